This design comes from an exercise in tuning for small area, a short achievable clock period and few clock cycles on the open sky130 flow, not from production work.
Only simulation tests tie the RTL to the original design; equivalence was not proved.
Runs are listed by start time; runs that overlapped did not see each other's results, and the first one shown may already differ from the original design.
Not every run is shown, and edits may drop behaviour that the tests do not exercise.
Power figures rest on the tool's default switching activity, not on a simulated workload.

==> design.v <==
module EPU(
  input clk,rst,
  input EPU_start,
  output logic im0_CEB,
  output logic im0_WEB,
  output logic [13:0]im0_A,
  output logic [7:0]im0_D,
  input [7:0]im0_Q,
  output logic im1_CEB,
  output logic im1_WEB,
  output logic [13:0]im1_A,
  output logic [7:0]im1_D,
  input [7:0]im1_Q,
  output logic w_CEB,
  output logic [13:0]w_A,
  input [7:0]w_Q,
  output logic EPU_done
);
  logic layer1_done;
  logic layer2_done;
  logic layer3_done;
  logic layer4_done;
  logic layer5_done;
  logic layer6_done;
  logic control_o_read_done;
  logic image_ctlr_o_gap_saved;
  logic image_ctlr_o_fc_saved;
  logic image_buf_shift;
  logic [13:0]Image_SRAM_A;
  logic Image_SRAM_CEB,Image_SRAM_WEB;
  logic [31:0]Image_SRAM_DI;
  logic     control_o_read_25_image;
  logic     control_o_read_16_image;
  logic     control_o_read_8_image;
  logic     control_o_read_5_image;
  logic     control_o_read_weight;
  logic     control_o_load;
  logic   control_o_cal_done;
  logic   control_o_image_new;
  logic [4:0] control_o_conv1_ifchannel;
  logic [4:0] control_o_conv1_ofchannel;
  logic     control_o_cal_start;
  logic     control_o_row_start;
  logic [2:0] control_o_layer;
  logic 	control_o_gap_cal;
  logic [23:0] PE_result;
  logic     psum_buffer_output_valid;
  logic [7:0] psum_buffer_data_out;
  logic       gap_unit_output_valid;
  logic [7:0] gap_unit_data_out;
  logic       image_ctlr_o_read_25_done;
  logic       image_ctlr_o_read_5_done;
  logic       image_ctlr_o_read_16_done;
  logic       image_ctlr_o_read_8_done;
  logic       image_ctlr_o_conv_2row_done;
  logic       image_ctlr_o_gap_done;
  logic       image_ctlr_o_image_new_25;
  logic       image_ctlr_o_image_new_5;
  logic       image_ctlr_o_image_new_16;
  logic       image_ctlr_o_image_new_8;
  logic [7:0] image_ctlr_o_image;
  logic [7:0] image_RC[0:24];
  logic       weight_ctlr_o_weight_new;
  logic       weight_ctlr_o_weight_new_16;
  logic       weight_ctlr_o_weight_new_8;
  logic [7:0] weight_ctlr_o_weight;
  logic       weight_ctlr_o_bias_new;
  logic [7:0] weight_ctlr_o_bias;
  logic [7:0] weight_RC[0:24];
  logic [7:0] weight_buf_bias;
EPU_Control epu_control(
  .clk                (clk                        ),
  .rst                (rst                        ),
  .i_EPU_start        (EPU_start                  ),
  .i_read_5_done      (image_ctlr_o_read_5_done   ),
  .i_read_8_done	  (image_ctlr_o_read_8_done	  ),
  .i_read_16_done     (image_ctlr_o_read_16_done  ),
  .i_read_25_done     (image_ctlr_o_read_25_done  ),
  .i_weight_done      (control_o_read_done        ),
  .i_2_row_done       (image_ctlr_o_conv_2row_done),
  .i_gap_saved        (image_ctlr_o_gap_saved     ),
  .i_fc_saved         (image_ctlr_o_fc_saved      ),
  .o_cal_start        (control_o_cal_start        ),
  .o_load             (control_o_load             ),
  .o_read_5_image     (control_o_read_5_image     ),
  .o_read_8_image     (control_o_read_8_image     ),
  .o_read_16_image    (control_o_read_16_image    ),
  .o_read_25_image    (control_o_read_25_image    ),
  .o_read_weight      (control_o_read_weight      ),
  .o_image_new        (control_o_image_new        ),
  .o_conv1_ifchannel  (control_o_conv1_ifchannel  ),
  .o_conv1_ofchannel  (control_o_conv1_ofchannel  ),
  .o_cal_done         (control_o_cal_done         ),
  .o_row_start        (control_o_row_start        ),
  .o_gap_cal		  (control_o_gap_cal		  ),
  .o_layer            (control_o_layer            ),
  .o_layer1_done      (layer1_done                ),
  .o_layer2_done      (layer2_done                ),
  .o_layer3_done      (layer3_done                ),
  .o_layer4_done      (layer4_done                ),
  .o_layer5_done      (layer5_done                ),
  .o_layer6_done      (layer6_done                ),
  .o_EPU_done         (EPU_done                   )
);
Image_SRAM_ctlr image_SRAM_ctlr(
  .clk                (clk                        ),
  .rst                (rst                        ),
  .i_read_25          (control_o_read_25_image    ),
  .i_read_5           (control_o_read_5_image     ),
  .i_read_16          (control_o_read_16_image    ),
  .i_read_8           (control_o_read_8_image     ),
  .i_image_new        (control_o_image_new        ),
  .i_layer            (control_o_layer            ),
  .i_if_channel       (control_o_conv1_ifchannel  ),
  .i_layer1_done      (layer1_done                ),
  .i_layer2_done      (layer2_done                ),
  .i_layer3_done      (layer3_done                ),
  .i_layer4_done      (layer4_done                ),
  .i_layer5_done      (layer5_done                ),
  .i_layer6_done      (layer6_done                ),
  .i_psum_new         (psum_buffer_output_valid   ),
  .i_psum             (psum_buffer_data_out       ),
  .i_gap_new          (gap_unit_output_valid      ),
  .i_gap              (gap_unit_data_out          ),
  .o_read_25_done     (image_ctlr_o_read_25_done  ),
  .o_read_5_done      (image_ctlr_o_read_5_done   ),
  .o_read_16_done     (image_ctlr_o_read_16_done  ),
  .o_read_8_done      (image_ctlr_o_read_8_done   ),
  .o_conv_2row_done   (image_ctlr_o_conv_2row_done),
  .o_gap_saved        (image_ctlr_o_gap_saved     ),
  .o_fc_saved         (image_ctlr_o_fc_saved      ),
  .o_image_new_25     (image_ctlr_o_image_new_25  ),
  .o_image_new_5      (image_ctlr_o_image_new_5   ),
  .o_image_new_16     (image_ctlr_o_image_new_16  ),
  .o_image_new_8      (image_ctlr_o_image_new_8   ),
  .o_image            (image_ctlr_o_image         ),
  .o_im0_CEB          (im0_CEB                    ),
  .o_im0_WEB          (im0_WEB                    ),
  .o_im0_A            (im0_A                      ),
  .o_im0_D            (im0_D                      ),
  .i_im0_Q            (im0_Q                      ),
  .o_im1_CEB          (im1_CEB                    ),
  .o_im1_WEB          (im1_WEB                    ),
  .o_im1_A            (im1_A                      ),
  .o_im1_D            (im1_D                      ),
  .i_im1_Q            (im1_Q                      )
);
Weight_SRAM_ctlr weight_SRAM_ctlr(
  .clk                (clk                        ),
  .rst                (rst                        ),
  .i_read             (control_o_read_weight      ),
  .i_layer            (control_o_layer            ),
  .i_if_channel       (control_o_conv1_ifchannel  ),
  .i_of_channel       (control_o_conv1_ofchannel  ),
  .o_read_done        (control_o_read_done        ),
  .o_weight_new       (weight_ctlr_o_weight_new   ),
  .o_weight_new_16    (weight_ctlr_o_weight_new_16),
  .o_weight_new_8     (weight_ctlr_o_weight_new_8 ),
  .o_weight           (weight_ctlr_o_weight       ),
  .o_bias_new         (weight_ctlr_o_bias_new     ),
  .o_bias             (weight_ctlr_o_bias         ),
  .o_w_CEB            (w_CEB                      ),
  .o_w_A              (w_A                        ),
  .i_w_Q              (w_Q                        )
);
assign image_buf_shift = control_o_cal_done && (control_o_layer < 3'd4);
Image_buf image_buf(
  .clk                (clk                        ),
  .rst                (rst                        ),
  .i_image_new_25     (image_ctlr_o_image_new_25  ),
  .i_image_new_5      (image_ctlr_o_image_new_5   ),
  .i_image_new_16     (image_ctlr_o_image_new_16  ),
  .i_image_new_8      (image_ctlr_o_image_new_8   ),
  .i_conv_done        (image_buf_shift            ),
  .i_image            (image_ctlr_o_image         ),
  .o_RC00             (image_RC[0]                ), 
  .o_RC01             (image_RC[1]                ), 
  .o_RC02             (image_RC[2]                ), 
  .o_RC03             (image_RC[3]                ), 
  .o_RC04             (image_RC[4]                ),
  .o_RC10             (image_RC[5]                ), 
  .o_RC11             (image_RC[6]                ), 
  .o_RC12             (image_RC[7]                ), 
  .o_RC13             (image_RC[8]                ), 
  .o_RC14             (image_RC[9]                ),
  .o_RC20             (image_RC[10]               ), 
  .o_RC21             (image_RC[11]               ), 
  .o_RC22             (image_RC[12]               ), 
  .o_RC23             (image_RC[13]               ), 
  .o_RC24             (image_RC[14]               ),
  .o_RC30             (image_RC[15]               ), 
  .o_RC31             (image_RC[16]               ), 
  .o_RC32             (image_RC[17]               ), 
  .o_RC33             (image_RC[18]               ), 
  .o_RC34             (image_RC[19]               ),
  .o_RC40             (image_RC[20]               ), 
  .o_RC41             (image_RC[21]               ),
  .o_RC42             (image_RC[22]               ), 
  .o_RC43             (image_RC[23]               ), 
  .o_RC44             (image_RC[24]               )
);
Weight_buf weight_buf(
  .clk                (clk                        ),
  .rst                (rst                        ),
  .i_weight_new       (weight_ctlr_o_weight_new   ),
  .i_weight_new_16    (weight_ctlr_o_weight_new_16),
  .i_weight_new_8     (weight_ctlr_o_weight_new_8 ),
  .i_weight           (weight_ctlr_o_weight       ),
  .i_bias_new         (weight_ctlr_o_bias_new     ),
  .i_bias             (weight_ctlr_o_bias         ),
  .o_RC00             (weight_RC[0]               ), 
  .o_RC01             (weight_RC[1]               ), 
  .o_RC02             (weight_RC[2]               ), 
  .o_RC03             (weight_RC[3]               ), 
  .o_RC04             (weight_RC[4]               ),
  .o_RC10             (weight_RC[5]               ), 
  .o_RC11             (weight_RC[6]               ), 
  .o_RC12             (weight_RC[7]               ), 
  .o_RC13             (weight_RC[8]               ), 
  .o_RC14             (weight_RC[9]               ),
  .o_RC20             (weight_RC[10]              ), 
  .o_RC21             (weight_RC[11]              ), 
  .o_RC22             (weight_RC[12]              ), 
  .o_RC23             (weight_RC[13]              ), 
  .o_RC24             (weight_RC[14]              ),
  .o_RC30             (weight_RC[15]              ), 
  .o_RC31             (weight_RC[16]              ), 
  .o_RC32             (weight_RC[17]              ), 
  .o_RC33             (weight_RC[18]              ), 
  .o_RC34             (weight_RC[19]              ),
  .o_RC40             (weight_RC[20]              ), 
  .o_RC41             (weight_RC[21]              ), 
  .o_RC42             (weight_RC[22]              ), 
  .o_RC43             (weight_RC[23]              ), 
  .o_RC44             (weight_RC[24]              ),
  .o_BIAS             (weight_buf_bias            )
);
PE_unit pe_unit(
  .clk                (clk                        ),
  .rst                (rst                        ),
  .Conv_en            (control_o_cal_start        ),
  .image1             (image_RC[0]                ),
  .image2             (image_RC[1]                ),
  .image3             (image_RC[2]                ),
  .image4             (image_RC[3]                ),
  .image5             (image_RC[4]                ),
  .image6             (image_RC[5]                ),
  .image7             (image_RC[6]                ),
  .image8             (image_RC[7]                ),
  .image9             (image_RC[8]                ),
  .image10            (image_RC[9]                ),
  .image11            (image_RC[10]               ),
  .image12            (image_RC[11]               ),
  .image13            (image_RC[12]               ),
  .image14            (image_RC[13]               ),
  .image15            (image_RC[14]               ),
  .image16            (image_RC[15]               ),
  .image17            (image_RC[16]               ),
  .image18            (image_RC[17]               ),
  .image19            (image_RC[18]               ),
  .image20            (image_RC[19]               ),
  .image21            (image_RC[20]               ),
  .image22            (image_RC[21]               ),
  .image23            (image_RC[22]               ),
  .image24            (image_RC[23]               ),
  .image25            (image_RC[24]               ),
  .weight1            (weight_RC[0]               ),
  .weight2            (weight_RC[1]               ),
  .weight3            (weight_RC[2]               ),
  .weight4            (weight_RC[3]               ),
  .weight5            (weight_RC[4]               ),
  .weight6            (weight_RC[5]               ),
  .weight7            (weight_RC[6]               ),
  .weight8            (weight_RC[7]               ),
  .weight9            (weight_RC[8]               ),
  .weight10           (weight_RC[9]               ),
  .weight11           (weight_RC[10]         	    ),
  .weight12           (weight_RC[11]         	    ),
  .weight13           (weight_RC[12]         	    ),
  .weight14           (weight_RC[13]         	    ),
  .weight15           (weight_RC[14]         	    ),
  .weight16           (weight_RC[15]         	    ),
  .weight17           (weight_RC[16]         	    ),
  .weight18           (weight_RC[17]         	    ),
  .weight19           (weight_RC[18]         	    ),
  .weight20           (weight_RC[19]         	    ),
  .weight21           (weight_RC[20]         	    ),
  .weight22           (weight_RC[21]         	    ),
  .weight23           (weight_RC[22]         	    ),
  .weight24           (weight_RC[23]         	    ),
  .weight25           (weight_RC[24]         	    ),
  .bias               (weight_buf_bias       	    ),
  .result             (PE_result             	    )
);
psum_buffer psum_buf(
  .clk              (clk                        ),
  .rst              (rst                        ),      
  .start            (control_o_row_start        ),
  .layer            (control_o_layer            ),
  .data_valid       (control_o_cal_done         ),
  .data_in          (PE_result                  ),
  .output_valid     (psum_buffer_output_valid   ),
  .data_out         (psum_buffer_data_out       )
);
GAP_unit gap_unit(
    .clk            (clk                        ),
    .rst            (rst                        ),
    .start          (control_o_read_16_image   	),
    .data_valid     (control_o_gap_cal	        ),
    .data_in_00     (image_RC[ 0]               ),
    .data_in_10     (image_RC[ 5]               ),
    .data_in_20     (image_RC[10]               ),
    .data_in_30     (image_RC[15]               ),
    .data_in_01     (image_RC[ 1]               ),
    .data_in_11     (image_RC[ 6]               ),
    .data_in_21     (image_RC[11]               ),
    .data_in_31     (image_RC[16]               ),
    .data_in_02     (image_RC[ 2]               ),
    .data_in_12     (image_RC[ 7]               ),
    .data_in_22     (image_RC[12]               ),
    .data_in_32     (image_RC[17]               ),
    .data_in_03     (image_RC[ 3]               ),
    .data_in_13     (image_RC[ 8]               ),
    .data_in_23     (image_RC[13]               ),
    .data_in_33     (image_RC[18]               ),
    .output_valid   (gap_unit_output_valid      ),
    .data_out       (gap_unit_data_out          )
);
endmodule
module EPU_Control(
	input clk,rst,
	input i_EPU_start,
	input i_read_5_done,
	input i_read_8_done,
	input i_read_25_done,
	input i_read_16_done,
	input i_weight_done,
	input i_2_row_done,
	input i_gap_saved,
	input i_fc_saved,		 
	output logic o_cal_start,
	output logic o_load,
	output logic o_read_5_image,
	output logic o_read_8_image,
	output logic o_read_16_image,
	output logic o_read_25_image,
	output logic o_read_weight,
	output logic o_image_new,
	output logic [4:0]o_conv1_ifchannel,
	output logic [4:0]o_conv1_ofchannel,
	output logic o_cal_done, 
	output logic o_row_start,
	output logic o_gap_cal,
	output logic [2:0]o_layer,
	output logic o_layer1_done,
	output logic o_layer2_done,
	output logic o_layer3_done,
	output logic o_layer4_done,
	output logic o_layer5_done,
	output logic o_layer6_done,
	output logic o_EPU_done
);
localparam IDLE 							= 6'd0;
localparam conv1_read_input_25 				= 6'd1;
localparam conv1_read_input_5 				= 6'd2;
localparam conv1_read_weight				= 6'd3;
localparam conv1_calculate					= 6'd4;
localparam conv1_1_row_done					= 6'd5;
localparam conv_2_row_done					= 6'd6;
localparam conv1_image_done					= 6'd7;
localparam conv1_save_layer					= 6'd8;
localparam conv1_save_2_row					= 6'd9;
localparam conv1_save_image					= 6'd10;
localparam layer1_done						= 6'd11;
localparam conv2_read_input_25				= 6'd12;
localparam conv2_read_input_5 				= 6'd13;
localparam conv2_read_weight				= 6'd14;
localparam conv2_calculate					= 6'd15;
localparam conv2_1_row_done					= 6'd16;
localparam conv2_2_row_done					= 6'd17;
localparam conv2_all_ifchannel_2_row_done	= 6'd18;
localparam conv2_save_data			   		= 6'd19;
localparam conv2_1_ofchannel_2_row_done		= 6'd20;
localparam conv2_all_ofchannel_2_row_done	= 6'd21;
localparam conv2_save_layer			   		= 6'd22;
localparam conv2_choose						= 6'd23;
localparam layer2_done						= 6'd24;
localparam conv3_read_input_25				= 6'd25;
localparam conv3_read_input_5 				= 6'd26;
localparam conv3_read_weight				= 6'd27;
localparam conv3_calculate					= 6'd28;
localparam conv3_1_row_done					= 6'd29;
localparam conv3_2_row_done					= 6'd30;
localparam conv3_all_ifchannel_2_row_done	= 6'd31;
localparam conv3_save_data			   		= 6'd32;
localparam conv3_1_ofchannel_2_row_done		= 6'd33;
localparam conv3_all_ofchannel_2_row_done	= 6'd34;
localparam conv3_save_layer			   		= 6'd35;
localparam conv3_choose						= 6'd36;
localparam layer3_done						= 6'd37;
localparam conv4_read_input_25				= 6'd38;
localparam conv4_read_input_5 				= 6'd39;
localparam conv4_read_weight				= 6'd40;
localparam conv4_calculate					= 6'd41;
localparam conv4_1_row_done					= 6'd42;
localparam conv4_2_row_done					= 6'd43;
localparam conv4_all_ifchannel_2_row_done	= 6'd44;
localparam conv4_save_data			   		= 6'd45;
localparam conv4_1_ofchannel_2_row_done		= 6'd46;
localparam conv4_all_ofchannel_2_row_done	= 6'd47;
localparam conv4_save_layer			   		= 6'd48;
localparam conv4_choose						= 6'd49;
localparam layer4_done						= 6'd50;
localparam gap1_read_input_16				= 6'd51;
localparam gap1_cal							= 6'd52;
localparam gap2_read_input_16				= 6'd53;
localparam gap2_cal							= 6'd54;
localparam layer5_done						= 6'd55;
localparam fc1_read_input_8					= 6'd56;
localparam fc1_read_weight					= 6'd57;
localparam fc1_calculate					= 6'd58;
localparam layer6_done						= 6'd59;
localparam fc2_read_input_16				= 6'd60;
localparam fc2_read_weight					= 6'd61;
localparam fc2_calculate					= 6'd62;
localparam EPU_done							= 6'd63;
	logic [5:0]state,next_state;
	logic Conv_1_pixel_done;
	logic Conv1_1_row_done;
	logic Conv1_1_image_done;
	logic Conv_2_row_done;
	logic Conv2_1_image_done;
	logic Conv1_all_ofchannel_done;
	logic Conv2_1_row_done;
	logic Conv2_ifchannel_done;
	logic Conv2_all_ofchannel_done;
	logic Conv2_1_ofchannel_done;
	logic Conv3_1_row_done;
	logic Conv3_ifchannel_done;
	logic Conv3_all_ofchannel_done;
	logic Conv3_1_ofchannel_done;
	logic Conv4_1_row_done;
	logic Conv4_ifchannel_done;
	logic Conv4_all_ofchannel_done;
	logic Conv4_1_ofchannel_done;
	logic fc1_all_ofchannel_done;
	logic fc2_all_ofchannel_done;
	logic [1:0]Conv_pixel_counter;
	logic [6:0]Conv_row_counter; 
	logic Conv_2_row_counter;
	logic [6:0]Conv_column_counter; 
	logic [4:0]Conv_ifchannel_counter; 
	logic [4:0]Conv_ofchannel_counter; 
	always_ff @(posedge clk or posedge rst)begin
		if (rst)
			Conv_pixel_counter <= 2'd0;
		else begin
			case(state)
				conv1_calculate:	Conv_pixel_counter <= Conv_pixel_counter + 2'd1;
				conv2_calculate:	Conv_pixel_counter <= Conv_pixel_counter + 2'd1;
				conv3_calculate:	Conv_pixel_counter <= Conv_pixel_counter + 2'd1;
				conv4_calculate:	Conv_pixel_counter <= Conv_pixel_counter + 2'd1;
				fc1_calculate:		Conv_pixel_counter <= Conv_pixel_counter + 2'd1;
				fc2_calculate:		Conv_pixel_counter <= Conv_pixel_counter + 2'd1;
				default:			Conv_pixel_counter <= 2'd0;
			endcase
		end
	end
	always_ff @(posedge clk or posedge rst)begin
		if (rst)
			Conv_row_counter <= 7'd0;
		else if(Conv_1_pixel_done && (Conv1_1_row_done || Conv2_1_row_done || Conv3_1_row_done || Conv4_1_row_done))
			Conv_row_counter <= 7'd0;
		else if(Conv_1_pixel_done) 
			Conv_row_counter <= Conv_row_counter + 7'd1;
		else
			Conv_row_counter <= Conv_row_counter;
	end
	always_ff @(posedge clk or posedge rst)begin
		if (rst)
			Conv_2_row_counter <= 1'd0;
		else if(state == conv1_save_2_row || state == conv2_2_row_done || state == conv3_2_row_done || state == conv4_2_row_done)
			Conv_2_row_counter <= 1'd0;
		else if(Conv_1_pixel_done && (Conv1_1_row_done || Conv2_1_row_done || Conv3_1_row_done || Conv4_1_row_done)) 
			Conv_2_row_counter <= Conv_2_row_counter + 1'd1;
		else
			Conv_2_row_counter <= Conv_2_row_counter;
	end
	always_ff @(posedge clk or posedge rst)begin
		if (rst)
			Conv_column_counter <= 7'd0;
		else if(state == layer1_done || state == layer2_done || state == layer3_done || state == layer4_done)
			Conv_column_counter <= 7'd0;
		else if(Conv_1_pixel_done && Conv1_1_image_done) 
			Conv_column_counter <= 7'd0;
		else if(state == conv2_1_ofchannel_2_row_done) 
			Conv_column_counter <= 7'd0;
		else if(state == conv3_1_ofchannel_2_row_done) 
			Conv_column_counter <= 7'd0;
		else if(state == conv4_1_ofchannel_2_row_done) 
			Conv_column_counter <= 7'd0;
		else if(next_state == conv4_all_ifchannel_2_row_done && state != conv4_all_ifchannel_2_row_done)
			Conv_column_counter <= Conv_column_counter + 7'd1;
		else if(next_state == conv3_all_ifchannel_2_row_done && state != conv3_all_ifchannel_2_row_done)
			Conv_column_counter <= Conv_column_counter + 7'd1;
		else if(next_state == conv2_all_ifchannel_2_row_done && state != conv2_all_ifchannel_2_row_done)
			Conv_column_counter <= Conv_column_counter + 7'd1;
		else if(Conv_1_pixel_done && Conv1_1_row_done)
			Conv_column_counter <= Conv_column_counter + 7'd1;
		else
			Conv_column_counter <= Conv_column_counter;
	end
	always_ff @(posedge clk or posedge rst)begin
		if (rst)
			Conv_ifchannel_counter <= 5'd0;
		else begin
			case(state)
				conv2_1_ofchannel_2_row_done:			Conv_ifchannel_counter <= 5'd0;
				conv2_all_ifchannel_2_row_done:			Conv_ifchannel_counter <= 5'd0;
				conv2_all_ofchannel_2_row_done:			Conv_ifchannel_counter <= 5'd0;
				conv3_1_ofchannel_2_row_done:			Conv_ifchannel_counter <= 5'd0;
				conv3_all_ifchannel_2_row_done:			Conv_ifchannel_counter <= 5'd0;
				conv3_all_ofchannel_2_row_done:			Conv_ifchannel_counter <= 5'd0;
				conv4_all_ifchannel_2_row_done:			Conv_ifchannel_counter <= 5'd0;
				conv4_1_ofchannel_2_row_done:			Conv_ifchannel_counter <= 5'd0;
				conv4_all_ofchannel_2_row_done:			Conv_ifchannel_counter <= 5'd0;
				conv2_choose:begin
					case(next_state)
						conv2_2_row_done:				Conv_ifchannel_counter <= Conv_ifchannel_counter + 5'd1;
						default:						Conv_ifchannel_counter <= Conv_ifchannel_counter;
					endcase
				end
				conv2_save_data:begin
					case(next_state)
						conv2_all_ifchannel_2_row_done:	Conv_ifchannel_counter <= 5'd0;
						conv2_1_ofchannel_2_row_done:	Conv_ifchannel_counter <= 5'd0;
						default:						Conv_ifchannel_counter <= Conv_ifchannel_counter;
					endcase
				end
				conv3_choose:begin
					case(next_state)
						conv3_2_row_done:				Conv_ifchannel_counter <= Conv_ifchannel_counter + 5'd1;
						default:						Conv_ifchannel_counter <= Conv_ifchannel_counter;
					endcase
				end
				conv3_save_data:begin
					case(next_state)
						conv3_all_ifchannel_2_row_done:	Conv_ifchannel_counter <= 5'd0;
						conv3_1_ofchannel_2_row_done:	Conv_ifchannel_counter <= 5'd0;
						default:						Conv_ifchannel_counter <= Conv_ifchannel_counter;
					endcase
				end
				conv4_choose:begin
					case(next_state)
						conv4_2_row_done:				Conv_ifchannel_counter <= Conv_ifchannel_counter + 5'd1;
						default:						Conv_ifchannel_counter <= Conv_ifchannel_counter;
					endcase
				end
				conv4_save_data:begin
					case(next_state)
						conv4_all_ifchannel_2_row_done:	Conv_ifchannel_counter <= 5'd0;
						conv4_1_ofchannel_2_row_done:	Conv_ifchannel_counter <= 5'd0;
						default:						Conv_ifchannel_counter <= Conv_ifchannel_counter;
					endcase
				end
				default:Conv_ifchannel_counter <= Conv_ifchannel_counter;
			endcase
		end
	end
	always_ff @(posedge clk or posedge rst)begin
		if (rst)
			Conv_ofchannel_counter <= 5'd0;
		else if(Conv_1_pixel_done && Conv1_1_image_done && o_layer == 3'd0) 
			Conv_ofchannel_counter <= Conv_ofchannel_counter + 5'd1;
		else begin
			case(state)
				layer1_done:							Conv_ofchannel_counter <= 5'd0;
				layer2_done:							Conv_ofchannel_counter <= 5'd0;
				layer3_done:							Conv_ofchannel_counter <= 5'd0;
				layer4_done:							Conv_ofchannel_counter <= 5'd0;
				layer5_done:							Conv_ofchannel_counter <= 5'd0;
				layer6_done:							Conv_ofchannel_counter <= 5'd0;
				conv2_save_data:begin
					case(next_state)
						conv2_1_ofchannel_2_row_done:	Conv_ofchannel_counter <= Conv_ofchannel_counter + 5'd1;
						default:						Conv_ofchannel_counter <= Conv_ofchannel_counter;
					endcase
				end
				conv3_save_data:begin
					case(next_state)
						conv3_1_ofchannel_2_row_done:	Conv_ofchannel_counter <= Conv_ofchannel_counter + 5'd1;
						default:						Conv_ofchannel_counter <= Conv_ofchannel_counter;
					endcase
				end
				conv4_save_data:begin
					case(next_state)
						conv4_1_ofchannel_2_row_done:	Conv_ofchannel_counter <= Conv_ofchannel_counter + 5'd1;
						default:						Conv_ofchannel_counter <= Conv_ofchannel_counter;
					endcase
				end
				fc1_read_weight:begin
					case(next_state)
						fc1_calculate:					Conv_ofchannel_counter <= Conv_ofchannel_counter + 5'd1;
						default:						Conv_ofchannel_counter <= Conv_ofchannel_counter;
					endcase
				end
				fc2_read_weight:begin
					case(next_state)
						fc2_calculate:					Conv_ofchannel_counter <= Conv_ofchannel_counter + 5'd1;
						default:						Conv_ofchannel_counter <= Conv_ofchannel_counter;
					endcase
				end
				default:Conv_ofchannel_counter <= Conv_ofchannel_counter;
			endcase
		end
	end
	assign Conv_1_pixel_done = (Conv_pixel_counter == 2'd2)? 1'b1: 1'b0;
	assign Conv1_1_row_done = (o_layer == 3'd0 && Conv_row_counter == 7'd95)? 1'b1: 1'b0;
	assign Conv2_1_row_done = (o_layer == 3'd1 && Conv_row_counter == 7'd43)? 1'b1: 1'b0;
	assign Conv3_1_row_done = (o_layer == 3'd2 && Conv_row_counter == 7'd17)? 1'b1: 1'b0;
	assign Conv4_1_row_done = (o_layer == 3'd3 && Conv_row_counter == 7'd3 )? 1'b1: 1'b0;
	assign Conv_2_row_done = (Conv_2_row_counter == 1'd1)? 1'b1: 1'b0;
	assign Conv1_1_image_done = (Conv_row_counter == 7'd95 && Conv_column_counter == 7'd95)? 1'b1: 1'b0;
	assign Conv2_ifchannel_done = (o_layer == 3'd1 && Conv_ifchannel_counter == 5'd3 )? 1'b1: 1'b0;
	assign Conv3_ifchannel_done = (o_layer == 3'd2 && Conv_ifchannel_counter == 5'd7 )? 1'b1: 1'b0;
	assign Conv4_ifchannel_done = (o_layer == 3'd3 && Conv_ifchannel_counter == 5'd7 )? 1'b1: 1'b0;
	assign Conv1_all_ofchannel_done = (o_layer == 3'd0 && Conv_ofchannel_counter == 5'd3)? 1'b1: 1'b0;
	assign Conv2_1_ofchannel_done 	= (o_layer == 3'd1 && Conv2_ifchannel_done && Conv_column_counter == 7'd21)? 1'b1: 1'b0;
	assign Conv2_all_ofchannel_done = (o_layer == 3'd1 && Conv_ofchannel_counter == 5'd7 && Conv2_1_ofchannel_done && Conv2_ifchannel_done)? 1'b1: 1'b0;
	assign Conv3_1_ofchannel_done	= (o_layer == 3'd2 && Conv3_ifchannel_done && Conv_column_counter == 7'd8)? 1'b1: 1'b0;
	assign Conv3_all_ofchannel_done = (o_layer == 3'd2 && Conv_ofchannel_counter == 5'd7 && Conv3_1_ofchannel_done && Conv3_ifchannel_done)? 1'b1: 1'b0;
	assign Conv4_1_ofchannel_done	= (o_layer == 3'd3 && Conv4_ifchannel_done && Conv_column_counter == 7'd1 )? 1'b1: 1'b0;
	assign Conv4_all_ofchannel_done = (o_layer == 3'd3 && Conv_ofchannel_counter == 5'd7 && Conv4_1_ofchannel_done && Conv4_ifchannel_done)? 1'b1: 1'b0;
	assign fc1_all_ofchannel_done   = (o_layer == 3'd5 && Conv_ofchannel_counter == 5'd16)? 1'b1: 1'b0;
	assign fc2_all_ofchannel_done   = (o_layer == 3'd6 && Conv_ofchannel_counter == 5'd5)? 1'b1: 1'b0;
	always_ff @(posedge clk or posedge rst)begin
        if (rst)
            state <= IDLE;	
        else
            state <= next_state;
    end
	always_comb begin
		case(state)
			IDLE:begin
				if(i_EPU_start)
					next_state = conv1_read_input_25;
				else
					next_state = IDLE;			
			end
			conv1_read_input_25:begin
				if(i_read_25_done)
					next_state = conv1_read_weight;
				else
					next_state = conv1_read_input_25;
			end
			conv1_read_input_5:begin
				if(i_read_5_done)
					next_state = conv1_calculate;
				else
					next_state = conv1_read_input_5;
			end
			conv1_read_weight:begin
				if(i_weight_done)
					next_state = conv1_calculate;
				else
					next_state = conv1_read_weight;
			end
			conv1_calculate:begin
				if(Conv_1_pixel_done)
					if(Conv1_all_ofchannel_done && Conv1_1_image_done)
						next_state = conv1_save_layer;
					else if(Conv1_1_image_done)
						next_state = conv1_save_image;
					else if(Conv_2_row_done && Conv1_1_row_done)
						next_state = conv1_save_2_row;
					else if(Conv1_1_row_done)
						next_state = conv1_1_row_done;
					else
						next_state = conv1_read_input_5;
				else
					next_state = conv1_calculate;
			end
			conv1_1_row_done:begin
				if(i_read_25_done)
					next_state = conv1_calculate;
				else
					next_state = conv1_1_row_done;
			end
			conv_2_row_done:begin
				if(i_read_25_done)
					next_state = conv1_calculate;
				else
					next_state = conv_2_row_done;
			end
			conv1_image_done:begin
				if(i_read_25_done)
					next_state = conv1_read_weight;
				else
					next_state = conv1_image_done;
			end
			conv1_save_image:begin
				if(i_2_row_done)
					next_state = conv1_image_done;
				else
					next_state = conv1_save_image;
			end
			conv1_save_2_row:begin
				if(i_2_row_done)
					next_state = conv_2_row_done;
				else
					next_state = conv1_save_2_row;
			end
			conv1_save_layer:begin
				if(i_2_row_done)
					next_state = layer1_done;
				else
					next_state = conv1_save_layer;
			end
			layer1_done:begin
				next_state = conv2_read_input_25;
			end
			conv2_read_input_25:begin
				if(i_read_25_done)
					next_state = conv2_read_weight;
				else
					next_state = conv2_read_input_25;
			end
			conv2_read_input_5:begin
				if(i_read_5_done)
					next_state = conv2_calculate;
				else
					next_state = conv2_read_input_5;
			end
			conv2_read_weight:begin
				if(i_weight_done)
					next_state = conv2_calculate;
				else
					next_state = conv2_read_weight;
			end
			conv2_calculate:begin
				if(Conv_1_pixel_done)
					if(Conv_2_row_done && Conv2_1_row_done)
						next_state = conv2_choose;
					else if(Conv2_1_row_done)
						next_state = conv2_1_row_done;
					else
						next_state = conv2_read_input_5;
				else
					next_state = conv2_calculate;
			end
			conv2_choose:begin
				if(Conv2_all_ofchannel_done)
					next_state = conv2_all_ofchannel_2_row_done;
				else if(Conv2_1_ofchannel_done || Conv2_ifchannel_done)
					next_state = conv2_save_data;
				else
					next_state = conv2_2_row_done;
			end
			conv2_1_row_done:begin
				if(i_read_25_done)
					next_state = conv2_calculate;
				else
					next_state = conv2_1_row_done;
			end
			conv2_2_row_done:begin
				if(i_read_25_done)
					next_state = conv2_read_weight;
				else 
					next_state = conv2_2_row_done;
			end
			conv2_all_ifchannel_2_row_done:begin
				if(i_read_25_done)
					next_state = conv2_read_weight;
				else
					next_state = conv2_all_ifchannel_2_row_done;
			end
			conv2_1_ofchannel_2_row_done:begin
				if(i_read_25_done)
					next_state = conv2_read_weight;
				else
					next_state = conv2_1_ofchannel_2_row_done;
			end
			conv2_all_ofchannel_2_row_done:begin
				next_state = conv2_save_layer;
			end
			conv2_save_data:begin
				if(i_2_row_done)begin
					if(Conv2_1_ofchannel_done && Conv2_ifchannel_done)
						next_state = conv2_1_ofchannel_2_row_done;
					else
						next_state = conv2_all_ifchannel_2_row_done;
				end
				else
					next_state = conv2_save_data;
			end
			conv2_save_layer:begin
				if(i_2_row_done)
					next_state = layer2_done;
				else
					next_state = conv2_save_layer;
			end
			layer2_done:begin
				next_state = conv3_read_input_25;
			end
			conv3_read_input_25:begin
				if(i_read_25_done)
					next_state = conv3_read_weight;
				else
					next_state = conv3_read_input_25;
			end
			conv3_read_input_5:begin
				if(i_read_5_done)
					next_state = conv3_calculate;
				else
					next_state = conv3_read_input_5;
			end
			conv3_read_weight:begin
				if(i_weight_done)
					next_state = conv3_calculate;
				else
					next_state = conv3_read_weight;
			end
			conv3_calculate:begin
				if(Conv_1_pixel_done)
					if(Conv_2_row_done && Conv3_1_row_done)
						next_state = conv3_choose;
					else if(Conv3_1_row_done)
						next_state = conv3_1_row_done;
					else
						next_state = conv3_read_input_5;
				else
					next_state = conv3_calculate;
			end
			conv3_choose:begin
				if(Conv3_all_ofchannel_done)
					next_state = conv3_all_ofchannel_2_row_done;
				else if(Conv3_1_ofchannel_done || Conv3_ifchannel_done)
					next_state = conv3_save_data;
				else
					next_state = conv3_2_row_done;
			end
			conv3_1_row_done:begin
				if(i_read_25_done)
					next_state = conv3_calculate;
				else
					next_state = conv3_1_row_done;
			end
			conv3_2_row_done:begin
				if(i_read_25_done)
					next_state = conv3_read_weight;
				else 
					next_state = conv3_2_row_done;
			end
			conv3_all_ifchannel_2_row_done:begin
				if(i_read_25_done)
					next_state = conv3_read_weight;
				else
					next_state = conv3_all_ifchannel_2_row_done;
			end
			conv3_1_ofchannel_2_row_done:begin
				if(i_read_25_done)
					next_state = conv3_read_weight;
				else
					next_state = conv3_1_ofchannel_2_row_done;
			end
			conv3_all_ofchannel_2_row_done:begin
				next_state = conv3_save_layer;
			end
			conv3_save_data:begin
				if(i_2_row_done)begin
					if(Conv3_1_ofchannel_done && Conv3_ifchannel_done)
						next_state = conv3_1_ofchannel_2_row_done;
					else
						next_state = conv3_all_ifchannel_2_row_done;
				end
				else
					next_state = conv3_save_data;
			end
			conv3_save_layer:begin
				if(i_2_row_done)
					next_state = layer3_done;
				else
					next_state = conv3_save_layer;
			end
			layer3_done:begin
				next_state = conv4_read_input_25;
			end
			conv4_read_input_25:begin
				if(i_read_25_done)
					next_state = conv4_read_weight;
				else
					next_state = conv4_read_input_25;
			end
			conv4_read_input_5:begin
				if(i_read_5_done)
					next_state = conv4_calculate;
				else
					next_state = conv4_read_input_5;
			end
			conv4_read_weight:begin
				if(i_weight_done)
					next_state = conv4_calculate;
				else
					next_state = conv4_read_weight;
			end
			conv4_calculate:begin
				if(Conv_1_pixel_done)
					if(Conv_2_row_done && Conv4_1_row_done)
						next_state = conv4_choose;
					else if(Conv4_1_row_done)
						next_state = conv4_1_row_done;
					else
						next_state = conv4_read_input_5;
				else
					next_state = conv4_calculate;
			end
			conv4_choose:begin
				if(Conv4_all_ofchannel_done)
					next_state = conv4_all_ofchannel_2_row_done;
				else if(Conv4_1_ofchannel_done || Conv4_ifchannel_done)
					next_state = conv4_save_data;
				else
					next_state = conv4_2_row_done;
			end
			conv4_1_row_done:begin
				if(i_read_25_done)
					next_state = conv4_calculate;
				else
					next_state = conv4_1_row_done;
			end
			conv4_2_row_done:begin
				if(i_read_25_done)
					next_state = conv4_read_weight;
				else 
					next_state = conv4_2_row_done;
			end
			conv4_all_ifchannel_2_row_done:begin
				if(i_read_25_done)
					next_state = conv4_read_weight;
				else
					next_state = conv4_all_ifchannel_2_row_done;
			end
			conv4_1_ofchannel_2_row_done:begin
				if(i_read_25_done)
					next_state = conv4_read_weight;
				else
					next_state = conv4_1_ofchannel_2_row_done;
			end
			conv4_all_ofchannel_2_row_done:begin
				next_state = conv4_save_layer;
			end
			conv4_save_data:begin
				if(i_2_row_done)begin
					if(Conv4_1_ofchannel_done && Conv4_ifchannel_done)
						next_state = conv4_1_ofchannel_2_row_done;
					else
						next_state = conv4_all_ifchannel_2_row_done;
				end
				else
					next_state = conv4_save_data;
			end
			conv4_save_layer:begin
				if(i_2_row_done)
					next_state = layer4_done;
				else
					next_state = conv4_save_layer;
			end
			layer4_done:begin
				next_state = gap1_read_input_16;
			end
			gap1_read_input_16:begin
				if(i_read_16_done)
					next_state = gap1_cal;
				else
					next_state = gap1_read_input_16;
			end
			gap1_cal:begin
				if(i_gap_saved)
					next_state = gap2_read_input_16;
				else
					next_state = gap1_cal;
			end
			gap2_read_input_16:begin
				if(i_read_16_done)
					next_state = gap2_cal;
				else
					next_state = gap2_read_input_16;
			end
			gap2_cal:begin
				if(i_gap_saved)
					next_state = layer5_done;
				else
					next_state = gap2_cal;
			end
			layer5_done:begin
				next_state = fc1_read_input_8;
			end
			fc1_read_input_8:begin
				if(i_read_8_done)
					next_state = fc1_read_weight;
				else
					next_state = fc1_read_input_8;
			end
			fc1_read_weight:begin
				if(i_weight_done)
					next_state = fc1_calculate;
				else
					next_state = fc1_read_weight;
			end
			fc1_calculate:begin
				if(Conv_1_pixel_done)begin
					if(fc1_all_ofchannel_done)
						next_state = layer6_done;
					else
						next_state = fc1_read_weight;
				end
				else
					next_state = fc1_calculate;
			end
			layer6_done:begin
				if(i_fc_saved)
					next_state = fc2_read_input_16;
				else
					next_state = layer6_done;
			end
			fc2_read_input_16:begin
				if(i_read_16_done)
					next_state = fc2_read_weight;
				else
					next_state = fc2_read_input_16;
			end
			fc2_read_weight:begin
				if(i_weight_done)
					next_state = fc2_calculate;
				else
					next_state = fc2_read_weight;
			end
			fc2_calculate:begin
				if(Conv_1_pixel_done)begin
					if(fc2_all_ofchannel_done)
						next_state = EPU_done;
					else
						next_state = fc2_read_weight;
				end
				else
					next_state = fc2_calculate;
			end
			EPU_done:begin
				if(i_fc_saved)
					next_state = IDLE;
				else
					next_state = EPU_done;
			end
		endcase
	end
	assign o_layer = ((6'd0  < state) && (state < 6'd11))? 3'd0 : 
					 ((6'd11 < state) && (state < 6'd25))? 3'd1 :
					 ((6'd24 < state) && (state < 6'd38))? 3'd2 :
					 ((6'd37 < state) && (state < 6'd51))? 3'd3 :
					 ((6'd50 < state) && (state < 6'd56))? 3'd4 :
					 ((6'd55 < state) && (state < 6'd60))? 3'd5 :
					 (6'd59 < state)					 ? 3'd6 : 3'd0;
	assign o_layer1_done = (state == layer1_done)? 1'b1 : 1'b0;
	assign o_layer2_done = (state == layer2_done)? 1'b1 : 1'b0;
	assign o_layer3_done = (state == layer3_done)? 1'b1 : 1'b0;
	assign o_layer4_done = (state == layer4_done)? 1'b1 : 1'b0;
	assign o_layer5_done = (state == layer5_done)? 1'b1 : 1'b0;
	assign o_layer6_done = (state == layer6_done)? 1'b1 : 1'b0;
	assign o_EPU_done	 = (state == EPU_done && i_fc_saved)? 1'b1 : 1'b0;	 
	logic [4:0]image_new_counter;
	always_ff @(posedge clk or posedge rst)begin
		if (rst)
			image_new_counter <= 5'd0;
		else begin
			case(state)
				conv1_image_done:				image_new_counter <= image_new_counter + 5'd1;
				conv2_2_row_done:				image_new_counter <= image_new_counter + 5'd1;
				conv3_2_row_done:				image_new_counter <= image_new_counter + 5'd1;
				conv4_2_row_done:				image_new_counter <= image_new_counter + 5'd1;
				conv2_1_ofchannel_2_row_done:	image_new_counter <= image_new_counter + 5'd1;
				conv3_1_ofchannel_2_row_done:	image_new_counter <= image_new_counter + 5'd1;
				conv4_1_ofchannel_2_row_done:	image_new_counter <= image_new_counter + 5'd1;
				default:						image_new_counter <= 5'd0;
			endcase
		end
	end
	always_comb begin
		o_conv1_ifchannel = Conv_ifchannel_counter;
		o_conv1_ofchannel = Conv_ofchannel_counter;
		o_load = !i_EPU_start;
		case(next_state)
			conv1_read_weight:begin
				case(state)
					conv1_read_weight:	o_read_weight = 1'b0;
					default:			o_read_weight = 1'b1;
				endcase
			end
			conv2_read_weight:begin
				case(state)
					conv2_read_weight:	o_read_weight = 1'b0;
					default:			o_read_weight = 1'b1;
				endcase
			end
			conv3_read_weight:begin
				case(state)
					conv3_read_weight:	o_read_weight = 1'b0;
					default:			o_read_weight = 1'b1;
				endcase
			end
			conv4_read_weight:begin
				case(state)
					conv4_read_weight:	o_read_weight = 1'b0;
					default:			o_read_weight = 1'b1;
				endcase
			end
			fc1_read_weight:begin
				case(state)
					fc1_read_weight:	o_read_weight = 1'b0;
					default:			o_read_weight = 1'b1;
				endcase
			end
			fc2_read_weight:begin
				case(state)
					fc2_read_weight:	o_read_weight = 1'b0;
					default:			o_read_weight = 1'b1;
				endcase
			end
			default:					o_read_weight = 1'b0;
		endcase
		case(state)
			conv1_read_input_25:			o_read_25_image = 1'b1;
			conv1_1_row_done:				o_read_25_image = 1'b1;
			conv_2_row_done:				o_read_25_image = 1'b1;
			conv1_image_done:				o_read_25_image = 1'b1;
			conv2_read_input_25:			o_read_25_image = 1'b1;
			conv2_1_row_done:				o_read_25_image = 1'b1;
			conv2_2_row_done:				o_read_25_image = 1'b1;
			conv2_all_ifchannel_2_row_done:	o_read_25_image = 1'b1;
			conv2_1_ofchannel_2_row_done:	o_read_25_image = 1'b1;
			conv3_read_input_25:			o_read_25_image = 1'b1;
			conv3_1_row_done:				o_read_25_image = 1'b1;
			conv3_2_row_done:				o_read_25_image = 1'b1;
			conv3_all_ifchannel_2_row_done:	o_read_25_image = 1'b1;
			conv3_1_ofchannel_2_row_done:	o_read_25_image = 1'b1;
			conv4_read_input_25:			o_read_25_image = 1'b1;
			conv4_1_row_done:				o_read_25_image = 1'b1;
			conv4_2_row_done:				o_read_25_image = 1'b1;
			conv4_all_ifchannel_2_row_done:	o_read_25_image = 1'b1;
			conv4_1_ofchannel_2_row_done:	o_read_25_image = 1'b1;
			default:						o_read_25_image = 1'b0;
		endcase
		case(state)
			conv1_read_input_5:				o_read_5_image = 1'b1;
			conv2_read_input_5:				o_read_5_image = 1'b1;
			conv3_read_input_5:				o_read_5_image = 1'b1;
			conv4_read_input_5:				o_read_5_image = 1'b1;
			default:						o_read_5_image = 1'b0;
		endcase
		case(state)
			gap1_read_input_16:				o_read_16_image = 1'b1;
			gap2_read_input_16:				o_read_16_image = 1'b1;
			fc2_read_input_16:				o_read_16_image = 1'b1;
			default:						o_read_16_image = 1'b0;
		endcase
		case(state)
			fc1_read_input_8:				o_read_8_image = 1'b1;
			default:						o_read_8_image = 1'b0;
		endcase
		case(state)
			conv1_image_done:begin
				case(image_new_counter)
					5'd0:					o_image_new = 1'b1;
					default:				o_image_new = 1'b0;
				endcase
			end
			conv2_2_row_done:begin
				case(image_new_counter)
					5'd0:begin
						case(Conv_column_counter)
							7'd0:			o_image_new = 1'b1;
							default:		o_image_new = 1'b0;
						endcase
					end
					default:				o_image_new = 1'b0;
				endcase
			end
			conv2_1_ofchannel_2_row_done:begin
				case(image_new_counter)
					5'd0:					o_image_new = 1'b1;
					default:				o_image_new = 1'b0;
				endcase
			end
			conv3_2_row_done:begin
				case(image_new_counter)
					5'd0:begin
						case(Conv_column_counter)
							7'd0:			o_image_new = 1'b1;
							default:		o_image_new = 1'b0;
						endcase
					end
					default:				o_image_new = 1'b0;
				endcase
			end
			conv3_1_ofchannel_2_row_done:begin
				case(image_new_counter)
					5'd0:					o_image_new = 1'b1;
					default:				o_image_new = 1'b0;
				endcase
			end
			conv4_2_row_done:begin
				case(image_new_counter)
					5'd0:begin
						case(Conv_column_counter)
							7'd0:			o_image_new = 1'b1;
							default:		o_image_new = 1'b0;
						endcase
					end
					default:				o_image_new = 1'b0;
				endcase
			end
			conv4_1_ofchannel_2_row_done:begin
				case(image_new_counter)
					5'd0:					o_image_new = 1'b1;
					default:				o_image_new = 1'b0;
				endcase
			end
			default:						o_image_new = 1'b0;
		endcase
	end
	always_comb begin
		case(state)
			gap1_cal:						o_gap_cal = 1'b1;
			gap2_cal:						o_gap_cal = 1'b1;
			default:						o_gap_cal = 1'b0;
		endcase
		case(Conv_pixel_counter)
			2'd3:							o_cal_done = 1'b1;
			default:						o_cal_done = 1'b0;
		endcase
		case(state)
			conv1_read_input_25:			o_row_start = 1'b1;
			conv_2_row_done:				o_row_start = 1'b1;
			conv1_image_done:				o_row_start = 1'b1;
			conv2_read_input_25:			o_row_start = 1'b1;
			conv2_all_ifchannel_2_row_done:	o_row_start = 1'b1;
			conv2_1_ofchannel_2_row_done:	o_row_start = 1'b1;
			conv3_read_input_25:			o_row_start = 1'b1;
			conv3_all_ifchannel_2_row_done:	o_row_start = 1'b1;
			conv3_1_ofchannel_2_row_done:	o_row_start = 1'b1;
			conv4_read_input_25:			o_row_start = 1'b1;
			conv4_all_ifchannel_2_row_done:	o_row_start = 1'b1;
			conv4_1_ofchannel_2_row_done:	o_row_start = 1'b1;
			fc1_read_weight:				o_row_start = 1'b1;
			fc2_read_weight:				o_row_start = 1'b1;
			default:						o_row_start = 1'b0;
		endcase
	end
	always_comb	begin
		case(state)
			conv1_calculate:				o_cal_start = 1'b1;
			conv2_calculate:				o_cal_start = 1'b1;
			conv3_calculate:				o_cal_start = 1'b1;
			conv4_calculate:				o_cal_start = 1'b1;
			fc1_calculate:					o_cal_start = 1'b1;
			fc2_calculate:					o_cal_start = 1'b1;
			default:						o_cal_start = 1'b0;
		endcase
	end
endmodule
module Image_SRAM_ctlr (
input                 clk,
input                 rst,
input                 i_read_25,         
input                 i_read_5,          
input                 i_read_16,         
input                 i_read_8,          
input                 i_image_new,
input         [2:0]   i_layer,           
input         [4:0]   i_if_channel,      
input                 i_layer1_done,
input                 i_layer2_done,
input                 i_layer3_done,
input                 i_layer4_done,
input                 i_layer5_done,
input                 i_layer6_done,
input                 i_psum_new,
input         [7:0]   i_psum,
input                 i_gap_new,
input         [7:0]   i_gap,
output  logic         o_read_25_done,
output  logic         o_read_5_done,
output  logic         o_read_16_done,
output  logic         o_read_8_done,
output  logic         o_conv_2row_done,     
output  logic         o_gap_saved,
output  logic         o_fc_saved,
output  logic         o_image_new_25,
output  logic         o_image_new_5,
output  logic         o_image_new_16,
output  logic         o_image_new_8,
output  logic [7:0]   o_image,
output  logic         o_im0_CEB,
output  logic         o_im0_WEB,
output  logic [13:0]  o_im0_A,
output  logic [7:0]   o_im0_D,
input         [7:0]   i_im0_Q,
output  logic         o_im1_CEB,
output  logic         o_im1_WEB,
output  logic [13:0]  o_im1_A,
output  logic [7:0]   o_im1_D,
input         [7:0]   i_im1_Q
);
logic [2:0]   layer_d;
logic [4:0]   if_channel_d;
logic         read_25_d;
logic         image_new_d;
logic         read_5_d;
logic [7:0]   psum_d;
logic         psum_new_d;
logic [7:0]   gap_d;
logic         gap_new_d;
logic         layer_done;
logic         rd_sel1;
logic [4:0]   rd_state;
logic [4:0]   rd_next_state;
logic [3:0]   wr_state;
logic [3:0]   wr_next_state;
logic [6:0]   col_cnt;
logic         row_last_col;
logic [13:0]  tla_inc;
logic         conv1_row_empty;
logic         conv2_row_empty;
logic         conv3_row_empty;
logic         conv4_row_empty;
logic [13:0]  C0_TLA, C1_TLA, C2_TLA, C3_TLA, C4_TLA, C5_TLA, C6_TLA, C7_TLA;
logic [13:0]  PSUM_A;
logic [6:0]   conv_PSUM_saved;
logic [4:0]   cnt_16;
logic [13:0]  rd16_addr;
logic [13:0]  GAP_A;
logic [3:0]   GAP_saved;
logic [4:0]   cnt_8;
logic [13:0]  rd8_addr;
logic         tobuf_state_25;
logic         tobuf_state_5;
logic [13:0]  image_SRAM_A_conv;
logic         addr_state_25;
logic         addr_state_5;
logic         image_SRAM0_CEB;
logic         image_SRAM0_WEB;
logic [13:0]  image_SRAM0_A;
logic [31:0]  image_SRAM0_DI;
logic [31:0]  image_SRAM0_DO;
logic         image_SRAM1_CEB;
logic         image_SRAM1_WEB;
logic [13:0]  image_SRAM1_A;
logic [31:0]  image_SRAM1_DI;
logic [31:0]  image_SRAM1_DO;
localparam  rdst_IDLE             = 5'd0;
localparam  rdst_RD25             = 5'd1;
localparam  rdst_RD25_RC00        = 5'd2;
localparam  rdst_RD25_RC10        = 5'd3;
localparam  rdst_RD25_RC20        = 5'd4;
localparam  rdst_RD25_RC30        = 5'd5;
localparam  rdst_RD25_RC40        = 5'd6;
localparam  rdst_RD25_TOBUF       = 5'd7;
localparam  rdst_RD5              = 5'd8;
localparam  rdst_RD5_RC00         = 5'd9;
localparam  rdst_RD5_RC10         = 5'd10;
localparam  rdst_RD5_RC20         = 5'd11;
localparam  rdst_RD5_RC30         = 5'd12;
localparam  rdst_RD5_RC40         = 5'd13;
localparam  rdst_RD5_TOBUF        = 5'd14;
localparam  rdst_RD16             = 5'd15;
localparam  rdst_RD16_ADDR        = 5'd16;
localparam  rdst_RD16_ADDR_TOBUF  = 5'd17;
localparam  rdst_RD16_TOBUF       = 5'd18;
localparam  rdst_RD8              = 5'd19;
localparam  rdst_RD8_ADDR         = 5'd20;
localparam  rdst_RD8_ADDR_TOBUF   = 5'd21;
localparam  rdst_RD8_TOBUF        = 5'd22;
localparam  wrst_IDLE       = 4'd0;
localparam  wrst_L1_WRPSUM  = 4'd1;
localparam  wrst_L2_WRPSUM  = 4'd2;
localparam  wrst_L3_WRPSUM  = 4'd3;
localparam  wrst_L4_WRPSUM  = 4'd4;
localparam  wrst_WRGAP      = 4'd5;
localparam  wrst_WRFC1      = 4'd6;
localparam  wrst_WRFC2      = 4'd7;
always_ff @(posedge clk or posedge rst) begin
  if (rst) begin
    layer_d       <= 3'd0;
    if_channel_d  <= 5'd0;
    image_new_d   <= 1'b0;
  end
  else if (i_read_25 || i_read_16 || i_read_8) begin
    layer_d       <= i_layer;
    if_channel_d  <= i_if_channel;
    image_new_d   <= i_image_new;
  end
end
always_ff @(posedge clk or posedge rst) begin
  if (rst)  read_25_d <= 1'b0;
  else      read_25_d <= i_read_25;
end
always_ff @(posedge clk or posedge rst) begin
  if (rst)  read_5_d  <= 1'b0;
  else      read_5_d  <= i_read_5;
end
always_ff @(posedge clk or posedge rst) begin
  if (rst) begin
    psum_d      <= 8'd0;
  end
  else if (i_psum_new) begin
    psum_d      <= i_psum;
  end
end
always_ff @(posedge clk or posedge rst) begin
  if (rst)  psum_new_d  <= 1'b0;
  else      psum_new_d  <= i_psum_new;
end
always_ff @(posedge clk or posedge rst) begin
  if (rst)  gap_d       <= 8'd0;
  else      gap_d       <= i_gap;
end
always_ff @(posedge clk or posedge rst) begin
  if (rst)  gap_new_d   <= 1'b0;
  else      gap_new_d   <= i_gap_new;
end
assign  layer_done  = i_layer1_done || i_layer2_done || i_layer3_done || i_layer4_done || i_layer5_done || i_layer6_done;
always_ff @(posedge clk or posedge rst) begin
  if (rst)  rd_state <= rdst_IDLE;
  else      rd_state <= rd_next_state;
end
always_comb begin
  case (rd_state)
    rdst_IDLE:            rd_next_state = i_read_25 ? rdst_RD25 :
                                          i_read_5  ? rdst_RD5  :
                                          i_read_16 ? rdst_RD16 :
                                          i_read_8  ? rdst_RD8  : rdst_IDLE;
    rdst_RD25:            rd_next_state = rdst_RD25_RC00;
    rdst_RD25_RC00:       rd_next_state = rdst_RD25_RC10;
    rdst_RD25_RC10:       rd_next_state = rdst_RD25_RC20;
    rdst_RD25_RC20:       rd_next_state = rdst_RD25_RC30;
    rdst_RD25_RC30:       rd_next_state = rdst_RD25_RC40;
    rdst_RD25_RC40:       rd_next_state = rdst_RD25_TOBUF;
    rdst_RD25_TOBUF:      rd_next_state = (col_cnt < 3'd5)  ? rdst_RD25_RC00 : rdst_IDLE;
    rdst_RD5:             rd_next_state = rdst_RD5_RC00;
    rdst_RD5_RC00:        rd_next_state = rdst_RD5_RC10;
    rdst_RD5_RC10:        rd_next_state = rdst_RD5_RC20;
    rdst_RD5_RC20:        rd_next_state = rdst_RD5_RC30;
    rdst_RD5_RC30:        rd_next_state = rdst_RD5_RC40;
    rdst_RD5_RC40:        rd_next_state = rdst_RD5_TOBUF;
    rdst_RD5_TOBUF:       rd_next_state = rdst_IDLE;
    rdst_RD16:            rd_next_state = rdst_RD16_ADDR;
    rdst_RD16_ADDR:       rd_next_state = rdst_RD16_ADDR_TOBUF;
    rdst_RD16_ADDR_TOBUF: rd_next_state = (cnt_16 == 5'd14) ? rdst_RD16_TOBUF : rdst_RD16_ADDR_TOBUF;
    rdst_RD16_TOBUF:      rd_next_state = rdst_IDLE;
    rdst_RD8:             rd_next_state = rdst_RD8_ADDR;
    rdst_RD8_ADDR:        rd_next_state = rdst_RD8_ADDR_TOBUF;
    rdst_RD8_ADDR_TOBUF:  rd_next_state = (cnt_8 == 5'd6)   ? rdst_RD8_TOBUF  : rdst_RD8_ADDR_TOBUF;
    rdst_RD8_TOBUF:       rd_next_state = rdst_IDLE;
    default:              rd_next_state = rdst_IDLE;
  endcase
end
always_ff @(posedge clk or posedge rst) begin
  if (rst)  wr_state  <= wrst_IDLE;
  else      wr_state  <= wr_next_state;
end
always_comb begin
  case (wr_state)
    wrst_IDLE:        wr_next_state = (i_psum_new && (layer_d == 3'd0)) ? wrst_L1_WRPSUM  :
                                      (i_psum_new && (layer_d == 3'd1)) ? wrst_L2_WRPSUM  :
                                      (i_psum_new && (layer_d == 3'd2)) ? wrst_L3_WRPSUM  :
                                      (i_psum_new && (layer_d == 3'd3)) ? wrst_L4_WRPSUM  :
                                      i_gap_new                         ? wrst_WRGAP      : 
                                      (i_psum_new && (layer_d == 3'd5)) ? wrst_WRFC1      :
                                      (i_psum_new && (layer_d == 3'd6)) ? wrst_WRFC2      : rdst_IDLE;
    wrst_L1_WRPSUM:   wr_next_state = wrst_IDLE;
    wrst_L2_WRPSUM:   wr_next_state = wrst_IDLE;
    wrst_L3_WRPSUM:   wr_next_state = wrst_IDLE;
    wrst_L4_WRPSUM:   wr_next_state = wrst_IDLE;
    wrst_WRGAP:       wr_next_state = (GAP_saved == 4'd4) ? wrst_IDLE : wrst_WRGAP;
    wrst_WRFC1:       wr_next_state = wrst_IDLE;
    wrst_WRFC2:       wr_next_state = wrst_IDLE;
    default:          wr_next_state = wrst_IDLE;
  endcase
end
always_ff @(posedge clk or posedge rst) begin
  if      (rst) col_cnt <= 7'd0;
  else if (row_last_col && (rd_state == rdst_RD5_RC40))  col_cnt <= 7'd0;
  else if ((rd_state == rdst_RD25_RC40) || (rd_state == rdst_RD5_RC40)) col_cnt <= col_cnt + 7'd1;
end
assign  row_last_col  = ((layer_d == 3'd0) && (col_cnt == 7'd99)) ||
                        ((layer_d == 3'd1) && (col_cnt == 7'd47)) ||
                        ((layer_d == 3'd2) && (col_cnt == 7'd21)) ||
                        ((layer_d == 3'd3) && (col_cnt == 7'd7));
assign  tla_inc       = ((layer_d == 3'd3) && (col_cnt == 7'd7)) ? 14'd2 : 14'd1;
always_ff @(posedge clk or posedge rst) begin
  if      (rst) conv1_row_empty <= 1'b0;
  else if ((layer_d == 3'd0) && (col_cnt == 7'd96)) conv1_row_empty <= 1'b1;
  else if (read_25_d) conv1_row_empty <= 1'b0;
end
always_ff @(posedge clk or posedge rst) begin
  if      (rst) conv2_row_empty <= 1'b0;
  else if ((layer_d == 3'd1) && (col_cnt == 7'd44)) conv2_row_empty <= 1'b1;
  else if (read_25_d) conv2_row_empty <= 1'b0;
end
always_ff @(posedge clk or posedge rst) begin
  if      (rst) conv3_row_empty <= 1'b0;
  else if ((layer_d == 3'd2) && (col_cnt == 7'd18)) conv3_row_empty <= 1'b1;
  else if (read_25_d) conv3_row_empty <= 1'b0;
end
always_ff @(posedge clk or posedge rst) begin
  if      (rst) conv4_row_empty <= 1'b0;
  else if ((layer_d == 3'd3) && (col_cnt == 7'd5)) conv4_row_empty <= 1'b1;
  else if (read_25_d) conv4_row_empty <= 1'b0;
end
always_ff @(posedge clk or posedge rst) begin
  if      (rst)                                                                                     C0_TLA  <= 14'd0;
  else if ((read_25_d && image_new_d && (layer_d == 3'd0) && (if_channel_d == 5'd0)) || layer_done) C0_TLA  <= 14'd0;      
  else if ((read_25_d && image_new_d && (layer_d == 3'd1) && (if_channel_d == 5'd0)) || layer_done) C0_TLA  <= 14'd0;      
  else if ((read_25_d && image_new_d && (layer_d == 3'd2) && (if_channel_d == 5'd0)) || layer_done) C0_TLA  <= 14'd0;      
  else if ((read_25_d && image_new_d && (layer_d == 3'd3) && (if_channel_d == 5'd0)) || layer_done) C0_TLA  <= 14'd0;      
  else if ((if_channel_d == 5'd0) && ((rd_state == rdst_RD25_RC40) || (rd_state == rdst_RD5_RC40))) C0_TLA  <= C0_TLA + tla_inc;
end
always_ff @(posedge clk or posedge rst) begin
  if      (rst)                                                                                     C1_TLA  <= 14'd0;
  else if (read_25_d && image_new_d && (layer_d == 3'd1) && (if_channel_d == 5'd1))                 C1_TLA  <= 14'd2304;   
  else if (read_25_d && image_new_d && (layer_d == 3'd2) && (if_channel_d == 5'd1))                 C1_TLA  <= 14'd484;    
  else if (read_25_d && image_new_d && (layer_d == 3'd3) && (if_channel_d == 5'd1))                 C1_TLA  <= 14'd81;     
  else if ((if_channel_d == 5'd1) && ((rd_state == rdst_RD25_RC40) || (rd_state == rdst_RD5_RC40))) C1_TLA  <= C1_TLA + tla_inc;
end
always_ff @(posedge clk or posedge rst) begin
  if      (rst)                                                                                     C2_TLA  <= 14'd0;
  else if (read_25_d && image_new_d && (layer_d == 3'd1) && (if_channel_d == 5'd2))                 C2_TLA  <= 14'd4608;   
  else if (read_25_d && image_new_d && (layer_d == 3'd2) && (if_channel_d == 5'd2))                 C2_TLA  <= 14'd968;    
  else if (read_25_d && image_new_d && (layer_d == 3'd3) && (if_channel_d == 5'd2))                 C2_TLA  <= 14'd162;    
  else if ((if_channel_d == 5'd2) && ((rd_state == rdst_RD25_RC40) || (rd_state == rdst_RD5_RC40))) C2_TLA  <= C2_TLA + tla_inc;
end
always_ff @(posedge clk or posedge rst) begin
  if      (rst)                                                                                     C3_TLA  <= 14'd0;
  else if (read_25_d && image_new_d && (layer_d == 3'd1) && (if_channel_d == 5'd3))                 C3_TLA  <= 14'd6912;   
  else if (read_25_d && image_new_d && (layer_d == 3'd2) && (if_channel_d == 5'd3))                 C3_TLA  <= 14'd1452;   
  else if (read_25_d && image_new_d && (layer_d == 3'd3) && (if_channel_d == 5'd3))                 C3_TLA  <= 14'd243;    
  else if ((if_channel_d == 5'd3) && ((rd_state == rdst_RD25_RC40) || (rd_state == rdst_RD5_RC40))) C3_TLA  <= C3_TLA + tla_inc;
end
always_ff @(posedge clk or posedge rst) begin
  if      (rst)                                                                                     C4_TLA  <= 14'd0;
  else if (read_25_d && image_new_d && (layer_d == 3'd2) && (if_channel_d == 5'd4))                 C4_TLA  <= 14'd1936;   
  else if (read_25_d && image_new_d && (layer_d == 3'd3) && (if_channel_d == 5'd4))                 C4_TLA  <= 14'd324;    
  else if ((if_channel_d == 5'd4) && ((rd_state == rdst_RD25_RC40) || (rd_state == rdst_RD5_RC40))) C4_TLA  <= C4_TLA + tla_inc;
end
always_ff @(posedge clk or posedge rst) begin
  if      (rst)                                                                                     C5_TLA  <= 14'd0;
  else if (read_25_d && image_new_d && (layer_d == 3'd2) && (if_channel_d == 5'd5))                 C5_TLA  <= 14'd2420;   
  else if (read_25_d && image_new_d && (layer_d == 3'd3) && (if_channel_d == 5'd5))                 C5_TLA  <= 14'd405;    
  else if ((if_channel_d == 5'd5) && ((rd_state == rdst_RD25_RC40) || (rd_state == rdst_RD5_RC40))) C5_TLA  <= C5_TLA + tla_inc;
end
always_ff @(posedge clk or posedge rst) begin
  if      (rst)                                                                                     C6_TLA  <= 14'd0;
  else if (read_25_d && image_new_d && (layer_d == 3'd2) && (if_channel_d == 5'd6))                 C6_TLA  <= 14'd2904;   
  else if (read_25_d && image_new_d && (layer_d == 3'd3) && (if_channel_d == 5'd6))                 C6_TLA  <= 14'd486;    
  else if ((if_channel_d == 5'd6) && ((rd_state == rdst_RD25_RC40) || (rd_state == rdst_RD5_RC40))) C6_TLA  <= C6_TLA + tla_inc;
end
always_ff @(posedge clk or posedge rst) begin
  if      (rst)                                                                                     C7_TLA  <= 14'd0;
  else if (read_25_d && image_new_d && (layer_d == 3'd2) && (if_channel_d == 5'd7))                 C7_TLA  <= 14'd3388;   
  else if (read_25_d && image_new_d && (layer_d == 3'd3) && (if_channel_d == 5'd7))                 C7_TLA  <= 14'd567;    
  else if ((if_channel_d == 5'd7) && ((rd_state == rdst_RD25_RC40) || (rd_state == rdst_RD5_RC40))) C7_TLA  <= C7_TLA + tla_inc;
end
always_ff @(posedge clk or posedge rst) begin
  if      (rst)           PSUM_A <= 14'd0;
  else if (layer_d != i_layer)   PSUM_A <= 14'd0;
  else if (psum_new_d)    PSUM_A <= PSUM_A + 14'd1;
end
assign  wrpsum_state  = (wr_state == wrst_L1_WRPSUM) || (wr_state == wrst_L2_WRPSUM) || (wr_state == wrst_L3_WRPSUM) || (wr_state == wrst_L4_WRPSUM);
always_ff @(posedge clk or posedge rst) begin
  if      (rst)                                               conv_PSUM_saved <= 7'd0;
  else if ((conv_PSUM_saved == 7'd48)  && (layer_d == 3'd0))  conv_PSUM_saved <= 7'd0;
  else if ((conv_PSUM_saved == 7'd22)  && (layer_d == 3'd1))  conv_PSUM_saved <= 7'd0;
  else if ((conv_PSUM_saved == 7'd9)   && (layer_d == 3'd2))  conv_PSUM_saved <= 7'd0;
  else if ((conv_PSUM_saved == 7'd2)   && (layer_d == 3'd3))  conv_PSUM_saved <= 7'd0;
  else if (wrpsum_state)                                      conv_PSUM_saved <= conv_PSUM_saved + 7'd1;
end
always_ff @(posedge clk or posedge rst) begin
  if      (rst)                               cnt_16  <= 5'd0;
  else if (rd_state == rdst_RD16_TOBUF)       cnt_16  <= 5'd0;
  else if (rd_state == rdst_RD16_ADDR_TOBUF)  cnt_16  <= cnt_16 + 5'd1;
end
always_ff @(posedge clk or posedge rst) begin
  if      (rst)                                                                 rd16_addr <= 14'd0;
  else if ((rd_state == rdst_RD16_ADDR) || (rd_state == rdst_RD16_ADDR_TOBUF))  rd16_addr <= rd16_addr + 14'd1;
end
always_ff @(posedge clk or posedge rst) begin
  if      (rst)       GAP_A <= 14'd0;
  else if (gap_new_d) GAP_A <= GAP_A + 14'd1;
end
always_ff @(posedge clk or posedge rst) begin
  if      (rst)                     GAP_saved <= 4'd0;
  else if (GAP_saved == 4'd4)       GAP_saved <= 4'd0;
  else if (wr_state == wrst_WRGAP)  GAP_saved <= GAP_saved + 4'd1;
end
always_ff @(posedge clk or posedge rst) begin
  if      (rst)                             cnt_8 <= 5'd0;
  else if (rd_state == rdst_RD8_TOBUF)      cnt_8 <= 5'd0;
  else if (rd_state == rdst_RD8_ADDR_TOBUF) cnt_8 <= cnt_8 + 5'd1;
end
always_ff @(posedge clk or posedge rst) begin
  if      (rst)                                                               rd8_addr  <= 14'd0;
  else if ((rd_state == rdst_RD8_ADDR) || (rd_state == rdst_RD8_ADDR_TOBUF))  rd8_addr  <= rd8_addr + 14'd1;
end
assign  tobuf_state_25    = (rd_state == rdst_RD25_RC10) || (rd_state == rdst_RD25_RC20) || (rd_state == rdst_RD25_RC30) || (rd_state == rdst_RD25_RC40) || (rd_state == rdst_RD25_TOBUF);
assign  tobuf_state_5     = (rd_state == rdst_RD5_RC10)  || (rd_state == rdst_RD5_RC20)  || (rd_state == rdst_RD5_RC30)  || (rd_state == rdst_RD5_RC40)  || (rd_state == rdst_RD5_TOBUF);
assign  tobuf_state_16    = (rd_state == rdst_RD16_ADDR_TOBUF)  || (rd_state == rdst_RD16_TOBUF);
assign  tobuf_state_8     = (rd_state == rdst_RD8_ADDR_TOBUF)   || (rd_state == rdst_RD8_TOBUF);
always_ff @(posedge clk or posedge rst) begin
  if      (rst)                                   rd_sel1 <= 1'b0;
  else if (!image_SRAM1_CEB && image_SRAM1_WEB)   rd_sel1 <= 1'b1;
  else if (!image_SRAM0_CEB && image_SRAM0_WEB)   rd_sel1 <= 1'b0;
end
assign  o_image           = (tobuf_state_25 || tobuf_state_5 || tobuf_state_16 || tobuf_state_8) ? (rd_sel1 ? image_SRAM1_DO[7:0] : image_SRAM0_DO[7:0]) : 8'd0;
assign  o_image_new_25    = tobuf_state_25;
assign  o_image_new_5     = tobuf_state_5;
assign  o_image_new_16    = tobuf_state_16;
assign  o_image_new_8     = tobuf_state_8;
assign  o_read_25_done    = (rd_state == rdst_RD25_TOBUF) && (rd_next_state == rdst_IDLE);
assign  o_read_5_done     = (rd_state == rdst_RD5_TOBUF)  && (rd_next_state == rdst_IDLE);
assign  o_read_16_done    = (rd_state == rdst_RD16_TOBUF) && (rd_next_state == rdst_IDLE);
assign  o_read_8_done     = (rd_state == rdst_RD8_TOBUF)  && (rd_next_state == rdst_IDLE);
assign  o_conv_2row_done  = (layer_d == 3'd0) ? (conv_PSUM_saved == 7'd48)  :
                            (layer_d == 3'd1) ? (conv_PSUM_saved == 7'd22)  :
                            (layer_d == 3'd2) ? (conv_PSUM_saved == 7'd9)   :
                            (layer_d == 3'd3) ? (conv_PSUM_saved == 7'd2)   : 1'b0;
assign  o_gap_saved       = (GAP_saved == 4'd4);
assign  o_fc_saved        = (wr_state == wrst_WRFC1) || (wr_state == wrst_WRFC2);
assign  RC00  = (rd_state == rdst_RD25_RC00) || (rd_state == rdst_RD5_RC00);
assign  RC10  = (rd_state == rdst_RD25_RC10) || (rd_state == rdst_RD5_RC10);
assign  RC20  = (rd_state == rdst_RD25_RC20) || (rd_state == rdst_RD5_RC20);
assign  RC30  = (rd_state == rdst_RD25_RC30) || (rd_state == rdst_RD5_RC30);
assign  RC40  = (rd_state == rdst_RD25_RC40) || (rd_state == rdst_RD5_RC40);
always_comb begin
  case ({RC40, RC30, RC20, RC10, RC00, layer_d, if_channel_d})
    {5'b00001, 3'd0, 5'd0}: image_SRAM_A_conv = C0_TLA;
    {5'b00010, 3'd0, 5'd0}: image_SRAM_A_conv = C0_TLA + 14'd100;
    {5'b00100, 3'd0, 5'd0}: image_SRAM_A_conv = C0_TLA + 14'd200;
    {5'b01000, 3'd0, 5'd0}: image_SRAM_A_conv = C0_TLA + 14'd300;
    {5'b10000, 3'd0, 5'd0}: image_SRAM_A_conv = C0_TLA + 14'd400;
    {5'b00001, 3'd1, 5'd0}: image_SRAM_A_conv = C0_TLA;
    {5'b00010, 3'd1, 5'd0}: image_SRAM_A_conv = C0_TLA + 14'd48;
    {5'b00100, 3'd1, 5'd0}: image_SRAM_A_conv = C0_TLA + 14'd96;
    {5'b01000, 3'd1, 5'd0}: image_SRAM_A_conv = C0_TLA + 14'd144;
    {5'b10000, 3'd1, 5'd0}: image_SRAM_A_conv = C0_TLA + 14'd192;
    {5'b00001, 3'd1, 5'd1}: image_SRAM_A_conv = C1_TLA;
    {5'b00010, 3'd1, 5'd1}: image_SRAM_A_conv = C1_TLA + 14'd48;
    {5'b00100, 3'd1, 5'd1}: image_SRAM_A_conv = C1_TLA + 14'd96;
    {5'b01000, 3'd1, 5'd1}: image_SRAM_A_conv = C1_TLA + 14'd144;
    {5'b10000, 3'd1, 5'd1}: image_SRAM_A_conv = C1_TLA + 14'd192;
    {5'b00001, 3'd1, 5'd2}: image_SRAM_A_conv = C2_TLA;
    {5'b00010, 3'd1, 5'd2}: image_SRAM_A_conv = C2_TLA + 14'd48;
    {5'b00100, 3'd1, 5'd2}: image_SRAM_A_conv = C2_TLA + 14'd96;
    {5'b01000, 3'd1, 5'd2}: image_SRAM_A_conv = C2_TLA + 14'd144;
    {5'b10000, 3'd1, 5'd2}: image_SRAM_A_conv = C2_TLA + 14'd192;
    {5'b00001, 3'd1, 5'd3}: image_SRAM_A_conv = C3_TLA;
    {5'b00010, 3'd1, 5'd3}: image_SRAM_A_conv = C3_TLA + 14'd48;
    {5'b00100, 3'd1, 5'd3}: image_SRAM_A_conv = C3_TLA + 14'd96;
    {5'b01000, 3'd1, 5'd3}: image_SRAM_A_conv = C3_TLA + 14'd144;
    {5'b10000, 3'd1, 5'd3}: image_SRAM_A_conv = C3_TLA + 14'd192;
    {5'b00001, 3'd2, 5'd0}: image_SRAM_A_conv = C0_TLA;
    {5'b00010, 3'd2, 5'd0}: image_SRAM_A_conv = C0_TLA + 14'd22;
    {5'b00100, 3'd2, 5'd0}: image_SRAM_A_conv = C0_TLA + 14'd44;
    {5'b01000, 3'd2, 5'd0}: image_SRAM_A_conv = C0_TLA + 14'd66;
    {5'b10000, 3'd2, 5'd0}: image_SRAM_A_conv = C0_TLA + 14'd88;
    {5'b00001, 3'd2, 5'd1}: image_SRAM_A_conv = C1_TLA;
    {5'b00010, 3'd2, 5'd1}: image_SRAM_A_conv = C1_TLA + 14'd22;
    {5'b00100, 3'd2, 5'd1}: image_SRAM_A_conv = C1_TLA + 14'd44;
    {5'b01000, 3'd2, 5'd1}: image_SRAM_A_conv = C1_TLA + 14'd66;
    {5'b10000, 3'd2, 5'd1}: image_SRAM_A_conv = C1_TLA + 14'd88;
    {5'b00001, 3'd2, 5'd2}: image_SRAM_A_conv = C2_TLA;
    {5'b00010, 3'd2, 5'd2}: image_SRAM_A_conv = C2_TLA + 14'd22;
    {5'b00100, 3'd2, 5'd2}: image_SRAM_A_conv = C2_TLA + 14'd44;
    {5'b01000, 3'd2, 5'd2}: image_SRAM_A_conv = C2_TLA + 14'd66;
    {5'b10000, 3'd2, 5'd2}: image_SRAM_A_conv = C2_TLA + 14'd88;
    {5'b00001, 3'd2, 5'd3}: image_SRAM_A_conv = C3_TLA;
    {5'b00010, 3'd2, 5'd3}: image_SRAM_A_conv = C3_TLA + 14'd22;
    {5'b00100, 3'd2, 5'd3}: image_SRAM_A_conv = C3_TLA + 14'd44;
    {5'b01000, 3'd2, 5'd3}: image_SRAM_A_conv = C3_TLA + 14'd66;
    {5'b10000, 3'd2, 5'd3}: image_SRAM_A_conv = C3_TLA + 14'd88;
    {5'b00001, 3'd2, 5'd4}: image_SRAM_A_conv = C4_TLA;
    {5'b00010, 3'd2, 5'd4}: image_SRAM_A_conv = C4_TLA + 14'd22;
    {5'b00100, 3'd2, 5'd4}: image_SRAM_A_conv = C4_TLA + 14'd44;
    {5'b01000, 3'd2, 5'd4}: image_SRAM_A_conv = C4_TLA + 14'd66;
    {5'b10000, 3'd2, 5'd4}: image_SRAM_A_conv = C4_TLA + 14'd88;
    {5'b00001, 3'd2, 5'd5}: image_SRAM_A_conv = C5_TLA;
    {5'b00010, 3'd2, 5'd5}: image_SRAM_A_conv = C5_TLA + 14'd22;
    {5'b00100, 3'd2, 5'd5}: image_SRAM_A_conv = C5_TLA + 14'd44;
    {5'b01000, 3'd2, 5'd5}: image_SRAM_A_conv = C5_TLA + 14'd66;
    {5'b10000, 3'd2, 5'd5}: image_SRAM_A_conv = C5_TLA + 14'd88;
    {5'b00001, 3'd2, 5'd6}: image_SRAM_A_conv = C6_TLA;
    {5'b00010, 3'd2, 5'd6}: image_SRAM_A_conv = C6_TLA + 14'd22;
    {5'b00100, 3'd2, 5'd6}: image_SRAM_A_conv = C6_TLA + 14'd44;
    {5'b01000, 3'd2, 5'd6}: image_SRAM_A_conv = C6_TLA + 14'd66;
    {5'b10000, 3'd2, 5'd6}: image_SRAM_A_conv = C6_TLA + 14'd88;
    {5'b00001, 3'd2, 5'd7}: image_SRAM_A_conv = C7_TLA;
    {5'b00010, 3'd2, 5'd7}: image_SRAM_A_conv = C7_TLA + 14'd22;
    {5'b00100, 3'd2, 5'd7}: image_SRAM_A_conv = C7_TLA + 14'd44;
    {5'b01000, 3'd2, 5'd7}: image_SRAM_A_conv = C7_TLA + 14'd66;
    {5'b10000, 3'd2, 5'd7}: image_SRAM_A_conv = C7_TLA + 14'd88;
    {5'b00001, 3'd3, 5'd0}: image_SRAM_A_conv = C0_TLA;
    {5'b00010, 3'd3, 5'd0}: image_SRAM_A_conv = C0_TLA + 14'd9;
    {5'b00100, 3'd3, 5'd0}: image_SRAM_A_conv = C0_TLA + 14'd18;
    {5'b01000, 3'd3, 5'd0}: image_SRAM_A_conv = C0_TLA + 14'd27;
    {5'b10000, 3'd3, 5'd0}: image_SRAM_A_conv = C0_TLA + 14'd36;
    {5'b00001, 3'd3, 5'd1}: image_SRAM_A_conv = C1_TLA;
    {5'b00010, 3'd3, 5'd1}: image_SRAM_A_conv = C1_TLA + 14'd9;
    {5'b00100, 3'd3, 5'd1}: image_SRAM_A_conv = C1_TLA + 14'd18;
    {5'b01000, 3'd3, 5'd1}: image_SRAM_A_conv = C1_TLA + 14'd27;
    {5'b10000, 3'd3, 5'd1}: image_SRAM_A_conv = C1_TLA + 14'd36;
    {5'b00001, 3'd3, 5'd2}: image_SRAM_A_conv = C2_TLA;
    {5'b00010, 3'd3, 5'd2}: image_SRAM_A_conv = C2_TLA + 14'd9;
    {5'b00100, 3'd3, 5'd2}: image_SRAM_A_conv = C2_TLA + 14'd18;
    {5'b01000, 3'd3, 5'd2}: image_SRAM_A_conv = C2_TLA + 14'd27;
    {5'b10000, 3'd3, 5'd2}: image_SRAM_A_conv = C2_TLA + 14'd36;
    {5'b00001, 3'd3, 5'd3}: image_SRAM_A_conv = C3_TLA;
    {5'b00010, 3'd3, 5'd3}: image_SRAM_A_conv = C3_TLA + 14'd9;
    {5'b00100, 3'd3, 5'd3}: image_SRAM_A_conv = C3_TLA + 14'd18;
    {5'b01000, 3'd3, 5'd3}: image_SRAM_A_conv = C3_TLA + 14'd27;
    {5'b10000, 3'd3, 5'd3}: image_SRAM_A_conv = C3_TLA + 14'd36;
    {5'b00001, 3'd3, 5'd4}: image_SRAM_A_conv = C4_TLA;
    {5'b00010, 3'd3, 5'd4}: image_SRAM_A_conv = C4_TLA + 14'd9;
    {5'b00100, 3'd3, 5'd4}: image_SRAM_A_conv = C4_TLA + 14'd18;
    {5'b01000, 3'd3, 5'd4}: image_SRAM_A_conv = C4_TLA + 14'd27;
    {5'b10000, 3'd3, 5'd4}: image_SRAM_A_conv = C4_TLA + 14'd36;
    {5'b00001, 3'd3, 5'd5}: image_SRAM_A_conv = C5_TLA;
    {5'b00010, 3'd3, 5'd5}: image_SRAM_A_conv = C5_TLA + 14'd9;
    {5'b00100, 3'd3, 5'd5}: image_SRAM_A_conv = C5_TLA + 14'd18;
    {5'b01000, 3'd3, 5'd5}: image_SRAM_A_conv = C5_TLA + 14'd27;
    {5'b10000, 3'd3, 5'd5}: image_SRAM_A_conv = C5_TLA + 14'd36;
    {5'b00001, 3'd3, 5'd6}: image_SRAM_A_conv = C6_TLA;
    {5'b00010, 3'd3, 5'd6}: image_SRAM_A_conv = C6_TLA + 14'd9;
    {5'b00100, 3'd3, 5'd6}: image_SRAM_A_conv = C6_TLA + 14'd18;
    {5'b01000, 3'd3, 5'd6}: image_SRAM_A_conv = C6_TLA + 14'd27;
    {5'b10000, 3'd3, 5'd6}: image_SRAM_A_conv = C6_TLA + 14'd36;
    {5'b00001, 3'd3, 5'd7}: image_SRAM_A_conv = C7_TLA;
    {5'b00010, 3'd3, 5'd7}: image_SRAM_A_conv = C7_TLA + 14'd9;
    {5'b00100, 3'd3, 5'd7}: image_SRAM_A_conv = C7_TLA + 14'd18;
    {5'b01000, 3'd3, 5'd7}: image_SRAM_A_conv = C7_TLA + 14'd27;
    {5'b10000, 3'd3, 5'd7}: image_SRAM_A_conv = C7_TLA + 14'd36;
    default:                image_SRAM_A_conv = 14'd0;
  endcase
end
assign  addr_state_25   = (rd_state == rdst_RD25_RC00) || (rd_state == rdst_RD25_RC10) || (rd_state == rdst_RD25_RC20) || (rd_state == rdst_RD25_RC30) || (rd_state == rdst_RD25_RC40);
assign  addr_state_5    = (rd_state == rdst_RD5_RC00)  || (rd_state == rdst_RD5_RC10)  || (rd_state == rdst_RD5_RC20)  || (rd_state == rdst_RD5_RC30)  || (rd_state == rdst_RD5_RC40);
assign  addr_state_16   = (rd_state == rdst_RD16_ADDR) || (rd_state == rdst_RD16_ADDR_TOBUF);
assign  addr_state_8    = (rd_state == rdst_RD8_ADDR)  || (rd_state == rdst_RD8_ADDR_TOBUF);
assign  image_SRAM0_CEB = ((addr_state_25 || addr_state_5) && (layer_d == 3'd0))  ? 1'b0              :
                          (wr_state == wrst_L2_WRPSUM)                            ? 1'b0              :
                          ((addr_state_25 || addr_state_5) && (layer_d == 3'd2))  ? 1'b0              :
                          (wr_state == wrst_L4_WRPSUM)                            ? 1'b0              :
                          addr_state_16                                           ? 1'b0              :
                          (wr_state == wrst_WRFC1)                                ? 1'b0              : 1'b1;
assign  image_SRAM0_WEB = (wr_state == wrst_L2_WRPSUM)                            ? 1'b0              :
                          (wr_state == wrst_L4_WRPSUM)                            ? 1'b0              :
                          (wr_state == wrst_WRFC1)                                ? 1'b0              : 1'b1;
assign  image_SRAM0_A   = ((addr_state_25 || addr_state_5) && (layer_d == 3'd0))  ? image_SRAM_A_conv :
                          (wr_state == wrst_L2_WRPSUM)                            ? PSUM_A            :
                          ((addr_state_25 || addr_state_5) && (layer_d == 3'd2))  ? image_SRAM_A_conv :
                          (wr_state == wrst_L4_WRPSUM)                            ? PSUM_A            :
                          addr_state_16                                           ? rd16_addr         :      
                          (wr_state == wrst_WRFC1)                                ? PSUM_A + 14'd32   : 14'd0;
assign  image_SRAM0_DI  = (wr_state == wrst_L2_WRPSUM)                            ? {24'd0, psum_d}   : 
                          (wr_state == wrst_L4_WRPSUM)                            ? {24'd0, psum_d}   :
                          (wr_state == wrst_WRFC1)                                ? {24'd0, psum_d}   : 32'd0;
assign  image_SRAM1_CEB = (wr_state == wrst_L1_WRPSUM)                            ? 1'b0              :
                          ((addr_state_25 || addr_state_5) && (layer_d == 3'd1))  ? 1'b0              :
                          (wr_state == wrst_L3_WRPSUM)                            ? 1'b0              :
                          ((addr_state_25 || addr_state_5) && (layer_d == 3'd3))  ? 1'b0              :
                          gap_new_d                                               ? 1'b0              :
                          addr_state_8                                            ? 1'b0              :      
                          (wr_state == wrst_WRFC2)                                ? 1'b0              : 1'b1;
assign  image_SRAM1_WEB = (wr_state == wrst_L1_WRPSUM)                            ? 1'b0              :
                          (wr_state == wrst_L3_WRPSUM)                            ? 1'b0              :
                          gap_new_d                                               ? 1'b0              :
                          (wr_state == wrst_WRFC2)                                ? 1'b0              : 1'b1;
assign  image_SRAM1_A   = (wr_state == wrst_L1_WRPSUM)                            ? PSUM_A            :
                          ((addr_state_25 || addr_state_5) && (layer_d == 3'd1))  ? image_SRAM_A_conv :
                          (wr_state == wrst_L3_WRPSUM)                            ? PSUM_A            :
                          ((addr_state_25 || addr_state_5) && (layer_d == 3'd3))  ? image_SRAM_A_conv :
                          gap_new_d                                               ? GAP_A             :
                          addr_state_8                                            ? rd8_addr          :      
                          (wr_state == wrst_WRFC2)                                ? PSUM_A            : 14'd0;
assign  image_SRAM1_DI  = (wr_state == wrst_L1_WRPSUM)                            ? {24'd0, psum_d}   :
                          (wr_state == wrst_L3_WRPSUM)                            ? {24'd0, psum_d}   :
                          gap_new_d                                               ? {24'd0, i_gap}    :
                          (wr_state == wrst_WRFC2)                                ? {24'd0, psum_d}   : 32'd0;
assign  o_im0_CEB       = image_SRAM0_CEB;
assign  o_im0_WEB       = image_SRAM0_WEB;
assign  o_im0_A         = image_SRAM0_A;
assign  o_im0_D         = image_SRAM0_DI[7:0];
assign  image_SRAM0_DO  = {24'd0, i_im0_Q};
assign  o_im1_CEB       = image_SRAM1_CEB;
assign  o_im1_WEB       = image_SRAM1_WEB;
assign  o_im1_A         = image_SRAM1_A;
assign  o_im1_D         = image_SRAM1_DI[7:0];
assign  image_SRAM1_DO  = {24'd0, i_im1_Q};
endmodule
module Weight_SRAM_ctlr (
input                 clk,
input                 rst,
input                 i_read,
input         [2:0]   i_layer,
input         [4:0]   i_if_channel,
input         [4:0]   i_of_channel,
output  logic         o_read_done,
output  logic         o_weight_new,
output  logic         o_weight_new_16,
output  logic         o_weight_new_8,
output  logic [7:0]   o_weight,
output  logic         o_bias_new,
output  logic [7:0]   o_bias,
output  logic         o_w_CEB,
output  logic [13:0]  o_w_A,
input         [7:0]   i_w_Q
);
logic         read_d;
logic [2:0]   layer_d;
logic [4:0]   if_channel_d;
logic [4:0]   of_channel_d;
logic [4:0]   of_channel_1t;
logic [2:0]   state;
logic [2:0]   next_state;
logic [4:0]   w_cnt;
logic [13:0]  w_addr;
logic [13:0]  b_addr;
logic         wtobuf_state;
logic         btobuf_state;
logic         waddr_state;
logic         baddr_state;
logic         weight_SRAM_CEB;
logic         weight_SRAM_WEB;
logic [13:0]  weight_SRAM_A;
logic [31:0]  weight_SRAM_DI;
logic [31:0]  weight_SRAM_DO;
localparam  st_IDLE         = 3'd0;
localparam  st_WADDR        = 3'd1;
localparam  st_WADDR_WTOBUF = 3'd2;
localparam  st_BADDR_WTOBUF = 3'd3;
localparam  st_WTOBUF       = 3'd4;
localparam  st_BTOBUF       = 3'd5;
always_ff @(posedge clk or posedge rst) begin
  if (rst) begin
    layer_d       <= 3'd0;
    if_channel_d  <= 5'd0;
    of_channel_d  <= 5'd0;
  end
  else if (i_read) begin
    layer_d       <= i_layer;
    if_channel_d  <= i_if_channel;
    of_channel_d  <= i_of_channel;
  end
end
always_ff @(posedge clk or posedge rst) begin
  if (rst)  read_d  <= 1'b0;
  else      read_d  <= i_read;
end
always_ff @(posedge clk or posedge rst) begin
  if (rst)  of_channel_1t <= 5'd0;
  else      of_channel_1t <= i_of_channel;
end
always_ff @(posedge clk or posedge rst) begin
  if (rst)  state <= st_IDLE;
  else      state <= next_state;
end
always_comb begin
  case (state)
    st_IDLE:          next_state  = read_d  ? st_WADDR : st_IDLE;
    st_WADDR:         next_state  = st_WADDR_WTOBUF;
    st_WADDR_WTOBUF:  next_state  = ((layer_d < 5'd4)  && (w_cnt == 5'd23)) ? st_BADDR_WTOBUF :
                                    ((layer_d == 5'd4) && (w_cnt == 5'd15)) ? st_WTOBUF      :
                                    ((layer_d == 5'd5) && (w_cnt == 5'd6))  ? st_BADDR_WTOBUF :
                                    ((layer_d == 5'd6) && (w_cnt == 5'd14)) ? st_BADDR_WTOBUF : st_WADDR_WTOBUF;
    st_BADDR_WTOBUF:  next_state  = st_BTOBUF;
    st_BTOBUF:        next_state  = st_IDLE;
    st_WTOBUF:        next_state  = st_IDLE;
    default:          next_state  = st_IDLE;
  endcase
end
always_ff @(posedge clk or posedge rst) begin
  if      (rst)                       w_cnt <= 5'd0;
  else if (state == st_BADDR_WTOBUF)  w_cnt <= 5'd0;
  else if (state == st_WTOBUF)        w_cnt <= 5'd0;
  else if (state == st_WADDR_WTOBUF)  w_cnt <= w_cnt + 5'd1;
end
always_ff @(posedge clk or posedge rst) begin
  if      (rst)                                                                             w_addr  <= 14'd0;
  else if (read_d && (layer_d == 3'd0) && (if_channel_d == 5'd0) && (of_channel_d == 5'd0)) w_addr  <= 14'd0;
  else if (read_d && (layer_d == 3'd1) && (if_channel_d == 5'd0) && (of_channel_d == 5'd0)) w_addr  <= 14'd100;
  else if (read_d && (layer_d == 3'd1) && (if_channel_d == 5'd0) && (of_channel_d == 5'd1)) w_addr  <= 14'd200;
  else if (read_d && (layer_d == 3'd1) && (if_channel_d == 5'd0) && (of_channel_d == 5'd2)) w_addr  <= 14'd300;
  else if (read_d && (layer_d == 3'd1) && (if_channel_d == 5'd0) && (of_channel_d == 5'd3)) w_addr  <= 14'd400;
  else if (read_d && (layer_d == 3'd1) && (if_channel_d == 5'd0) && (of_channel_d == 5'd4)) w_addr  <= 14'd500;
  else if (read_d && (layer_d == 3'd1) && (if_channel_d == 5'd0) && (of_channel_d == 5'd5)) w_addr  <= 14'd600;
  else if (read_d && (layer_d == 3'd1) && (if_channel_d == 5'd0) && (of_channel_d == 5'd6)) w_addr  <= 14'd700;
  else if (read_d && (layer_d == 3'd1) && (if_channel_d == 5'd0) && (of_channel_d == 5'd7)) w_addr  <= 14'd800;
  else if (read_d && (layer_d == 3'd2) && (if_channel_d == 5'd0) && (of_channel_d == 5'd0)) w_addr  <= 14'd900;
  else if (read_d && (layer_d == 3'd2) && (if_channel_d == 5'd0) && (of_channel_d == 5'd1)) w_addr  <= 14'd1100;
  else if (read_d && (layer_d == 3'd2) && (if_channel_d == 5'd0) && (of_channel_d == 5'd2)) w_addr  <= 14'd1300;
  else if (read_d && (layer_d == 3'd2) && (if_channel_d == 5'd0) && (of_channel_d == 5'd3)) w_addr  <= 14'd1500;
  else if (read_d && (layer_d == 3'd2) && (if_channel_d == 5'd0) && (of_channel_d == 5'd4)) w_addr  <= 14'd1700;
  else if (read_d && (layer_d == 3'd2) && (if_channel_d == 5'd0) && (of_channel_d == 5'd5)) w_addr  <= 14'd1900;
  else if (read_d && (layer_d == 3'd2) && (if_channel_d == 5'd0) && (of_channel_d == 5'd6)) w_addr  <= 14'd2100;
  else if (read_d && (layer_d == 3'd2) && (if_channel_d == 5'd0) && (of_channel_d == 5'd7)) w_addr  <= 14'd2300;
  else if (read_d && (layer_d == 3'd3) && (if_channel_d == 5'd0) && (of_channel_d == 5'd0)) w_addr  <= 14'd2500;
  else if (read_d && (layer_d == 3'd3) && (if_channel_d == 5'd0) && (of_channel_d == 5'd1)) w_addr  <= 14'd2700;
  else if (read_d && (layer_d == 3'd3) && (if_channel_d == 5'd0) && (of_channel_d == 5'd2)) w_addr  <= 14'd2900;
  else if (read_d && (layer_d == 3'd3) && (if_channel_d == 5'd0) && (of_channel_d == 5'd3)) w_addr  <= 14'd3100;
  else if (read_d && (layer_d == 3'd3) && (if_channel_d == 5'd0) && (of_channel_d == 5'd4)) w_addr  <= 14'd3300;
  else if (read_d && (layer_d == 3'd3) && (if_channel_d == 5'd0) && (of_channel_d == 5'd5)) w_addr  <= 14'd3500;
  else if (read_d && (layer_d == 3'd3) && (if_channel_d == 5'd0) && (of_channel_d == 5'd6)) w_addr  <= 14'd3700;
  else if (read_d && (layer_d == 3'd3) && (if_channel_d == 5'd0) && (of_channel_d == 5'd7)) w_addr  <= 14'd3900;
  else if (read_d && (layer_d == 3'd5) && (if_channel_d == 5'd0) && (of_channel_d == 5'd0)) w_addr  <= 14'd4100;
  else if (read_d && (layer_d == 3'd6) && (if_channel_d == 5'd0) && (of_channel_d == 5'd0)) w_addr  <= 14'd4228;
  else if ((state == st_WADDR) || (state == st_WADDR_WTOBUF))                               w_addr  <= w_addr + 14'd1;
end
always_ff @(posedge clk or posedge rst) begin
  if (rst)  b_addr  <= 13'd0;
  else if (read_d && (layer_d == 3'd0) && (of_channel_d == 3'd0)) b_addr  <= 14'd5120;     
  else if (read_d && (layer_d == 3'd1) && (if_channel_d == 3'd0) && (of_channel_d == 3'd0)) b_addr  <= 14'd5124;
  else if (read_d && (layer_d == 3'd2) && (if_channel_d == 3'd0) && (of_channel_d == 3'd0)) b_addr  <= 14'd5132;
  else if (read_d && (layer_d == 3'd3) && (if_channel_d == 3'd0) && (of_channel_d == 3'd0)) b_addr  <= 14'd5140;
  else if (read_d && (layer_d == 3'd5) && (if_channel_d == 3'd0) && (of_channel_d == 3'd0)) b_addr  <= 14'd5148;
  else if (read_d && (layer_d == 3'd6) && (if_channel_d == 3'd0) && (of_channel_d == 3'd0)) b_addr  <= 14'd5164;
  else if (of_channel_1t != i_of_channel)                                                   b_addr  <= b_addr + 14'd1;
end
assign  wtobuf_state    = (state == st_WADDR_WTOBUF) || (state == st_BADDR_WTOBUF) || (state == st_WTOBUF);
assign  btobuf_state    = (state == st_BTOBUF);
assign  o_weight        = wtobuf_state ? weight_SRAM_DO[7:0]  : 8'd0;
assign  o_weight_new    = wtobuf_state && (layer_d < 3'd4);    
assign  o_weight_new_16 = wtobuf_state && (layer_d == 3'd5);   
assign  o_weight_new_8  = wtobuf_state && (layer_d == 3'd6);   
assign  o_bias          = (btobuf_state && (if_channel_d == 5'd0)) ? weight_SRAM_DO[7:0] : 8'd0;  
assign  o_bias_new      = btobuf_state;
assign  o_read_done     = (state == st_BTOBUF) && (next_state == st_IDLE);
assign  waddr_state     = (state == st_WADDR) || (state == st_WADDR_WTOBUF);
assign  baddr_state     = (state == st_BADDR_WTOBUF);
assign  weight_SRAM_CEB = waddr_state   ? 1'b0          :
                          baddr_state   ? 1'b0          : 1'b1;
assign  weight_SRAM_WEB = 1'b1;
assign  weight_SRAM_A   = waddr_state   ? w_addr        :
                          baddr_state   ? b_addr        : 14'd0;
assign  weight_SRAM_DI  = 32'd0;
assign  o_w_CEB         = weight_SRAM_CEB;
assign  o_w_A           = weight_SRAM_A;
assign  weight_SRAM_DO  = {24'd0, i_w_Q};
endmodule
module Image_buf (
input               clk,
input               rst,
input               i_image_new_25,
input               i_image_new_5,
input               i_image_new_16,
input               i_image_new_8,
input               i_conv_done,
input         [7:0] i_image,
output  logic [7:0] o_RC00, o_RC01, o_RC02, o_RC03, o_RC04,
output  logic [7:0] o_RC10, o_RC11, o_RC12, o_RC13, o_RC14,
output  logic [7:0] o_RC20, o_RC21, o_RC22, o_RC23, o_RC24,
output  logic [7:0] o_RC30, o_RC31, o_RC32, o_RC33, o_RC34,
output  logic [7:0] o_RC40, o_RC41, o_RC42, o_RC43, o_RC44
);
logic [7:0] buf0    [4:0];
logic [7:0] buf1    [4:0];
logic [7:0] buf2    [4:0];
logic [7:0] buf3    [4:0];
logic [7:0] buf4    [4:0];
logic [3:0] row_cnt;
logic [3:0] col_cnt;
always_ff @(posedge clk or posedge rst) begin
  if (rst) begin
    for (int i = 0; i < 5; i++) buf0[i] <= 8'd0;
    for (int i = 0; i < 5; i++) buf1[i] <= 8'd0;
    for (int i = 0; i < 5; i++) buf2[i] <= 8'd0;
    for (int i = 0; i < 5; i++) buf3[i] <= 8'd0;
    for (int i = 0; i < 5; i++) buf4[i] <= 8'd0;
  end
  else begin
    if (i_image_new_25) begin
      case (row_cnt)
        3'd0: buf0[col_cnt] <= i_image;
        3'd1: buf1[col_cnt] <= i_image;
        3'd2: buf2[col_cnt] <= i_image;
        3'd3: buf3[col_cnt] <= i_image;
        3'd4: buf4[col_cnt] <= i_image;
        default:  begin
          buf0[col_cnt] <= 8'd0;
          buf1[col_cnt] <= 8'd0;
          buf2[col_cnt] <= 8'd0;
          buf3[col_cnt] <= 8'd0;
          buf4[col_cnt] <= 8'd0;
        end
      endcase
    end
    else if (i_image_new_5) begin
      case (row_cnt)
        3'd0: buf0[4] <= i_image;
        3'd1: buf1[4] <= i_image;
        3'd2: buf2[4] <= i_image;
        3'd3: buf3[4] <= i_image;
        3'd4: buf4[4] <= i_image;
        default:  begin
          buf0[4] <= 8'd0;
          buf1[4] <= 8'd0;
          buf2[4] <= 8'd0;
          buf3[4] <= 8'd0;
          buf4[4] <= 8'd0;
        end
      endcase
    end
    else if (i_image_new_16 || i_image_new_8) begin
      case (row_cnt)
        3'd0: buf0[col_cnt] <= i_image;
        3'd1: buf1[col_cnt] <= i_image;
        3'd2: buf2[col_cnt] <= i_image;
        3'd3: buf3[col_cnt] <= i_image;
        3'd4: buf4[col_cnt] <= 8'd0;
        default: begin
          buf0[4] <= 8'd0;
          buf1[4] <= 8'd0;
          buf2[4] <= 8'd0;
          buf3[4] <= 8'd0;
          buf4[4] <= 8'd0;
        end
      endcase
    end
    else if (i_conv_done) begin    
      buf0[0] <= buf0[1];
      buf0[1] <= buf0[2];
      buf0[2] <= buf0[3];
      buf0[3] <= buf0[4];
      buf1[0] <= buf1[1];
      buf1[1] <= buf1[2];
      buf1[2] <= buf1[3];
      buf1[3] <= buf1[4];
      buf2[0] <= buf2[1];
      buf2[1] <= buf2[2];
      buf2[2] <= buf2[3];
      buf2[3] <= buf2[4];
      buf3[0] <= buf3[1];
      buf3[1] <= buf3[2];
      buf3[2] <= buf3[3];
      buf3[3] <= buf3[4];
      buf4[0] <= buf4[1];
      buf4[1] <= buf4[2];
      buf4[2] <= buf4[3];
      buf4[3] <= buf4[4];
    end
  end
end
always_ff @(posedge clk or posedge rst) begin
  if      (rst) row_cnt <= 3'd0;
  else if ((i_image_new_5 || i_image_new_25) && (row_cnt == 3'd4))  row_cnt <= 3'd0;
  else if ((i_image_new_16 || i_image_new_8) && (row_cnt == 3'd3))  row_cnt <= 3'd0;
  else if (i_image_new_5 || i_image_new_25 || i_image_new_16 || i_image_new_8)  row_cnt <= row_cnt + 3'd1;
end
always_ff @(posedge clk or posedge rst) begin
  if      (rst) col_cnt <= 3'd0;
  else if (i_image_new_25 && (col_cnt == 3'd4) && (row_cnt == 3'd4))  col_cnt <= 3'd0;
  else if ((i_image_new_16 || i_image_new_8) && (col_cnt == 3'd3) && (row_cnt == 3'd3)) col_cnt <= 3'd0;
  else if (i_image_new_8 && (col_cnt == 3'd1) && (row_cnt == 3'd3)) col_cnt <= 3'd0;    
  else if (i_image_new_25 && (row_cnt == 3'd4)) col_cnt <= col_cnt + 3'd1;
  else if ((i_image_new_16 || i_image_new_8) && (row_cnt == 3'd3))  col_cnt <= col_cnt + 3'd1;
end
assign  o_RC00  = buf0[0];
assign  o_RC01  = buf0[1];
assign  o_RC02  = buf0[2];
assign  o_RC03  = buf0[3];
assign  o_RC04  = buf0[4];
assign  o_RC10  = buf1[0];
assign  o_RC11  = buf1[1];
assign  o_RC12  = buf1[2];
assign  o_RC13  = buf1[3];
assign  o_RC14  = buf1[4];
assign  o_RC20  = buf2[0];
assign  o_RC21  = buf2[1];
assign  o_RC22  = buf2[2];
assign  o_RC23  = buf2[3];
assign  o_RC24  = buf2[4];
assign  o_RC30  = buf3[0];
assign  o_RC31  = buf3[1];
assign  o_RC32  = buf3[2];
assign  o_RC33  = buf3[3];
assign  o_RC34  = buf3[4];
assign  o_RC40  = buf4[0];
assign  o_RC41  = buf4[1];
assign  o_RC42  = buf4[2];
assign  o_RC43  = buf4[3];
assign  o_RC44  = buf4[4];
endmodule
module Weight_buf (
input               clk,
input               rst,
input               i_weight_new,
input               i_weight_new_16,
input               i_weight_new_8,
input         [7:0] i_weight,
input               i_bias_new,
input         [7:0] i_bias,
output  logic [7:0] o_RC00, o_RC01, o_RC02, o_RC03, o_RC04,
output  logic [7:0] o_RC10, o_RC11, o_RC12, o_RC13, o_RC14,
output  logic [7:0] o_RC20, o_RC21, o_RC22, o_RC23, o_RC24,
output  logic [7:0] o_RC30, o_RC31, o_RC32, o_RC33, o_RC34,
output  logic [7:0] o_RC40, o_RC41, o_RC42, o_RC43, o_RC44,
output  logic [7:0] o_BIAS
);
logic   [7:0] buf0 [4:0];
logic   [7:0] buf1 [4:0];
logic   [7:0] buf2 [4:0];
logic   [7:0] buf3 [4:0];
logic   [7:0] buf4 [4:0];
logic   [7:0] bias_buf;
logic   [2:0] row_cnt;
logic   [2:0] col_cnt;
logic   [4:0] fc_cnt;
always_ff @(posedge clk or posedge rst) begin
  if (rst) begin
    for (int i = 0; i < 5; i++) buf0[i] <= 8'd0;
    for (int i = 0; i < 5; i++) buf1[i] <= 8'd0;
    for (int i = 0; i < 5; i++) buf2[i] <= 8'd0;
    for (int i = 0; i < 5; i++) buf3[i] <= 8'd0;
    for (int i = 0; i < 5; i++) buf4[i] <= 8'd0;
  end
  else begin
    if (i_weight_new) begin
      case (row_cnt)
        3'd0: buf0[col_cnt] <= i_weight;
        3'd1: buf1[col_cnt] <= i_weight;
        3'd2: buf2[col_cnt] <= i_weight;
        3'd3: buf3[col_cnt] <= i_weight;
        3'd4: buf4[col_cnt] <= i_weight;
        default:  begin
          buf0[col_cnt] <= 8'd0;
          buf1[col_cnt] <= 8'd0;
          buf2[col_cnt] <= 8'd0;
          buf3[col_cnt] <= 8'd0;
          buf4[col_cnt] <= 8'd0;
        end
      endcase
    end
    else if (i_weight_new_16 || i_weight_new_8) begin
      if (fc_cnt == 5'd0) begin
        for (int i = 0; i < 5; i++) buf0[i] <= 8'd0;
        for (int i = 0; i < 5; i++) buf1[i] <= 8'd0;
        for (int i = 0; i < 5; i++) buf2[i] <= 8'd0;
        for (int i = 0; i < 5; i++) buf3[i] <= 8'd0;
        for (int i = 0; i < 5; i++) buf4[i] <= 8'd0;
      end
      case (fc_cnt[3:2])
        2'd0: buf0[fc_cnt[1:0]] <= i_weight;
        2'd1: buf1[fc_cnt[1:0]] <= i_weight;
        2'd2: buf2[fc_cnt[1:0]] <= i_weight;
        2'd3: buf3[fc_cnt[1:0]] <= i_weight;
      endcase
    end
  end
end
always_ff @(posedge clk or posedge rst) begin
  if      (rst)                                 fc_cnt  <= 5'd0;
  else if (i_bias_new)                          fc_cnt  <= 5'd0;
  else if (i_weight_new_16 || i_weight_new_8)   fc_cnt  <= fc_cnt + 5'd1;
end
always_ff @(posedge clk or posedge rst) begin
  if      (rst) bias_buf  <= 8'd0;
  else if (i_bias_new)  bias_buf  <= i_bias;
end
always_ff @(posedge clk or posedge rst) begin
  if      (rst) row_cnt <= 3'd0;
  else if (i_weight_new && (row_cnt == 3'd4)) row_cnt <= 3'd0;
  else if (i_weight_new_16 && (row_cnt == 3'd3))  row_cnt <= 3'd0;
  else if (i_weight_new_8  && (row_cnt == 3'd3))  row_cnt <= 3'd0;
  else if (i_weight_new || i_weight_new_16 || i_weight_new_8) row_cnt <= row_cnt + 3'd1;
end
always_ff @(posedge clk or posedge rst) begin
  if      (rst) col_cnt <= 3'd0;
  else if (i_weight_new && (col_cnt == 3'd4) && (row_cnt == 3'd4))  col_cnt <= 3'd0;
  else if (i_weight_new_16 && (col_cnt == 3'd3) && (row_cnt == 3'd3)) col_cnt <= 3'd0;
  else if (i_weight_new_8  && (col_cnt == 3'd1) && (row_cnt == 3'd3)) col_cnt <= 3'd0;
  else if (i_weight_new && (row_cnt == 3'd4)) col_cnt <= col_cnt + 3'd1;
  else if (i_weight_new_16 && (row_cnt == 3'd3))  col_cnt <= col_cnt + 3'd1;
  else if (i_weight_new_8  && (row_cnt == 3'd3))  col_cnt <= col_cnt + 3'd1;
end
assign  o_RC00  = buf0[0];
assign  o_RC01  = buf1[0];
assign  o_RC02  = buf2[0];
assign  o_RC03  = buf3[0];
assign  o_RC04  = buf4[0];
assign  o_RC10  = buf0[1];
assign  o_RC11  = buf1[1];
assign  o_RC12  = buf2[1];
assign  o_RC13  = buf3[1];
assign  o_RC14  = buf4[1];
assign  o_RC20  = buf0[2];
assign  o_RC21  = buf1[2];
assign  o_RC22  = buf2[2];
assign  o_RC23  = buf3[2];
assign  o_RC24  = buf4[2];
assign  o_RC30  = buf0[3];
assign  o_RC31  = buf1[3];
assign  o_RC32  = buf2[3];
assign  o_RC33  = buf3[3];
assign  o_RC34  = buf4[3];
assign  o_RC40  = buf0[4];
assign  o_RC41  = buf1[4];
assign  o_RC42  = buf2[4];
assign  o_RC43  = buf3[4];
assign  o_RC44  = buf4[4];
assign  o_BIAS  = bias_buf;
endmodule
module PE_unit(
	input clk,rst,
	input Conv_en,
	input [7:0]image1,
	input [7:0]image2,
	input [7:0]image3,
	input [7:0]image4,
	input [7:0]image5,
	input [7:0]image6,
	input [7:0]image7,
	input [7:0]image8,
	input [7:0]image9,
	input [7:0]image10,
	input [7:0]image11,
	input [7:0]image12,
	input [7:0]image13,
	input [7:0]image14,
	input [7:0]image15,
	input [7:0]image16,
	input [7:0]image17,
	input [7:0]image18,
	input [7:0]image19,
	input [7:0]image20,
	input [7:0]image21,
	input [7:0]image22,
	input [7:0]image23,
	input [7:0]image24,
	input [7:0]image25,
	input [7:0]weight1,
	input [7:0]weight2,
	input [7:0]weight3,
	input [7:0]weight4,
	input [7:0]weight5,
	input [7:0]weight6,
	input [7:0]weight7,
	input [7:0]weight8,
	input [7:0]weight9,
	input [7:0]weight10,
	input [7:0]weight11,
	input [7:0]weight12,
	input [7:0]weight13,
	input [7:0]weight14,
	input [7:0]weight15,
	input [7:0]weight16,
	input [7:0]weight17,
	input [7:0]weight18,
	input [7:0]weight19,
	input [7:0]weight20,
	input [7:0]weight21,
	input [7:0]weight22,
	input [7:0]weight23,
	input [7:0]weight24,
	input [7:0]weight25,
	input [7:0]bias,
	output logic [23:0]result
);
	logic [23:0]conv[0:24];
	logic [23:0]sum1,sum2,sum3,sum4,sum5;
	logic [23:0]sum11,sum12,sum13;
	logic [23:0]sum;
	logic [23:0]bias_extend;
	assign bias_extend = {{16{bias[7]}},bias};
	always_ff @(posedge clk or posedge rst) begin
		if(rst)begin
			for(int i=0;i<25;i++)begin
				conv[i] <= 24'd0;
			end
		end
		else if(Conv_en)begin
			conv[0]  <= $signed(image1)  * $signed(weight1);
			conv[1]  <= $signed(image2)  * $signed(weight2);
			conv[2]  <= $signed(image3)  * $signed(weight3);
			conv[3]  <= $signed(image4)  * $signed(weight4);
			conv[4]  <= $signed(image5)  * $signed(weight5);
			conv[5]  <= $signed(image6)  * $signed(weight6);
			conv[6]  <= $signed(image7)  * $signed(weight7);
			conv[7]  <= $signed(image8)  * $signed(weight8);
			conv[8]  <= $signed(image9)  * $signed(weight9);
			conv[9]  <= $signed(image10) * $signed(weight10);
			conv[10] <= $signed(image11) * $signed(weight11);
			conv[11] <= $signed(image12) * $signed(weight12);
			conv[12] <= $signed(image13) * $signed(weight13);
			conv[13] <= $signed(image14) * $signed(weight14);
			conv[14] <= $signed(image15) * $signed(weight15);
			conv[15] <= $signed(image16) * $signed(weight16);
			conv[16] <= $signed(image17) * $signed(weight17);
			conv[17] <= $signed(image18) * $signed(weight18);
			conv[18] <= $signed(image19) * $signed(weight19);
			conv[19] <= $signed(image20) * $signed(weight20);
			conv[20] <= $signed(image21) * $signed(weight21);
			conv[21] <= $signed(image22) * $signed(weight22);
			conv[22] <= $signed(image23) * $signed(weight23);
			conv[23] <= $signed(image24) * $signed(weight24);
			conv[24] <= $signed(image25) * $signed(weight25);
		end
		else begin
			for(int i=0;i<25;i++)begin
				conv[i] <= 24'd0;
			end
		end
	end
	always_ff @(posedge clk or posedge rst) begin
		if(rst)begin
			sum1 <= 24'd0;
			sum2 <= 24'd0;
			sum3 <= 24'd0;
			sum4 <= 24'd0;
			sum5 <= 24'd0;
		end
		else if(Conv_en) begin
			sum1 <= conv[0]  + conv[1]  + conv[2]  + conv[3]  + conv[4];
			sum2 <=	conv[5]  + conv[6]  + conv[7]  + conv[8]  + conv[9];
			sum3 <= conv[10] + conv[11] + conv[12] + conv[13] + conv[14];	
			sum4 <= conv[15] + conv[16] + conv[17] + conv[18] + conv[19];
			sum5 <= conv[20] + conv[21] + conv[22] + conv[23] + conv[24];
		end
		else begin
			sum1 <= 24'd0;
			sum2 <= 24'd0;
			sum3 <= 24'd0;
			sum4 <= 24'd0;
			sum5 <= 24'd0;
		end
	end
	always_ff @(posedge clk or posedge rst) begin
		if(rst)
			sum <= 24'd0;
		else if(Conv_en)
			sum <= sum1 + sum2 + sum3 + sum4 + sum5 + bias_extend;
		else
			sum <= 24'd0;
	end
	always_comb begin
		result = sum;
	end
endmodule
module psum_buffer(
input                   clk,
input                   rst,
input                   start,
input           [ 2:0]  layer,
input                   data_valid,
input           [23:0]  data_in,
output logic            output_valid,
output logic    [ 7:0]  data_out
);
localparam IDLE           = 3'd0;
localparam FIRST          = 3'd1;
localparam SECOND         = 3'd2;
localparam MAX_POOL       = 3'd3;
localparam FC             = 3'd4;
localparam RE_QUAN        = 3'd5;
localparam POP            = 3'd6;
localparam INPUT_SIZE_0   = 7'd95;   
localparam INPUT_SIZE_1   = 7'd43;   
localparam INPUT_SIZE_2   = 7'd17;   
localparam INPUT_SIZE_3   = 7'd3;    
localparam OUTPUT_SIZE_0  = 7'd47;   
localparam OUTPUT_SIZE_1  = 7'd21;   
localparam OUTPUT_SIZE_2  = 7'd8;    
localparam OUTPUT_SIZE_3  = 7'd1;    
localparam CHANNEL_SIZE_1 = 4'd0;    
localparam CHANNEL_SIZE_4 = 4'd3;    
localparam CHANNEL_SIZE_8 = 4'd7;    
logic [ 2:0] cur_state;
logic [ 2:0] next_state;
logic [ 2:0] layer_latch;    
logic [ 6:0] input_size;             
logic [ 6:0] output_size;            
logic [ 3:0] channel_size;           
logic [ 3:0] count_c;                
logic [ 6:0] count_1;                
logic [ 6:0] count_2;                
logic [ 6:0] count_mp;               
logic [ 6:0] count_mp1;              
logic [ 6:0] count_o;                
logic [23:0] psum_1[0:95];           
logic [23:0] psum_2[0:95];           
logic [23:0] psum_fc;                
logic [23:0] psum_mp;                
logic [23:0] psum_relu;              
logic        round_0;
logic        round_1;
logic        round_2;
logic        round_3;
logic        round_5;
logic        round_6;
assign count_mp1    = count_mp + 7'd1;
assign output_valid = (cur_state == POP)       ? 1'b1   : 1'b0;
assign round_0      = (layer_latch == 3'd0) && ((psum_relu[9:0] > 10'b10_0000_0000) || (psum_relu[9:0] == 10'b10_0000_0000 && psum_relu[10]));
assign round_1      = (layer_latch == 3'd1) && ((psum_relu[8:0] >   9'b1_0000_0000) || (psum_relu[8:0] ==   9'b1_0000_0000 && psum_relu[9]));
assign round_2      = (layer_latch == 3'd2) && ((psum_relu[8:0] >   9'b1_0000_0000) || (psum_relu[8:0] ==   9'b1_0000_0000 && psum_relu[9]));
assign round_3      = (layer_latch == 3'd3) && ((psum_relu[8:0] >   9'b1_0000_0000) || (psum_relu[8:0] ==   9'b1_0000_0000 && psum_relu[9]));
assign round_5      = (layer_latch == 3'd5) && ((psum_relu[6:0] >      7'b100_0000) || (psum_relu[6:0] ==      7'b100_0000 && psum_relu[7]));
assign round_6      = (layer_latch == 3'd6) && ((psum_relu[6:0] >      7'b100_0000) || (psum_relu[6:0] ==      7'b100_0000 && psum_relu[7]));
assign psum_relu    = ((layer_latch == 3'd0 || layer_latch == 3'd1 || layer_latch == 3'd2 || layer_latch == 3'd3) && (~psum_mp[23])) ? psum_mp : 
                      ((layer_latch == 3'd5 || layer_latch == 3'd6) && (~psum_fc[23]))                                               ? psum_fc : 24'd0;
always_ff@(posedge clk or posedge rst)begin
    if(rst) cur_state <= IDLE;
    else    cur_state <= next_state;
end
always_comb 
begin
    case(cur_state)
    IDLE:       next_state = (start) ? (layer == 3'd5 || layer == 3'd6) ? FC : FIRST : IDLE;
    FIRST:      next_state = (data_valid && count_1 == input_size) ? SECOND : FIRST;
    SECOND:     next_state = (data_valid && count_2 == input_size) ? ((count_c == channel_size) ? MAX_POOL : FIRST) : SECOND;
    MAX_POOL:   next_state = RE_QUAN;
    FC:         next_state = (data_valid) ? RE_QUAN : FC;
    RE_QUAN:    next_state = POP;
    POP:        next_state = (count_o == output_size) ? IDLE : MAX_POOL;
    default:    next_state = IDLE;
    endcase
end
always_ff@(posedge clk or posedge rst)begin
    if(rst)
        layer_latch <= 3'd0;
    else if(start)
        layer_latch <= layer;
    else
        layer_latch <= layer_latch;
end
assign input_size   =   (layer_latch == 3'd0) ? INPUT_SIZE_0    :
                        (layer_latch == 3'd1) ? INPUT_SIZE_1    :
                        (layer_latch == 3'd2) ? INPUT_SIZE_2    :
                        (layer_latch == 3'd3) ? INPUT_SIZE_3    : 7'd0;
assign output_size  =   (layer_latch == 3'd0) ? OUTPUT_SIZE_0   :
                        (layer_latch == 3'd1) ? OUTPUT_SIZE_1   :
                        (layer_latch == 3'd2) ? OUTPUT_SIZE_2   :
                        (layer_latch == 3'd3) ? OUTPUT_SIZE_3   : 7'd0;
assign channel_size =   (layer_latch == 3'd0) ? CHANNEL_SIZE_1  :
                        (layer_latch == 3'd1) ? CHANNEL_SIZE_4  :
                        (layer_latch == 3'd2) ? CHANNEL_SIZE_8  :
                        (layer_latch == 3'd3) ? CHANNEL_SIZE_8  : 4'd0;
always_ff@(posedge clk or posedge rst)begin
    if(rst)
        count_1 <= 7'd0;
    else if(cur_state == SECOND)
        count_1 <= 7'd0;
    else if(cur_state == FIRST && data_valid)
        count_1 <= count_1 + 7'd1;
    else
        count_1 <= count_1;
end
always_ff@(posedge clk or posedge rst)begin
    if(rst)begin
        for(integer i=0; i<96; i=i+1)
            psum_1[i] <= 24'd0;
    end
    else if(cur_state == IDLE)begin
        for(integer j=0; j<96; j=j+1)
            psum_1[j] <= 24'd0;
    end
    else if(cur_state == FIRST && data_valid)begin
        for(integer j=0; j<95; j=j+1)
            psum_1[j] <= psum_1[j+1];
        case(layer_latch)
        3'd0:    psum_1[95] <= psum_1[0] + data_in;
        3'd1:    psum_1[43] <= psum_1[0] + data_in;
        3'd2:    psum_1[17] <= psum_1[0] + data_in;
        3'd3:    psum_1[3]  <= psum_1[0] + data_in;
        default: psum_1[0]  <= psum_1[0] + data_in;
        endcase
    end
    else if(cur_state == MAX_POOL)begin
        for(integer j=0; j<94; j=j+1)
            psum_1[j] <= psum_1[j+2];
    end
end
always_ff@(posedge clk or posedge rst)begin
    if(rst)
        count_2 <= 7'd0;
    else if(cur_state == FIRST)
        count_2 <= 7'd0;
    else if(cur_state == SECOND && data_valid)
        count_2 <= count_2 + 7'd1;
    else
        count_2 <= count_2;
end
always_ff@(posedge clk or posedge rst)begin
    if(rst)begin
        for(integer i=0; i<96; i=i+1)
            psum_2[i] <= 24'd0;
    end
    else if(cur_state == IDLE)begin
        for(integer j=0; j<96; j=j+1)
            psum_2[j] <= 24'd0;
    end
    else if(cur_state == SECOND && data_valid)begin
        for(integer j=0; j<95; j=j+1)
            psum_2[j] <= psum_2[j+1];
        case(layer_latch)
        3'd0:    psum_2[95] <= psum_2[0] + data_in;
        3'd1:    psum_2[43] <= psum_2[0] + data_in;
        3'd2:    psum_2[17] <= psum_2[0] + data_in;
        3'd3:    psum_2[3]  <= psum_2[0] + data_in;
        default: psum_2[0]  <= psum_2[0] + data_in;
        endcase
    end
    else if(cur_state == MAX_POOL)begin
        for(integer j=0; j<94; j=j+1)
            psum_2[j] <= psum_2[j+2];
    end
end
always_ff@(posedge clk or posedge rst)begin
    if(rst)
        count_c <= 4'd0;
    else if(cur_state == IDLE)
        count_c <= 4'd0;
    else if(data_valid && count_2 == input_size)
        count_c <= count_c + 4'd1;
    else
        count_c <= count_c;
end
always_ff@(posedge clk or posedge rst)begin
    if(rst)
        count_mp <= 7'd0;
    else if(cur_state == IDLE)
        count_mp <= 7'd0;
    else if(cur_state == MAX_POOL)
        count_mp <= count_mp + 7'd2;
    else
        count_mp <= count_mp;
end
always_ff@(posedge clk or posedge rst)begin
    if(rst)
        psum_mp <= 24'd0;
    else if(cur_state == MAX_POOL)begin
        if(($signed(psum_1[0])>=$signed(psum_1[1])) && ($signed(psum_1[0])>=$signed(psum_2[0])) && ($signed(psum_1[0])>=$signed(psum_2[1])))
            psum_mp <= psum_1[0];
        else if(($signed(psum_1[1])>=$signed(psum_1[0])) && ($signed(psum_1[1])>=$signed(psum_2[0])) && ($signed(psum_1[1])>=$signed(psum_2[1])))
            psum_mp <= psum_1[1];
        else if(($signed(psum_2[0])>=$signed(psum_1[0])) && ($signed(psum_2[0])>=$signed(psum_1[1])) && ($signed(psum_2[0])>=$signed(psum_2[1])))
            psum_mp <= psum_2[0];
        else
            psum_mp <= psum_2[1];
    end
end
always_ff@(posedge clk or posedge rst)begin
    if(rst)
        psum_fc <= 24'd0;
    else if(cur_state == IDLE)
        psum_fc <= 24'd0;
    else if(cur_state == FC && data_valid)
        psum_fc <= data_in;
    else 
        psum_fc <= psum_fc;
end
always_ff@(posedge clk or posedge rst)begin
    if(rst)
        data_out <= 8'd0;
    else if(cur_state == RE_QUAN)begin
        case(layer_latch)
        3'd0:    data_out <= (round_0) ? psum_relu[17:10] + 8'd1 : psum_relu[17:10];
        3'd1:    data_out <= (round_1) ? psum_relu[16:9]  + 8'd1 : psum_relu[16:9];
        3'd2:    data_out <= (round_2) ? psum_relu[16:9]  + 8'd1 : psum_relu[16:9];
        3'd3:    data_out <= (round_3) ? psum_relu[16:9]  + 8'd1 : psum_relu[16:9];
        3'd5:    data_out <= (round_5) ? psum_relu[14:7]  + 8'd1 : psum_relu[14:7];
        3'd6:    data_out <= (round_6) ? psum_relu[14:7]  + 8'd1 : psum_relu[14:7];
        default: data_out <= 8'd0;
        endcase
    end
end
always_ff@(posedge clk or posedge rst)begin
    if(rst)
        count_o <= 7'd0;
    else if(cur_state == IDLE)
        count_o <= 7'd0;
    else if(cur_state == POP)
        count_o <= count_o + 7'd1;
    else
        count_o <= count_o;
end
endmodule
module GAP_unit(
    input                   clk,
    input                   rst,
    input                   start,
    input                   data_valid,
    input           [7:0]   data_in_00,
    input           [7:0]   data_in_10,
    input           [7:0]   data_in_20,
    input           [7:0]   data_in_30,
    input           [7:0]   data_in_01,
    input           [7:0]   data_in_11,
    input           [7:0]   data_in_21,
    input           [7:0]   data_in_31,
    input           [7:0]   data_in_02,
    input           [7:0]   data_in_12,
    input           [7:0]   data_in_22,
    input           [7:0]   data_in_32,
    input           [7:0]   data_in_03,
    input           [7:0]   data_in_13,
    input           [7:0]   data_in_23,
    input           [7:0]   data_in_33,
    output logic            output_valid,
    output logic    [7:0]   data_out
);
localparam IDLE = 2'd0;
localparam SUM  = 2'd1;
localparam POP  = 2'd2;
logic [1:0] cur_state;
logic [1:0] next_state;
logic [1:0] count_o;
logic [9:0] sum_0;
logic [9:0] sum_1;
logic [9:0] sum_2;
logic [9:0] sum_3;
logic [7:0] data_out_0;
logic [7:0] data_out_1;
logic [7:0] data_out_2;
logic [7:0] data_out_3;
assign output_valid = (cur_state == POP) ? 1'b1 : 1'b0;
assign data_out_0 = ((sum_0[1] && sum_0[0]) || (sum_0[2] && sum_0[1] && ~sum_0[0]))? sum_0[9:2] + 8'd1 : sum_0[9:2];
assign data_out_1 = ((sum_1[1] && sum_1[0]) || (sum_1[2] && sum_1[1] && ~sum_1[0]))? sum_1[9:2] + 8'd1 : sum_1[9:2];
assign data_out_2 = ((sum_2[1] && sum_2[0]) || (sum_2[2] && sum_2[1] && ~sum_2[0]))? sum_2[9:2] + 8'd1 : sum_2[9:2];
assign data_out_3 = ((sum_3[1] && sum_3[0]) || (sum_3[2] && sum_3[1] && ~sum_3[0]))? sum_3[9:2] + 8'd1 : sum_3[9:2];
always_ff@(posedge clk or posedge rst)begin
    if(rst) cur_state <= IDLE;
    else    cur_state <= next_state;
end
always_comb
begin
    case(cur_state)
    IDLE: next_state = (start)           ? SUM  : IDLE;
    SUM:  next_state = (data_valid)      ? POP  : SUM;
    POP:  next_state = (count_o == 2'd3) ? IDLE : POP;
    default: next_state = IDLE;
    endcase
end
always_ff@(posedge clk or posedge rst)begin
    if(rst)begin
        sum_0 <= 10'd0;
        sum_1 <= 10'd0;
        sum_2 <= 10'd0;
        sum_3 <= 10'd0;
    end
    else if(data_valid)begin
        sum_0 <= data_in_00 + data_in_10 + data_in_20 + data_in_30; 
        sum_1 <= data_in_01 + data_in_11 + data_in_21 + data_in_31; 
        sum_2 <= data_in_02 + data_in_12 + data_in_22 + data_in_32; 
        sum_3 <= data_in_03 + data_in_13 + data_in_23 + data_in_33;
    end 
end
always_ff@(posedge clk or posedge rst)begin
    if(rst)
        count_o <= 2'd0;
    else if(cur_state == IDLE)
        count_o <= 2'd0;
    else if(cur_state == POP)
        count_o <= count_o + 2'd1;
    else
        count_o <= count_o;
end
always_ff@(posedge clk or posedge rst)begin
    if(rst)
        data_out <= 8'd0;
    else if(cur_state == POP)begin
        case(count_o)
        2'd0: data_out <= data_out_0;
        2'd1: data_out <= data_out_1;
        2'd2: data_out <= data_out_2;
        2'd3: data_out <= data_out_3;
        endcase
    end
end
endmodule
==> run.sh <==
#!/bin/bash
# synth_recipe.tcl (not shown) runs the flow's synth.tcl, then flattens the netlist and writes it again
# the make line also repeats each setting of config.mk as NAME=value (left out here)
make -C /OpenROAD-flow-scripts/flow DESIGN_CONFIG=/design/flow/config.mk WORK_HOME=/design/flow/orfs CLKGATE_MAP_FILE= SYNTH_SCRIPT=/design/flow/synth_recipe.tcl finish
==> config.mk <==
export PLATFORM = sky130hd
export DESIGN_NAME = EPU
export DESIGN_NICKNAME = EPU
export VERILOG_FILES = /design/flow/design.v
export SDC_FILE = /design/flow/constraint.sdc
export NUM_CORES = 8
export LEC_CHECK = 0
export CAP_MARGIN = 20
export CORE_MARGIN = 2
export CORE_UTILIZATION = 35
export SLEW_MARGIN = 20
==> constraint.sdc <==
create_clock -name core_clock -period 11.0 [get_ports {clk}]
set_input_delay 2.2000 -clock core_clock [delete_from_list [all_inputs] [get_ports {clk}]]
set_output_delay 2.2000 -clock core_clock [all_outputs]
set_load 0.01 [all_outputs]
==> qor.txt, run 1 <==
WORST HOLD PATH
----------------------------------------------------------------------------------------------------
Worst hold-check path type                                                                reg -> reg

POWER AND IR DROP
----------------------------------------------------------------------------------------------------
Net switching fraction of the power                                                            0.285
Static leakage                                                                                197 nW
Share of total power in sequential cells                                                       0.392
Post-route total power                                                                       57.3 mW
Combinational share of power                                                                   0.192
Clock share of power                                                                           0.416
Int Power                                                                                    41.0 mW
Worst voltage drop across the vdd grid                                                      0.207 mV
Power per cell area                                                                       142 nW/um2
Psw                                                                                          16.3 mW

LOGIC SYNTHESIS
----------------------------------------------------------------------------------------------------
Number of instances in the synthesized netlist                                                 37600
Post-synthesis share of cell area spent on and, or, nand and nor gates                         0.125
Mean Syn Cell Area                                                                          9.68 um2
Combinational family with the most area after synthesis                                  adder cells
Main area contributors after synthesis                                                  sky130_fd_sc_hd__dfrtp_1 (41%), sky130_fd_sc_hd__mux2i_1 (12%), sky130_fd_sc_hd__fa_1 (9.9%)
Post-synth net total                                                                           40600
Most common flop cell mapped by yosys                                                   sky130_fd_sc_hd__dfrtp_1
Flip-flop and latch count after synthesis                                                       6026
Complex-gate fraction of the synthesized area                                                  0.129
Synth top area share                                                                           0.414
Synth Area in XOR/XNOR                                                                        0.0226
Warnings, synthesis                                                                               34
Mux cell area share after synthesis                                                            0.122
Netlist area before placement                                                             364000 um2
Adder-cell area share of the yosys netlist                                                     0.139
Unique cell type count in the Yosys netlist                                                      119
Largest area contributor in the netlist                                                 sky130_fd_sc_hd__dfrtp_1
Share of async-settable or async-resettable flops after synthesis                               1.00
Sequential area share after synthesis                                                          0.414
Number of flops mapped to enable cells by yosys                                                    0

FLOORPLANNING
----------------------------------------------------------------------------------------------------
Total core area                                                                          1040000 um2
Number of placement rows                                                                         374
Die Wd                                                                                       1020 um
Chip Height                                                                                  1020 um
Initial cell density of the core                                                               0.351
Full die area                                                                            1050000 um2
Top-level I/O count                                                                               91

FINISH
----------------------------------------------------------------------------------------------------
Fraction of final layout cells sized beyond drive strength 1                                  0.0545
Fill cell instance count of the final layout                                                  102000
Biggest regs                                                                            psum_buf.psum_1 x2304, psum_buf.psum_2 x2304, pe_unit.conv x400
Area Growth Syn to Fin                                                                         10.6%
Fin cells                                                                                      50900
Area of the multi-input gates                                                             196000 um2
Register area                                                                             151000 um2
Total Nets Final                                                                               39600

CLOCK NETWORK
----------------------------------------------------------------------------------------------------
Clock buffers created by TritonCTS                                                               683
Setup fix buffers added after clock tree synthesis                                                 0
CTS Root Cell                                                                           sky130_fd_sc_hd__clkbuf_16
Clock latency on the worst-skew pair                                                         1.20 ns
Number of hold buffers added after cts                                                             0
H-Tree Level Count                                                                                 6
Clock-pin slew reported for the worst setup and hold paths after clock tree synthesis        0.06 ns
Number of clock sinks                                                                           6026
Count of cells resized by post-cts repair                                                          0
Clock tree from TritonCTS                                                                        yes
Number of buffers between clock root and the deepest sink                                          5

TIMING
----------------------------------------------------------------------------------------------------
Max Clock Freq                                                                              92.3 MHz
Worst clock skew on the final layout                                                        0.117 ns
Final count of negative-setup-slack endpoints                                                      0
Post-route minimum period                                                                   10.84 ns
Final setup TNS                                                                                 0 ns
Slew margin rel.                                                                               0.107
Final Hold Viols                                                                                   0
Final period util                                                                              0.985
Measured slew at the worst slew-check pin                                                    1.33 ns
Setup repair after global routing missed its margin                                               no
Final Max Tran Viols                                                                               0

DETAILED ROUTING
----------------------------------------------------------------------------------------------------
Detailed-route via count                                                                      270000
Per-cell via count in the routed design                                                         5.32
DRC violations left                                                                                0
DR iter-0 viols                                                                                22000
Detail-routed net length per standard cell                                                   22.4 um
Routed WL                                                                                 1140000 um
Antenna Nets Post-Route                                                                            0
Router iterations before antenna repair                                                            6

CRITICAL PATH
----------------------------------------------------------------------------------------------------
Critical path's top delay family                                                        simple AND/OR/NAND/NOR gates
Class of the most critical setup path                                                     reg -> out
Req. time, crit path                                                                         8.80 ns
Sequence of cells on the critical path                                                  nor4_1 -> buf_4 -> and2_1 -> nand2_1 -> inv_1 -> ha_1 -> a21o_1 -> a21oi_1 -> o21ai_0 -> nand2b_1 -> xnor2_1 -> a211o_1 -> a31oi_1 -> o221ai_1 -> nor4_1 -> nand4b_1 -> a221o_1 -> clkdlybuf4s50_1
Most common cell type on the critical path                                              sky130_fd_sc_hd__nor4_1
Biggest cell delay along the critical path                                                   0.80 ns
Sum of buffers and inverters on the critical path                                                  3
Worst reg-to-reg setup slack                                                                 5.04 ns
Cell with the largest stage delay on the worst path                                     sky130_fd_sc_hd__nor4_1
Type of element launching the critical path                                                     flop
Max Fanout on Critical Path                                                                       17
CP Capture Type                                                                           output pin
CP arrival                                                                                   8.64 ns

PLACE
----------------------------------------------------------------------------------------------------
Global placement routability congestion                                                        0.937
IO Port Bufs                                                                                      90
Placed cell count                                                                              49600
Post-DP HPWL                                                                               817000 um

OUTCOME
----------------------------------------------------------------------------------------------------
Run status                                                                  timing/DRC/antenna clean

RUN
----------------------------------------------------------------------------------------------------
Reported max-cap violation count                                                                   0

GRT
----------------------------------------------------------------------------------------------------
Global-route wire length before repair                                                    1740000 um
GR Util All Layers                                                                             0.213
Pin count of the biggest net entering global routing                                             258
Number of global-route vias before repair                                                     273000
Antenna violations before repair                                                                  63
Global route overflow                                                                              0

area by class of cell:
type | count | area share
Timing Repair Buffer | 693 | 0.0165
Tap cell | 13700 | 0.0426
Clock buffer | 968 | 0.0491
Antenna cell | 34 | 0.000211
Multi-Input combinational cell | 26900 | 0.488
Clock inverter | 248 | 0.00859
Inverter | 2230 | 0.0208
Sequential cell | 6026 | 0.375
kinds of logic (layout without fill, tap and decap cells):
logic type | after synthesis | after routing
xor gates and xnor gates | 938 | 938
adders and majority gates | 2971 | 2971
and+or+nand+nor | 10400 | 10400
other | 0 | 34
DFF | 6026 | 6026
buffers and inverters | 4632 | 4139
AOI/OAI and AO/OA | 8249 | 8249
muxes | 4419 | 4419
Yosys cell counts (all sizes together), types with 39 or more instances:
library cell	count
a211o	43
clkbuf	2068
and3	126
mux2	66
dfrtp	6026
xor2	292
nor2b	92
and2	1088
o31ai	187
nand2	6217
o21ai	5350
a22o	186
o211ai	109
nor4	57
mux2i	4351
o22ai	125
a31oi	66
nand2b	280
a21oi	1015
or3	67
a21o	163
a211oi	100
nand4	134
a22oi	177
o21bai	176
nor2	1429
nor3	349
fa	1791
o21a	77
xnor2	645
nand3	318
inv	2226
o41ai	39
ha	1179
buf	334
a221oi	52
routing by layer:
| metal | vias up | track usage | part of all wire | routed length (um) |
|---|---|---|---|---|
| met5 | - | 0 | 0.00011 | 130 |
| met4 | 16 | 0.0751 | 0.039 | 45000 |
| met3 | 1593 | 0.0276 | 0.045 | 51300 |
| met2 | 5710 | 0.350 | 0.47 | 535000 |
| met1 | 138000 | 0.292 | 0.45 | 510000 |
| li1 | 125000 | - | - | - |
stage by stage:
| stage | worst slack, ns | utilization | hold slack [ns] | instance area [um2] |
|---|---|---|---|---|
| after global routing | 0.140 | 0.388 | 0.482 | 403000 |
| after floorplan | -75.28 | - | 0.352 | 364000 |
| after detailed placement | 1.72 | 0.366 | 0.445 | 379000 |
| final | 0.160 | 0.388 | 0.456 | 403000 |
| after CTS | 0.476 | 0.388 | 0.455 | 402000 |
| after global placement | 1.06 | 0.366 | 0.430 | 379000 |
worst register-to-register path, cell delays in order (launching register included):
cell                      delay [ns]
sky130_fd_sc_hd__dfrtp_1        0.94
sky130_fd_sc_hd__or3b_1         0.58
sky130_fd_sc_hd__a21oi_4        0.61
sky130_fd_sc_hd__buf_4          0.61
sky130_fd_sc_hd__buf_4          0.53
sky130_fd_sc_hd__nand2_1        0.22
sky130_fd_sc_hd__nor3b_2        1.10
sky130_fd_sc_hd__nand2_1        0.25
sky130_fd_sc_hd__or3_1          0.53
sky130_fd_sc_hd__or3_1          0.38
sky130_fd_sc_hd__a21oi_1        0.14
power by group through the flow:
stage / registers (mW) / clock network [mW] / logic [mW]
final: 22.5 / 23.8 / 11.0
after detailed placement: 22.9 / 0 / 11.1
after global routing: 22.4 / 25.3 / 12.7
after CTS: 22.4 / 24.4 / 11.2
after floorplan: 23.0 / 0 / 8.67
after global placement: 22.9 / 0 / 11.0
placed cells by master (no fill, tap or decap), types with 48 or more instances in the layout:
master,synthesis,layout
sky130_fd_sc_hd__dfrtp_1,6026,6013
sky130_fd_sc_hd__a22oi_1,177,177
sky130_fd_sc_hd__a22o_1,186,186
sky130_fd_sc_hd__nand4_1,134,134
sky130_fd_sc_hd__o211ai_1,109,109
sky130_fd_sc_hd__bufinv_16,0,60
sky130_fd_sc_hd__buf_4,18,501
sky130_fd_sc_hd__inv_1,2225,2223
sky130_fd_sc_hd__o21a_1,77,76
sky130_fd_sc_hd__a21o_1,163,162
sky130_fd_sc_hd__mux2_2,59,59
sky130_fd_sc_hd__clkbuf_1,2058,136
sky130_fd_sc_hd__xnor2_1,645,624
sky130_fd_sc_hd__o22ai_1,125,125
sky130_fd_sc_hd__nand2b_1,280,280
sky130_fd_sc_hd__o31ai_1,186,186
sky130_fd_sc_hd__a31oi_1,65,65
sky130_fd_sc_hd__or3_1,65,63
sky130_fd_sc_hd__buf_12,0,91
sky130_fd_sc_hd__nor3_1,345,330
sky130_fd_sc_hd__clkbuf_8,0,138
sky130_fd_sc_hd__nor2_1,1422,1411
sky130_fd_sc_hd__clkinv_2,0,98
sky130_fd_sc_hd__a211oi_1,96,89
sky130_fd_sc_hd__nor2b_1,92,87
sky130_fd_sc_hd__and2_1,1083,1075
sky130_fd_sc_hd__a221oi_1,49,48
sky130_fd_sc_hd__mux2i_1,4351,4351
sky130_fd_sc_hd__nor4_1,55,54
sky130_fd_sc_hd__o21ai_0,5304,5301
sky130_fd_sc_hd__a21oi_1,1012,1006
sky130_fd_sc_hd__nand3_1,317,315
sky130_fd_sc_hd__nand2_1,6217,6205
sky130_fd_sc_hd__clkdlybuf4s50_1,0,90
sky130_fd_sc_hd__o21bai_1,176,176
sky130_fd_sc_hd__clkbuf_16,0,694
sky130_fd_sc_hd__and3_1,126,125
sky130_fd_sc_hd__fa_1,1791,1791
sky130_fd_sc_hd__ha_1,1179,1179
sky130_fd_sc_hd__xor2_1,292,273
worst paths after layout:
check	to	depth (start not counted)	start
setup / recovery	im1_A[13]	18	image_SRAM_ctlr.layer_d[2]
hold / removal	gap_unit.cur_state[0]	1	gap_unit.cur_state[1]
setup reg to reg	image_SRAM_ctlr.C0_TLA[11]	10	image_SRAM_ctlr.rd_state[1]
hold reg to reg	gap_unit.cur_state[0]	1	gap_unit.cur_state[1]
max in group asynchronous	psum_buf.psum_2[73][3]	7	rst
min in group asynchronous	psum_buf.psum_1[39][13]	2	rst
Testbench counts, summed over its fixed seeds: cycles 5,947,672.
==> inputs of run 2 (changes only) <==
==> design.v (replaced) <==
module EPU(
  input clk,rst,
  input EPU_start,
  output logic im0_CEB,
  output logic im0_WEB,
  output logic [13:0]im0_A,
  output logic [7:0]im0_D,
  input [7:0]im0_Q,
  output logic im1_CEB,
  output logic im1_WEB,
  output logic [13:0]im1_A,
  output logic [7:0]im1_D,
  input [7:0]im1_Q,
  output logic w_CEB,
  output logic [13:0]w_A,
  input [7:0]w_Q,
  output logic EPU_done
);
  localparam S_IDLE  = 3'd0;
  localparam S_BIAS  = 3'd1;
  localparam S_MAC   = 3'd2;
  localparam S_DRAIN = 3'd3;
  localparam S_FIN   = 3'd4;
  logic [2:0]  st;
  logic [2:0]  layer;
  logic [3:0]  oc;
  logic [5:0]  yy, xx;
  logic [1:0]  q;
  logic [2:0]  ic, ki, kj;
  logic [2:0]  dcnt;
  logic        lend;
  logic [5:0]  bp;
  logic [13:0] wb;
  logic        conv, gap;
  logic [2:0]  c_m1;        
  logic [5:0]  p_m1;        
  logic [3:0]  oc_m1;       
  logic [13:0] in_base;
  logic [13:0] s_i, s_ic, s_q0, s_q1, s_q3, s_q3x;
  function automatic [13:0] k14(input integer v);
    k14 = v[13:0];
  endfunction
  always_comb begin
    conv = (layer < 3'd4);
    gap  = (layer == 3'd4);
    in_base = (layer == 3'd6) ? 14'd32 : 14'd0;
    c_m1 = 3'd7; p_m1 = 6'd0; oc_m1 = 4'd7;
    s_i = 14'd0; s_ic = 14'd0; s_q0 = 14'd0; s_q1 = 14'd0; s_q3 = 14'd0; s_q3x = 14'd0;
    case (layer)
      3'd0: begin c_m1 = 3'd0; p_m1 = 6'd47; oc_m1 = 4'd3;
        s_i = k14(96); s_ic = k14(0); s_q0 = k14(-403); s_q1 = k14(-305); s_q3 = k14(-503); s_q3x = k14(-399); end
      3'd1: begin c_m1 = 3'd3; p_m1 = 6'd21; oc_m1 = 4'd7;
        s_i = k14(44); s_ic = k14(2108); s_q0 = k14(-7107); s_q1 = k14(-7061); s_q3 = k14(-7155); s_q3x = k14(-7103); end
      3'd2: begin c_m1 = 3'd7; p_m1 = 6'd8; oc_m1 = 4'd7;
        s_i = k14(18); s_ic = k14(392); s_q0 = k14(-3479); s_q1 = k14(-3459); s_q3 = k14(-3501); s_q3x = k14(-3475); end
      3'd3: begin c_m1 = 3'd7; p_m1 = 6'd1; oc_m1 = 4'd7;
        s_i = k14(5); s_ic = k14(41); s_q0 = k14(-606); s_q1 = k14(-599); s_q3 = k14(-615); s_q3x = k14(-601); end
      3'd4: begin p_m1 = 6'd3;  oc_m1 = 4'd7; end
      3'd5: begin p_m1 = 6'd7;  oc_m1 = 4'd15; end
      default: begin p_m1 = 6'd15; oc_m1 = 4'd4; end
    endcase
  end
  logic e_j, e_i, e_c, e_q, e_x, e_y;
  logic win_end, grp_end, lay_end;
  logic t_first, t_pf, t_pl;
  assign e_j = (kj == 3'd4);
  assign e_i = (ki == 3'd4);
  assign e_c = (ic == c_m1);
  assign e_q = (q == 2'd3);
  assign e_x = (xx == p_m1);
  assign e_y = (yy == p_m1);
  assign win_end = conv ? (e_j & e_i & e_c) : e_x;
  assign grp_end = conv ? (win_end & e_q & e_x & e_y) : e_x;
  assign lay_end = grp_end & (oc == oc_m1);
  assign t_first = conv ? (kj == 3'd0 && ki == 3'd0 && ic == 3'd0) : (xx == 6'd0);
  assign t_pf    = conv ? (q == 2'd0) : 1'b1;
  assign t_pl    = conv ? e_q : 1'b1;
  logic [13:0] a_in;
  logic [13:0] step;
  logic [13:0] a_in_nx;
  assign a_in = layer[0] ? im1_A : im0_A;
  always_comb begin
    if (!conv)            step = 14'd1;
    else if (!e_j)        step = 14'd1;
    else if (!e_i)        step = s_i;
    else if (!e_c)        step = s_ic;
    else if (q == 2'd1)   step = s_q1;
    else if (!e_q)        step = s_q0;
    else if (!e_x)        step = s_q3;
    else                  step = s_q3x;
  end
  assign a_in_nx = (grp_end && !gap) ? in_base : a_in + step;
  logic [2:0]  st_n;
  logic [2:0]  layer_n;
  logic        new_layer;    
  logic [13:0] bias_addr;
  assign bias_addr = {8'b01010000, bp};
  always_comb begin
    st_n = st;
    layer_n = layer;
    new_layer = 1'b0;
    case (st)
      S_IDLE:  if (EPU_start) begin st_n = S_BIAS; layer_n = 3'd0; new_layer = 1'b1; end
      S_BIAS:  st_n = S_MAC;
      S_MAC:   if (grp_end) st_n = (lay_end && layer == 3'd6) ? S_FIN : S_DRAIN;
      S_DRAIN: if (dcnt == 3'd7) begin
                 st_n = S_BIAS;
                 if (lend) begin layer_n = layer + 3'd1; new_layer = 1'b1; end
               end
      S_FIN:   st_n = S_FIN;
      default: st_n = S_IDLE;
    endcase
  end
  logic d_wr;
  always_ff @(posedge clk or posedge rst) begin
    if (rst) begin
      st <= S_IDLE;
      layer <= 3'd0;
      EPU_done <= 1'b0;
    end else begin
      st <= st_n;
      layer <= layer_n;
      EPU_done <= 1'b0;
      if (st == S_FIN && d_wr) begin
        EPU_done <= 1'b1;
        st <= S_IDLE;
      end
    end
  end
  always_ff @(posedge clk) begin
    if (st == S_IDLE) begin
      oc <= 4'd0; yy <= 6'd0; xx <= 6'd0; q <= 2'd0; ic <= 3'd0; ki <= 3'd0; kj <= 3'd0;
      bp <= 6'd0; wb <= 14'd0; dcnt <= 3'd0; lend <= 1'b0;
    end else begin
      if (st == S_BIAS && !gap) bp <= bp + 6'd1;
      if (st == S_DRAIN) begin
        dcnt <= dcnt + 3'd1;
        if (dcnt == 3'd7 && lend) oc <= 4'd0;
      end else dcnt <= 3'd0;
      if (st == S_MAC) begin
        if (!win_end) begin
          if (conv) begin
            kj <= e_j ? 3'd0 : kj + 3'd1;
            if (e_j) begin
              ki <= e_i ? 3'd0 : ki + 3'd1;
              if (e_i) ic <= ic + 3'd1;
            end
          end else xx <= xx + 6'd1;
        end else begin
          kj <= 3'd0; ki <= 3'd0; ic <= 3'd0;
          if (grp_end) begin
            q <= 2'd0; xx <= 6'd0; yy <= 6'd0;
            lend <= lay_end;
            if (!lay_end) oc <= oc + 4'd1;
            if (!gap) wb <= w_A + 14'd1;
          end else begin
            q <= q + 2'd1;
            if (e_q) begin
              xx <= e_x ? 6'd0 : xx + 6'd1;
              if (e_x) yy <= yy + 6'd1;
            end
          end
        end
      end
    end
  end
  logic gap_n;
  assign gap_n = (layer_n == 3'd4);
  always_ff @(posedge clk or posedge rst) begin
    if (rst) begin
      w_CEB <= 1'b1;
      w_A <= 14'd0;
    end else begin
      w_CEB <= !((st_n == S_BIAS || st_n == S_MAC) && !gap_n);
      if (st_n == S_BIAS) w_A <= bias_addr;
      else if (st == S_BIAS) w_A <= wb;
      else if (st == S_MAC) w_A <= win_end ? wb : w_A + 14'd1;
    end
  end
  logic [7:0]  pix_r, w_r, bias_r;
  logic        r_bias, r_first, r_last, r_pf, r_pl;
  logic        m_first, m_last, m_pf, m_pl;
  logic        a_first, a_last, a_pf, a_pl;
  logic        x_last, x_pf, x_pl;
  logic        v_wr;
  logic signed [15:0] prod;
  logic signed [22:0] acc, mx, vb;
  always_ff @(posedge clk or posedge rst) begin
    if (rst) begin
      r_bias <= 1'b0; r_first <= 1'b0; r_last <= 1'b0; r_pf <= 1'b0; r_pl <= 1'b0;
      m_first <= 1'b0; m_last <= 1'b0; m_pf <= 1'b0; m_pl <= 1'b0;
      a_first <= 1'b0; a_last <= 1'b0; a_pf <= 1'b0; a_pl <= 1'b0;
      x_last <= 1'b0; x_pf <= 1'b0; x_pl <= 1'b0;
      v_wr <= 1'b0; d_wr <= 1'b0;
    end else begin
      r_bias  <= (st == S_BIAS);
      r_first <= (st == S_MAC) & t_first;
      r_last  <= (st == S_MAC) & win_end;
      r_pf    <= t_pf;
      r_pl    <= t_pl;
      m_first <= r_first; m_last <= r_last; m_pf <= r_pf; m_pl <= r_pl;
      a_first <= m_first; a_last <= m_last; a_pf <= m_pf; a_pl <= m_pl;
      x_last  <= a_last;  x_pf <= a_pf;     x_pl <= a_pl;
      v_wr    <= x_last & x_pl;
      d_wr    <= v_wr;
    end
  end
  always_ff @(posedge clk) begin
    pix_r <= layer[0] ? im1_Q : im0_Q;
    w_r   <= w_Q;
    if (r_bias) bias_r <= gap ? 8'd0 : w_Q;
    prod  <= gap ? $signed({8'd0, pix_r}) : $signed(pix_r) * $signed(w_r);
    acc   <= (a_first ? 23'sd0 : acc) + prod;
    if (x_last && (x_pf || acc > mx)) mx <= acc;
    vb    <= mx + $signed(bias_r);
  end
  logic [22:0] rl;
  logic [7:0]  qv;
  logic        rnd;
  assign rl = vb[22] ? 23'd0 : vb;
  always_comb begin
    case (layer)
      3'd0:    begin qv = rl[17:10]; rnd = rl[9] & ((|rl[8:0]) | rl[10]); end
      3'd4:    begin qv = rl[9:2];   rnd = rl[1] & (rl[0] | rl[2]); end
      3'd5, 3'd6: begin qv = rl[14:7]; rnd = rl[6] & ((|rl[5:0]) | rl[7]); end
      default: begin qv = rl[16:9];  rnd = rl[8] & ((|rl[7:0]) | rl[9]); end
    endcase
  end
  logic [7:0] d_r;
  assign im0_D = d_r;
  assign im1_D = d_r;
  always_ff @(posedge clk) if (d_wr) d_r <= qv + {7'd0, rnd};
  logic rd_n;
  assign rd_n = (st_n == S_MAC);
  always_ff @(posedge clk or posedge rst) begin
    if (rst) begin
      im0_CEB <= 1'b1; im0_WEB <= 1'b1;
      im1_CEB <= 1'b1; im1_WEB <= 1'b1;
    end else begin
      im0_CEB <= !((rd_n && !layer_n[0]) || (d_wr && layer[0]));
      im0_WEB <= !(d_wr && layer[0]);
      im1_CEB <= !((rd_n &&  layer_n[0]) || (d_wr && !layer[0]));
      im1_WEB <= !(d_wr && !layer[0]);
    end
  end
  logic [13:0] out_base_n, in_base_n;
  assign out_base_n = (layer_n == 3'd5) ? 14'd32 : 14'd0;
  assign in_base_n  = (layer_n == 3'd6) ? 14'd32 : 14'd0;
  always_ff @(posedge clk) begin
    if (new_layer) begin
      im0_A <= layer_n[0] ? out_base_n : in_base_n;
      im1_A <= layer_n[0] ? in_base_n : out_base_n;
    end else begin
      if (!layer[0]) begin
        if (st == S_MAC) im0_A <= a_in_nx;
        if (!im1_WEB) im1_A <= im1_A + 14'd1;
      end else begin
        if (st == S_MAC) im1_A <= a_in_nx;
        if (!im0_WEB) im0_A <= im0_A + 14'd1;
      end
    end
  end
endmodule
==> qor.txt, run 2 <==
OUTCOME
----------------------------------------------------------------------------------------------------
Run status                                                                  timing/DRC/antenna clean

PLACE
----------------------------------------------------------------------------------------------------
Post-DP HPWL                                                                                29000 um
IO Port Bufs                                                                                      90
Place WS                                                                                     4.52 ns
Global placement routability congestion                                                        0.877

LOGIC SYNTHESIS
----------------------------------------------------------------------------------------------------
Warnings, synthesis                                                                                1
Number of instances in the synthesized netlist                                                  1756
Unique cell type count in the Yosys netlist                                                       82
Netlist area before placement                                                              16200 um2
Main area contributors after synthesis                                                  sky130_fd_sc_hd__dfxtp_1 (15%), sky130_fd_sc_hd__edfxtp_1 (12%), sky130_fd_sc_hd__ha_1 (11%)
Post-synth net total                                                                            1977
Most frequent cell after synthesis                                                      sky130_fd_sc_hd__nor2_1
Sequential area share after synthesis                                                          0.347
Share of async-settable or async-resettable flops after synthesis                              0.186
Most common flop cell mapped by yosys                                                   sky130_fd_sc_hd__dfxtp_1
Synth top area share                                                                           0.154
Most common library cells after synthesis                                               sky130_fd_sc_hd__nor2_1 (150), sky130_fd_sc_hd__nand2_1 (148), sky130_fd_sc_hd__ha_1 (136)
Flip-flop and latch count after synthesis                                                        236
Mean Syn Cell Area                                                                          9.23 um2
Largest area contributor in the netlist                                                 sky130_fd_sc_hd__dfxtp_1
Number of flops mapped to enable cells by yosys                                                   67

GRT
----------------------------------------------------------------------------------------------------
Highest-utilization routing layer at the global route stage                                     met2
Met1 usage in global routing                                                                   0.230
Antenna violations before repair                                                                   0
Routing usage on met2                                                                          0.263
Met3 Resource Use GR                                                                          0.0202
Pin count of the biggest net entering global routing                                              78
Global route overflow                                                                              0
Number of global-route vias before repair                                                      12500
GR Util All Layers                                                                             0.163
Global-route wire length before repair                                                      64100 um

CLOCK NETWORK
----------------------------------------------------------------------------------------------------
Count of cells resized by post-cts repair                                                          0
Setup fix buffers added after clock tree synthesis                                                 0
Clock buffers created by TritonCTS                                                                28
Clock-pin slew reported for the worst setup and hold paths after clock tree synthesis        0.06 ns
Clock tree from TritonCTS                                                                        yes
Clock latency on the worst-skew pair                                                         0.57 ns
Number of buffers between clock root and the deepest sink                                          3
H-Tree Level Count                                                                                 1
CTS Root Cell                                                                           sky130_fd_sc_hd__clkbuf_16
Number of hold buffers added after cts                                                             0
Number of clock sinks                                                                            236

TIMING
----------------------------------------------------------------------------------------------------
Setup repair after global routing missed its margin                                               no
Least setup slack across all paths after layout                                              4.46 ns
Final Hold Viols                                                                                   0
Final count of negative-setup-slack endpoints                                                      0
Worst clock skew on the final layout                                                       0.0343 ns
Final Max Tran Viols                                                                               0
Final setup TNS                                                                                 0 ns
Max Clock Freq                                                                               153 MHz
Measured slew at the worst slew-check pin                                                   0.958 ns
Post-route minimum period                                                                    6.54 ns
Final period util                                                                              0.594
Slew margin rel.                                                                               0.360

FINISH
----------------------------------------------------------------------------------------------------
Fraction of final layout cells sized beyond drive strength 1                                  0.0746
Antenna cells                                                                                      0
Fill cell instance count of the final layout                                                    4502
Commonest non-fill, non-tap cell in the layout                                          sky130_fd_sc_hd__nor2_1
Area Growth Syn to Fin                                                                         14.6%
Total Nets Final                                                                                2036
Highest-count cells in the layout ignoring fill and taps                                sky130_fd_sc_hd__nor2_1 (150), sky130_fd_sc_hd__nand2_1 (148), sky130_fd_sc_hd__ha_1 (136), sky130_fd_sc_hd__dfxtp_1 (125), sky130_fd_sc_hd__inv_1 (118)
Fin util                                                                                       0.407
Register area                                                                               5620 um2
Biggest regs                                                                            acc x23, mx x23, vb x19
Area of the multi-input gates                                                               9800 um2

POWER AND IR DROP
----------------------------------------------------------------------------------------------------
Worst voltage drop across the vdd grid                                                      0.136 mV
Static leakage                                                                               7.60 nW
Int Power                                                                                    2.13 mW
Power per cell area                                                                       172 nW/um2
Clock share of power                                                                           0.299
Post-route total power                                                                       3.20 mW
Net switching fraction of the power                                                            0.333
Psw                                                                                          1.07 mW
Combinational share of power                                                                   0.369
Share of total power in sequential cells                                                       0.332

DETAILED ROUTING
----------------------------------------------------------------------------------------------------
Detailed-route via count                                                                       12600
DR iter-0 viols                                                                                  871
Routed WL                                                                                   39100 um
DRC violations left                                                                                0
Antenna Nets Post-Route                                                                            0
Per-cell via count in the routed design                                                         5.16
Router iterations before antenna repair                                                            6
Detail-routed net length per standard cell                                                   16.0 um

FLOORPLANNING
----------------------------------------------------------------------------------------------------
Top-level I/O count                                                                               91
Initial cell density of the core                                                               0.355
Number of placement rows                                                                          78
Chip Height                                                                                   219 um
Die Wd                                                                                        219 um
Total core area                                                                            45600 um2
Full die area                                                                              48000 um2

RUN
----------------------------------------------------------------------------------------------------
Reported max-cap violation count                                                                   0

CRITICAL PATH
----------------------------------------------------------------------------------------------------
Cell with the largest stage delay on the worst path                                     sky130_fd_sc_hd__buf_4
Crit path launch                                                                            layer[0]
Sum of buffers and inverters on the critical path                                                  3
Critical path's top delay family                                                        compound AO/OA/AOI/OAI gates
CP arrival                                                                                   6.83 ns
Max Fanout on Critical Path                                                                       77
CP Capture Type                                                                                 flop
Type of element launching the critical path                                                     flop
Req. time, crit path                                                                        11.29 ns
Sequence of cells on the critical path                                                  buf_4 -> clkinv_1 -> ha_1 -> buf_4 -> nor4bb_1 -> a31oi_1 -> o21ai_0 -> and3_1 -> and3_1 -> o41ai_1 -> nor2_1 -> a211oi_1 -> ha_1 -> nor2b_1 -> o21ai_0 -> a21boi_0 -> o211a_1 -> o31a_1 -> and3b_1 -> o41ai_1 -> a21oi_1
Class of the most critical setup path                                                     reg -> reg
Startpoint of the most critical register-to-register path                                   layer[0]
Biggest cell delay along the critical path                                                   0.63 ns

WORST HOLD PATH
----------------------------------------------------------------------------------------------------
Worst hold-check path type                                                                reg -> reg
Hold path start                                                                              r_first

-- run 2: cell count changes after synthesis, sizes merged, moves of 322 or more --
cell    delta
nand2   -6069
dfrtp   -5987
o21ai   -5273
mux2i   -4341
inv     -2107
clkbuf  -2025
fa      -1733
nor2    -1269
ha      -1043
and2    -1033
a21oi    -899
xnor2    -566
nor3     -322
-- run 2: area by class of cell --
cell class | count | area share
inverters | 121 | 0.0245
flip-flops and latches | 236 | 0.303
well taps | 600 | 0.0404
clock buffers | 38 | 0.0425
repair buffers | 100 | 0.0526
multi-input cells | 1328 | 0.528
clock inverters | 14 | 0.00903
-- run 2: cells by family (layout without fill, tap and decap cells) --
family	Yosys count	in the layout	synth area share
flip-flops	236	236	0.347
adder cells (fa/ha/maj)	194	194	0.177
AO/OA/AOI/OAI	378	378	0.153
multiplexers	40	40	0.0270
AND/OR/NAND/NOR	595	595	0.183
XOR/XNOR	121	121	0.0654
buffers and inverters	192	273	0.0486
-- run 2: worst paths after layout --
kind | to | cells after the start | slack [ns]
setup / recovery | im1_A[12] | 21 | 4.46
hold / removal | m_first | 0 | 0.34
setup reg to reg | im1_A[12] | 21 | 4.46
hold reg to reg | m_first | 0 | 0.34
max in group asynchronous | layer[0] | 3 | 8.39
min in group asynchronous | d_wr | 3 | 2.14
-- run 2: power groups by stage --
stage                     logic (mW)  clock network [mW]  registers (mW)
after global routing            1.36                1.01            1.07
after CTS                       1.19               0.981            1.06
after detailed placement        1.18                   0            1.08
after floorplan                0.963                   0            1.05
final                           1.18               0.956            1.06
after global placement          1.15                   0            1.08
-- run 2: per-stage QoR --
step | instances | hold WS, ns | cell area, um2
final | 2437 | 0.344 | 18600
after global routing | 2437 | 0.355 | 18600
after CTS | 2437 | 0.347 | 18600
after detailed placement | 2385 | 0.335 | 17600
after global placement | 2385 | 0.332 | 17600
after floorplan | 1756 | 0.331 | 16200
-- run 2: metal layers --
layer | vias up | wire length (um)
met4 | 0 | 798
met3 | 57 | 1660
met5 | - | 0
met2 | 263 | 17500
li1 | 6232 | -
met1 | 6024 | 19100
Testbench counts for the RTL of run 2, summed over its fixed seeds: cycles 12,060,612.
==> inputs of run 3 (changes only) <==
==> design.v (replaced) <==
module EPU(
  input clk,rst,
  input EPU_start,
  output logic im0_CEB,
  output logic im0_WEB,
  output logic [13:0]im0_A,
  output logic [7:0]im0_D,
  input [7:0]im0_Q,
  output logic im1_CEB,
  output logic im1_WEB,
  output logic [13:0]im1_A,
  output logic [7:0]im1_D,
  input [7:0]im1_Q,
  output logic w_CEB,
  output logic [13:0]w_A,
  input [7:0]w_Q,
  output logic EPU_done
);
  localparam S_IDLE  = 3'd0;
  localparam S_BIAS  = 3'd1;
  localparam S_MAC   = 3'd2;
  localparam S_DRAIN = 3'd3;
  localparam S_FIN   = 3'd4;
  logic [2:0]  st;
  logic [2:0]  layer;
  logic [3:0]  oc;           
  logic [5:0]  yy, xx;       
  logic [2:0]  ic;           
  logic [2:0]  pr, pc;       
  logic [3:0]  dcnt;         
  logic [13:0] wb;           
  function automatic [13:0] k14(input integer v);
    k14 = v[13:0];
  endfunction
  logic        conv, gap;
  logic [2:0]  c_m1;        
  logic [5:0]  p_m1;        
  logic [3:0]  oc_m1;       
  logic [5:0]  b_base;      
  logic [13:0] s_r, s_ic, s_x, s_y;
  always_comb begin
    conv = !layer[2];
    gap  = (layer == 3'd4);
    c_m1 = 3'd7; p_m1 = 6'd0; oc_m1 = 4'd7; b_base = 6'd0;
    s_r = 14'd0; s_ic = 14'd0; s_x = 14'd0; s_y = 14'd0;
    case (layer)
      3'd0: begin c_m1 = 3'd0; p_m1 = 6'd47; oc_m1 = 4'd3; b_base = 6'd0;
        s_r = k14(95); s_ic = k14(0); s_x = k14(-503); s_y = k14(-399); end
      3'd1: begin c_m1 = 3'd3; p_m1 = 6'd21; oc_m1 = 4'd7; b_base = 6'd4;
        s_r = k14(43); s_ic = k14(2059); s_x = k14(-7155); s_y = k14(-7103); end
      3'd2: begin c_m1 = 3'd7; p_m1 = 6'd8; oc_m1 = 4'd7; b_base = 6'd12;
        s_r = k14(17); s_ic = k14(369); s_x = k14(-3501); s_y = k14(-3475); end
      3'd3: begin c_m1 = 3'd7; p_m1 = 6'd1; oc_m1 = 4'd7; b_base = 6'd20;
        s_r = k14(4); s_ic = k14(31); s_x = k14(-615); s_y = k14(-601); end
      3'd4: begin p_m1 = 6'd3;  oc_m1 = 4'd7; end
      3'd5: begin p_m1 = 6'd7;  oc_m1 = 4'd15; b_base = 6'd28; end
      default: begin p_m1 = 6'd15; oc_m1 = 4'd4; b_base = 6'd44; end
    endcase
  end
  logic [2:0] layer_nx;
  logic [2:0] c_m1_nx;
  logic [5:0] p_m1_nx;
  assign layer_nx = layer + 3'd1;
  always_comb begin
    case (layer_nx)
      3'd1: begin c_m1_nx = 3'd3; p_m1_nx = 6'd21; end
      3'd2: begin c_m1_nx = 3'd7; p_m1_nx = 6'd8; end
      3'd3: begin c_m1_nx = 3'd7; p_m1_nx = 6'd1; end
      3'd4: begin c_m1_nx = 3'd7; p_m1_nx = 6'd3; end
      3'd5: begin c_m1_nx = 3'd7; p_m1_nx = 6'd7; end
      3'd6: begin c_m1_nx = 3'd7; p_m1_nx = 6'd15; end
      default: begin c_m1_nx = 3'd0; p_m1_nx = 6'd47; end
    endcase
  end
  logic e_c, e_r, e_ic, e_x, e_y;
  logic win_end, grp_end, lay_end;
  logic t_valid, t_first;
  assign e_c  = (pc == 3'd5);
  assign e_r  = (pr == 3'd5);
  assign e_ic = (ic == 3'd0);
  assign e_x  = (xx == 6'd0);
  assign e_y  = (yy == 6'd0);
  assign win_end = conv ? (e_c & e_r & e_ic) : e_x;
  assign grp_end = win_end & (!conv | (e_x & e_y));
  assign lay_end = grp_end & (oc == oc_m1);
  assign t_valid = !conv | ((pr != 3'd0) & (pc != 3'd0));
  assign t_first = conv ? (ic == c_m1 && pr == 3'd1 && pc == 3'd1) : (xx == p_m1);
  logic [13:0] step;
  always_comb begin
    if (!conv || !e_c) step = 14'd1;
    else if (!e_r)     step = s_r;
    else if (!e_ic)    step = s_ic;
    else if (!e_x)     step = s_x;
    else               step = s_y;
  end
  logic [2:0]  st_n;
  logic        new_layer;    
  logic        start;
  logic        lend;         
  assign start = (st == S_IDLE) && EPU_start;
  always_comb begin
    st_n = st;
    new_layer = 1'b0;
    case (st)
      S_IDLE:  if (EPU_start) st_n = S_BIAS;
      S_BIAS:  st_n = S_MAC;
      S_MAC:   if (grp_end) st_n = (lay_end && layer == 3'd6) ? S_FIN : S_DRAIN;
      S_DRAIN: if (dcnt == 4'd10) begin st_n = S_BIAS; new_layer = lend; end
      S_FIN:   st_n = S_FIN;
      default: st_n = S_IDLE;
    endcase
  end
  logic [2:0] ph;
  always_ff @(posedge clk or posedge rst) begin
    if (rst) begin
      st <= S_IDLE;
      layer <= 3'd0;
      EPU_done <= 1'b0;
    end else begin
      st <= st_n;
      if (start) layer <= 3'd0;
      else if (new_layer) layer <= layer_nx;
      EPU_done <= 1'b0;
      if (st == S_FIN && ph == 3'd6) begin
        EPU_done <= 1'b1;
        st <= S_IDLE;
      end
    end
  end
  always_ff @(posedge clk) begin
    if (start) begin
      oc <= 4'd0; yy <= 6'd47; xx <= 6'd47; ic <= 3'd0; pr <= 3'd0; pc <= 3'd0; lend <= 1'b0;
    end else if (new_layer) begin
      oc <= 4'd0; yy <= p_m1_nx; xx <= p_m1_nx; ic <= c_m1_nx; pr <= 3'd0; pc <= 3'd0;
    end else if (st == S_MAC) begin
      if (conv) begin
        pc <= e_c ? 3'd0 : pc + 3'd1;
        if (e_c) begin
          pr <= e_r ? 3'd0 : pr + 3'd1;
          if (e_r) begin
            ic <= e_ic ? c_m1 : ic - 3'd1;
            if (e_ic) begin
              xx <= e_x ? p_m1 : xx - 6'd1;
              if (e_x) yy <= e_y ? p_m1 : yy - 6'd1;
            end
          end
        end
      end else begin
        xx <= e_x ? p_m1 : xx - 6'd1;
      end
      if (grp_end) begin
        lend <= lay_end;
        if (!lay_end) oc <= oc + 4'd1;
      end
    end
  end
  always_ff @(posedge clk) begin
    if (st == S_DRAIN) dcnt <= dcnt + 4'd1;
    else               dcnt <= 4'd0;
  end
  logic [13:0] step_r;
  logic        ld_r, upd_wb;
  always_ff @(posedge clk) begin
    step_r   <= (st == S_MAC) ? step : 14'd0;
    ld_r     <= (st == S_MAC) && grp_end && !gap;
    upd_wb   <= (st == S_MAC) && grp_end && !gap;
  end
  logic [13:0] w_inc;
  assign w_inc = w_A + 14'd1;
  always_ff @(posedge clk) begin
    if (start)       wb <= 14'd0;
    else if (upd_wb) wb <= w_inc;
  end
  always_ff @(posedge clk or posedge rst) begin
    if (rst) w_CEB <= 1'b1;
    else     w_CEB <= !((st == S_BIAS || (st == S_MAC && t_valid)) && !gap);
  end
  always_ff @(posedge clk) begin
    if (st == S_BIAS) w_A <= {8'b01010000, b_base + {2'b00, oc}};
    else if (st == S_MAC && t_valid) w_A <= t_first ? wb : w_inc;
  end
  logic        p_bias, p_valid, p_first, p_last;
  logic        r_bias, r_valid, r_first, r_last;
  logic        m_first, m_last;
  logic        a_first, a_last;
  always_ff @(posedge clk) begin
    p_bias  <= (st == S_BIAS);
    p_valid <= (st == S_MAC) & t_valid;
    p_first <= (st == S_MAC) & t_first;
    r_bias  <= p_bias;
    r_valid <= p_valid;
    r_first <= p_first;
    m_first <= r_first;
    a_first <= m_first;
  end
  always_ff @(posedge clk or posedge rst) begin
    if (rst) begin
      p_last <= 1'b0; r_last <= 1'b0; m_last <= 1'b0; a_last <= 1'b0;
    end else begin
      p_last  <= (st == S_MAC) & win_end;
      r_last  <= p_last;
      m_last  <= r_last;
      a_last  <= m_last;
    end
  end
  logic [7:0] d0, d1, d2, d3, d4, d5, d6, d7;
  logic [7:0] w_r, bias_r;
  always_ff @(posedge clk) begin
    d0 <= layer[0] ? im1_Q : im0_Q;
    d1 <= d0; d2 <= d1; d3 <= d2; d4 <= d3; d5 <= d4; d6 <= d5; d7 <= d6;
    w_r <= !r_valid ? 8'd0 : gap ? 8'd1 : w_Q;
    if (r_bias) bias_r <= gap ? 8'd0 : w_Q;
  end
  logic [15:0] s00, c00, s01, c01, s10, c10, s11, c11;
  PE_unit mul00 (.a(d7), .b(w_r), .g(1'b0), .s(s00), .c(c00));
  PE_unit mul01 (.a(d6), .b(w_r), .g(1'b0), .s(s01), .c(c01));
  PE_unit mul10 (.a(d1), .b(w_r), .g(1'b0), .s(s10), .c(c10));
  PE_unit mul11 (.a(d0), .b(w_r), .g(gap),  .s(s11), .c(c11));
  logic [14:0] s00_r, s01_r, s10_r, s11_r;
  logic [15:0] c00_r, c01_r, c10_r, c11_r;
  logic [22:0] acc00, acc01, acc10, acc11;
  localparam logic [22:0] PK = 23'h7F8000;    
  always_ff @(posedge clk) begin
    s00_r <= s00[14:0]; c00_r <= c00;
    s01_r <= s01[14:0]; c01_r <= c01;
    s10_r <= s10[14:0]; c10_r <= c10;
    s11_r <= s11[14:0]; c11_r <= c11;
    acc00 <= (a_first ? 23'd0 : acc00) + {8'd0, s00_r} + {7'd0, c00_r} + PK;
    acc01 <= (a_first ? 23'd0 : acc01) + {8'd0, s01_r} + {7'd0, c01_r} + PK;
    acc10 <= (a_first ? 23'd0 : acc10) + {8'd0, s10_r} + {7'd0, c10_r} + PK;
    acc11 <= (a_first ? 23'd0 : acc11) + {8'd0, s11_r} + {7'd0, c11_r} + PK;
  end
  logic [22:0] mx, acc_sel;
  always_comb begin
    case (ph)
      3'd1:    acc_sel = conv ? acc00 : acc11;
      3'd2:    acc_sel = acc01;
      3'd3:    acc_sel = acc10;
      default: acc_sel = acc11;
    endcase
  end
  always_ff @(posedge clk or posedge rst) begin
    if (rst) ph <= 3'd0;
    else if (a_last) ph <= 3'd1;
    else if (ph == 3'd1 && !conv) ph <= 3'd5;
    else if (ph == 3'd6) ph <= 3'd0;
    else if (ph != 3'd0) ph <= ph + 3'd1;
  end
  always_ff @(posedge clk) begin
    if (ph == 3'd1 || ((ph == 3'd2 || ph == 3'd3 || ph == 3'd4) && $signed(acc_sel) > $signed(mx)))
      mx <= acc_sel;
    else if (ph == 3'd5)
      mx <= mx + {{15{bias_r[7]}}, bias_r};
  end
  logic [22:0] rl;
  logic [7:0]  qv;
  logic        rnd;
  assign rl = mx[22] ? 23'd0 : mx;
  always_comb begin
    case (layer)
      3'd0:    begin qv = rl[17:10]; rnd = rl[9] & ((|rl[8:0]) | rl[10]); end
      3'd4:    begin qv = rl[9:2];   rnd = rl[1] & (rl[0] | rl[2]); end
      3'd5, 3'd6: begin qv = rl[14:7]; rnd = rl[6] & ((|rl[5:0]) | rl[7]); end
      default: begin qv = rl[16:9];  rnd = rl[8] & ((|rl[7:0]) | rl[9]); end
    endcase
  end
  logic [7:0] d_r;
  assign im0_D = d_r;
  assign im1_D = d_r;
  always_ff @(posedge clk) d_r <= qv + {7'd0, rnd};
  logic rd, wr;
  assign rd = (st == S_MAC);
  assign wr = (ph == 3'd6);
  always_ff @(posedge clk or posedge rst) begin
    if (rst) begin
      im0_CEB <= 1'b1; im0_WEB <= 1'b1;
      im1_CEB <= 1'b1; im1_WEB <= 1'b1;
    end else begin
      im0_CEB <= !((rd && !layer[0]) || (wr && layer[0]));
      im0_WEB <= !(wr && layer[0]);
      im1_CEB <= !((rd &&  layer[0]) || (wr && !layer[0]));
      im1_WEB <= !(wr && !layer[0]);
    end
  end
  logic [13:0] a_in, a_in_nx, in_base;
  assign a_in = layer[0] ? im1_A : im0_A;
  assign in_base = (layer == 3'd6) ? 14'd32 : 14'd0;
  assign a_in_nx = ld_r ? in_base : a_in + step_r;
  always_ff @(posedge clk) begin
    if (start) begin
      im0_A <= 14'd0;
      im1_A <= 14'd0;
    end else if (new_layer) begin
      im0_A <= (layer_nx == 3'd5 || layer_nx == 3'd6) ? 14'd32 : 14'd0;
      im1_A <= 14'd0;
    end else begin
      if (!layer[0]) begin
        im0_A <= a_in_nx;
        if (!im1_WEB) im1_A <= im1_A + 14'd1;
      end else begin
        im1_A <= a_in_nx;
        if (!im0_WEB) im0_A <= im0_A + 14'd1;
      end
    end
  end
endmodule
module PE_unit(
  input  [7:0]  a,
  input  [7:0]  b,
  input         g,
  output [15:0] s,
  output [15:0] c
);
  wire pp_0_0;
  wire pp_0_1;
  wire pp_0_2;
  wire pp_0_3;
  wire pp_0_4;
  wire pp_0_5;
  wire pp_0_6;
  wire pp_0_7;
  wire pp_1_0;
  wire pp_1_1;
  wire pp_1_2;
  wire pp_1_3;
  wire pp_1_4;
  wire pp_1_5;
  wire pp_1_6;
  wire pp_1_7;
  wire pp_2_0;
  wire pp_2_1;
  wire pp_2_2;
  wire pp_2_3;
  wire pp_2_4;
  wire pp_2_5;
  wire pp_2_6;
  wire pp_2_7;
  wire pp_3_0;
  wire pp_3_1;
  wire pp_3_2;
  wire pp_3_3;
  wire pp_3_4;
  wire pp_3_5;
  wire pp_3_6;
  wire pp_3_7;
  wire pp_4_0;
  wire pp_4_1;
  wire pp_4_2;
  wire pp_4_3;
  wire pp_4_4;
  wire pp_4_5;
  wire pp_4_6;
  wire pp_4_7;
  wire pp_5_0;
  wire pp_5_1;
  wire pp_5_2;
  wire pp_5_3;
  wire pp_5_4;
  wire pp_5_5;
  wire pp_5_6;
  wire pp_5_7;
  wire pp_6_0;
  wire pp_6_1;
  wire pp_6_2;
  wire pp_6_3;
  wire pp_6_4;
  wire pp_6_5;
  wire pp_6_6;
  wire pp_6_7;
  wire pp_7_0;
  wire pp_7_1;
  wire pp_7_2;
  wire pp_7_3;
  wire pp_7_4;
  wire pp_7_5;
  wire pp_7_6;
  wire pp_7_7;
  wire pp_g;
  wire t1;
  wire t2;
  wire t3;
  wire t4;
  wire t5;
  wire t6;
  wire t7;
  wire t8;
  wire t9;
  wire t10;
  wire t11;
  wire t12;
  wire t13;
  wire t14;
  wire t15;
  wire t16;
  wire t17;
  wire t18;
  wire t19;
  wire t20;
  wire t21;
  wire t22;
  wire t23;
  wire t24;
  wire t25;
  wire t26;
  wire t27;
  wire t28;
  wire t29;
  wire t30;
  wire t31;
  wire t32;
  wire t33;
  wire t34;
  wire t35;
  wire t36;
  wire t37;
  wire t38;
  wire t39;
  wire t40;
  wire t41;
  wire t42;
  wire t43;
  wire t44;
  wire t45;
  wire t46;
  wire t47;
  wire t48;
  wire t49;
  wire t50;
  wire t51;
  wire t52;
  wire t53;
  wire t54;
  wire t55;
  wire t56;
  wire t57;
  wire t58;
  wire t59;
  wire t60;
  wire t61;
  wire t62;
  wire t63;
  wire t64;
  wire t65;
  wire t66;
  wire t67;
  wire t68;
  wire t69;
  wire t70;
  wire t71;
  wire t72;
  wire t73;
  wire t74;
  wire t75;
  wire t76;
  wire t77;
  wire t78;
  wire t79;
  wire t80;
  wire t81;
  wire t82;
  wire t83;
  wire t84;
  wire t85;
  wire t86;
  wire t87;
  wire t88;
  wire t89;
  wire t90;
  wire t91;
  wire t92;
  wire t93;
  wire t94;
  wire t95;
  wire t96;
  wire t97;
  wire t98;
  assign pp_0_0 = a[0] & b[0];
  assign pp_0_1 = a[0] & b[1];
  assign pp_0_2 = a[0] & b[2];
  assign pp_0_3 = a[0] & b[3];
  assign pp_0_4 = a[0] & b[4];
  assign pp_0_5 = a[0] & b[5];
  assign pp_0_6 = a[0] & b[6];
  assign pp_0_7 = ~(a[0] & b[7]);
  assign pp_1_0 = a[1] & b[0];
  assign pp_1_1 = a[1] & b[1];
  assign pp_1_2 = a[1] & b[2];
  assign pp_1_3 = a[1] & b[3];
  assign pp_1_4 = a[1] & b[4];
  assign pp_1_5 = a[1] & b[5];
  assign pp_1_6 = a[1] & b[6];
  assign pp_1_7 = ~(a[1] & b[7]);
  assign pp_2_0 = a[2] & b[0];
  assign pp_2_1 = a[2] & b[1];
  assign pp_2_2 = a[2] & b[2];
  assign pp_2_3 = a[2] & b[3];
  assign pp_2_4 = a[2] & b[4];
  assign pp_2_5 = a[2] & b[5];
  assign pp_2_6 = a[2] & b[6];
  assign pp_2_7 = ~(a[2] & b[7]);
  assign pp_3_0 = a[3] & b[0];
  assign pp_3_1 = a[3] & b[1];
  assign pp_3_2 = a[3] & b[2];
  assign pp_3_3 = a[3] & b[3];
  assign pp_3_4 = a[3] & b[4];
  assign pp_3_5 = a[3] & b[5];
  assign pp_3_6 = a[3] & b[6];
  assign pp_3_7 = ~(a[3] & b[7]);
  assign pp_4_0 = a[4] & b[0];
  assign pp_4_1 = a[4] & b[1];
  assign pp_4_2 = a[4] & b[2];
  assign pp_4_3 = a[4] & b[3];
  assign pp_4_4 = a[4] & b[4];
  assign pp_4_5 = a[4] & b[5];
  assign pp_4_6 = a[4] & b[6];
  assign pp_4_7 = ~(a[4] & b[7]);
  assign pp_5_0 = a[5] & b[0];
  assign pp_5_1 = a[5] & b[1];
  assign pp_5_2 = a[5] & b[2];
  assign pp_5_3 = a[5] & b[3];
  assign pp_5_4 = a[5] & b[4];
  assign pp_5_5 = a[5] & b[5];
  assign pp_5_6 = a[5] & b[6];
  assign pp_5_7 = ~(a[5] & b[7]);
  assign pp_6_0 = a[6] & b[0];
  assign pp_6_1 = a[6] & b[1];
  assign pp_6_2 = a[6] & b[2];
  assign pp_6_3 = a[6] & b[3];
  assign pp_6_4 = a[6] & b[4];
  assign pp_6_5 = a[6] & b[5];
  assign pp_6_6 = a[6] & b[6];
  assign pp_6_7 = ~(a[6] & b[7]);
  assign pp_7_0 = ~(a[7] & b[0]);
  assign pp_7_1 = ~(a[7] & b[1]);
  assign pp_7_2 = ~(a[7] & b[2]);
  assign pp_7_3 = ~(a[7] & b[3]);
  assign pp_7_4 = ~(a[7] & b[4]);
  assign pp_7_5 = ~(a[7] & b[5]);
  assign pp_7_6 = ~(a[7] & b[6]);
  assign pp_7_7 = a[7] & b[7];
  assign pp_g = g & a[7];
  assign t1 = pp_0_6 ^ pp_1_5;
  assign t2 = pp_0_6 & pp_1_5;
  assign t3 = pp_0_7 ^ pp_1_6 ^ pp_2_5;
  assign t4 = (pp_0_7 & pp_1_6) | (pp_0_7 & pp_2_5) | (pp_1_6 & pp_2_5);
  assign t5 = pp_3_4 ^ pp_4_3;
  assign t6 = pp_3_4 & pp_4_3;
  assign t7 = pp_1_7 ^ pp_2_6 ^ pp_3_5;
  assign t8 = (pp_1_7 & pp_2_6) | (pp_1_7 & pp_3_5) | (pp_2_6 & pp_3_5);
  assign t9 = pp_4_4 ^ pp_5_3 ^ pp_6_2;
  assign t10 = (pp_4_4 & pp_5_3) | (pp_4_4 & pp_6_2) | (pp_5_3 & pp_6_2);
  assign t11 = pp_7_1 ^ pp_g;
  assign t12 = pp_7_1 & pp_g;
  assign t13 = pp_2_7 ^ pp_3_6 ^ pp_4_5;
  assign t14 = (pp_2_7 & pp_3_6) | (pp_2_7 & pp_4_5) | (pp_3_6 & pp_4_5);
  assign t15 = pp_5_4 ^ pp_6_3;
  assign t16 = pp_5_4 & pp_6_3;
  assign t17 = pp_3_7 ^ pp_4_6;
  assign t18 = pp_3_7 & pp_4_6;
  assign t19 = pp_0_4 ^ pp_1_3;
  assign t20 = pp_0_4 & pp_1_3;
  assign t21 = pp_0_5 ^ pp_1_4 ^ pp_2_3;
  assign t22 = (pp_0_5 & pp_1_4) | (pp_0_5 & pp_2_3) | (pp_1_4 & pp_2_3);
  assign t23 = pp_3_2 ^ pp_4_1;
  assign t24 = pp_3_2 & pp_4_1;
  assign t25 = t1 ^ pp_2_4 ^ pp_3_3;
  assign t26 = (t1 & pp_2_4) | (t1 & pp_3_3) | (pp_2_4 & pp_3_3);
  assign t27 = pp_4_2 ^ pp_5_1 ^ pp_6_0;
  assign t28 = (pp_4_2 & pp_5_1) | (pp_4_2 & pp_6_0) | (pp_5_1 & pp_6_0);
  assign t29 = t3 ^ t5 ^ pp_5_2;
  assign t30 = (t3 & t5) | (t3 & pp_5_2) | (t5 & pp_5_2);
  assign t31 = pp_6_1 ^ pp_7_0 ^ t2;
  assign t32 = (pp_6_1 & pp_7_0) | (pp_6_1 & t2) | (pp_7_0 & t2);
  assign t33 = t7 ^ t9 ^ t11;
  assign t34 = (t7 & t9) | (t7 & t11) | (t9 & t11);
  assign t35 = 1'b1 ^ t4 ^ t6;
  assign t36 = (1'b1 & t4) | (1'b1 & t6) | (t4 & t6);
  assign t37 = t13 ^ t15 ^ pp_7_2;
  assign t38 = (t13 & t15) | (t13 & pp_7_2) | (t15 & pp_7_2);
  assign t39 = t8 ^ t10 ^ t12;
  assign t40 = (t8 & t10) | (t8 & t12) | (t10 & t12);
  assign t41 = t17 ^ pp_5_5 ^ pp_6_4;
  assign t42 = (t17 & pp_5_5) | (t17 & pp_6_4) | (pp_5_5 & pp_6_4);
  assign t43 = pp_7_3 ^ t14 ^ t16;
  assign t44 = (pp_7_3 & t14) | (pp_7_3 & t16) | (t14 & t16);
  assign t45 = pp_4_7 ^ pp_5_6 ^ pp_6_5;
  assign t46 = (pp_4_7 & pp_5_6) | (pp_4_7 & pp_6_5) | (pp_5_6 & pp_6_5);
  assign t47 = pp_7_4 ^ t18;
  assign t48 = pp_7_4 & t18;
  assign t49 = pp_5_7 ^ pp_6_6;
  assign t50 = pp_5_7 & pp_6_6;
  assign t51 = pp_0_3 ^ pp_1_2;
  assign t52 = pp_0_3 & pp_1_2;
  assign t53 = t19 ^ pp_2_2 ^ pp_3_1;
  assign t54 = (t19 & pp_2_2) | (t19 & pp_3_1) | (pp_2_2 & pp_3_1);
  assign t55 = t21 ^ t23 ^ pp_5_0;
  assign t56 = (t21 & t23) | (t21 & pp_5_0) | (t23 & pp_5_0);
  assign t57 = t25 ^ t27 ^ t22;
  assign t58 = (t25 & t27) | (t25 & t22) | (t27 & t22);
  assign t59 = t29 ^ t31 ^ t26;
  assign t60 = (t29 & t31) | (t29 & t26) | (t31 & t26);
  assign t61 = t33 ^ t35 ^ t30;
  assign t62 = (t33 & t35) | (t33 & t30) | (t35 & t30);
  assign t63 = t37 ^ t39 ^ t34;
  assign t64 = (t37 & t39) | (t37 & t34) | (t39 & t34);
  assign t65 = t41 ^ t43 ^ t38;
  assign t66 = (t41 & t43) | (t41 & t38) | (t43 & t38);
  assign t67 = t45 ^ t47 ^ t42;
  assign t68 = (t45 & t47) | (t45 & t42) | (t47 & t42);
  assign t69 = t49 ^ pp_7_5 ^ t46;
  assign t70 = (t49 & pp_7_5) | (t49 & t46) | (pp_7_5 & t46);
  assign t71 = pp_6_7 ^ pp_7_6;
  assign t72 = pp_6_7 & pp_7_6;
  assign t73 = pp_0_2 ^ pp_1_1;
  assign t74 = pp_0_2 & pp_1_1;
  assign t75 = t51 ^ pp_2_1 ^ pp_3_0;
  assign t76 = (t51 & pp_2_1) | (t51 & pp_3_0) | (pp_2_1 & pp_3_0);
  assign t77 = t53 ^ pp_4_0 ^ t52;
  assign t78 = (t53 & pp_4_0) | (t53 & t52) | (pp_4_0 & t52);
  assign t79 = t55 ^ t20 ^ t54;
  assign t80 = (t55 & t20) | (t55 & t54) | (t20 & t54);
  assign t81 = t57 ^ t24 ^ t56;
  assign t82 = (t57 & t24) | (t57 & t56) | (t24 & t56);
  assign t83 = t59 ^ t28 ^ t58;
  assign t84 = (t59 & t28) | (t59 & t58) | (t28 & t58);
  assign t85 = t61 ^ t32 ^ t60;
  assign t86 = (t61 & t32) | (t61 & t60) | (t32 & t60);
  assign t87 = t63 ^ t36 ^ t62;
  assign t88 = (t63 & t36) | (t63 & t62) | (t36 & t62);
  assign t89 = t65 ^ t40 ^ t64;
  assign t90 = (t65 & t40) | (t65 & t64) | (t40 & t64);
  assign t91 = t67 ^ t44 ^ t66;
  assign t92 = (t67 & t44) | (t67 & t66) | (t44 & t66);
  assign t93 = t69 ^ t48 ^ t68;
  assign t94 = (t69 & t48) | (t69 & t68) | (t48 & t68);
  assign t95 = t71 ^ t50 ^ t70;
  assign t96 = (t71 & t50) | (t71 & t70) | (t50 & t70);
  assign t97 = pp_7_7 ^ t72;
  assign t98 = pp_7_7 & t72;
  assign s[0] = pp_0_0;
  assign c[0] = 1'b0;
  assign s[1] = pp_0_1;
  assign c[1] = pp_1_0;
  assign s[2] = t73;
  assign c[2] = pp_2_0;
  assign s[3] = t75;
  assign c[3] = t74;
  assign s[4] = t77;
  assign c[4] = t76;
  assign s[5] = t79;
  assign c[5] = t78;
  assign s[6] = t81;
  assign c[6] = t80;
  assign s[7] = t83;
  assign c[7] = t82;
  assign s[8] = t85;
  assign c[8] = t84;
  assign s[9] = t87;
  assign c[9] = t86;
  assign s[10] = t89;
  assign c[10] = t88;
  assign s[11] = t91;
  assign c[11] = t90;
  assign s[12] = t93;
  assign c[12] = t92;
  assign s[13] = t95;
  assign c[13] = t94;
  assign s[14] = t97;
  assign c[14] = t96;
  assign s[15] = 1'b1;
  assign c[15] = t98;
endmodule
==> qor.txt, run 3 <==
OUTCOME
----------------------------------------------------------------------------------------------------
Run status                                                                  timing/DRC/antenna clean

FINISH
----------------------------------------------------------------------------------------------------
Fraction of final layout cells sized beyond drive strength 1                                  0.0558
Register area                                                                               9510 um2
Total Nets Final                                                                                3480
Highest-count cells in the layout ignoring fill and taps                                sky130_fd_sc_hd__dfxtp_1 (390), sky130_fd_sc_hd__inv_1 (260), sky130_fd_sc_hd__nand2_1 (244), sky130_fd_sc_hd__ha_1 (232), sky130_fd_sc_hd__nor2_1 (202)
Commonest non-fill, non-tap cell in the layout                                          sky130_fd_sc_hd__dfxtp_1
Area of the multi-input gates                                                              17400 um2
Antenna cells                                                                                      0
Area Growth Syn to Fin                                                                         12.9%
Fill cell instance count of the final layout                                                    7904

TIMING
----------------------------------------------------------------------------------------------------
Worst clock skew on the final layout                                                       0.0314 ns
Measured slew at the worst slew-check pin                                                    1.01 ns
Final count of negative-setup-slack endpoints                                                      0
Final period util                                                                              0.457
Final Max Tran Viols                                                                               0
Slew margin rel.                                                                               0.327
Final setup TNS                                                                                 0 ns
Setup repair after global routing missed its margin                                               no
Max Clock Freq                                                                               199 MHz
Post-route minimum period                                                                    5.02 ns
Worst hold slack                                                                            0.324 ns
Final Hold Viols                                                                                   0

RUN
----------------------------------------------------------------------------------------------------
Reported max-cap violation count                                                                   0

LOGIC SYNTHESIS
----------------------------------------------------------------------------------------------------
Most common library cells after synthesis                                               sky130_fd_sc_hd__dfxtp_1 (395), sky130_fd_sc_hd__inv_1 (260), sky130_fd_sc_hd__nand2_1 (244)
Unique cell type count in the Yosys netlist                                                       81
Flip-flop and latch count after synthesis                                                        451
Number of flops mapped to enable cells by yosys                                                   37
Number of instances in the synthesized netlist                                                  2963
Synth top area share                                                                           0.280
Post-synth net total                                                                            3422
Largest area contributor in the netlist                                                 sky130_fd_sc_hd__dfxtp_1
Netlist area before placement                                                              28300 um2
Main area contributors after synthesis                                                  sky130_fd_sc_hd__dfxtp_1 (28%), sky130_fd_sc_hd__fa_1 (14%), sky130_fd_sc_hd__ha_1 (10%)
Share of async-settable or async-resettable flops after synthesis                             0.0421
Warnings, synthesis                                                                                1
Most frequent cell after synthesis                                                      sky130_fd_sc_hd__dfxtp_1
Sequential area share after synthesis                                                          0.336
Mean Syn Cell Area                                                                          9.54 um2
Most common flop cell mapped by yosys                                                   sky130_fd_sc_hd__dfxtp_1

CLOCK NETWORK
----------------------------------------------------------------------------------------------------
Clock-pin slew reported for the worst setup and hold paths after clock tree synthesis        0.06 ns
Clock latency on the worst-skew pair                                                         0.61 ns
H-Tree Level Count                                                                                 2
Clock tree from TritonCTS                                                                        yes
CTS Root Cell                                                                           sky130_fd_sc_hd__clkbuf_16
Number of hold buffers added after cts                                                             0
Clock buffers created by TritonCTS                                                                52
Number of clock sinks                                                                            451
Number of buffers between clock root and the deepest sink                                          3
Setup fix buffers added after clock tree synthesis                                                 0
Count of cells resized by post-cts repair                                                          0

FLOORPLANNING
----------------------------------------------------------------------------------------------------
Number of placement rows                                                                         104
Initial cell density of the core                                                               0.352
Die Wd                                                                                        288 um
Full die area                                                                              83000 um2
Top-level I/O count                                                                               91
Chip Height                                                                                   288 um
Total core area                                                                            80300 um2

GRT
----------------------------------------------------------------------------------------------------
Antenna violations before repair                                                                   0
Number of global-route vias before repair                                                      20400
Global route overflow                                                                              0
Global-route wire length before repair                                                     113000 um
Pin count of the biggest net entering global routing                                              65
GR Util All Layers                                                                             0.172

CRITICAL PATH
----------------------------------------------------------------------------------------------------
Type of element launching the critical path                                                     flop
CP arrival                                                                                   5.36 ns
Reg2Reg Depth                                                                                     18
CP Capture Type                                                                                 flop
Class of the most critical setup path                                                     reg -> reg
Max Fanout on Critical Path                                                                       26
Req. time, crit path                                                                        11.34 ns

DETAILED ROUTING
----------------------------------------------------------------------------------------------------
Antenna Nets Post-Route                                                                            0
Detailed-route via count                                                                       20700
Detail-routed net length per standard cell                                                   17.3 um
Per-cell via count in the routed design                                                         5.02
Routed WL                                                                                   71200 um
DRC violations left                                                                                0
DR iter-0 viols                                                                                 1396
Router iterations before antenna repair                                                            7

PLACE
----------------------------------------------------------------------------------------------------
IO Port Bufs                                                                                      90
Post-DP HPWL                                                                                53000 um
Global placement routability congestion                                                        0.879

POWER AND IR DROP
----------------------------------------------------------------------------------------------------
Worst voltage drop across the vdd grid                                                      0.158 mV
Power per cell area                                                                       324 nW/um2
Post-route total power                                                                       10.3 mW
Static leakage                                                                               14.2 nW

WORST HOLD PATH
----------------------------------------------------------------------------------------------------
Worst hold-check path type                                                                reg -> reg
Number of instances on the worst hold path                                                         0

run 3: cell types whose count changed after synthesis, sizes merged, moves of 29 or more:
cell,before,now
edfxtp,67,37
a21oi,116,147
clkbuf,43,87
nand2,148,244
ha,136,232
and2,55,193
fa,58,200
nor2,160,202
nor2b,34,81
xnor2,79,108
dfxtp,125,395
inv,119,260
o21ai,77,108
run 3: final timing paths:
check,to,slack (ns),from
min,d4[0],0.32,d3[0]
max,mx[5],5.98,ph[0]
max reg2reg,mx[5],5.98,ph[0]
max in group asynchronous,layer[0],8.34,rst
min in group asynchronous,st[2],2.07,rst
min reg2reg,d4[0],0.32,d3[0]
run 3: power breakdown:
part	internal, mW	switching (mW)
clock	0.987	0.737
sequential	2.36	0.678
combinational	2.55	3.02
run 3: through the flow:
stage	utilization	setup WS [ns]	area, um2	instances
floorplan	-	6.95	28300	2963
global placement	0.376	6.12	30200	4026
detailed placement	0.376	6.08	30200	4026
CTS	0.397	6.04	31900	4123
global route	0.398	5.61	31900	4124
finish	0.398	5.98	31900	4124
run 3: kinds of logic (layout without fill, tap and decap cells):
group	after synthesis	in the layout	share of synthesized area
adders and majority gates	432	432	0.244
DFF	451	451	0.336
AOI/OAI and AO/OA	515	515	0.120
xor gates and xnor gates	162	162	0.0502
muxes	69	69	0.0263
buffers and inverters	365	466	0.0498
and+or+nand+nor	969	969	0.173
run 3: worst max-delay path, cell delays in order (launching register included):
cell and delay, ns:
sky130_fd_sc_hd__dfrtp_1 0.48, sky130_fd_sc_hd__and2_1 0.17, sky130_fd_sc_hd__ha_1 0.81, sky130_fd_sc_hd__mux2i_1 0.16
sky130_fd_sc_hd__nand2_1 0.11, sky130_fd_sc_hd__o21ai_1 0.06, sky130_fd_sc_hd__buf_4 0.25, sky130_fd_sc_hd__a221o_1 0.33
sky130_fd_sc_hd__ha_1 0.29, sky130_fd_sc_hd__nor2b_1 0.13, sky130_fd_sc_hd__o21a_1 0.17, sky130_fd_sc_hd__o21bai_1 0.12
sky130_fd_sc_hd__a21oi_1 0.08, sky130_fd_sc_hd__nor3_1 0.24, sky130_fd_sc_hd__xor2_1 0.18, sky130_fd_sc_hd__o211ai_1 0.14
sky130_fd_sc_hd__o21ai_2 0.27, sky130_fd_sc_hd__buf_4 0.35, sky130_fd_sc_hd__mux2_2 0.37
run 3: cell type report:
class                           instances  area share
Sequential cell                       451       0.298
Clock inverter                         30     0.00882
Inverter                              260      0.0306
Clock buffer                           67      0.0441
Timing Repair Buffer                  109      0.0329
Multi-Input combinational cell       2147       0.544
Tap cell                             1060      0.0416
run 3: per-layer routing:
| layer | wire length [um] | track usage | vias up | part of all wire |
|---|---|---|---|---|
| met5 | 0 | 0 | - | 0 |
| met4 | 1240 | 0.0405 | 0 | 0.017 |
| met3 | 3340 | 0.0184 | 81 | 0.047 |
| met2 | 32000 | 0.273 | 490 | 0.45 |
| met1 | 34600 | 0.249 | 10000 | 0.49 |
| li1 | - | - | 10100 | - |
Testbench counts for the RTL of run 3, summed over its fixed seeds: cycles 4,344,424.
==> inputs of run 4 (changes only) <==
==> design.v (replaced) <==
module EPU(
  input clk,rst,
  input EPU_start,
  output logic im0_CEB,
  output logic im0_WEB,
  output logic [13:0]im0_A,
  output logic [7:0]im0_D,
  input [7:0]im0_Q,
  output logic im1_CEB,
  output logic im1_WEB,
  output logic [13:0]im1_A,
  output logic [7:0]im1_D,
  input [7:0]im1_Q,
  output logic w_CEB,
  output logic [13:0]w_A,
  input [7:0]w_Q,
  output logic EPU_done
);
  localparam S_IDLE  = 3'd0;
  localparam S_BIAS  = 3'd1;
  localparam S_MAC   = 3'd2;
  localparam S_DRAIN = 3'd3;
  localparam S_FIN   = 3'd4;
  localparam S_INIT  = 3'd5;
  logic [2:0]  st;
  logic [2:0]  layer;
  logic [3:0]  oc;           
  logic [5:0]  yy, xx;       
  logic [2:0]  ic;           
  logic [2:0]  pr, pc;       
  logic [3:0]  dcnt;         
  logic [13:0] wb;           
  logic [5:0]  bp;           
  function automatic [13:0] k14(input integer v);
    k14 = v[13:0];
  endfunction
  logic        conv, gap;
  logic [2:0]  c_m1;        
  logic [5:0]  p_m1;        
  logic [3:0]  oc_m1;       
  logic [13:0] s_r, s_ic, s_x, s_y;
  always_comb begin
    conv = !layer[2];
    gap  = (layer == 3'd4);
    c_m1 = 3'd7; p_m1 = 6'd0; oc_m1 = 4'd7;
    s_r = 14'd0; s_ic = 14'd0; s_x = 14'd0; s_y = 14'd0;
    case (layer)
      3'd0: begin c_m1 = 3'd0; p_m1 = 6'd47; oc_m1 = 4'd3;
        s_r = k14(95); s_ic = k14(0); s_x = k14(-503); s_y = k14(-399); end
      3'd1: begin c_m1 = 3'd3; p_m1 = 6'd21; oc_m1 = 4'd7;
        s_r = k14(43); s_ic = k14(2059); s_x = k14(-7155); s_y = k14(-7103); end
      3'd2: begin c_m1 = 3'd7; p_m1 = 6'd8; oc_m1 = 4'd7;
        s_r = k14(17); s_ic = k14(369); s_x = k14(-3501); s_y = k14(-3475); end
      3'd3: begin c_m1 = 3'd7; p_m1 = 6'd1; oc_m1 = 4'd7;
        s_r = k14(4); s_ic = k14(31); s_x = k14(-615); s_y = k14(-601); end
      3'd4: begin p_m1 = 6'd3;  oc_m1 = 4'd7; end
      3'd5: begin p_m1 = 6'd7;  oc_m1 = 4'd15; end
      default: begin p_m1 = 6'd15; oc_m1 = 4'd4; end
    endcase
  end
  logic [2:0] layer_nx;
  logic [2:0] c_m1_nx;
  logic [5:0] p_m1_nx;
  assign layer_nx = layer + 3'd1;
  always_comb begin
    case (layer_nx)
      3'd1: begin c_m1_nx = 3'd3; p_m1_nx = 6'd21; end
      3'd2: begin c_m1_nx = 3'd7; p_m1_nx = 6'd8; end
      3'd3: begin c_m1_nx = 3'd7; p_m1_nx = 6'd1; end
      3'd4: begin c_m1_nx = 3'd7; p_m1_nx = 6'd3; end
      3'd5: begin c_m1_nx = 3'd7; p_m1_nx = 6'd7; end
      3'd6: begin c_m1_nx = 3'd7; p_m1_nx = 6'd15; end
      default: begin c_m1_nx = 3'd0; p_m1_nx = 6'd47; end
    endcase
  end
  logic e_c, e_r, e_ic, e_x, e_y;
  logic win_end, grp_end, lay_end;
  logic t_valid, t_first;
  assign e_c  = (pc == 3'd5);
  assign e_r  = (pr == 3'd5);
  assign e_ic = (ic == 3'd0);
  assign e_x  = (xx == 6'd0);
  assign e_y  = (yy == 6'd0);
  assign win_end = conv ? (e_c & e_r & e_ic) : e_x;
  assign grp_end = win_end & (!conv | (e_x & e_y));
  assign lay_end = grp_end & (oc == oc_m1);
  assign t_valid = !conv | ((pr != 3'd0) & (pc != 3'd0));
  assign t_first = conv ? (ic == c_m1 && pr == 3'd1 && pc == 3'd1) : (xx == p_m1);
  logic [13:0] step;
  always_comb begin
    if (!conv || !e_c) step = 14'd1;
    else if (!e_r)     step = s_r;
    else if (!e_ic)    step = s_ic;
    else if (!e_x)     step = s_x;
    else               step = s_y;
  end
  logic [2:0]  st_n;
  logic        new_layer;    
  logic        start;
  assign start = (st == S_INIT);
  always_comb begin
    st_n = st;
    new_layer = 1'b0;
    case (st)
      S_IDLE:  if (EPU_start) st_n = S_INIT;
      S_INIT:  st_n = S_BIAS;
      S_BIAS:  st_n = S_MAC;
      S_MAC:   if (grp_end) st_n = !lay_end ? S_BIAS : (layer == 3'd6) ? S_FIN : S_DRAIN;
      S_DRAIN: if (dcnt == 4'd10) begin st_n = S_BIAS; new_layer = 1'b1; end
      S_FIN:   st_n = S_FIN;
      default: st_n = S_IDLE;
    endcase
  end
  logic ph5;    
  always_ff @(posedge clk or posedge rst) begin
    if (rst) begin
      st <= S_IDLE;
      layer <= 3'd0;
      EPU_done <= 1'b0;
    end else begin
      st <= st_n;
      if (start) layer <= 3'd0;
      else if (new_layer) layer <= layer_nx;
      EPU_done <= 1'b0;
      if (st == S_FIN && ph5) begin
        EPU_done <= 1'b1;
        st <= S_IDLE;
      end
    end
  end
  always_ff @(posedge clk) begin
    if (start) begin
      oc <= 4'd0; yy <= 6'd47; xx <= 6'd47; ic <= 3'd0; pr <= 3'd0; pc <= 3'd0;
    end else if (new_layer) begin
      oc <= 4'd0; yy <= p_m1_nx; xx <= p_m1_nx; ic <= c_m1_nx; pr <= 3'd0; pc <= 3'd0;
    end else if (st == S_MAC) begin
      if (conv) begin
        pc <= e_c ? 3'd0 : pc + 3'd1;
        if (e_c) begin
          pr <= e_r ? 3'd0 : pr + 3'd1;
          if (e_r) begin
            ic <= e_ic ? c_m1 : ic - 3'd1;
            if (e_ic) begin
              xx <= e_x ? p_m1 : xx - 6'd1;
              if (e_x) yy <= e_y ? p_m1 : yy - 6'd1;
            end
          end
        end
      end else begin
        xx <= e_x ? p_m1 : xx - 6'd1;
      end
      if (grp_end && !lay_end) oc <= oc + 4'd1;
    end
  end
  always_ff @(posedge clk) begin
    if (st == S_DRAIN) dcnt <= dcnt + 4'd1;
    else               dcnt <= 4'd0;
  end
  logic [13:0] step_r;
  logic        ld_r, upd_wb;
  always_ff @(posedge clk) begin
    step_r   <= (st == S_MAC) ? step : 14'd0;
    ld_r     <= (st == S_MAC) && grp_end && !gap;
    upd_wb   <= (st == S_MAC) && grp_end && !gap;
  end
  logic [13:0] w_inc;
  assign w_inc = w_A + 14'd1;
  always_ff @(posedge clk) begin
    if (start)       wb <= 14'd0;
    else if (upd_wb) wb <= w_inc;
    if (start)       bp <= 6'd0;
    else if (st == S_BIAS && !gap) bp <= bp + 6'd1;
  end
  logic wce;
  always_ff @(posedge clk or posedge rst) begin
    if (rst) wce <= 1'b0;
    else     wce <= (st == S_BIAS || (st == S_MAC && t_valid)) && !gap;
  end
  assign w_CEB = !wce;
  logic w_step;
  assign w_step = (st == S_MAC) && t_valid;
  always_ff @(posedge clk) begin
    if (st == S_BIAS)          w_A <= {8'b01010000, bp};
    else if (w_step && t_first) w_A <= wb;
    else                       w_A <= w_A + {13'd0, w_step};
  end
  logic        p_bias, p_valid, p_first, p_last;
  logic        r_bias, r_valid, r_first, r_last;
  logic        m_first, m_last;
  logic        a_first, a_last;
  always_ff @(posedge clk) begin
    p_bias  <= (st == S_BIAS);
    p_valid <= (st == S_MAC) & t_valid;
    p_first <= (st == S_MAC) & t_first;
    r_bias  <= p_bias;
    r_valid <= p_valid;
    r_first <= p_first;
    m_first <= r_first;
    a_first <= m_first;
  end
  always_ff @(posedge clk or posedge rst) begin
    if (rst) begin
      p_last <= 1'b0; r_last <= 1'b0; m_last <= 1'b0; a_last <= 1'b0;
    end else begin
      p_last  <= (st == S_MAC) & win_end;
      r_last  <= p_last;
      m_last  <= r_last;
      a_last  <= m_last;
    end
  end
  logic [7:0] d0, d1, d2, d3, d4, d5, d6, d7;
  logic [7:0] wsel, bias_r;
  logic [3:0] bone, btwo, bneg, one_r, two_r, neg_r;
  assign wsel = !r_valid ? 8'd0 : gap ? 8'd1 : w_Q;
  always_comb begin
    for (int k = 0; k < 4; k++) begin
      logic hi, mid, lo;
      hi  = wsel[2*k+1];
      mid = wsel[2*k];
      lo  = (k == 0) ? 1'b0 : wsel[2*k-1];
      bone[k] = mid ^ lo;
      btwo[k] = (hi & ~mid & ~lo) | (~hi & mid & lo);
      bneg[k] = hi;
    end
  end
  always_ff @(posedge clk) begin
    d0 <= layer[0] ? im1_Q : im0_Q;
    d1 <= d0; d2 <= d1; d3 <= d2; d4 <= d3; d5 <= d4; d6 <= d5; d7 <= d6;
    one_r <= bone; two_r <= btwo; neg_r <= bneg;
    if (r_bias) bias_r <= gap ? 8'd0 : w_Q;
  end
  logic [16:0] s00, c00, s01, c01, s10, c10, s11, c11;
  PE_unit mul00 (.a(d7), .one(one_r), .two(two_r), .neg(neg_r), .g(1'b0), .s(s00), .c(c00));
  PE_unit mul01 (.a(d6), .one(one_r), .two(two_r), .neg(neg_r), .g(1'b0), .s(s01), .c(c01));
  PE_unit mul10 (.a(d1), .one(one_r), .two(two_r), .neg(neg_r), .g(1'b0), .s(s10), .c(c10));
  PE_unit mul11 (.a(d0), .one(one_r), .two(two_r), .neg(neg_r), .g(gap),  .s(s11), .c(c11));
  logic [14:0] s00_r, c00_r, s01_r, c01_r, s10_r, c10_r, s11_r, c11_r;
  logic [22:0] acc00, acc01, acc10, acc11;
  logic [22:0] bias_x;
  localparam logic [22:0] PK = 23'h7F8000;    
  assign bias_x = {{15{bias_r[7]}}, bias_r};
  always_ff @(posedge clk) begin
    s00_r <= s00[14:0]; c00_r <= c00[14:0];
    s01_r <= s01[14:0]; c01_r <= c01[14:0];
    s10_r <= s10[14:0]; c10_r <= c10[14:0];
    s11_r <= s11[14:0]; c11_r <= c11[14:0];
    acc00 <= (a_first ? bias_x : acc00) + {8'd0, s00_r} + {8'd0, c00_r} + PK;
    acc01 <= (a_first ? bias_x : acc01) + {8'd0, s01_r} + {8'd0, c01_r} + PK;
    acc10 <= (a_first ? bias_x : acc10) + {8'd0, s10_r} + {8'd0, c10_r} + PK;
    acc11 <= (a_first ? bias_x : acc11) + {8'd0, s11_r} + {8'd0, c11_r} + PK;
  end
  logic ph1, ph2, ph3, ph4;
  logic sel00, sel01, sel10, sel11;
  logic [22:0] mx, acc_sel;
  logic        gt;
  always_ff @(posedge clk or posedge rst) begin
    if (rst) begin
      ph1 <= 1'b0; ph2 <= 1'b0; ph3 <= 1'b0; ph4 <= 1'b0; ph5 <= 1'b0;
    end else begin
      ph1 <= a_last;
      ph2 <= ph1 & conv;
      ph3 <= ph2;
      ph4 <= ph3;
      ph5 <= ph4 | (ph1 & !conv);
    end
  end
  always_ff @(posedge clk) begin
    sel00 <= a_last & conv;
    sel01 <= ph1 & conv;
    sel10 <= ph2;
    sel11 <= (a_last & !conv) | ph3;
  end
  assign acc_sel = ({23{sel00}} & acc00) | ({23{sel01}} & acc01) |
                   ({23{sel10}} & acc10) | ({23{sel11}} & acc11);
  assign gt = $signed(acc_sel) > $signed(mx);
  always_ff @(posedge clk)
    if (ph1 || ((ph2 || ph3 || ph4) && gt)) mx <= acc_sel;
  logic [22:0] rl;
  logic [7:0]  qv;
  logic        rnd;
  assign rl = mx[22] ? 23'd0 : mx;
  always_comb begin
    case (layer)
      3'd0:    begin qv = rl[17:10]; rnd = rl[9] & ((|rl[8:0]) | rl[10]); end
      3'd4:    begin qv = rl[9:2];   rnd = rl[1] & (rl[0] | rl[2]); end
      3'd5, 3'd6: begin qv = rl[14:7]; rnd = rl[6] & ((|rl[5:0]) | rl[7]); end
      default: begin qv = rl[16:9];  rnd = rl[8] & ((|rl[7:0]) | rl[9]); end
    endcase
  end
  logic [7:0] d_r;
  assign im0_D = d_r;
  assign im1_D = d_r;
  always_ff @(posedge clk) d_r <= qv + {7'd0, rnd};
  logic rd, wr;
  logic ce0, we0, ce1, we1;
  assign rd = (st == S_MAC);
  assign wr = ph5;
  always_ff @(posedge clk or posedge rst) begin
    if (rst) begin
      ce0 <= 1'b0; we0 <= 1'b0;
      ce1 <= 1'b0; we1 <= 1'b0;
    end else begin
      ce0 <= (rd && !layer[0]) || (wr && layer[0]);
      we0 <= wr && layer[0];
      ce1 <= (rd &&  layer[0]) || (wr && !layer[0]);
      we1 <= wr && !layer[0];
    end
  end
  assign im0_CEB = !ce0;
  assign im0_WEB = !we0;
  assign im1_CEB = !ce1;
  assign im1_WEB = !we1;
  logic [13:0] in_base;
  assign in_base = (layer == 3'd6) ? 14'd32 : 14'd0;
  logic [13:0] inc0, inc1;
  assign inc0 = layer[0] ? {13'd0, we0} : step_r;
  assign inc1 = layer[0] ? step_r : {13'd0, we1};
  always_ff @(posedge clk) begin
    if (start) begin
      im0_A <= 14'd0;
      im1_A <= 14'd0;
    end else if (new_layer) begin
      im0_A <= (layer_nx == 3'd5 || layer_nx == 3'd6) ? 14'd32 : 14'd0;
      im1_A <= 14'd0;
    end else begin
      im0_A <= (ld_r && !layer[0]) ? in_base : im0_A + inc0;
      im1_A <= (ld_r &&  layer[0]) ? in_base : im1_A + inc1;
    end
  end
endmodule
module PE_unit(
  input  [7:0]  a,
  input  [3:0]  one,
  input  [3:0]  two,
  input  [3:0]  neg,
  input         g,
  output [16:0] s,
  output [16:0] c
);
  wire sel_0_0;
  wire x_0_0;
  wire sel_0_1;
  wire x_0_1;
  wire sel_0_2;
  wire x_0_2;
  wire sel_0_3;
  wire x_0_3;
  wire sel_0_4;
  wire x_0_4;
  wire sel_0_5;
  wire x_0_5;
  wire sel_0_6;
  wire x_0_6;
  wire sel_0_7;
  wire x_0_7;
  wire sel_0_8;
  wire x_0_8;
  wire sel_1_0;
  wire x_1_0;
  wire sel_1_1;
  wire x_1_1;
  wire sel_1_2;
  wire x_1_2;
  wire sel_1_3;
  wire x_1_3;
  wire sel_1_4;
  wire x_1_4;
  wire sel_1_5;
  wire x_1_5;
  wire sel_1_6;
  wire x_1_6;
  wire sel_1_7;
  wire x_1_7;
  wire sel_1_8;
  wire x_1_8;
  wire sel_2_0;
  wire x_2_0;
  wire sel_2_1;
  wire x_2_1;
  wire sel_2_2;
  wire x_2_2;
  wire sel_2_3;
  wire x_2_3;
  wire sel_2_4;
  wire x_2_4;
  wire sel_2_5;
  wire x_2_5;
  wire sel_2_6;
  wire x_2_6;
  wire sel_2_7;
  wire x_2_7;
  wire sel_2_8;
  wire x_2_8;
  wire sel_3_0;
  wire x_3_0;
  wire sel_3_1;
  wire x_3_1;
  wire sel_3_2;
  wire x_3_2;
  wire sel_3_3;
  wire x_3_3;
  wire sel_3_4;
  wire x_3_4;
  wire sel_3_5;
  wire x_3_5;
  wire sel_3_6;
  wire x_3_6;
  wire sel_3_7;
  wire x_3_7;
  wire sel_3_8;
  wire x_3_8;
  wire pp_g;
  wire t1;
  wire t2;
  wire t3;
  wire t4;
  wire t5;
  wire t6;
  wire t7;
  wire t8;
  wire t9;
  wire t10;
  wire t11;
  wire t12;
  wire t13;
  wire t14;
  wire t15;
  wire t16;
  wire t17;
  wire t18;
  wire t19;
  wire t20;
  wire t21;
  wire t22;
  wire t23;
  wire t24;
  wire t25;
  wire t26;
  wire t27;
  wire t28;
  wire t29;
  wire t30;
  wire t31;
  wire t32;
  wire t33;
  wire t34;
  wire t35;
  wire t36;
  wire t37;
  wire t38;
  wire t39;
  wire t40;
  wire t41;
  wire t42;
  wire t43;
  wire t44;
  wire t45;
  wire t46;
  wire t47;
  wire t48;
  wire t49;
  wire t50;
  assign sel_0_0 = one[0] & a[0];
  assign x_0_0 = sel_0_0 ^ neg[0];
  assign sel_0_1 = (one[0] & a[1]) | (two[0] & a[0]);
  assign x_0_1 = sel_0_1 ^ neg[0];
  assign sel_0_2 = (one[0] & a[2]) | (two[0] & a[1]);
  assign x_0_2 = sel_0_2 ^ neg[0];
  assign sel_0_3 = (one[0] & a[3]) | (two[0] & a[2]);
  assign x_0_3 = sel_0_3 ^ neg[0];
  assign sel_0_4 = (one[0] & a[4]) | (two[0] & a[3]);
  assign x_0_4 = sel_0_4 ^ neg[0];
  assign sel_0_5 = (one[0] & a[5]) | (two[0] & a[4]);
  assign x_0_5 = sel_0_5 ^ neg[0];
  assign sel_0_6 = (one[0] & a[6]) | (two[0] & a[5]);
  assign x_0_6 = sel_0_6 ^ neg[0];
  assign sel_0_7 = (one[0] & a[7]) | (two[0] & a[6]);
  assign x_0_7 = sel_0_7 ^ neg[0];
  assign sel_0_8 = (one[0] & a[7]) | (two[0] & a[7]);
  assign x_0_8 = ~(sel_0_8 ^ neg[0]);
  assign sel_1_0 = one[1] & a[0];
  assign x_1_0 = sel_1_0 ^ neg[1];
  assign sel_1_1 = (one[1] & a[1]) | (two[1] & a[0]);
  assign x_1_1 = sel_1_1 ^ neg[1];
  assign sel_1_2 = (one[1] & a[2]) | (two[1] & a[1]);
  assign x_1_2 = sel_1_2 ^ neg[1];
  assign sel_1_3 = (one[1] & a[3]) | (two[1] & a[2]);
  assign x_1_3 = sel_1_3 ^ neg[1];
  assign sel_1_4 = (one[1] & a[4]) | (two[1] & a[3]);
  assign x_1_4 = sel_1_4 ^ neg[1];
  assign sel_1_5 = (one[1] & a[5]) | (two[1] & a[4]);
  assign x_1_5 = sel_1_5 ^ neg[1];
  assign sel_1_6 = (one[1] & a[6]) | (two[1] & a[5]);
  assign x_1_6 = sel_1_6 ^ neg[1];
  assign sel_1_7 = (one[1] & a[7]) | (two[1] & a[6]);
  assign x_1_7 = sel_1_7 ^ neg[1];
  assign sel_1_8 = (one[1] & a[7]) | (two[1] & a[7]);
  assign x_1_8 = ~(sel_1_8 ^ neg[1]);
  assign sel_2_0 = one[2] & a[0];
  assign x_2_0 = sel_2_0 ^ neg[2];
  assign sel_2_1 = (one[2] & a[1]) | (two[2] & a[0]);
  assign x_2_1 = sel_2_1 ^ neg[2];
  assign sel_2_2 = (one[2] & a[2]) | (two[2] & a[1]);
  assign x_2_2 = sel_2_2 ^ neg[2];
  assign sel_2_3 = (one[2] & a[3]) | (two[2] & a[2]);
  assign x_2_3 = sel_2_3 ^ neg[2];
  assign sel_2_4 = (one[2] & a[4]) | (two[2] & a[3]);
  assign x_2_4 = sel_2_4 ^ neg[2];
  assign sel_2_5 = (one[2] & a[5]) | (two[2] & a[4]);
  assign x_2_5 = sel_2_5 ^ neg[2];
  assign sel_2_6 = (one[2] & a[6]) | (two[2] & a[5]);
  assign x_2_6 = sel_2_6 ^ neg[2];
  assign sel_2_7 = (one[2] & a[7]) | (two[2] & a[6]);
  assign x_2_7 = sel_2_7 ^ neg[2];
  assign sel_2_8 = (one[2] & a[7]) | (two[2] & a[7]);
  assign x_2_8 = ~(sel_2_8 ^ neg[2]);
  assign sel_3_0 = one[3] & a[0];
  assign x_3_0 = sel_3_0 ^ neg[3];
  assign sel_3_1 = (one[3] & a[1]) | (two[3] & a[0]);
  assign x_3_1 = sel_3_1 ^ neg[3];
  assign sel_3_2 = (one[3] & a[2]) | (two[3] & a[1]);
  assign x_3_2 = sel_3_2 ^ neg[3];
  assign sel_3_3 = (one[3] & a[3]) | (two[3] & a[2]);
  assign x_3_3 = sel_3_3 ^ neg[3];
  assign sel_3_4 = (one[3] & a[4]) | (two[3] & a[3]);
  assign x_3_4 = sel_3_4 ^ neg[3];
  assign sel_3_5 = (one[3] & a[5]) | (two[3] & a[4]);
  assign x_3_5 = sel_3_5 ^ neg[3];
  assign sel_3_6 = (one[3] & a[6]) | (two[3] & a[5]);
  assign x_3_6 = sel_3_6 ^ neg[3];
  assign sel_3_7 = (one[3] & a[7]) | (two[3] & a[6]);
  assign x_3_7 = sel_3_7 ^ neg[3];
  assign sel_3_8 = (one[3] & a[7]) | (two[3] & a[7]);
  assign x_3_8 = ~(sel_3_8 ^ neg[3]);
  assign pp_g = g & a[7];
  assign t1 = x_0_6 ^ x_1_4;
  assign t2 = x_0_6 & x_1_4;
  assign t3 = x_0_7 ^ x_1_5;
  assign t4 = x_0_7 & x_1_5;
  assign t5 = x_0_8 ^ x_1_6 ^ x_2_4;
  assign t6 = (x_0_8 & x_1_6) | (x_0_8 & x_2_4) | (x_1_6 & x_2_4);
  assign t7 = x_3_2 ^ pp_g;
  assign t8 = x_3_2 & pp_g;
  assign t9 = x_1_7 ^ x_2_5 ^ x_3_3;
  assign t10 = (x_1_7 & x_2_5) | (x_1_7 & x_3_3) | (x_2_5 & x_3_3);
  assign t11 = x_0_4 ^ x_1_2;
  assign t12 = x_0_4 & x_1_2;
  assign t13 = x_0_5 ^ x_1_3;
  assign t14 = x_0_5 & x_1_3;
  assign t15 = t1 ^ x_2_2 ^ x_3_0;
  assign t16 = (t1 & x_2_2) | (t1 & x_3_0) | (x_2_2 & x_3_0);
  assign t17 = t3 ^ x_2_3 ^ x_3_1;
  assign t18 = (t3 & x_2_3) | (t3 & x_3_1) | (x_2_3 & x_3_1);
  assign t19 = t5 ^ t7 ^ t4;
  assign t20 = (t5 & t7) | (t5 & t4) | (t7 & t4);
  assign t21 = t9 ^ t6 ^ t8;
  assign t22 = (t9 & t6) | (t9 & t8) | (t6 & t8);
  assign t23 = x_1_8 ^ x_2_6 ^ x_3_4;
  assign t24 = (x_1_8 & x_2_6) | (x_1_8 & x_3_4) | (x_2_6 & x_3_4);
  assign t25 = x_2_7 ^ x_3_5;
  assign t26 = x_2_7 & x_3_5;
  assign t27 = x_0_2 ^ x_1_0;
  assign t28 = x_0_2 & x_1_0;
  assign t29 = x_0_3 ^ x_1_1;
  assign t30 = x_0_3 & x_1_1;
  assign t31 = t11 ^ x_2_0 ^ neg[2];
  assign t32 = (t11 & x_2_0) | (t11 & neg[2]) | (x_2_0 & neg[2]);
  assign t33 = t13 ^ x_2_1 ^ t12;
  assign t34 = (t13 & x_2_1) | (t13 & t12) | (x_2_1 & t12);
  assign t35 = t15 ^ neg[3] ^ t14;
  assign t36 = (t15 & neg[3]) | (t15 & t14) | (neg[3] & t14);
  assign t37 = t17 ^ t2 ^ t16;
  assign t38 = (t17 & t2) | (t17 & t16) | (t2 & t16);
  assign t39 = t19 ^ t18 ^ 1'b1;
  assign t40 = (t19 & t18) | (t19 & 1'b1) | (t18 & 1'b1);
  assign t41 = t21 ^ t20 ^ 1'b1;
  assign t42 = (t21 & t20) | (t21 & 1'b1) | (t20 & 1'b1);
  assign t43 = t23 ^ t10 ^ t22;
  assign t44 = (t23 & t10) | (t23 & t22) | (t10 & t22);
  assign t45 = t25 ^ t24 ^ 1'b1;
  assign t46 = (t25 & t24) | (t25 & 1'b1) | (t24 & 1'b1);
  assign t47 = x_2_8 ^ x_3_6 ^ t26;
  assign t48 = (x_2_8 & x_3_6) | (x_2_8 & t26) | (x_3_6 & t26);
  assign t49 = x_3_7 ^ 1'b1;
  assign t50 = x_3_7 & 1'b1;
  assign s[0] = x_0_0;
  assign c[0] = neg[0];
  assign s[1] = x_0_1;
  assign c[1] = 1'b0;
  assign s[2] = t27;
  assign c[2] = neg[1];
  assign s[3] = t29;
  assign c[3] = t28;
  assign s[4] = t31;
  assign c[4] = t30;
  assign s[5] = t33;
  assign c[5] = t32;
  assign s[6] = t35;
  assign c[6] = t34;
  assign s[7] = t37;
  assign c[7] = t36;
  assign s[8] = t39;
  assign c[8] = t38;
  assign s[9] = t41;
  assign c[9] = t40;
  assign s[10] = t43;
  assign c[10] = t42;
  assign s[11] = t45;
  assign c[11] = t44;
  assign s[12] = t47;
  assign c[12] = t46;
  assign s[13] = t49;
  assign c[13] = t48;
  assign s[14] = x_3_8;
  assign c[14] = t50;
  assign s[15] = 1'b1;
  assign c[15] = 1'b0;
  assign s[16] = 1'b1;
  assign c[16] = 1'b0;
endmodule
==> flow/run.sh (new file) <==
#!/bin/bash
# Layout flow: the standard flow (standard.sh, which runs ORFS from
# synthesis to the final layout with the standard flow's config.mk and constraints),
# with these changes to how the layout is optimised:
#  - repair_timing aims for 7.5 ns of setup slack instead of 0, so the
#    resizer upsizes and buffers paths for a shorter achieved period;
#  - clock tree clusters of up to 25 sinks within 80 um (fewer, larger
#    leaf buffers);
#  - the port buffers that buffer_ports inserts are buf_4 cells.
# The clock period, constraints, synthesis and every other step are the
# standard flow's. ORFS writes each step's full log under orfs/logs/.
export SETUP_SLACK_MARGIN=7.5
export CTS_CLUSTER_SIZE=25
export CTS_CLUSTER_DIAMETER=80
export BUFFER_PORTS_ARGS="-buffer_cell sky130_fd_sc_hd__buf_4"
bash standard.sh > standard.log 2>&1
==> standard.sh (new file) <==
#!/bin/bash
# synth_recipe.tcl (not shown) runs the flow's synth.tcl, then flattens the netlist and writes it again
# the make line also repeats each setting of config.mk as NAME=value (left out here)
make -C /OpenROAD-flow-scripts/flow DESIGN_CONFIG=/design/flow/config.mk WORK_HOME=/design/flow/orfs CLKGATE_MAP_FILE= SYNTH_SCRIPT=/design/flow/synth_recipe.tcl "${@:-finish}"
removed: run.sh
==> qor.txt, run 4 <==
GRT
----------------------------------------------------------------------------------------------------
Antenna violations before repair                                                                   4
Global route overflow                                                                              0
Pin count of the biggest net entering global routing                                              46
Number of global-route vias before repair                                                      19600
GR Util All Layers                                                                             0.171
Global-route wire length before repair                                                     107000 um

POWER AND IR DROP
----------------------------------------------------------------------------------------------------
Psw                                                                                          2.32 mW
Static leakage                                                                               12.9 nW
Post-route total power                                                                       6.15 mW
Int Power                                                                                    3.83 mW
Power per cell area                                                                       205 nW/um2
Clock share of power                                                                           0.207
Net switching fraction of the power                                                            0.377
Combinational share of power                                                                   0.423
Worst voltage drop across the vdd grid                                                      0.134 mV
Share of total power in sequential cells                                                       0.370

LOGIC SYNTHESIS
----------------------------------------------------------------------------------------------------
Number of flops mapped to enable cells by yosys                                                   31
Unique cell type count in the Yosys netlist                                                       84
Adder-cell area share of the yosys netlist                                                     0.178
Sequential area share after synthesis                                                          0.362
Mean Syn Cell Area                                                                          9.43 um2
Most frequent cell after synthesis                                                      sky130_fd_sc_hd__dfxtp_1
Complex-gate fraction of the synthesized area                                                  0.174
Post-synth net total                                                                            3133
Most common library cells after synthesis                                               sky130_fd_sc_hd__dfxtp_1 (404), sky130_fd_sc_hd__inv_1 (217), sky130_fd_sc_hd__ha_1 (204)
Number of instances in the synthesized netlist                                                  2795
Synth Area in XOR/XNOR                                                                        0.0950
Most common flop cell mapped by yosys                                                   sky130_fd_sc_hd__dfxtp_1
Post-synthesis share of cell area spent on and, or, nand and nor gates                         0.115
Synth top area share                                                                           0.307
Main area contributors after synthesis                                                  sky130_fd_sc_hd__dfxtp_1 (31%), sky130_fd_sc_hd__ha_1 (9.7%), sky130_fd_sc_hd__fa_1 (8.1%)
Mux cell area share after synthesis                                                           0.0194
Flip-flop and latch count after synthesis                                                        456
Warnings, synthesis                                                                                1
Largest area contributor in the netlist                                                 sky130_fd_sc_hd__dfxtp_1
Netlist area before placement                                                              26400 um2
Combinational family with the most area after synthesis                                  adder cells
Share of async-settable or async-resettable flops after synthesis                             0.0461

TIMING
----------------------------------------------------------------------------------------------------
Final period util                                                                              0.322
Post-route minimum period                                                                    3.54 ns
Setup repair after global routing missed its margin                                              yes
Max Clock Freq                                                                               282 MHz
Final count of negative-setup-slack endpoints                                                      0
Final setup TNS                                                                                 0 ns
Measured slew at the worst slew-check pin                                                   0.844 ns
Worst clock skew on the final layout                                                       0.0259 ns
Slew margin rel.                                                                               0.437
Final Hold Viols                                                                                   0
Final Max Tran Viols                                                                               0

DETAILED ROUTING
----------------------------------------------------------------------------------------------------
Per-cell via count in the routed design                                                         5.21
Routed WL                                                                                   68000 um
DRC violations left                                                                                0
Detailed-route via count                                                                       19800
Detail-routed net length per standard cell                                                   17.9 um
DR iter-0 viols                                                                                 1328
Router iterations before antenna repair                                                            5
Antenna Nets Post-Route                                                                            0

CRITICAL PATH
----------------------------------------------------------------------------------------------------
Req. time, crit path                                                                        11.51 ns
Most common cell type on the critical path                                              sky130_fd_sc_hd__clkbuf_16
Type of element launching the critical path                                                     flop
CP arrival                                                                                   4.05 ns
Critical path's top delay family                                                        compound AO/OA/AOI/OAI gates
Class of the most critical setup path                                                     reg -> reg
Crit path launch                                                                             a_first
Sequence of cells on the critical path                                                  clkbuf_16 -> and2_4 -> clkbuf_16 -> a21o_1 -> fa_1 -> ha_1 -> a21oi_1 -> o21ai_1 -> a2111oi_2 -> buf_4 -> a211oi_2 -> o31ai_2 -> mux2i_1 -> o211ai_1
CP Capture Type                                                                                 flop
Cell with the largest stage delay on the worst path                                     sky130_fd_sc_hd__dfxtp_4
Max Fanout on Critical Path                                                                        7
Startpoint of the most critical register-to-register path                                    a_first
Sum of buffers and inverters on the critical path                                                  3
Biggest cell delay along the critical path                                                   0.44 ns

CLOCK NETWORK
----------------------------------------------------------------------------------------------------
Number of buffers between clock root and the deepest sink                                          3
Clock-pin slew reported for the worst setup and hold paths after clock tree synthesis        0.10 ns
H-Tree Level Count                                                                                 1
Number of clock sinks                                                                            456
Clock buffers created by TritonCTS                                                                30
Clock latency on the worst-skew pair                                                         0.63 ns
CTS Root Cell                                                                           sky130_fd_sc_hd__clkbuf_16
Clock tree from TritonCTS                                                                        yes

FLOORPLANNING
----------------------------------------------------------------------------------------------------
Top-level I/O count                                                                               91
Number of placement rows                                                                         100
Chip Height                                                                                   278 um
Total core area                                                                            74400 um2
Initial cell density of the core                                                               0.354
Full die area                                                                              77500 um2
Die Wd                                                                                        278 um

FINISH
----------------------------------------------------------------------------------------------------
Area Growth Syn to Fin                                                                         13.7%
Total Nets Final                                                                                3149
Commonest non-fill, non-tap cell in the layout                                          sky130_fd_sc_hd__dfxtp_1
Fraction of final layout cells sized beyond drive strength 1                                   0.126
Highest-count cells in the layout ignoring fill and taps                                sky130_fd_sc_hd__dfxtp_1 (389), sky130_fd_sc_hd__inv_1 (217), sky130_fd_sc_hd__nor2_1 (197), sky130_fd_sc_hd__xnor2_1 (179), sky130_fd_sc_hd__ha_1 (179)
Final design area excluding fillers                                                        30000 um2
Fin util                                                                                       0.403

PLACE
----------------------------------------------------------------------------------------------------
IO Port Bufs                                                                                      90
Post-DP HPWL                                                                                47500 um
Cell area after placement                                                                  27800 um2
Global placement routability congestion                                                        0.863

OUTCOME
----------------------------------------------------------------------------------------------------
Run status                                                                  timing/DRC/antenna clean

WORST HOLD PATH
----------------------------------------------------------------------------------------------------
Hold path start                                                                                d3[0]
Worst hold-check path type                                                                reg -> reg

RUN
----------------------------------------------------------------------------------------------------
Reported max-cap violation count                                                                   0

==> run 4: cell count changes after synthesis, moves of 28 or more <==
cell / delta
sky130_fd_sc_hd__a22oi_1: +152
sky130_fd_sc_hd__xor2_1: +53
sky130_fd_sc_hd__and2_1: -163
sky130_fd_sc_hd__ha_1: -28
sky130_fd_sc_hd__inv_1: -43
sky130_fd_sc_hd__fa_1: -93
sky130_fd_sc_hd__nand2_1: -103
sky130_fd_sc_hd__xnor2_1: +71
sky130_fd_sc_hd__a21o_1: +31
sky130_fd_sc_hd__nor2b_1: -47
==> run 4: final timing paths <==
kind | end | cells after the start | slack (ns)
max | acc10[20] | 14 | 7.46
min | d4[0] | 0 | 0.33
max reg2reg | acc10[20] | 14 | 7.46
min reg2reg | d4[0] | 0 | 0.33
max in group asynchronous | layer[0] | 2 | 8.62
min in group asynchronous | ph2 | 2 | 1.76
==> run 4: repair_timing <==
item                                    in CTS  in global routing
endpoints found under the setup margin     116                 81
resized for setup                           77                105
hold buffers                                 0                  0
gates cloned                                 5                  2
setup buffers                                3                 19
pin swaps                                    5                 41
==> run 4: stage by stage <==
step | instances | hold slack (ns) | worst slack (ns)
6_report | 3805 | 0.328 | 7.46
5_1_grt | 3803 | 0.332 | 7.30
3_3_place_gp | 3719 | 0.310 | 6.56
3_5_place_dp | 3719 | 0.312 | 6.51
2_1_floorplan | 2795 | 0.310 | 7.52
4_1_cts | 3782 | 0.329 | 7.36
==> run 4: layer usage <==
metal  GRT usage  vias up  wire [um]
met5           0        -         12
met4      0.0460        2       1660
met3      0.0235       94       3080
met2       0.290      464      31900
met1       0.229     9533      31400
li1            -     9717          -
==> run 4: worst reg2reg max path, stage by stage (launching register included) <==
cell                        delay [ns]
sky130_fd_sc_hd__dfxtp_4          0.44
sky130_fd_sc_hd__clkbuf_16        0.20
sky130_fd_sc_hd__and2_4           0.25
sky130_fd_sc_hd__clkbuf_16        0.19
sky130_fd_sc_hd__a21o_1           0.10
sky130_fd_sc_hd__fa_1             0.42
sky130_fd_sc_hd__ha_1             0.40
sky130_fd_sc_hd__a21oi_1          0.18
sky130_fd_sc_hd__o21ai_1          0.11
sky130_fd_sc_hd__a2111oi_2        0.24
sky130_fd_sc_hd__buf_4            0.19
sky130_fd_sc_hd__a211oi_2         0.08
sky130_fd_sc_hd__o31ai_2          0.31
sky130_fd_sc_hd__mux2i_1          0.24
sky130_fd_sc_hd__o211ai_1         0.10
==> run 4: cells by family (layout without fill, tap and decap cells) <==
family / Yosys count / in the layout
buffers and inverters: 378 / 417
AO/OA/AOI/OAI: 693 / 693
XOR/XNOR: 286 / 286
adder cells (fa/ha/maj): 311 / 311
other: 0 / 2
multiplexers: 49 / 49
AND/OR/NAND/NOR: 622 / 622
flip-flops: 456 / 456
==> run 4: power groups by stage <==
stage	Combinational [mW]	Sequential, mW	Clock [mW]
2_1_floorplan	1.75	2.22	0
3_3_place_gp	2.13	2.32	0
3_5_place_dp	2.17	2.31	0
4_1_cts	2.33	2.28	1.31
5_1_grt	2.92	2.32	1.37
6_report	2.60	2.28	1.27
==> run 4: layout make-up <==
type                            count  area [um2]
Sequential cell                   456        9570
Antenna cell                        2        5.00
Clock inverter                     23         265
Tap cell                          969        1210
Fill cell                        7237       44500
Multi-Input combinational cell   1961       16000
Clock buffer                       32         801
Timing Repair Buffer              143        1300
Inverter                          219         835
Testbench counts for the RTL of run 4, summed over its fixed seeds: cycles 4,342,224.
==> inputs of run 5 (changes only) <==
--- a/design.v
+++ b/design.v
@@ -211,6 +211,7 @@
   logic [7:0] d0, d1, d2, d3, d4, d5, d6, d7;
   logic [7:0] wsel, bias_r;
   logic [3:0] bone, btwo, bneg, one_r, two_r, neg_r;
+  logic       g_r;
   assign wsel = !r_valid ? 8'd0 : gap ? 8'd1 : w_Q;
   always_comb begin
     for (int k = 0; k < 4; k++) begin
@@ -227,37 +228,56 @@
     d0 <= layer[0] ? im1_Q : im0_Q;
     d1 <= d0; d2 <= d1; d3 <= d2; d4 <= d3; d5 <= d4; d6 <= d5; d7 <= d6;
     one_r <= bone; two_r <= btwo; neg_r <= bneg;
+    g_r <= gap & r_valid;    
     if (r_bias) bias_r <= gap ? 8'd0 : w_Q;
   end
   logic [16:0] s00, c00, s01, c01, s10, c10, s11, c11;
+  logic [14:0] s00_r, c00_r, s01_r, c01_r, s10_r, c10_r, s11_r, c11_r;
   PE_unit mul00 (.a(d7), .one(one_r), .two(two_r), .neg(neg_r), .g(1'b0), .s(s00), .c(c00));
   PE_unit mul01 (.a(d6), .one(one_r), .two(two_r), .neg(neg_r), .g(1'b0), .s(s01), .c(c01));
   PE_unit mul10 (.a(d1), .one(one_r), .two(two_r), .neg(neg_r), .g(1'b0), .s(s10), .c(c10));
-  PE_unit mul11 (.a(d0), .one(one_r), .two(two_r), .neg(neg_r), .g(gap),  .s(s11), .c(c11));
-  logic [14:0] s00_r, c00_r, s01_r, c01_r, s10_r, c10_r, s11_r, c11_r;
-  logic [22:0] acc00, acc01, acc10, acc11;
+  PE_unit mul11 (.a(d0), .one(one_r), .two(two_r), .neg(neg_r), .g(g_r),  .s(s11), .c(c11));
+  logic        h_first;
+  always_ff @(posedge clk) h_first <= a_first;
+  logic [15:0] lo00, lo01, lo10, lo11;
+  logic [6:0]  hi00, hi01, hi10, hi11;
+  logic        up00, up01, up10, up11, dn00, dn01, dn10, dn11;
+  logic [16:0] t00, t01, t10, t11;
   logic [22:0] bias_x;
-  localparam logic [22:0] PK = 23'h7F8000;    
   assign bias_x = {{15{bias_r[7]}}, bias_r};
+  assign t00 = (a_first ? bias_x[15:0] : lo00) + {2'b0, s00_r} + {2'b0, c00_r};
+  assign t01 = (a_first ? bias_x[15:0] : lo01) + {2'b0, s01_r} + {2'b0, c01_r};
+  assign t10 = (a_first ? bias_x[15:0] : lo10) + {2'b0, s10_r} + {2'b0, c10_r};
+  assign t11 = (a_first ? bias_x[15:0] : lo11) + {2'b0, s11_r} + {2'b0, c11_r};
   always_ff @(posedge clk) begin
     s00_r <= s00[14:0]; c00_r <= c00[14:0];
     s01_r <= s01[14:0]; c01_r <= c01[14:0];
     s10_r <= s10[14:0]; c10_r <= c10[14:0];
     s11_r <= s11[14:0]; c11_r <= c11[14:0];
-    acc00 <= (a_first ? bias_x : acc00) + {8'd0, s00_r} + {8'd0, c00_r} + PK;
-    acc01 <= (a_first ? bias_x : acc01) + {8'd0, s01_r} + {8'd0, c01_r} + PK;
-    acc10 <= (a_first ? bias_x : acc10) + {8'd0, s10_r} + {8'd0, c10_r} + PK;
-    acc11 <= (a_first ? bias_x : acc11) + {8'd0, s11_r} + {8'd0, c11_r} + PK;
+    lo00 <= {~t00[15], t00[14:0]}; up00 <= t00[16] & t00[15]; dn00 <= !t00[16] & !t00[15];
+    lo01 <= {~t01[15], t01[14:0]}; up01 <= t01[16] & t01[15]; dn01 <= !t01[16] & !t01[15];
+    lo10 <= {~t10[15], t10[14:0]}; up10 <= t10[16] & t10[15]; dn10 <= !t10[16] & !t10[15];
+    lo11 <= {~t11[15], t11[14:0]}; up11 <= t11[16] & t11[15]; dn11 <= !t11[16] & !t11[15];
+    hi00 <= (h_first ? bias_x[22:16] : hi00) + {{6{dn00}}, up00 | dn00};
+    hi01 <= (h_first ? bias_x[22:16] : hi01) + {{6{dn01}}, up01 | dn01};
+    hi10 <= (h_first ? bias_x[22:16] : hi10) + {{6{dn10}}, up10 | dn10};
+    hi11 <= (h_first ? bias_x[22:16] : hi11) + {{6{dn11}}, up11 | dn11};
   end
-  logic ph1, ph2, ph3, ph4;
+  logic [22:0] acc00, acc01, acc10, acc11;
+  assign acc00 = {hi00, lo00};
+  assign acc01 = {hi01, lo01};
+  assign acc10 = {hi10, lo10};
+  assign acc11 = {hi11, lo11};
+  logic x_last, ph1, ph2, ph3, ph4;
   logic sel00, sel01, sel10, sel11;
   logic [22:0] mx, acc_sel;
   logic        gt;
   always_ff @(posedge clk or posedge rst) begin
     if (rst) begin
-      ph1 <= 1'b0; ph2 <= 1'b0; ph3 <= 1'b0; ph4 <= 1'b0; ph5 <= 1'b0;
+      x_last <= 1'b0; ph1 <= 1'b0; ph2 <= 1'b0; ph3 <= 1'b0; ph4 <= 1'b0; ph5 <= 1'b0;
     end else begin
-      ph1 <= a_last;
+      x_last <= a_last;
+      ph1 <= x_last;
       ph2 <= ph1 & conv;
       ph3 <= ph2;
       ph4 <= ph3;
@@ -265,10 +285,10 @@
     end
   end
   always_ff @(posedge clk) begin
-    sel00 <= a_last & conv;
+    sel00 <= x_last & conv;
     sel01 <= ph1 & conv;
     sel10 <= ph2;
-    sel11 <= (a_last & !conv) | ph3;
+    sel11 <= (x_last & !conv) | ph3;
   end
   assign acc_sel = ({23{sel00}} & acc00) | ({23{sel01}} & acc01) |
                    ({23{sel10}} & acc10) | ({23{sel11}} & acc11);
@@ -279,13 +299,17 @@
   logic [7:0]  qv;
   logic        rnd;
   assign rl = mx[22] ? 23'd0 : mx;
+  logic sh10, sh2, sh7;    
+  always_ff @(posedge clk) begin
+    sh10 <= (layer == 3'd0);
+    sh2  <= (layer == 3'd4);
+    sh7  <= (layer == 3'd5) || (layer == 3'd6);
+  end
   always_comb begin
-    case (layer)
-      3'd0:    begin qv = rl[17:10]; rnd = rl[9] & ((|rl[8:0]) | rl[10]); end
-      3'd4:    begin qv = rl[9:2];   rnd = rl[1] & (rl[0] | rl[2]); end
-      3'd5, 3'd6: begin qv = rl[14:7]; rnd = rl[6] & ((|rl[5:0]) | rl[7]); end
-      default: begin qv = rl[16:9];  rnd = rl[8] & ((|rl[7:0]) | rl[9]); end
-    endcase
+    if (sh10)     begin qv = rl[17:10]; rnd = rl[9] & ((|rl[8:0]) | rl[10]); end
+    else if (sh2) begin qv = rl[9:2];   rnd = rl[1] & (rl[0] | rl[2]); end
+    else if (sh7) begin qv = rl[14:7];  rnd = rl[6] & ((|rl[5:0]) | rl[7]); end
+    else          begin qv = rl[16:9];  rnd = rl[8] & ((|rl[7:0]) | rl[9]); end
   end
   logic [7:0] d_r;
   assign im0_D = d_r;
==> qor.txt, run 5 <==
LOGIC SYNTHESIS
----------------------------------------------------------------------------------------------------
Netlist area before placement                                                              26300 um2
Share of async-settable or async-resettable flops after synthesis                             0.0468
Sequential area share after synthesis                                                          0.374
Largest area contributor in the netlist                                                 sky130_fd_sc_hd__dfxtp_1
Most frequent cell after synthesis                                                      sky130_fd_sc_hd__dfxtp_1
Main area contributors after synthesis                                                  sky130_fd_sc_hd__dfxtp_1 (32%), sky130_fd_sc_hd__ha_1 (9.7%), sky130_fd_sc_hd__fa_1 (8.5%)
Number of instances in the synthesized netlist                                                  2758
Most common library cells after synthesis                                               sky130_fd_sc_hd__dfxtp_1 (417), sky130_fd_sc_hd__inv_1 (275), sky130_fd_sc_hd__ha_1 (204)
Most common flop cell mapped by yosys                                                   sky130_fd_sc_hd__dfxtp_1
Warnings, synthesis                                                                                1
Number of flops mapped to enable cells by yosys                                                   31
Mean Syn Cell Area                                                                          9.52 um2
Post-synth net total                                                                            3100
Flip-flop and latch count after synthesis                                                        470
Unique cell type count in the Yosys netlist                                                       85
Synth top area share                                                                           0.318

GRT
----------------------------------------------------------------------------------------------------
Global-route wire length before repair                                                     103000 um
GR Util All Layers                                                                             0.165
Antenna violations before repair                                                                   0
Number of global-route vias before repair                                                      18300
Pin count of the biggest net entering global routing                                              48
Global route overflow                                                                              0

FINISH
----------------------------------------------------------------------------------------------------
Number of flip-flops in the largest register                                                      23
Antenna cells                                                                                      0
Highest-count cells in the layout ignoring fill and taps                                sky130_fd_sc_hd__dfxtp_1 (397), sky130_fd_sc_hd__inv_1 (274), sky130_fd_sc_hd__ha_1 (202), sky130_fd_sc_hd__xnor2_1 (185), sky130_fd_sc_hd__nor2_1 (175)
Register area                                                                               9860 um2
Area Growth Syn to Fin                                                                         10.1%
Commonest non-fill, non-tap cell in the layout                                          sky130_fd_sc_hd__dfxtp_1
Fill cell instance count of the final layout                                                    7487
Total Nets Final                                                                                3095
Register bank with the most flops                                                                 mx
Area of the multi-input gates                                                              14800 um2
Final design area excluding fillers                                                        28900 um2
Fraction of final layout cells sized beyond drive strength 1                                  0.0894

RUN
----------------------------------------------------------------------------------------------------
Reported max-cap violation count                                                                   0

DETAILED ROUTING
----------------------------------------------------------------------------------------------------
Routed WL                                                                                   65300 um
DR iter-0 viols                                                                                 1220
Per-cell via count in the routed design                                                         5.03
Antenna Nets Post-Route                                                                            0
DRC violations left                                                                                0
Detail-routed net length per standard cell                                                   17.5 um
Detailed-route via count                                                                       18800
Router iterations before antenna repair                                                            5

FLOORPLANNING
----------------------------------------------------------------------------------------------------
Die Wd                                                                                        278 um
Full die area                                                                              77200 um2
Top-level I/O count                                                                               91
Total core area                                                                            74300 um2
Number of placement rows                                                                         100
Chip Height                                                                                   278 um
Initial cell density of the core                                                               0.353

CLOCK NETWORK
----------------------------------------------------------------------------------------------------
Clock buffers created by TritonCTS                                                                29
H-Tree Level Count                                                                                 1
Number of buffers between clock root and the deepest sink                                          3
Clock tree from TritonCTS                                                                        yes
Clock-pin slew reported for the worst setup and hold paths after clock tree synthesis        0.10 ns
Clock latency on the worst-skew pair                                                         0.62 ns
CTS Root Cell                                                                           sky130_fd_sc_hd__clkbuf_16
Number of clock sinks                                                                            470

POWER AND IR DROP
----------------------------------------------------------------------------------------------------
Post-route total power                                                                       7.37 mW
Worst voltage drop across the vdd grid                                                      0.196 mV
Power per cell area                                                                       255 nW/um2
Static leakage                                                                               12.8 nW

PLACE
----------------------------------------------------------------------------------------------------
Post-DP HPWL                                                                                47300 um
Cell area after placement                                                                  27600 um2
IO Port Bufs                                                                                      90
Global placement routability congestion                                                        0.897

TIMING
----------------------------------------------------------------------------------------------------
Final count of negative-setup-slack endpoints                                                      0
Final setup TNS                                                                                 0 ns
Worst hold slack                                                                            0.333 ns
Post-route minimum period                                                                    3.40 ns
Max Clock Freq                                                                               294 MHz
Slew margin rel.                                                                               0.369
Final period util                                                                              0.309
Final Max Tran Viols                                                                               0
Final Hold Viols                                                                                   0
Setup repair after global routing missed its margin                                              yes
Measured slew at the worst slew-check pin                                                   0.938 ns
Worst clock skew on the final layout                                                       0.0299 ns

CRITICAL PATH
----------------------------------------------------------------------------------------------------
Type of element launching the critical path                                                     flop
Cell with the largest stage delay on the worst path                                     sky130_fd_sc_hd__dfxtp_1
Max Fanout on Critical Path                                                                        5
Req. time, crit path                                                                         8.80 ns
Sum of buffers and inverters on the critical path                                                  1
Sequence of cells on the critical path                                                         buf_4
Critical path's top delay family                                                          flip-flops
CP arrival                                                                                   1.20 ns
Biggest cell delay along the critical path                                                   0.43 ns
Crit path launch                                                                             w_A[12]
CP Capture Type                                                                           output pin
Class of the most critical setup path                                                     reg -> out
Startpoint of the most critical register-to-register path                                  bias_r[7]

OUTCOME
----------------------------------------------------------------------------------------------------
Run status                                                                  timing/DRC/antenna clean

WORST HOLD PATH
----------------------------------------------------------------------------------------------------
Worst hold-check path type                                                                reg -> reg
Hold path start                                                                                d4[1]

run 5: worst paths after layout:
kind,cells after the start,to,slack (ns)
worst max-delay path,1,w_A[12],7.60
max in group asynchronous,2,we0,8.90
worst max register to register,12,dn11,7.64
worst min register to register,0,d5[1],0.33
min in group asynchronous,2,ph2,1.69
worst min-delay path,0,d5[1],0.33
run 5: kinds of logic after synthesis:
group	Yosys count	share of synthesized area
AOI/OAI and AO/OA	637	0.157
and+or+nand+nor	578	0.108
DFF	470	0.374
buffers and inverters	430	0.0664
adders and majority gates	315	0.182
xor gates and xnor gates	279	0.0931
muxes	49	0.0194
run 5: per-stage QoR:
step | utilization | setup slack (ns) | std cells
after global placement | 0.372 | 7.02 | 3684
final | 0.389 | 7.60 | 3743
after CTS | 0.387 | 7.52 | 3738
after detailed placement | 0.372 | 6.94 | 3684
after global routing | 0.389 | 7.45 | 3743
after floorplan | - | 7.59 | 2758
run 5: final cells by class:
| cell class | instances | area share |
|---|---|---|
| clock buffer | 35 | 0.0259 |
| multi-input combinational | 1859 | 0.513 |
| inverter | 275 | 0.0357 |
| tap | 969 | 0.0419 |
| timing repair buffer | 118 | 0.0339 |
| sequential | 470 | 0.341 |
| clock inverter | 17 | 0.00844 |
run 5: timing repair:
action,4_1_cts,5_1_grt
pin swaps,0,6
hold buffers,0,0
buffers inserted,0,3
setup endpoints to repair,76,59
resized for setup,27,26
gates cloned,2,2
run 5: power breakdown:
group	internal, mW	total (mW)	switching (mW)
Combinational	1.70	3.69	1.99
Sequential	2.14	2.45	0.305
Clock	0.548	1.23	0.684
run 5: per-layer routing:
layer  vias up  track usage  part of all wire
li1       9349            -                 -
met1      9023        0.243              0.49
met2       411        0.261              0.45
met3        61       0.0209             0.050
met4         0       0.0299             0.014
met5         -            0                 0
Testbench counts for the RTL of run 5, summed over its fixed seeds: cycles 4,342,228.

-- port drivers added, routing unchanged --
Ports are ideal in the flow. The routed layouts listed here were re-timed in OpenROAD.
Step 1 sets driving cells, clkbuf_16 on the clock port and buf_2 on the other inputs (assumed; they add their load-dependent delay and slew).
Step 2 adds t to the input delays and takes it off the output delays; t is the mean of the earliest and latest rising clock arrival at the registers after step 1. Input paths then give back, and output paths get back, about the clock's delay inside the block.
Three values: no drivers, after step 1, after step 2; two values: the first two.
| run | t (ns) | setup slack, ns | slew at the worst register clock pin (ns) |
|---|---|---|---|
| run 1 | 1.279 | 0.160 / 0.015 / 1.294 | 0.08 / 0.08 |
| run 2 | 0.607 | 4.465 / 4.465 / 4.465 | 0.06 / 0.06 |
| run 3 | 0.663 | 5.976 / 5.976 / 5.976 | 0.07 / 0.07 |
| run 4 | 0.674 | 7.456 / 7.456 / 7.456 | 0.10 / 0.10 |
| run 5 | 0.669 | 7.600 / 7.535 / 7.637 | 0.10 / 0.10 |
After both steps every run listed still meets setup and hold.
